From an optimization exercise on the open Yosys and OpenROAD flow, aimed at small area; shortcuts taken in it are not production practice.
Where RTL was checked, it was by simulation tests only, not by an equivalence proof against the original.
Order is by start time. A run may have started before the one above it ended, and the first run may already hold edits.
Not every run is shown, and edits may drop behaviour that the tests do not exercise.
No functional check of the RTL was part of run 1.
The clock input has no modelled driver; a real chip could not lean on it and would need a root buffer or a full tree.
No activity file was given, so power comes from the tool's default toggle rates.

==> flow/design.v <==
module graphics(
	input vgaclk,  
	input rst,  
	input [63:0] grid_flat,
	input [1:0] state,
	input [9:0] hc,
	input [9:0] vc,
	output reg [11:0] color  
);
	wire [3:0] grid [0:15];
	genvar g;
	generate for (g = 0; g < 16; g = g + 1) begin : grid_unpack
		assign grid[g] = grid_flat[4*g+3:4*g];
	end endgenerate
	localparam [0:3071] bitmap = {
		16'b0000000000000000,
		16'b0000000000000000,
		16'b0000000000000000,
		16'b0000000000000000,
		16'b0000000000000000,
		16'b0000000000000000,
		16'b0000000000000000,
		16'b0000000000000000,
		16'b0000000000000000,
		16'b0000000000000000,
		16'b0000000000000000,
		16'b0000000000000000,
		16'b0000000000000000,
		16'b0000000000000000,
		16'b0000000000000000,
		16'b0000000000000000,
		16'b0000000000000000,
		16'b0001100000000000,
		16'b0010010000000000,
		16'b0000010000000000,
		16'b0000100000000000,
		16'b0001000000000000,
		16'b0011110000000000,
		16'b0000000000000000,
		16'b0000000000000000,
		16'b0000000000000000,
		16'b0000000000000000,
		16'b0000000000000000,
		16'b0000000000000000,
		16'b0000000000000000,
		16'b0000000000000000,
		16'b0000000000000000,
		16'b0000000000000000,
		16'b0000110000000000,
		16'b0001010000000000,
		16'b0010010000000000,
		16'b0011111000000000,
		16'b0000010000000000,
		16'b0000010000000000,
		16'b0000000000000000,
		16'b0000000000000000,
		16'b0000000000000000,
		16'b0000000000000000,
		16'b0000000000000000,
		16'b0000000000000000,
		16'b0000000000000000,
		16'b0000000000000000,
		16'b0000000000000000,
		16'b0000000000000000,
		16'b0011110000000000,
		16'b0010010000000000,
		16'b0010010000000000,
		16'b0011110000000000,
		16'b0010010000000000,
		16'b0011110000000000,
		16'b0000000000000000,
		16'b0000000000000000,
		16'b0000000000000000,
		16'b0000000000000000,
		16'b0000000000000000,
		16'b0000000000000000,
		16'b0000000000000000,
		16'b0000000000000000,
		16'b0000000000000000,
		16'b0000000000000000,
		16'b0000100000111100,
		16'b0001100000100000,
		16'b0010100000100000,
		16'b0000100000111100,
		16'b0000100000100100,
		16'b0011110000111100,
		16'b0000000000000000,
		16'b0000000000000000,
		16'b0000000000000000,
		16'b0000000000000000,
		16'b0000000000000000,
		16'b0000000000000000,
		16'b0000000000000000,
		16'b0000000000000000,
		16'b0000000000000000,
		16'b0000000000000000,
		16'b0011110000011000,
		16'b0000010000100100,
		16'b0000010000000100,
		16'b0011110000001000,
		16'b0000010000010000,
		16'b0011110000111100,
		16'b0000000000000000,
		16'b0000000000000000,
		16'b0000000000000000,
		16'b0000000000000000,
		16'b0000000000000000,
		16'b0000000000000000,
		16'b0000000000000000,
		16'b0000000000000000,
		16'b0000000000000000,
		16'b0000000000000000,
		16'b0011110000001100,
		16'b0010000000010100,
		16'b0010000000100100,
		16'b0011110000111110,
		16'b0010010000000100,
		16'b0011110000000100,
		16'b0000000000000000,
		16'b0000000000000000,
		16'b0000000000000000,
		16'b0000000000000000,
		16'b0000000000000000,
		16'b0000000000000000,
		16'b0000000000000000,
		16'b0000000000000000,
		16'b0000000000000000,
		16'b0000000000000000,
		16'b0000100000011000,
		16'b0001100000100100,
		16'b0010100000000100,
		16'b0000100000001000,
		16'b0000100000010000,
		16'b0011110000111100,
		16'b0000000000000000,
		16'b0000000000000000,
		16'b0011110000000000,
		16'b0010010000000000,
		16'b0010010000000000,
		16'b0011110000000000,
		16'b0010010000000000,
		16'b0011110000000000,
		16'b0000000000000000,
		16'b0000000000000000,
		16'b0001100000111100,
		16'b0010010000100000,
		16'b0000010000100000,
		16'b0000100000111100,
		16'b0001000000000100,
		16'b0011110000111100,
		16'b0000000000000000,
		16'b0000000000000000,
		16'b0011110000000000,
		16'b0010000000000000,
		16'b0010000000000000,
		16'b0011110000000000,
		16'b0010010000000000,
		16'b0011110000000000,
		16'b0000000000000000,
		16'b0000000000000000,
		16'b0011110000001000,
		16'b0010000000011000,
		16'b0010000000101000,
		16'b0011110000001000,
		16'b0000010000001000,
		16'b0011110000111100,
		16'b0000000000000000,
		16'b0000000000000000,
		16'b0001100000000000,
		16'b0010010000000000,
		16'b0000010000000000,
		16'b0000100000000000,
		16'b0001000000000000,
		16'b0011110000000000,
		16'b0000000000000000,
		16'b0000000000000000,
		16'b0000100000111100,
		16'b0001100000100100,
		16'b0010100000100100,
		16'b0000100000100100,
		16'b0000100000100100,
		16'b0011110000111100,
		16'b0000000000000000,
		16'b0000000000000000,
		16'b0001100000001100,
		16'b0010010000010100,
		16'b0000010000100100,
		16'b0000100000111110,
		16'b0001000000000100,
		16'b0011110000000100,
		16'b0000000000000000,
		16'b0000000000000000,
		16'b0001100000111100,
		16'b0010010000100100,
		16'b0000010000100100,
		16'b0000100000100100,
		16'b0001000000100100,
		16'b0011110000111100,
		16'b0000000000000000,
		16'b0000000000000000,
		16'b0000110000111100,
		16'b0001010000100100,
		16'b0010010000100100,
		16'b0011111000111100,
		16'b0000010000100100,
		16'b0000010000111100,
		16'b0000000000000000
	};
	wire [11:0] palette [0:23];
	reg [6:0] x;
	reg [6:0] y;
	assign x = hc/7;
	assign y = vc/7;
	reg [3:0] xi;
	reg [3:0] yi;
	assign xi = x % 16;
	assign yi = y % 16;
	reg [3:0] block;
	assign block = x/16 + (y/16)*4;
	always @(posedge vgaclk) begin
		if (x >= 64 || y >= 64 || block >= 16) begin
			color <= 12'd0;
		end else begin
			color <= palette[grid[block]*2 + bitmap[grid[block]*256 + xi + yi*16]];
		end
	end
	assign palette[0]  = 12'b1111_1111_1111;
	assign palette[1]  = 12'b0000_0000_0000;
	assign palette[2]  = 12'b1111_0000_0000;
	assign palette[3]  = 12'b0000_0000_0000;
	assign palette[4]  = 12'b1111_1000_0000;
	assign palette[5]  = 12'b0000_0000_0000;
	assign palette[6]  = 12'b1111_1111_0000;
	assign palette[7]  = 12'b0000_0000_0000;
	assign palette[8]  = 12'b1000_1111_0000;
	assign palette[9]  = 12'b0000_0000_0000;
	assign palette[10] = 12'b0000_1111_0000;
	assign palette[11] = 12'b0000_0000_0000;
	assign palette[12] = 12'b0000_1111_1000;
	assign palette[13] = 12'b0000_0000_0000;
	assign palette[14] = 12'b0000_1111_1111;
	assign palette[15] = 12'b0000_0000_0000;
	assign palette[16] = 12'b0000_1000_1111;
	assign palette[17] = 12'b0000_0000_0000;
	assign palette[18] = 12'b0000_0000_1111;
	assign palette[19] = 12'b0000_0000_0000;
	assign palette[20] = 12'b1000_0000_1111;
	assign palette[21] = 12'b0000_0000_0000;
	assign palette[22] = 12'b1111_0000_1111;
	assign palette[23] = 12'b0000_0000_0000;
endmodule
module vga(
	input vgaclk,
	input rst,
	input [3:0] input_red,
	input [3:0] input_green,
	input [3:0] input_blue,
	output logic [9:0] hc_out,
	output logic [9:0] vc_out,
	output logic hsync,
	output logic vsync,
	output logic [3:0] red,
	output logic [3:0] green,
	output logic [3:0] blue
);
	localparam HPIXELS  = 640;     
	localparam HFP      = 16;      
	localparam HSPULSE  = 96;      
	localparam HBP      = 48;      
	localparam VPIXELS  = 480;     
	localparam VFP      = 10;      
	localparam VSPULSE  = 2;       
	localparam VBP      = 33;      
	localparam WIDTH    = HPIXELS + HFP + HSPULSE + HBP;
	localparam HEIGHT   = VPIXELS + VFP + VSPULSE + VBP;
	initial begin
		if (HPIXELS + HFP + HSPULSE + HBP != 800 || VPIXELS + VFP + VSPULSE + VBP != 525) begin
			$error("Expected horizontal pixels to add up to 800 and vertical pixels to add up to 525");
		end
	end
	logic [9:0] hc;
	logic [9:0] vc;
	assign hc_out = hc;
	assign vc_out = vc;
	always_ff @(posedge vgaclk) begin
		if (!rst) begin
			hc <= 0;
			vc <= 0;
		end else begin
			if (hc == WIDTH-1 && vc == HEIGHT-1) begin
				hc <= 0;
				vc <= 0;
			end else if (hc == WIDTH-1) begin
				hc <= 0;
				vc <= vc + 1;
			end else begin
				hc <= hc + 1;
			end
		end
	end
	always @(*) begin
		if (hc >= HPIXELS + HFP && hc <= HPIXELS + HFP + HSPULSE - 1)
			hsync = 0;
		else
			hsync = 1;
		if (vc >= VPIXELS + VFP && vc <= VPIXELS + VFP + VSPULSE - 1)
			vsync = 0;
		else
			vsync = 1;
	end
	always_comb begin
		if (hc < HPIXELS && vc < VPIXELS) begin
			red = input_red;
			green = input_green;
			blue = input_blue;
		end else begin
        		red = 0;
        		green = 0;
        		blue = 0;
		end
	end
endmodule
module display_top (
	input         clk,     
	input         rst_n,   
	input  [63:0] grid,
	output        hsync,
	output        vsync,
	output [3:0]  red,
	output [3:0]  green,
	output [3:0]  blue
);
	wire [9:0]  hc;
	wire [9:0]  vc;
	wire [11:0] color;
	graphics graphics1(clk, rst_n, grid, 2'd0, hc, vc, color);
	vga vga1(clk, rst_n, color[11:8], color[7:4], color[3:0],
		hc, vc, hsync, vsync, red, green, blue);
endmodule
==> flow/run.sh <==
#!/bin/bash
# synth_recipe.tcl (not shown) runs the flow's synth.tcl, then flattens the netlist and writes it again
# the make line also repeats each setting of config.mk as NAME=value (left out here)
make -C /OpenROAD-flow-scripts/flow DESIGN_CONFIG=/design/flow/config.mk WORK_HOME=/design/flow/orfs CLKGATE_MAP_FILE= SYNTH_SCRIPT=/design/flow/synth_recipe.tcl finish
==> flow/config.mk <==
export PLATFORM = sky130hd
export DESIGN_NAME = display_top
export DESIGN_NICKNAME = display_top
export VERILOG_FILES = /design/flow/design.v
export SDC_FILE = /design/flow/constraint.sdc
export NUM_CORES = 4
export LEC_CHECK = 0
export CAP_MARGIN = 20
export CORE_MARGIN = 2
export CORE_UTILIZATION = 40
export SLEW_MARGIN = 20
==> flow/constraint.sdc <==
create_clock -name core_clock -period 39.7 [get_ports {clk}]
set_input_delay 7.9400 -clock core_clock [delete_from_list [all_inputs] [get_ports {clk}]]
set_output_delay 7.9400 -clock core_clock [all_outputs]
set_load 0.01 [all_outputs]
==> reports/results.txt, run 1 <==
The tool flagged a number of max-cap violations equal to 0. The area of the die came out at 0.01580 mm2. The library cells used most frequently in the layout, excluding fill and tap cells, are sky130_fd_sc_hd__nand2_1, sky130_fd_sc_hd__clkdlybuf4s50_1, sky130_fd_sc_hd__nor2_1. The detailed router finished its first iteration with 1009 violations. By area the synthesized netlist is led by sky130_fd_sc_hd__dfxtp_1, sky130_fd_sc_hd__nand2_1, sky130_fd_sc_hd__ha_1. The cell count of the worst hold path was 1. The sink count of the clock tree was 26.

For this design, the slowest cell found on the critical path is sky130_fd_sc_hd__mux2i_2. Summed over all layers, the global routing overflow is 0. The run gives 31.7% as the sequential share of power.

The flow ran to the end and the layout has no timing, DRC or antenna violations. Area growth from synthesis to layout: 13.83%. Post-CTS repair changed the size of 0 cells. The number of antenna diodes in the final layout is 0. The smallest clock period supported by the final layout is computed as 13.57 ns.

In this run the vertical extent of the chip is 125.7 um. The tools report the worst flop-to-flop path startpoint as vga1.vc[8]. The worst hold path terminates at vga1.hc[0]. The worst register-to-register path has a setup slack of 30.18 ns.

Library cell occupying the most area in the post-synthesis netlist: sky130_fd_sc_hd__dfxtp_1. Counting cells, the worst reg-to-reg path comes to 42. Across the routed clock network, the largest skew measured is 0.008456 ns. Traced cell by cell, the critical path runs through clkdlybuf4s50_1 > a21oi_1 > a311oi_1 > a31oi_1 > a21oi_1 > o32a_1 > inv_1 > ha_1 > nor2b_1 > o21ai_0 > nand2_1 > a211oi_1 > a21oi_2 > mux2i_2 > o21ai_1 > or2_0 > o311ai_0 > a41oi_1 > a32oi_1 > a31o_1 > nor2_2 > or4_1 > nand3_1. The final layout contains routed wiring with a total length of 19280 um.

Dividing the detail-routed wire length by the instance count gives 17.96 um. For the final routed database, the setup TNS stands at 0 ns. For the cell area reported after detailed placement, the log shows 0.006639 mm2. The HPWL after detailed placement is 14310 um. Final max-slew violation count: 0. The largest net degree at the start of global routing was 26; the initial antenna violation count was 0. The run gives 6134 as the via count of the first global-routing pass.

The run gives 13.80 ns as the data arrival time of the critical path. The finished layout holds 1074 standard cells, fillers aside. Number of top-level design ports: 80.

The deepest level of the CTS H-tree was 1; the fmax was 73.68 MHz. The tools report the wire length of the first global-routing pass as 31330 um. The detail route stage leaves a number of antenna-violating nets equal to 0. Leaving out fill and tap cells, the most frequent cell in the layout is sky130_fd_sc_hd__nand2_1. The worst setup path is captured at a flip-flop.

The tools report the headroom to the max-slew limit as 40.57%. Cell internal power was estimated by the tool at 0.06319 mW. The tools report the starting density of the core as 40.92%.

The routed layout has 6915 vias. The part of the total power dissipated in the clock network is 36.9%, and the final-report setup violation count is 0. In this run the mean area of a mapped cell was 6.857 um2. Setup repair after global routing left no endpoint under its margin.

The largest single stage delay on the critical path is 0.64 ns. The tools report the number of search-and-repair iterations in the first detailed-routing pass as 5. The number of buffers created by CTS came out at 3. TritonCTS built the clock tree. The share of total power dissipated in combinational logic is 31.5%. The run gives 7 as the total of warnings raised by yosys. The run gives 106 as the post-synthesis cell type count.

The net load switching power was 0.02547 mW; the total power per unit cell area was 13.15 mW/mm2. The most used flip-flop cell after synthesis is sky130_fd_sc_hd__dfxtp_1. Counting flops with a built-in enable in the synthesized netlist gives 0.

Summing internal, switching and leakage power gives 0.08867 mW. Summed over its instances, the top area cell type makes up 8.786% of the synthesized netlist area. After routing the design area is 0.006744 mm2.

After clock tree synthesis, the flow added hold-fix buffers numbering 0. The number of buffers between clock root and the deepest sink was 2. In this run, placement finished with an instance count of 1070.

For this run, the total global-route usage over all layers was measured as 23.39%. At the worst endpoint, the required time is 39.93 ns. The share of synthesized area occupied by flip-flops and latches is 8.786%, and the post-CTS setup repair buffer count is 0.

The endpoint identified for the worst register-to-register timing path is graphics1.color[6]. The most critical setup path has its startpoint at grid[12]. Cells with a size suffix above 1 make up 6.966% of the layout. In the routed layout, each cell is associated on average with a via count of 6.439. For the worst-skew pair, the clock arrives at the later sink with an insertion delay of 0.28 ns. In this design, the largest share of critical-path delay is due to compound AO/OA/AOI/OAI gates. Buffers placed on the I/O ports in this run total 79.

The floorplan step defined a core boundary enclosing 0.01448 mm2. The floorplan die width came out at 125.7 um. The number of buffers and inverters on the critical path is 2. The netlist area before placement is 0.005924 mm2, and the number of hold violations in the final report is 0. The floorplan has 44 rows. The synthesized flop and latch total was 26; the weighted congestion reported at the end of routability-driven placement was 0.9383. Number of nets in the synthesized netlist: 953.

After detailed routing, the number of remaining DRC violations is 0. The switching power as a share of total power was 28.73%. The tree is rooted in a sky130_fd_sc_hd__clkbuf_16.

IR analysis of the VDD net gives a maximum drop of 0.02256 mV. The most numerous cell type found on the critical path is sky130_fd_sc_hd__a21oi_1. The worst path uses 34.19% of the clock period. In this run the worst hold path is classified as reg2reg. In this run the static leakage power is 2.529 nW. The clock slew seen by the registers of the worst setup and hold paths is 0.09 ns, and the maximum fanout along the worst path is 12. The slew of the pin with the lowest slew margin came out at 0.8848 ns. The net count of the finished layout is 980.

The critical path is of the in2reg type. The post-synthesis async set-or-reset flop share works out to 0%. The launching element type of the critical path was an input port. The worst hold path begins at vga1.hc[0]. The number of instances in the synthesized netlist was 864.
==> kinds of logic after synthesis <==
group	share of synthesized area [%]
compound gates	41.16
xor+xnor	4.287
simple gates	28.68
fa+ha+maj	5.026
flops	8.786
buf+inv	7.962
mux	4.097
==> worst max-delay path by stage <==
stage	to	cells past startpoint
floorplan	graphics1.color[6]	24
global placement	graphics1.color[6]	21
detailed placement	graphics1.color[6]	23
CTS	graphics1.color[6]	23
global route	graphics1.color[6]	23
finish	graphics1.color[6]	23
==> power by group through the flow <==
stage	Combinational [mW]	Sequential (mW)	Clock, mW
finish	0.0279	0.0281	0.0327
global route	0.0304	0.0283	0.0344
CTS	0.0279	0.0281	0.0333
detailed placement	0.0277	0.0287	0
global placement	0.0279	0.0287	0
floorplan	0.0158	0.0284	0
==> layout make-up <==
class | count | area, um2
clock inverters | 1 | 30.03
well taps | 184 | 230.2
repair buffers | 85 | 835.8
flip-flops and latches | 26 | 520.5
inverters | 32 | 120.1
multi-input cells | 743 | 4932
fillers | 1483 | 7735
clock buffers | 3 | 75.07
==> synth_stat cells, types with 23 or more instances <==
cell and count:
sky130_fd_sc_hd__a211oi_1 24, sky130_fd_sc_hd__dfxtp_1 26, sky130_fd_sc_hd__inv_1 29, sky130_fd_sc_hd__nand3_1 36, sky130_fd_sc_hd__o21ai_0 43, sky130_fd_sc_hd__clkbuf_1 32, sky130_fd_sc_hd__nand2_1 102, sky130_fd_sc_hd__ha_1 23
sky130_fd_sc_hd__nor3_1 29, sky130_fd_sc_hd__nor2_1 70, sky130_fd_sc_hd__a21oi_1 56
==> layer usage <==
layer | GRT usage [%] | routed length [um] | vias up
met5 | 0 | 0 | -
met4 | 5.948 | 397 | 0
met3 | 3.229 | 1673 | 39
met2 | 38.31 | 8553 | 340
met1 | 32.38 | 8660 | 3175
li1 | - | - | 3361
==> state kept, by name (all words and copies together), names as in the netlist <==
name,count
graphics1.color,6
vga1.vc,10
vga1.hc,10
==> through the flow <==
step,worst slack [ns],hold slack [ns],utilization (%)
after floorplan,27.38,0.4297,-
after global placement,25.96,0.4523,45.85
after detailed placement,25.99,0.4569,45.85
after CTS,26.25,0.4772,46.58
after global routing,25.72,0.5238,46.58
final,26.13,0.4744,46.58
==> run 2: changes to the inputs <==
==> flow/design.v (replaced) <==
module graphics(
	input             vgaclk,
	input      [63:0] grid_flat,
	input      [6:0]  x,
	input      [6:0]  y,
	output     [3:0]  red,
	output     [3:0]  green,
	output     [3:0]  blue
);
	wire [3:0] v = grid_flat[{y[5:4], x[5:4], 2'b00} +: 4];
	reg       gv;
	reg [2:0] gi;
	always @* begin
		gv = 1'b1;
		gi = 3'bxxx;
		case ({v, y[3], x[3]})
			6'd4: gi = 3'd0;
			6'd8: gi = 3'd1;
			6'd12: gi = 3'd2;
			6'd16: gi = 3'd3;
			6'd17: gi = 3'd4;
			6'd20: gi = 3'd5;
			6'd21: gi = 3'd0;
			6'd24: gi = 3'd4;
			6'd25: gi = 3'd1;
			6'd28: gi = 3'd3;
			6'd29: gi = 3'd0;
			6'd30: gi = 3'd2;
			6'd32: gi = 3'd0;
			6'd33: gi = 3'd6;
			6'd34: gi = 3'd4;
			6'd36: gi = 3'd6;
			6'd37: gi = 3'd3;
			6'd38: gi = 3'd0;
			6'd40: gi = 3'd3;
			6'd41: gi = 3'd7;
			6'd42: gi = 3'd0;
			6'd43: gi = 3'd1;
			6'd44: gi = 3'd0;
			6'd45: gi = 3'd7;
			6'd46: gi = 3'd1;
			6'd47: gi = 3'd2;
			default: gv = 1'b0;
		endcase
	end
	reg gb;
	always @* begin
		case ({gi, y[2:0], x[2:0]})
			9'd11: gb = 1'b1;
			9'd12: gb = 1'b1;
			9'd18: gb = 1'b1;
			9'd21: gb = 1'b1;
			9'd29: gb = 1'b1;
			9'd36: gb = 1'b1;
			9'd43: gb = 1'b1;
			9'd50: gb = 1'b1;
			9'd51: gb = 1'b1;
			9'd52: gb = 1'b1;
			9'd53: gb = 1'b1;
			9'd76: gb = 1'b1;
			9'd77: gb = 1'b1;
			9'd83: gb = 1'b1;
			9'd85: gb = 1'b1;
			9'd90: gb = 1'b1;
			9'd93: gb = 1'b1;
			9'd98: gb = 1'b1;
			9'd99: gb = 1'b1;
			9'd100: gb = 1'b1;
			9'd101: gb = 1'b1;
			9'd102: gb = 1'b1;
			9'd109: gb = 1'b1;
			9'd117: gb = 1'b1;
			9'd138: gb = 1'b1;
			9'd139: gb = 1'b1;
			9'd140: gb = 1'b1;
			9'd141: gb = 1'b1;
			9'd146: gb = 1'b1;
			9'd149: gb = 1'b1;
			9'd154: gb = 1'b1;
			9'd157: gb = 1'b1;
			9'd162: gb = 1'b1;
			9'd163: gb = 1'b1;
			9'd164: gb = 1'b1;
			9'd165: gb = 1'b1;
			9'd170: gb = 1'b1;
			9'd173: gb = 1'b1;
			9'd178: gb = 1'b1;
			9'd179: gb = 1'b1;
			9'd180: gb = 1'b1;
			9'd181: gb = 1'b1;
			9'd204: gb = 1'b1;
			9'd211: gb = 1'b1;
			9'd212: gb = 1'b1;
			9'd218: gb = 1'b1;
			9'd220: gb = 1'b1;
			9'd228: gb = 1'b1;
			9'd236: gb = 1'b1;
			9'd242: gb = 1'b1;
			9'd243: gb = 1'b1;
			9'd244: gb = 1'b1;
			9'd245: gb = 1'b1;
			9'd266: gb = 1'b1;
			9'd267: gb = 1'b1;
			9'd268: gb = 1'b1;
			9'd269: gb = 1'b1;
			9'd274: gb = 1'b1;
			9'd282: gb = 1'b1;
			9'd290: gb = 1'b1;
			9'd291: gb = 1'b1;
			9'd292: gb = 1'b1;
			9'd293: gb = 1'b1;
			9'd298: gb = 1'b1;
			9'd301: gb = 1'b1;
			9'd306: gb = 1'b1;
			9'd307: gb = 1'b1;
			9'd308: gb = 1'b1;
			9'd309: gb = 1'b1;
			9'd330: gb = 1'b1;
			9'd331: gb = 1'b1;
			9'd332: gb = 1'b1;
			9'd333: gb = 1'b1;
			9'd341: gb = 1'b1;
			9'd349: gb = 1'b1;
			9'd354: gb = 1'b1;
			9'd355: gb = 1'b1;
			9'd356: gb = 1'b1;
			9'd357: gb = 1'b1;
			9'd365: gb = 1'b1;
			9'd370: gb = 1'b1;
			9'd371: gb = 1'b1;
			9'd372: gb = 1'b1;
			9'd373: gb = 1'b1;
			9'd394: gb = 1'b1;
			9'd395: gb = 1'b1;
			9'd396: gb = 1'b1;
			9'd397: gb = 1'b1;
			9'd402: gb = 1'b1;
			9'd410: gb = 1'b1;
			9'd418: gb = 1'b1;
			9'd419: gb = 1'b1;
			9'd420: gb = 1'b1;
			9'd421: gb = 1'b1;
			9'd429: gb = 1'b1;
			9'd434: gb = 1'b1;
			9'd435: gb = 1'b1;
			9'd436: gb = 1'b1;
			9'd437: gb = 1'b1;
			9'd458: gb = 1'b1;
			9'd459: gb = 1'b1;
			9'd460: gb = 1'b1;
			9'd461: gb = 1'b1;
			9'd466: gb = 1'b1;
			9'd469: gb = 1'b1;
			9'd474: gb = 1'b1;
			9'd477: gb = 1'b1;
			9'd482: gb = 1'b1;
			9'd485: gb = 1'b1;
			9'd490: gb = 1'b1;
			9'd493: gb = 1'b1;
			9'd498: gb = 1'b1;
			9'd499: gb = 1'b1;
			9'd500: gb = 1'b1;
			9'd501: gb = 1'b1;
			default: gb = 1'b0;
		endcase
	end
	wire pix = gv & gb;
	wire black = x[6] | y[6] | pix;
	reg [3:0] code;
	always @(posedge vgaclk)
		code <= {v[3] | black, v[2] | black, v[1:0]};
	wire red_hi = (code == 4'd0) | (code == 4'd1) | (code == 4'd2) | (code == 4'd3) | (code == 4'd4) | (code == 4'd10) | (code == 4'd11);
	wire red_lo = (code == 4'd0) | (code == 4'd1) | (code == 4'd2) | (code == 4'd3) | (code == 4'd11);
	wire green_hi = (code == 4'd0) | (code == 4'd2) | (code == 4'd3) | (code == 4'd4) | (code == 4'd5) | (code == 4'd6) | (code == 4'd7) | (code == 4'd8);
	wire green_lo = (code == 4'd0) | (code == 4'd3) | (code == 4'd4) | (code == 4'd5) | (code == 4'd6) | (code == 4'd7);
	wire blue_hi = (code == 4'd0) | (code == 4'd6) | (code == 4'd7) | (code == 4'd8) | (code == 4'd9) | (code == 4'd10) | (code == 4'd11);
	wire blue_lo = (code == 4'd0) | (code == 4'd7) | (code == 4'd8) | (code == 4'd9) | (code == 4'd10) | (code == 4'd11);
	assign red = {red_hi, {3{red_lo}}};
	assign green = {green_hi, {3{green_lo}}};
	assign blue = {blue_hi, {3{blue_lo}}};
endmodule
module vga(
	input            vgaclk,
	input            rst,       
	output reg [6:0] hq,
	output reg [2:0] hr,
	output reg [6:0] vq,
	output reg [2:0] vr,
	output           hsync,
	output           vsync
);
	wire hr_wrap  = (hr == 3'd6);
	wire line_end = (hq == 7'd114) && (hr == 3'd1);
	wire vr_wrap  = (vr == 3'd6);
	wire frame_end = (vq == 7'd74) && vr_wrap;
	always @(posedge vgaclk) begin
		if (!rst || line_end) begin
			hq <= 7'd0;
			hr <= 3'd0;
		end else if (hr_wrap) begin
			hq <= hq + 7'd1;
			hr <= 3'd0;
		end else begin
			hr <= hr + 3'd1;
		end
		if (!rst || (line_end && frame_end)) begin
			vq <= 7'd0;
			vr <= 3'd0;
		end else if (line_end) begin
			if (vr_wrap) begin
				vq <= vq + 7'd1;
				vr <= 3'd0;
			end else begin
				vr <= vr + 3'd1;
			end
		end
	end
	assign hsync = !((hq > 7'd93 && hq < 7'd107) ||
	                 (hq == 7'd93 && hr >= 3'd5) ||
	                 (hq == 7'd107 && hr <= 3'd2));
	assign vsync = !(vq == 7'd70 && vr <= 3'd1);
endmodule
module display_top (
	input         clk,     
	input         rst_n,   
	input  [63:0] grid,
	output        hsync,
	output        vsync,
	output [3:0]  red,
	output [3:0]  green,
	output [3:0]  blue
);
	wire [6:0] hq, vq;
	wire [2:0] hr, vr;
	vga vga1(clk, rst_n, hq, hr, vq, vr, hsync, vsync);
	graphics graphics1(clk, grid, hq, vq, red, green, blue);
endmodule
==> reports/results.txt, run 2 <==
The run finished with no timing, DRC or antenna violations. The overall global routing resource usage came out at 20.03% (-3.4 points). The logs give 80 (unchanged) for the number of top-level design ports and 39.86 ns (-0.07 ns) for the required time at the worst-slack endpoint.

For the initial antenna violation count, the log shows 0 (unchanged). The number of search-and-repair iterations in the first detailed-routing pass is 5 (unchanged), and the peak per-stage delay on the critical path is 0.50 ns (-0.14 ns). The violation count after the first detailed-route iteration was 110 (-89%); the HPWL reported at the end of detailed placement was 5811 um (-59%). The biggest area contributor in the post-synthesis netlist is sky130_fd_sc_hd__dfxtp_1. The mean area per synthesized cell is 8.464 um2 (+23%), and the netlist area before placement is 0.002700 mm2 (-54%). Post-synthesis async set-or-reset flop share: 0% (unchanged). The synthesized flop and latch total works out to 24 (-7.7%).

The most frequent standard cell in the layout excluding fill and tap cells is sky130_fd_sc_hd__clkdlybuf4s50_1. The mux share of post-synthesis cell area is 17.24% (+13 points), and the weighted congestion reported at the end of routability-driven placement is 0.8605 (-8.3%). For the remaining antenna violation count after routing, the log shows 0 (unchanged). The worst setup path is of the in2reg kind. The final period utilization is 27.18% (-7.0 points). For the via count of the first global-routing pass, the log shows 2406 (-61%). The met2 routed wirelength is 3400 um (-60%), and the deepest level of the CTS H-tree is 1 (unchanged).

The post-synthesis simple-gate area fraction is 20.48% (-8.2 points), and the wire length of the first global-routing pass is 11960 um (-62%). The tools report the remaining global-route overflow as 0 (unchanged). The tools report the final-report setup violation count as 0 (unchanged). The share of synthesized area occupied by flip-flops and latches was 17.79% (+9.0 points). Number of hold violations in the final report: 0 (unchanged). Area share of the largest cell type after synthesis: 17.79% (+9.0 points). Post-synthesis adder-cell area fraction: 8.804% (+3.8 points). The share of the synthesized netlist area taken by xor and xnor gates came out at 4.217% (-0.070 points).

Setup repair after global routing left no endpoint under its margin. Worst-skew pair later-pin latency: 0.28 ns (about the same). The sort of element at the end of the critical path is a flip-flop. For the routed length on met3, the log shows 263 um (-84%). By area, the combinational part of the netlist is dominated by compound AO/OA/AOI/OAI gates. In the layout the commonest cells are sky130_fd_sc_hd__clkdlybuf4s50_1, sky130_fd_sc_hd__nor2_1, sky130_fd_sc_hd__nand2_1. Starting density of the core: 42.04% (+1.1 points). The average wire per cell in the routed design was 16.17 um (-10%). The antenna diode instance count is 0 (unchanged), and the count of input and output buffers is 79 (unchanged). The cell area reported after detailed placement was 0.003393 mm2 (-49%); the number of nets in the synthesized netlist was 404 (-58%).

The logs give 0.01722 mW (-32%) for the net load switching power and 33.6% (-3.3 points) for the part of the total power dissipated in the clock network. The run gives 0 (unchanged) as the count of hold buffers inserted by post-cts repair. The signal on the critical path passes through clkdlybuf4s50_1 > mux4_1 > a22oi_1 > and3_1 > inv_4 > a211oi_1 > o21ai_1 > a21o_1 > a21o_1 > a311oi_1 > o31ai_1.

The fraction of layout cells with a size suffix above 1 was 8.000% (+1.0 points). TritonCTS built the clock tree. The routed via count is 2582 (-63%), and the floorplan die width is 86.16 um (-31%). The largest net degree at the start of global routing is 22 (-15%), and the number of buffers created by CTS is 3 (unchanged).

The headroom to the max-slew limit is 40.52% (-0.051 points). The leakage component of the power is 1.202 nW (-52%). Complex-gate fraction of the synthesized area: 21.41% (-20 points). On the critical path, the stage with the largest delay is an instance of sky130_fd_sc_hd__mux4_1. The clock tree skew after final layout is 0.004245 ns (-0.004211 ns). Data arrival time of the critical path: 10.95 ns (-2.85 ns).

The logs give 0.003465 mm2 (-49%) for the post-layout instance area and 319 (-63%) for the number of instances in the synthesized netlist. The DRC violation count after routing was 0 (unchanged). The area growth from synthesis to layout was 28.31%; the worst setup slack for register-to-register paths was 36.13 ns (+5.95 ns). The maximum fanout along the worst path was 12 (unchanged). The buffer and inverter count on the worst path was 2 (unchanged). The internal power contribution was 0.05051 mW (-20%).

The total length of routed wires is 7308 um (-62%), and the number of enable flip-flop cells after synthesis is 0 (unchanged). For the sequential share of power, the log shows 37.8% (+6.1 points). Number of buffers between clock root and the deepest sink: 2 (unchanged).

The run gives 28.6% (-2.9 points) as the combinational power share. The logs give 0 (unchanged) for the number of max-cap violations and 3496 um (-60%) for the routed metal-1 wire length. The path class of the tightest hold or removal check is reg2reg. The fmax is 92.66 MHz (+26%). The tools report the total of warnings raised by yosys as 2 (-5). The run gives 0 (unchanged) as the post-CTS setup repair buffer count. The root cell of the clock tree was sky130_fd_sc_hd__clkbuf_8. The number of nets in the layout is 461 (-53%).

The most used flip-flop cell after synthesis is sky130_fd_sc_hd__dfxtp_1. The largest registers in the layout are vga1.hq (7), vga1.vq (7), graphics1.code (4). The cell repeated most along the worst path is sky130_fd_sc_hd__a21o_1. The highest metal layer used by the detailed router is met4. The run gives 29 (-34%) as the number of rows in the core area. STA classifies the critical path startpoint as an input port. The most frequent cell after synthesis is sky130_fd_sc_hd__nor2_1. The logs give 24 (-7.7%) for the sink count of the clock tree and 0 (unchanged) for the final max-slew violation count. The final setup TNS came out at 0 ns (unchanged). By area the synthesized netlist is led by sky130_fd_sc_hd__dfxtp_1, sky130_fd_sc_hd__ha_1, sky130_fd_sc_hd__mux4_1. For the area of the core, the log shows 0.006422 mm2 (-56%). The commonest cells after synthesis are sky130_fd_sc_hd__nor2_1, sky130_fd_sc_hd__nand2_1, sky130_fd_sc_hd__dfxtp_1. The final critical-path required period is 10.79 ns (-2.780 ns). The cell class contributing the biggest share of worst-path delay was compound AO/OA/AOI/OAI gates. The clock slew seen by the registers of the worst setup and hold paths is 0.10 ns (about the same).

The count of filler cells inserted in the layout is 594 (-60%). The worst supply voltage drop on vdd is 0.01490 mV (-34%), and the number of vias per cell is 5.712 (-11%). Total power per unit cell area: 19.55 mW/mm2 (+49%).

The run gives 0.007424 mm2 (-53%) as the area of the die. The total power of the final layout was 0.06773 mW (-24%); the slew of the pin with the lowest slew margin was 0.8910 ns (+0.006199 ns). Die boundary height: 86.16 um (-31%).

The logs give 0.5154 ns (+0.04102 ns) for the worst-case hold slack and 452 (-58%) for the final non-filler cell total. The post-synthesis cell type count is 61 (-42%), and the switching power as a share of total power is 25.42% (-3.3 points). The tools report the count of instances resized after the clock tree is built as 0 (unchanged). The run gives 448 (-58%) as the cell count after placement.
==> run 2: cell types whose count changed after synthesis, sizes merged, moves of 15 or more <==
cell | previous run | this run
nor3 | 32 | 11
and2 | 19 | 4
a211oi | 27 | 8
nand2 | 104 | 27
nand3 | 36 | 9
nor2 | 73 | 34
clkbuf | 32 | 8
a21oi | 60 | 18
o21ai | 58 | 19
==> run 2: layout make-up <==
| type | count | area (um2) | area share (%) |
|---|---|---|---|
| inverters | 18 | 70.07 | 2.022 |
| clock inverters | 1 | 30.03 | 0.8667 |
| flip-flops and latches | 24 | 480.5 | 13.87 |
| well taps | 77 | 96.34 | 2.781 |
| repair buffers | 80 | 798.3 | 23.04 |
| clock buffers | 3 | 41.29 | 1.192 |
| multi-input cells | 249 | 1948 | 56.23 |
==> run 2: kinds of logic (layout without fill, tap and decap cells) <==
kind of cell	count (synthesis)	in the layout
flops	24	24
xor+xnor	13	13
buf+inv	46	102
mux	25	25
compound gates	79	79
fa+ha+maj	19	19
simple gates	113	113
==> run 2: through the flow <==
step,utilization [%],setup slack (ns)
finish,53.95,28.91
global route,53.95,28.70
CTS,53.95,28.94
detailed placement,52.83,28.64
global placement,52.83,28.76
floorplan,-,29.47
==> run 2: power by group through the flow <==
stage	combinational, mW	sequential [mW]	clock (mW)
finish	0.0194	0.0256	0.0227
global route	0.0209	0.0258	0.0247
floorplan	0.0113	0.0259	0
CTS	0.0193	0.0256	0.0233
detailed placement	0.0193	0.0262	0
global placement	0.0190	0.0262	0
==> run 2: worst paths after layout <==
check | start | cells past startpoint | to
max | grid[1] | 11 | graphics1.code[3]
min | vga1.hr[0] | 1 | vga1.hr[0]
max reg2reg | vga1.hq[5] | 10 | graphics1.code[3]
min reg2reg | vga1.hr[0] | 1 | vga1.hr[0]
==> run 2: per-layer routing <==
metal / vias up / track usage, %
li1: 1287 / -
met1: 1199 / 27.80
met2: 80 / 32.06
met3: 16 / 3.080
met4: 0 / 5.916
met5: - / 0
==> run 3: changes to the inputs <==
==> flow/flow/run.sh (new file) <==
#!/bin/bash
# Own layout flow: the standard synthesis, its combinational logic re-mapped
# for area (flip-flops untouched), then the standard ORFS layout with the
# port buffers made of the smallest buffer cell.
set -euo pipefail
WORK=$PWD
FLOWDIR=$WORK/flow
R=$WORK/orfs/results/$FLOW_PLATFORM/display_top/base

bash standard.sh synth > $WORK/std_synth.log 2>&1

cp $R/1_2_yosys.v $WORK/std_netlist.v
LIB=$FLOW_HOME/platforms/sky130hd/lib/sky130_fd_sc_hd__tt_025C_1v80.lib
DU=$(cat $FLOWDIR/dont_use.txt)
LIB_FILE=$LIB STD_NETLIST=$WORK/std_netlist.v OUT_NETLIST=$WORK/resynth_netlist.v \
  ABC_SCRIPT=$FLOWDIR/resynth.abc DONT_USE_ARGS="$DU" RESYNTH_STAT=$WORK/resynth_stat.txt \
  yosys -c $FLOWDIR/resynth.tcl > $WORK/resynth.log 2>&1
cp $WORK/resynth_netlist.v $R/1_2_yosys.v
rm -f $R/1_synth.odb $R/1_synth.sdc

bash standard.sh "BUFFER_PORTS_ARGS=-buffer_cell sky130_fd_sc_hd__buf_1" finish > $WORK/std_layout.log 2>&1
==> flow/flow/dont_use.txt (new file) <==
-dont_use sky130_fd_sc_hd__lpflow_bleeder_1 -dont_use sky130_fd_sc_hd__lpflow_clkbufkapwr_1 -dont_use sky130_fd_sc_hd__lpflow_clkbufkapwr_16 -dont_use sky130_fd_sc_hd__lpflow_clkbufkapwr_2 -dont_use sky130_fd_sc_hd__lpflow_clkbufkapwr_4 -dont_use sky130_fd_sc_hd__lpflow_clkbufkapwr_8 -dont_use sky130_fd_sc_hd__lpflow_clkinvkapwr_1 -dont_use sky130_fd_sc_hd__lpflow_clkinvkapwr_16 -dont_use sky130_fd_sc_hd__lpflow_clkinvkapwr_2 -dont_use sky130_fd_sc_hd__lpflow_clkinvkapwr_4 -dont_use sky130_fd_sc_hd__lpflow_clkinvkapwr_8 -dont_use sky130_fd_sc_hd__lpflow_decapkapwr_12 -dont_use sky130_fd_sc_hd__lpflow_decapkapwr_3 -dont_use sky130_fd_sc_hd__lpflow_decapkapwr_4 -dont_use sky130_fd_sc_hd__lpflow_decapkapwr_6 -dont_use sky130_fd_sc_hd__lpflow_decapkapwr_8 -dont_use sky130_fd_sc_hd__lpflow_inputiso0n_1 -dont_use sky130_fd_sc_hd__lpflow_inputiso0p_1 -dont_use sky130_fd_sc_hd__lpflow_inputiso1n_1 -dont_use sky130_fd_sc_hd__lpflow_inputiso1p_1 -dont_use sky130_fd_sc_hd__lpflow_inputisolatch_1 -dont_use sky130_fd_sc_hd__lpflow_isobufsrc_1 -dont_use sky130_fd_sc_hd__lpflow_isobufsrc_16 -dont_use sky130_fd_sc_hd__lpflow_isobufsrc_2 -dont_use sky130_fd_sc_hd__lpflow_isobufsrc_4 -dont_use sky130_fd_sc_hd__lpflow_isobufsrc_8 -dont_use sky130_fd_sc_hd__lpflow_isobufsrckapwr_16 -dont_use sky130_fd_sc_hd__lpflow_lsbuf_lh_hl_isowell_tap_1 -dont_use sky130_fd_sc_hd__lpflow_lsbuf_lh_hl_isowell_tap_2 -dont_use sky130_fd_sc_hd__lpflow_lsbuf_lh_hl_isowell_tap_4 -dont_use sky130_fd_sc_hd__lpflow_lsbuf_lh_isowell_4 -dont_use sky130_fd_sc_hd__lpflow_lsbuf_lh_isowell_tap_1 -dont_use sky130_fd_sc_hd__lpflow_lsbuf_lh_isowell_tap_2 -dont_use sky130_fd_sc_hd__lpflow_lsbuf_lh_isowell_tap_4 -dont_use sky130_fd_sc_hd__probe_p_8 -dont_use sky130_fd_sc_hd__probec_p_8 
==> flow/flow/resynth.abc (new file) <==
strash
&get -n
&deepsyn -T 90
&put
&get -n
&dch -f
&nf -R 1000
&put
==> flow/flow/resynth.tcl (new file) <==
# Re-maps the combinational logic of the standard synthesis netlist for area.
# The flip-flops stay as they are (same instances, names and cells).
set lib $::env(LIB_FILE)
yosys read_liberty -ignore_miss_func $lib
yosys read_verilog $::env(STD_NETLIST)
yosys hierarchy -top $::env(FLOW_TOP)
foreach ff {dfxtp_1 dfxtp_2 dfxtp_4} {
  yosys setattr -mod -set keep_hierarchy 1 sky130_fd_sc_hd__$ff
}
yosys flatten
yosys opt_clean -purge
yosys select $::env(FLOW_TOP)
yosys abc -liberty $lib {*}$::env(DONT_USE_ARGS) -script $::env(ABC_SCRIPT)
yosys opt_clean -purge
yosys hilomap -singleton -hicell sky130_fd_sc_hd__conb_1 HI -locell sky130_fd_sc_hd__conb_1 LO
yosys insbuf -buf sky130_fd_sc_hd__buf_1 A X
yosys select -clear
yosys tee -o $::env(RESYNTH_STAT) stat -liberty $lib $::env(FLOW_TOP)
yosys select $::env(FLOW_TOP)
yosys write_verilog -noattr -selected $::env(OUT_NETLIST)
==> flow/standard.sh (new file) <==
#!/bin/bash
# synth_recipe.tcl (not shown) runs the flow's synth.tcl, then flattens the netlist and writes it again
# the make line also repeats each setting of config.mk as NAME=value (left out here)
make -C /OpenROAD-flow-scripts/flow DESIGN_CONFIG=/design/flow/config.mk WORK_HOME=/design/flow/orfs CLKGATE_MAP_FILE= SYNTH_SCRIPT=/design/flow/synth_recipe.tcl "${@:-finish}"
removed: flow/run.sh
==> reports/results.txt, run 3 <==
The flow ran to the end and the layout has no timing, DRC or antenna violations. The run gives 0 (unchanged) as the remaining antenna violation count after routing. The remaining global-route overflow was 0 (unchanged). The clock slew seen by the registers of the worst setup and hold paths was 0.09 ns (about the same). The logs give 39.85 ns (about the same) for the required time at the worst-slack endpoint and 153 (+39%) for the violation count after the first detailed-route iteration.

The fraction of layout cells with a size suffix above 1 was 1.231% (-6.8 points). The tools report the launching element type of the critical path as an input port. The routed via count is 2123 (-18%). The floorplan die width came out at 69.68 um (-19%). In this run the most critical hold path is launched from vga1.vq[6]. The average wire per cell in the routed design works out to 13.10 um (-19%). Leaving out fill and tap cells, the most frequent cell in the layout is sky130_fd_sc_hd__buf_1.

For the DRC violation count after routing, the log shows 0 (unchanged). For the count of instances resized after the clock tree is built, the log shows 0 (unchanged). The run gives 0 ns (unchanged) as the final setup TNS. The weighted congestion reported at the end of routability-driven placement was 0.8686 (+0.94%). The logs give 0.002133 mm2 (-38%) for the post-layout instance area and 24 (unchanged) for the sink count of the clock tree.

The final period utilization was 26.16% (-1.0 points); the final-report setup violation count was 0 (unchanged). Setup repair after global routing left no endpoint under its margin. The sort of element at the end of the critical path is a flip-flop.

Kind of path behind the tightest hold check: reg2reg. Number of hold violations in the final report: 0 (unchanged). The area growth from synthesis to layout works out to 23.64%. The logs give 0 (unchanged) for the count of hold buffers inserted by post-cts repair and 2 (unchanged) for the total of warnings raised by yosys.

In the final layout, the registers with the most flip-flops are vga1.hq (7), vga1.vq (7), graphics1.code (4). For the clock tree skew after final layout, the log shows 0.004154 ns (-0.00009015 ns). Final max-slew violation count: 0 (unchanged). The maximum fanout along the worst path came out at 6 (-6). The tools report the root cell of the clock tree as sky130_fd_sc_hd__clkbuf_8.

The antenna diode instance count is 0 (unchanged). The slew of the pin with the lowest slew margin was 1.042 ns (+0.1508 ns). Timing startpoint of the critical path: grid[8]. The total power per unit cell area is 26.28 mW/mm2 (+34%).

For the sequential share of power, the log shows 45.4% (+7.6 points). The logs give 0.01395 mW (-19%) for the net load switching power and 0.004086 mm2 (-36%) for the area of the core. The run gives 1933 (-20%) as the via count of the first global-routing pass. The starting density of the core was 42.22% (+0.18 points). The number of buffers between clock root and the deepest sink is 2 (unchanged).

Number of vias per cell: 5.661 (-0.89%). The fmax was 96.28 MHz (+3.9%); the initial antenna violation count was 0 (unchanged). HPWL reported at the end of detailed placement: 3895 um (-33%). The worst setup path is of the in2reg kind.

The deepest level of the CTS H-tree is 1 (unchanged), and the final critical-path required period is 10.39 ns (-0.4062 ns). The tools report the number of nets in the layout as 392 (-15%). The mean area per synthesized cell came out at 6.957 um2 (-18%). Leakage component of the power: 0.7254 nW (-40%). The switching power as a share of total power is 24.88% (-0.54 points), and the worst setup slack for register-to-register paths is 36.19 ns (+0.06 ns). The tools report the wire length of the first global-routing pass as 8452 um (-29%).

The tools report the number of search-and-repair iterations in the first detailed-routing pass as 7 (+2). Count of input and output buffers: 79 (unchanged). The post-route core utilization is 52.20% (-1.7 points), and the data arrival time of the critical path is 10.54 ns (-0.41 ns).

The netlist area before placement is 0.001725 mm2 (-36%). Part of the total power dissipated in the clock network: 39.0% (+5.4 points). The die boundary height was 69.68 um (-19%); the largest net degree at the start of global routing was 18 (-18%). The worst-skew pair later-pin latency is 0.27 ns (about the same). The worst flop-to-flop path startpoint is vga1.vq[4].

The number of nets in the synthesized netlist was 314 (-22%). The internal power contribution is 0.04210 mW (-17%), and the number of buffers created by CTS is 3 (unchanged). The tools report the post-CTS setup repair buffer count as 0 (unchanged).

For the number of instances in the synthesized netlist, the log shows 248 (-22%). The total length of routed wires is 4911 um (-33%), and the number of max-cap violations is 0 (unchanged). Number of rows in the core area: 23 (-21%). For the worst supply voltage drop on vdd, the log shows 0.02552 mV (+71%). The logs give 0.002062 mm2 (-39%) for the cell area reported after detailed placement and 20.76% (+0.73 points) for the overall global routing resource usage.

Number of top-level design ports: 80 (unchanged). In the layout the commonest cells are sky130_fd_sc_hd__buf_1, sky130_fd_sc_hd__nand2_1, sky130_fd_sc_hd__nor2_1. The area of the die was 0.004855 mm2 (-35%); the combinational power share was 15.6% (-13 points). The headroom to the max-slew limit came out at 29.64% (-11 points). TritonCTS built the clock tree.
-- run 3: worst max-delay path, cell delays in order --
cell and delay [ns]:
sky130_fd_sc_hd__buf_1 0.06, sky130_fd_sc_hd__o21ai_0 0.14, sky130_fd_sc_hd__nor2_1 0.06, sky130_fd_sc_hd__o21ai_0 0.06
sky130_fd_sc_hd__o21ai_0 0.10, sky130_fd_sc_hd__nor3_1 0.51, sky130_fd_sc_hd__xor2_1 0.29, sky130_fd_sc_hd__nor2_1 0.08
sky130_fd_sc_hd__a21oi_1 0.25, sky130_fd_sc_hd__nor2_1 0.10, sky130_fd_sc_hd__o21ai_0 0.13, sky130_fd_sc_hd__o21ai_0 0.14
sky130_fd_sc_hd__a221oi_1 0.31, sky130_fd_sc_hd__a31o_1 0.14, sky130_fd_sc_hd__a21oi_1 0.05, sky130_fd_sc_hd__o21ai_0 0.10
sky130_fd_sc_hd__nand3_1 0.09
-- run 3: final timing paths --
kind | end | depth (start not counted)
max | graphics1.code[2] | 17
min | vga1.vq[6] | 1
max reg2reg | graphics1.code[2] | 15
min reg2reg | vga1.vq[6] | 1
-- run 3: power groups by stage --
| stage | sequential (mW) | combinational [mW] | clock [mW] |
|---|---|---|---|
| after floorplan | 0.0258 | 0.00518 | 0 |
| after global placement | 0.0260 | 0.00871 | 0 |
| after detailed placement | 0.0260 | 0.00873 | 0 |
| after CTS | 0.0254 | 0.00878 | 0.0227 |
| after global routing | 0.0256 | 0.00995 | 0.0235 |
| final | 0.0254 | 0.00874 | 0.0219 |
-- run 3: routing by layer --
metal	up-vias	routed length [um]	track usage, %
met3	5	332	4.215
met2	66	2279	36.00
met4	0	44	4.701
li1	1095	-	-
met5	-	0	0
met1	957	2255	26.51
-- run 3: final cells by class --
cell class	instances	area [um2]
inverters	4	15.01
flip-flops and latches	24	480.5
multi-input cells	214	1207
fillers	419	1953
clock inverters	1	30.03
well taps	50	62.56
repair buffers	79	296.5
clock buffers	3	41.29
-- run 3: through the flow --
| step | hold WS [ns] | std cells | power [mW] | setup WS (ns) |
|---|---|---|---|---|
| after floorplan | 0.4708 | 248 | 0.03100 | 29.46 |
| after global placement | 0.4966 | 371 | 0.03473 | 29.10 |
| after detailed placement | 0.5012 | 371 | 0.03474 | 29.01 |
| after CTS | 0.5149 | 375 | 0.05692 | 29.31 |
| after global routing | 0.5430 | 375 | 0.05908 | 28.72 |
| final | 0.5161 | 375 | 0.05605 | 29.31 |
==> run 4: changes to the inputs <==
--- a/flow/flow/run.sh
+++ b/flow/flow/run.sh
@@ -18,4 +18,6 @@
 cp $WORK/resynth_netlist.v $R/1_2_yosys.v
 rm -f $R/1_synth.odb $R/1_synth.sdc
 
-bash standard.sh "BUFFER_PORTS_ARGS=-buffer_cell sky130_fd_sc_hd__buf_1" finish > $WORK/std_layout.log 2>&1
+bash standard.sh "BUFFER_PORTS_ARGS=-buffer_cell sky130_fd_sc_hd__buf_1" \
+  "CTS_ARGS=-sink_clustering_enable -sink_clustering_size 30 -sink_clustering_max_diameter 300 -repair_clock_nets -dont_use_dummy_load -buf_list sky130_fd_sc_hd__clkbuf_8 -root_buf sky130_fd_sc_hd__clkbuf_8" \
+  finish > $WORK/std_layout.log 2>&1
==> reports/results.txt, run 4 <==
The run finished with no timing, DRC or antenna violations. The number of nets in the synthesized netlist is 322 (+2.5%). The largest registers in the layout are vga1.hq (7), vga1.vq (7), graphics1.code (4). The area of the die was 0.004871 mm2 (+0.34%); the overall global routing resource usage was 20.60% (-0.16 points).

The reg-to-reg endpoint was graphics1.code[2]. The worst supply voltage drop on vdd is 0.01783 mV (-30%). The run gives 436 (+4.1%) as the count of filler cells inserted in the layout.

The number of top-level design ports is 80 (unchanged), and the slew of the pin with the lowest slew margin is 0.8104 ns (-0.2314 ns). The tree is rooted in a sky130_fd_sc_hd__clkbuf_8. The logs give 480.5 um2 (unchanged) for the sequential cell area and 0 (unchanged) for the count of instances resized after the clock tree is built. The maximum fanout along the worst path works out to 4 (-2). The number of max-cap violations came out at 0 (unchanged).

The via count of the first global-routing pass was 1966 (+1.7%); the post-layout worst setup margin was 29.20 ns (-0.1138 ns). For the number of rows in the core area, the log shows 23 (unchanged). The total length of routed wires came out at 5012 um (+2.1%).

For the post-placement setup slack, the log shows 28.95 ns (-0.06210 ns). The worst hold path belongs to the class reg2reg. The worst setup path category was in2reg. The met2 demand-to-capacity share in global routing is 35.56% (-0.45 points), and the count of hold buffers inserted by post-cts repair is 0 (unchanged). The run gives 45.51% (+16 points) as the headroom to the max-slew limit. Launching element type of the critical path: an input port.

For the routed via count, the log shows 2133 (+0.47%). The run gives 0.01298 ns (+0.008829 ns) as the clock tree skew after final layout. TritonCTS built the clock tree. The netlist area before placement is 0.001732 mm2 (+0.36%). The global routing met1 resource utilization came out at 26.76% (+0.25 points). The mean area per synthesized cell is 6.764 um2 (-2.8%), and the starting density of the core is 42.38% (+0.15 points). Sink count of the clock tree: 24 (unchanged). The post-route core utilization came out at 51.62% (-0.58 points). The leakage component of the power came out at 0.7009 nW (-3.4%). The worst register-to-register path begins at vga1.vq[5]. The required time at the worst-slack endpoint was 39.89 ns (+0.04 ns); the weighted congestion reported at the end of routability-driven placement was 0.8800 (+1.3%). The timing startpoint of the critical path was grid[20]. The critical path ends at graphics1.code[2].

Leaving out fill and tap cells, the most frequent cell in the layout is sky130_fd_sc_hd__buf_1. The tools report the sort of element at the end of the critical path as a flip-flop. Remaining antenna violation count after routing: 0 (unchanged). The initial antenna violation count was 0 (unchanged). The run gives 8528 um (+0.90%) as the wire length of the first global-routing pass.

The library cells used most frequently in the layout, excluding fill and tap cells, are sky130_fd_sc_hd__buf_1, sky130_fd_sc_hd__nor2_1, sky130_fd_sc_hd__nand2_1. Most utilized layer in the global route result: met2. The run gives 36.12 ns (-0.07 ns) as the worst setup slack for register-to-register paths. The average wire per cell in the routed design was 13.12 um (+0.19%); the floorplan die width was 69.80 um (+0.17%). The area of the core was 0.004086 mm2 (unchanged); the worst-skew pair later-pin latency was 0.28 ns (about the same).

For the final max-slew violation count, the log shows 0 (unchanged). The run gives 3 (unchanged) as the number of buffers created by CTS. The number of vias per cell came out at 5.584 (-1.4%). The final period utilization works out to 26.45% (+0.29 points). The final setup TNS was 0 ns (unchanged); the count of input and output buffers was 79 (unchanged). The remaining global-route overflow was 0 (unchanged); the data arrival time of the critical path was 10.69 ns (+0.15 ns). The met3 routing resource usage after global routing was 4.651% (+0.44 points); the number of instances in the synthesized netlist was 256 (+3.2%). The logs give 0.001217 mm2 (+0.83%) for the area used by multi-input combinational logic and 3961 um (+1.7%) for the HPWL reported at the end of detailed placement. Setup repair after global routing left no endpoint under its margin.

The final non-filler cell total was 382 (+1.9%). The clock slew seen by the registers of the worst setup and hold paths is 0.09 ns (about the same), and the number of buffers between clock root and the deepest sink is 2 (unchanged). The run gives 0 (unchanged) as the final-report setup violation count.

The deepest level of the CTS H-tree was 1 (unchanged). The final critical-path required period was 10.50 ns (+0.1138 ns). The total power per unit cell area is 22.93 mW/mm2 (-13%), and the area growth from synthesis to layout is 21.82%.

The cell count after placement is 379 (+2.2%). The fraction of layout cells with a size suffix above 1 works out to 0.9036% (-0.33 points). The total of warnings raised by yosys is 2 (unchanged).

The count of cells along the worst register-to-register path was 16 (+1). The DRC violation count after routing is 0 (unchanged). For the number of hold violations in the final report, the log shows 0 (unchanged). The die boundary height was 69.80 um (+0.17%); the number of search-and-repair iterations in the first detailed-routing pass was 4 (-3). The logs give 0 (unchanged) for the antenna diode instance count and 178 (+16%) for the violation count after the first detailed-route iteration. The run gives 0 (unchanged) as the post-CTS setup repair buffer count. For the fmax, the log shows 95.24 MHz (-1.1%).

The largest net degree at the start of global routing is 15 (-3), and the number of nets in the layout is 400 (+2.0%).
## run 4: area by class of cell
type	count	share of cell area, %
clock buffers	3	1.957
inverters	3	0.5338
multi-input cells	223	57.71
flip-flops and latches	24	22.78
well taps	50	2.966
repair buffers	79	14.06
## run 4: layer usage
layer | wire length (um) | share of wire [%]
met1 | 2281 | 46
met2 | 2450 | 49
met3 | 237 | 4.7
met4 | 43 | 0.86
met5 | 0 | 0
## run 4: worst min path at each step
stage	from	endpoint	slack, ns	depth (start not counted)
after detailed placement	vga1.vr[2]	vga1.vr[2]	0.49	2
after global routing	vga1.vr[1]	vga1.vr[1]	0.56	1
final	vga1.vr[0]	vga1.vr[0]	0.52	2
after global placement	vga1.vr[2]	vga1.vr[2]	0.49	2
after floorplan	vga1.vr[2]	vga1.vr[2]	0.45	2
after CTS	vga1.vr[2]	vga1.vr[2]	0.51	2
## run 4: per-stage QoR
stage	cell area, um2	total power [mW]	hold slack (ns)
floorplan	1732	0.03053	0.4516
global placement	2068	0.03412	0.4868
detailed placement	2068	0.03417	0.4947
CTS	2110	0.04869	0.5140
global route	2110	0.05102	0.5552
finish	2110	0.04838	0.5167
## run 4: report_power, final
group | switching, mW | internal [mW] | leakage (nW)
combinational | 0.00457 | 0.00377 | 0.484
sequential | 0.000701 | 0.0246 | 0.195
clock | 0.00796 | 0.00681 | 0.0216
## run 4: worst max-delay path, stage by stage
cell and delay, ns:
sky130_fd_sc_hd__buf_1 0.07, sky130_fd_sc_hd__o21ai_0 0.17, sky130_fd_sc_hd__nor3_1 0.08, sky130_fd_sc_hd__or4_1 0.59, sky130_fd_sc_hd__or2_0 0.29, sky130_fd_sc_hd__and2_0 0.19
sky130_fd_sc_hd__nor2_1 0.11, sky130_fd_sc_hd__xor2_1 0.08, sky130_fd_sc_hd__nor2_1 0.20, sky130_fd_sc_hd__nor2_1 0.11, sky130_fd_sc_hd__a22oi_1 0.19, sky130_fd_sc_hd__xnor2_1 0.15
sky130_fd_sc_hd__a22oi_1 0.09, sky130_fd_sc_hd__o22ai_1 0.22, sky130_fd_sc_hd__nand2_1 0.07, sky130_fd_sc_hd__o211ai_1 0.16
==> run 5: changes to the inputs <==
--- a/flow/flow/run.sh
+++ b/flow/flow/run.sh
@@ -19,5 +19,5 @@
 rm -f $R/1_synth.odb $R/1_synth.sdc
 
 bash standard.sh "BUFFER_PORTS_ARGS=-buffer_cell sky130_fd_sc_hd__buf_1" \
-  "CTS_ARGS=-sink_clustering_enable -sink_clustering_size 30 -sink_clustering_max_diameter 300 -repair_clock_nets -dont_use_dummy_load -buf_list sky130_fd_sc_hd__clkbuf_8 -root_buf sky130_fd_sc_hd__clkbuf_8" \
+  "CTS_ARGS=-repair_clock_nets -dont_use_dummy_load -buf_list sky130_fd_sc_hd__clkbuf_8 -root_buf sky130_fd_sc_hd__clkbuf_8" \
   finish > $WORK/std_layout.log 2>&1
==> reports/results.txt, run 5 <==
The run finished with no timing, DRC or antenna violations. The HPWL reported at the end of detailed placement was 3961 um (unchanged). The largest registers in the layout are vga1.hq (7), vga1.vq (7), graphics1.code (4). The die boundary height works out to 69.80 um (unchanged). The fraction of layout cells with a size suffix above 1 was 0.9036% (unchanged); the fmax was 95.24 MHz (unchanged). The worst setup path is captured at a flip-flop. The number of top-level design ports is 80 (unchanged). The tools report the final max-slew violation count as 0 (unchanged). Setup repair after global routing left no endpoint under its margin. The worst supply voltage drop on vdd was 0.01783 mV (unchanged). For the data arrival time of the critical path, the log shows 10.69 ns (about the same). Root cell of the clock tree: sky130_fd_sc_hd__clkbuf_8.

The top cell types in the final layout, fill and taps aside, are sky130_fd_sc_hd__buf_1, sky130_fd_sc_hd__nor2_1, sky130_fd_sc_hd__nand2_1. The remaining antenna violation count after routing is 0 (unchanged), and the area of the core is 0.004086 mm2 (unchanged). The number of buffers between clock root and the deepest sink came out at 2 (unchanged). The number of buffers created by CTS was 3 (unchanged); the violation count after the first detailed-route iteration was 178 (unchanged). The number of rows in the core area was 23 (unchanged); the count of filler cells inserted in the layout was 436 (unchanged). TritonCTS built the clock tree. The wire length of the first global-routing pass was 8528 um (unchanged). The run gives 5012 um (unchanged) as the total length of routed wires.

The mean area per synthesized cell works out to 6.764 um2 (unchanged). The number of max-cap violations is 0 (unchanged), and the weighted congestion reported at the end of routability-driven placement is 0.8800 (unchanged). The slew of the pin with the lowest slew margin came out at 0.8104 ns (unchanged). The maximum fanout along the worst path works out to 4 (unchanged). For the number of search-and-repair iterations in the first detailed-routing pass, the log shows 4 (unchanged). The tools report the count of hold buffers inserted by post-cts repair as 0 (unchanged). The critical path is of the in2reg type. The required time at the worst-slack endpoint came out at 39.89 ns (about the same). The kind of path behind the tightest hold check was reg2reg.

The starting density of the core is 42.38% (unchanged), and the final critical-path required period is 10.50 ns (unchanged). The area growth from synthesis to layout is 21.82% (unchanged). The largest net degree at the start of global routing came out at 15 (unchanged).

The count of input and output buffers is 79 (unchanged). Leaving out fill and tap cells, the most frequent cell in the layout is sky130_fd_sc_hd__buf_1. The final setup TNS is 0 ns (unchanged), and the clock tree skew after final layout is 0.01298 ns (unchanged).

The floorplan die width was 69.80 um (unchanged); the netlist area before placement was 0.001732 mm2 (unchanged). The final period utilization works out to 26.45% (unchanged). The tools report the number of hold violations in the final report as 0 (unchanged). Via count of the first global-routing pass: 1966 (unchanged). The clock slew seen by the registers of the worst setup and hold paths is 0.09 ns (about the same). The launching element type of the critical path is an input port. The final-report setup violation count came out at 0 (unchanged).

The DRC violation count after routing is 0 (unchanged), and the initial antenna violation count is 0 (unchanged). The count of instances resized after the clock tree is built was 0 (unchanged); the post-CTS setup repair buffer count was 0 (unchanged). The final non-filler cell total is 382 (unchanged). The sink count of the clock tree was 24 (unchanged); the total power per unit cell area was 22.93 mW/mm2 (unchanged).

The cell count after placement is 379 (unchanged). The total of warnings raised by yosys is 2 (unchanged), and the antenna diode instance count is 0 (unchanged). The overall global routing resource usage was 20.60% (unchanged). The run gives 1 (unchanged) as the deepest level of the CTS H-tree. The number of nets in the synthesized netlist is 322 (unchanged). The leakage component of the power is 0.7009 nW (unchanged), and the average wire per cell in the routed design is 13.12 um (unchanged). The number of vias per cell is 5.584 (unchanged). The worst-skew pair later-pin latency is 0.28 ns (about the same).

The number of instances in the synthesized netlist was 256 (unchanged); the routed via count was 2133 (unchanged). The headroom to the max-slew limit was 45.51% (unchanged); the number of nets in the layout was 400 (unchanged). The tools report the remaining global-route overflow as 0 (unchanged). The area of the die was 0.004871 mm2 (unchanged).
## run 5: cell counts in the layout (fill, tap and decap cells not counted)
Identical to the previous run, type by type.
## run 5: worst paths after layout
| check | slack, ns | depth (start not counted) | endpoint | startpoint |
|---|---|---|---|---|
| worst min-delay path | 0.52 | 2 | vga1.vr[0] | vga1.vr[0] |
| worst max-delay path | 29.20 | 16 | graphics1.code[2] | grid[20] |
| worst min register to register | 0.52 | 2 | vga1.vr[0] | vga1.vr[0] |
| worst max register to register | 36.12 | 16 | graphics1.code[2] | vga1.vq[5] |
## run 5: cell type report
cell class / count / area, um2 / share of cell area, %
Clock buffer: 3 / 41.29 / 1.957
Sequential cell: 24 / 480.5 / 22.78
Multi-Input combinational cell: 223 / 1217 / 57.71
Timing Repair Buffer: 79 / 296.5 / 14.06
Inverter: 3 / 11.26 / 0.5338
Tap cell: 50 / 62.56 / 2.966
## run 5: metrics by stage
stage	area, um2	power (mW)	utilization [%]	hold WS, ns	setup WS, ns
2_1_floorplan	1732	0.03053	-	0.4516	29.28
3_3_place_gp	2068	0.03412	50.61	0.4868	29.02
3_5_place_dp	2068	0.03417	50.61	0.4947	28.95
4_1_cts	2110	0.04869	51.62	0.5140	29.21
5_1_grt	2110	0.05102	51.62	0.5552	28.91
6_report	2110	0.04838	51.62	0.5167	29.20
## run 5: critical path, stage by stage
cell and delay [ns]:
sky130_fd_sc_hd__buf_1 0.07, sky130_fd_sc_hd__o21ai_0 0.17, sky130_fd_sc_hd__nor3_1 0.08, sky130_fd_sc_hd__or4_1 0.59, sky130_fd_sc_hd__or2_0 0.29, sky130_fd_sc_hd__and2_0 0.19
sky130_fd_sc_hd__nor2_1 0.11, sky130_fd_sc_hd__xor2_1 0.08, sky130_fd_sc_hd__nor2_1 0.20, sky130_fd_sc_hd__nor2_1 0.11, sky130_fd_sc_hd__a22oi_1 0.19, sky130_fd_sc_hd__xnor2_1 0.15
sky130_fd_sc_hd__a22oi_1 0.09, sky130_fd_sc_hd__o22ai_1 0.22, sky130_fd_sc_hd__nand2_1 0.07, sky130_fd_sc_hd__o211ai_1 0.16
## run 5: metal layers
metal,wire length [um],global-route usage (%)
met1,2281,26.76
met2,2450,35.56
met3,237,4.651
met4,43,2.991
met5,0,0
## run 5: where the power goes
| group | leakage (nW) | switching, mW | internal [mW] |
|---|---|---|---|
| combinational | 0.484 | 0.00457 | 0.00377 |
| sequential | 0.195 | 0.000701 | 0.0246 |
| clock | 0.0216 | 0.00796 | 0.00681 |
==> run 6: changes to the inputs <==
==> flow/design.v (replaced) <==
module graphics(
	input             vgaclk,
	input      [63:0] grid_flat,
	input      [6:0]  x,
	input      [6:0]  y,
	output     [3:0]  red,
	output     [3:0]  green,
	output     [3:0]  blue
);
	wire [3:0] v = grid_flat[{y[5:4], x[5:4], 2'b00} +: 4];
	reg       gv;
	reg [2:0] gi;
	always @* begin
		gv = 1'b1;
		gi = 3'd0;
		case ({v, y[3], x[3]})
			6'd4: gi = 3'd0;
			6'd8: gi = 3'd1;
			6'd12: gi = 3'd2;
			6'd16: gi = 3'd3;
			6'd17: gi = 3'd4;
			6'd20: gi = 3'd5;
			6'd21: gi = 3'd0;
			6'd24: gi = 3'd4;
			6'd25: gi = 3'd1;
			6'd28: gi = 3'd3;
			6'd29: gi = 3'd0;
			6'd30: gi = 3'd2;
			6'd32: gi = 3'd0;
			6'd33: gi = 3'd6;
			6'd34: gi = 3'd4;
			6'd36: gi = 3'd6;
			6'd37: gi = 3'd3;
			6'd38: gi = 3'd0;
			6'd40: gi = 3'd3;
			6'd41: gi = 3'd7;
			6'd42: gi = 3'd0;
			6'd43: gi = 3'd1;
			6'd44: gi = 3'd0;
			6'd45: gi = 3'd7;
			6'd46: gi = 3'd1;
			6'd47: gi = 3'd2;
			default: gv = 1'b0;
		endcase
	end
	reg [7:0] grow;
	always @* begin
		case ({gi, y[2:0]})
			6'd1: grow = 8'b00011000;
			6'd2: grow = 8'b00100100;
			6'd3: grow = 8'b00100000;
			6'd4: grow = 8'b00010000;
			6'd5: grow = 8'b00001000;
			6'd6: grow = 8'b00111100;
			6'd9: grow = 8'b00110000;
			6'd10: grow = 8'b00101000;
			6'd11: grow = 8'b00100100;
			6'd12: grow = 8'b01111100;
			6'd13: grow = 8'b00100000;
			6'd14: grow = 8'b00100000;
			6'd17: grow = 8'b00111100;
			6'd18: grow = 8'b00100100;
			6'd19: grow = 8'b00100100;
			6'd20: grow = 8'b00111100;
			6'd21: grow = 8'b00100100;
			6'd22: grow = 8'b00111100;
			6'd25: grow = 8'b00010000;
			6'd26: grow = 8'b00011000;
			6'd27: grow = 8'b00010100;
			6'd28: grow = 8'b00010000;
			6'd29: grow = 8'b00010000;
			6'd30: grow = 8'b00111100;
			6'd33: grow = 8'b00111100;
			6'd34: grow = 8'b00000100;
			6'd35: grow = 8'b00000100;
			6'd36: grow = 8'b00111100;
			6'd37: grow = 8'b00100100;
			6'd38: grow = 8'b00111100;
			6'd41: grow = 8'b00111100;
			6'd42: grow = 8'b00100000;
			6'd43: grow = 8'b00100000;
			6'd44: grow = 8'b00111100;
			6'd45: grow = 8'b00100000;
			6'd46: grow = 8'b00111100;
			6'd49: grow = 8'b00111100;
			6'd50: grow = 8'b00000100;
			6'd51: grow = 8'b00000100;
			6'd52: grow = 8'b00111100;
			6'd53: grow = 8'b00100000;
			6'd54: grow = 8'b00111100;
			6'd57: grow = 8'b00111100;
			6'd58: grow = 8'b00100100;
			6'd59: grow = 8'b00100100;
			6'd60: grow = 8'b00100100;
			6'd61: grow = 8'b00100100;
			6'd62: grow = 8'b00111100;
			default: grow = 8'd0;
		endcase
	end
	wire pix = gv & grow[x[2:0]];
	wire black = x[6] | y[6] | pix;
	reg [3:0] code;
	always @(posedge vgaclk)
		code <= {v[3] | black, v[2] | black, v[1:0]};
	wire red_hi = (code == 4'd0) | (code == 4'd1) | (code == 4'd2) | (code == 4'd3) | (code == 4'd4) | (code == 4'd10) | (code == 4'd11);
	wire red_lo = (code == 4'd0) | (code == 4'd1) | (code == 4'd2) | (code == 4'd3) | (code == 4'd11);
	wire green_hi = (code == 4'd0) | (code == 4'd2) | (code == 4'd3) | (code == 4'd4) | (code == 4'd5) | (code == 4'd6) | (code == 4'd7) | (code == 4'd8);
	wire green_lo = (code == 4'd0) | (code == 4'd3) | (code == 4'd4) | (code == 4'd5) | (code == 4'd6) | (code == 4'd7);
	wire blue_hi = (code == 4'd0) | (code == 4'd6) | (code == 4'd7) | (code == 4'd8) | (code == 4'd9) | (code == 4'd10) | (code == 4'd11);
	wire blue_lo = (code == 4'd0) | (code == 4'd7) | (code == 4'd8) | (code == 4'd9) | (code == 4'd10) | (code == 4'd11);
	assign red = {red_hi, {3{red_lo}}};
	assign green = {green_hi, {3{green_lo}}};
	assign blue = {blue_hi, {3{blue_lo}}};
endmodule
module vga(
	input            vgaclk,
	input            rst,       
	output reg [6:0] hq,
	output reg [2:0] hr,
	output reg [6:0] vq,
	output reg [2:0] vr,
	output           hsync,
	output           vsync
);
	wire hr_wrap   = hr[2] & hr[1];                           
	wire line_end  = hq[6] & hq[5] & hq[4] & hq[1] & (hr == 3'd1);  
	wire vr_wrap   = vr[2] & vr[1];                           
	wire frame_end = vq[6] & vq[3] & vq[1] & vr_wrap;         
	always @(posedge vgaclk) begin
		if (!rst || line_end) begin
			hq <= 7'd0;
			hr <= 3'd0;
		end else if (hr_wrap) begin
			hq <= hq + 7'd1;
			hr <= 3'd0;
		end else begin
			hr <= hr + 3'd1;
		end
		if (!rst || (line_end && frame_end)) begin
			vq <= 7'd0;
			vr <= 3'd0;
		end else if (line_end) begin
			if (vr_wrap) begin
				vq <= vq + 7'd1;
				vr <= 3'd0;
			end else begin
				vr <= vr + 3'd1;
			end
		end
	end
	assign hsync = !((hq > 7'd93 && hq < 7'd107) ||
	                 (hq == 7'd93 && hr >= 3'd5) ||
	                 (hq == 7'd107 && hr <= 3'd2));
	assign vsync = !(vq[6] & ~vq[3] & vq[2] & vq[1] & ~vq[0] & ~vr[2] & ~vr[1]);
endmodule
module display_top (
	input         clk,     
	input         rst_n,   
	input  [63:0] grid,
	output        hsync,
	output        vsync,
	output [3:0]  red,
	output [3:0]  green,
	output [3:0]  blue
);
	wire [6:0] hq, vq;
	wire [2:0] hr, vr;
	vga vga1(clk, rst_n, hq, hr, vq, vr, hsync, vsync);
	graphics graphics1(clk, grid, hq, vq, red, green, blue);
endmodule
==> reports/results.txt, run 6 <==
The number of hold violations in the final report was 0 (unchanged); the fraction of layout cells with a size suffix above 1 was 0.9524% (+0.049 points). The final non-filler cell total came out at 365 (-4.5%). The largest registers in the layout are vga1.hq (7), vga1.vq (7), graphics1.code (4). The tools report the worst supply voltage drop on vdd as 0.01464 mV (-18%). The run gives 0 (unchanged) as the post-CTS setup repair buffer count. The slew of the pin with the lowest slew margin is 0.9476 ns (+0.1373 ns). The area growth from synthesis to layout is 22.64%, and the data arrival time of the critical path is 11.36 ns (+0.67 ns). The worst register-to-register path ends at graphics1.code[2]. The final-report setup violation count came out at 0 (unchanged).

The clock tree skew after final layout was 0.009641 ns (-0.003343 ns); the mean area per synthesized cell was 6.984 um2 (+3.2%). Total length of routed wires: 4744 um (-5.3%). The run finished with no timing, DRC or antenna violations.

For the worst setup slack for register-to-register paths, the log shows 34.90 ns (-1.22 ns). The routed length on met3 is 348 um (+47%). Setup repair after global routing left no endpoint under its margin. The worst setup path is captured at a flip-flop.

The met2 routed wirelength came out at 2213 um (-9.7%). TritonCTS built the clock tree. The largest net degree at the start of global routing came out at 16 (+1). Die boundary height: 68.60 um (-1.7%). Routed signal wires occupy layers up through met4. Sink count of the clock tree: 24 (unchanged). The deepest level of the CTS H-tree is 1 (unchanged).

The peak per-stage delay on the critical path works out to 0.58 ns (about the same). The leakage component of the power is 0.6818 nW (-2.7%), and the final max-slew violation count is 0 (unchanged). Cell count after placement: 362 (-4.5%). The worst setup path is of the in2reg kind. On the critical path, the stage with the largest delay is an instance of sky130_fd_sc_hd__o32ai_1. The number of vias per cell was 5.696 (+2.0%); the worst-skew pair later-pin latency was 0.26 ns (-0.02 ns).

The termination of the worst setup path was graphics1.code[2]. The clock slew seen by the registers of the worst setup and hold paths was 0.08 ns (about the same). The tools report the number of instances in the synthesized netlist as 239 (-6.6%).

The headroom to the max-slew limit is 36.69% (-8.8 points). The wire length of the first global-routing pass is 7169 um (-16%). The min-delay analysis places its worst path in the category reg2reg.

Traced cell by cell, the critical path runs through buf_1 > a222oi_1 > and3_1 > a21oi_1 > and3_1 > clkinv_1 > xnor2_1 > nor2_1 > nor2_1 > o32ai_1 > clkinv_1 > a21oi_1 > o21ai_0 > a21oi_1 > o21ai_0 > o21ai_0 > nand2_1 > a311oi_1 > nand2_1. The tools report the timing startpoint of the critical path as grid[37]. The tools report the area of the die as 0.004705 mm2 (-3.4%).

Root cell of the clock tree: sky130_fd_sc_hd__clkbuf_8. The area used by multi-input combinational logic is 0.001151 mm2 (-5.4%), and the routed metal-1 wire length is 2161 um (-5.3%). Via count of the first global-routing pass: 1617 (-18%).

Fmax: 89.20 MHz (-6.3%). The maximum fanout along the worst path was 6 (+2). Number of rows in the core area: 23 (unchanged).

The weighted congestion reported at the end of routability-driven placement was 0.9205 (+4.6%); the HPWL reported at the end of detailed placement was 3755 um (-5.2%). The run gives 233 (+31%) as the violation count after the first detailed-route iteration. The launching element type of the critical path is an input port. The overall global routing resource usage came out at 19.36% (-1.2 points). The total power per unit cell area is 23.32 mW/mm2 (+1.7%), and the starting density of the core is 41.73% (-0.65 points). The tools report the number of buffers between clock root and the deepest sink as 2 (unchanged). The most frequent standard cell in the layout excluding fill and tap cells was sky130_fd_sc_hd__buf_1.

The number of buffers created by CTS was 3 (unchanged). The logs give 383 (-4.3%) for the number of nets in the layout and 0.001669 mm2 (-3.6%) for the netlist area before placement. The count of cells along the worst register-to-register path came out at 19 (+3).

The count of instances resized after the clock tree is built is 0 (unchanged), and the routed via count is 2079 (-2.5%). The worst register-to-register path begins at vga1.hq[5]. The floorplan die width is 68.60 um (-1.7%), and the required time at the worst-slack endpoint is 39.84 ns (-0.05 ns). The tools report the sequential cell area as 480.5 um2 (unchanged).

The area of the core was 0.004000 mm2 (-2.1%). The tools report the worst-case hold slack as 0.4910 ns (-0.02569 ns). The initial antenna violation count is 0 (unchanged), and the number of top-level design ports is 80 (unchanged). Count of filler cells inserted in the layout: 412 (-5.5%). The number of search-and-repair iterations in the first detailed-routing pass came out at 9 (+5). Leaving out fill and tap cells, the most frequent cells in the layout are sky130_fd_sc_hd__buf_1, sky130_fd_sc_hd__nor2_1, sky130_fd_sc_hd__nand2_1.

The remaining antenna violation count after routing was 0 (unchanged); the number of nets in the synthesized netlist was 305 (-5.3%). Final period utilization: 28.24% (+1.8 points). The final setup TNS is 0 ns (unchanged), and the number of max-cap violations is 0 (unchanged). The final critical-path required period came out at 11.21 ns (+0.7113 ns).

The antenna diode instance count is 0 (unchanged), and the DRC violation count after routing is 0 (unchanged). The remaining global-route overflow was 0 (unchanged). Average wire per cell in the routed design: 13.00 um (-0.94%). Count of hold buffers inserted by post-cts repair: 0 (unchanged). The count of input and output buffers was 79 (unchanged); the total of warnings raised by yosys was 2 (unchanged).
==> run 6: cell types whose count changed in the layout (fill, tap and decap cells not counted), moves of 4 or more <==
cell                      before  now
sky130_fd_sc_hd__and3_1        5   10
sky130_fd_sc_hd__o21ai_0       9   14
sky130_fd_sc_hd__nor3b_1       4    0
sky130_fd_sc_hd__nor2_1       42   29
sky130_fd_sc_hd__nand2_1      40   28
sky130_fd_sc_hd__nor3_1       17   13
sky130_fd_sc_hd__nor2b_1       9    5
sky130_fd_sc_hd__a21oi_1      14   24
sky130_fd_sc_hd__o22ai_1       7    2
==> run 6: area by class of cell <==
type	instances	area share, %
Tap cell	50	3.056
Timing Repair Buffer	79	14.49
Multi-Input combinational cell	205	56.23
Inverter	4	0.7335
Clock buffer	3	2.017
Sequential cell	24	23.47
==> run 6: how the worst min path moves through the flow <==
stage                          start    endpoint  slack [ns]  cells past startpoint
after floorplan           vga1.hr[0]  vga1.hr[0]        0.44                      1
after global placement    vga1.hr[0]  vga1.hr[0]        0.47                      1
after detailed placement  vga1.hr[0]  vga1.hr[0]        0.48                      1
after CTS                 vga1.vr[0]  vga1.vr[0]        0.49                      2
after global routing      vga1.hr[0]  vga1.hr[0]        0.53                      1
final                     vga1.vr[0]  vga1.vr[0]        0.49                      2
==> run 6: critical path, delay by kind of cell <==
kind                      cells  cell delay (ns)
AOI/OAI and AO/OA             9             1.89
buffers and inverters         3             0.43
and+or+nand+nor               6             0.92
xor gates and xnor gates      1             0.17
==> run 6: metal layers <==
layer  GRT usage, %  up-vias
met5              0        -
met1          29.18      916
met2          29.09       87
li1               -     1071
met3          3.247        5
met4          3.000        0
==> run 6: power by group <==
group	leakage [nW]	switching, mW	internal [mW]	total (mW)
clock network	0.0216	0.00716	0.00677	0.0139
registers	0.195	0.000632	0.0245	0.0252
logic	0.465	0.00481	0.00380	0.00862
==> run 6: stage by stage <==
stage / total power [mW] / cell area [um2] / util (%) / setup slack (ns)
6_report: 0.04773 / 2047 / 51.17 / 28.49
5_1_grt: 0.05066 / 2047 / 51.17 / 27.96
4_1_cts: 0.04822 / 2047 / 51.17 / 28.51
3_5_place_dp: 0.03428 / 2006 / 50.14 / 28.25
3_3_place_gp: 0.03427 / 2006 / 50.14 / 28.36
2_1_floorplan: 0.03069 / 1669 / - / 28.78
==> run 7: changes to the inputs <==
--- a/flow/flow/run.sh
+++ b/flow/flow/run.sh
@@ -12,9 +12,17 @@
 cp $R/1_2_yosys.v $WORK/std_netlist.v
 LIB=$FLOW_HOME/platforms/sky130hd/lib/sky130_fd_sc_hd__tt_025C_1v80.lib
 DU=$(cat $FLOWDIR/dont_use.txt)
-LIB_FILE=$LIB STD_NETLIST=$WORK/std_netlist.v OUT_NETLIST=$WORK/resynth_netlist.v \
-  ABC_SCRIPT=$FLOWDIR/resynth.abc DONT_USE_ARGS="$DU" RESYNTH_STAT=$WORK/resynth_stat.txt \
-  yosys -c $FLOWDIR/resynth.tcl > $WORK/resynth.log 2>&1
+# deepsyn is randomised: run it with a few seeds and keep the smallest netlist
+for S in 1 2 3 4; do
+  sed "s/@SEED@/$S/" $FLOWDIR/resynth.abc > $WORK/resynth_$S.abc
+  LIB_FILE=$LIB STD_NETLIST=$WORK/std_netlist.v OUT_NETLIST=$WORK/resynth_netlist_$S.v \
+    ABC_SCRIPT=$WORK/resynth_$S.abc DONT_USE_ARGS="$DU" RESYNTH_STAT=$WORK/resynth_stat_$S.txt \
+    yosys -c $FLOWDIR/resynth.tcl > $WORK/resynth_$S.log 2>&1 &
+done
+wait
+BEST=$(for S in 1 2 3 4; do echo "$(awk '/Chip area/{print $NF}' $WORK/resynth_stat_$S.txt) $S"; done | sort -g | head -1 | cut -d' ' -f2)
+echo "best seed $BEST" > $WORK/resynth_choice.txt
+cp $WORK/resynth_netlist_$BEST.v $WORK/resynth_netlist.v
 cp $WORK/resynth_netlist.v $R/1_2_yosys.v
 rm -f $R/1_synth.odb $R/1_synth.sdc
 
==> flow/flow/resynth.abc (replaced) <==
strash
&get -n
&deepsyn -T 60 -S @SEED@
&put
&get -n
&dch -f
&nf -R 1000
&put
==> reports/results.txt, run 7 <==
The run gives 3805 um (+1.3%) as the HPWL reported at the end of detailed placement. Data arrival time of the critical path: 11.48 ns (+0.12 ns). The number of buffers created by CTS is 3 (unchanged), and the die boundary height is 68.89 um (+0.42%). The tools report the violation count after the first detailed-route iteration as 83 (-64%). The run gives 0 (unchanged) as the number of max-cap violations. The peak per-stage delay on the critical path was 0.91 ns (+0.33 ns); the switching power as a share of total power was 26.55% (+0.14 points).

The logs give 17 (+1) for the largest net degree at the start of global routing and 27.6% (-1.6 points) for the part of the total power dissipated in the clock network. The run gives 80 (unchanged) as the number of top-level design ports. The logs give 369 (+1.9%) for the cell count after placement and 0 (unchanged) for the final-report setup violation count. The run gives 35.38 ns (+0.48 ns) as the worst setup slack for register-to-register paths. The net load switching power was 0.01290 mW (+2.4%); the clock slew seen by the registers of the worst setup and hold paths was 0.08 ns (about the same). The area of the core is 0.004029 mm2 (+0.72%). Worst setup path category: in2reg.

Floorplan die width: 68.89 um (+0.42%). TritonCTS built the clock tree. The maximum fanout along the worst path works out to 7 (+1). The number of vias per cell was 5.546 (-2.6%); the total power of the final layout was 0.04860 mW (+1.8%). The cell that appears most often on the critical path is sky130_fd_sc_hd__nor2_1. The remaining antenna violation count after routing is 0 (unchanged), and the count of instances resized after the clock tree is built is 0 (unchanged). The overall global routing resource usage was 21.29% (+1.9 points).

Kind of path behind the tightest hold check: reg2reg. Worst flop-to-flop path startpoint: vga1.vq[4]. For the routed via count, the log shows 2063 (-0.77%). Walking the worst path, the cells encountered are buf_1 > o22ai_1 > nor4_1 > nor4_1 > nor2_1 > nor2_1 > nand2b_1 > o21ai_0 > a22o_1 > nand2_1 > nor2_1 > a21oi_1 > o32ai_1 > o21ai_0 > nand2_1 > o311ai_0 > a311o_1 > or2_0.

The sink count of the clock tree was 24 (unchanged); the total of warnings raised by yosys was 2 (unchanged). The tools report the post-CTS setup repair buffer count as 0 (unchanged). The count of cells along the worst register-to-register path came out at 17 (-2).

Most frequent standard cell in the layout excluding fill and tap cells: sky130_fd_sc_hd__buf_1. Number of search-and-repair iterations in the first detailed-routing pass: 7 (-2). The run gives 0 (unchanged) as the final max-slew violation count.

The starting density of the core was 41.80% (+0.075 points); the area growth from synthesis to layout was 22.44%. Netlist area before placement: 0.001684 mm2 (+0.90%). The count of input and output buffers is 79 (unchanged), and the area of the die is 0.004745 mm2 (+0.85%). The largest registers in the layout are vga1.hq (7), vga1.vq (7), graphics1.code (4).

The number of instances in the synthesized netlist was 246 (+2.9%). The depth of the critical timing path with buffers and inverters included was 18 (-1); the sequential share of power was 54.0% (+1.3 points). The fraction of layout cells with a size suffix above 1 was 0.9317% (-0.021 points). Tracing the worst setup path back leads to its startpoint at grid[13]. The cell family contributing the most delay on the critical path is simple AND/OR/NAND/NOR gates.

Leaving out fill and tap cells, the most frequent cells in the layout are sky130_fd_sc_hd__buf_1, sky130_fd_sc_hd__nor2_1, sky130_fd_sc_hd__nand2_1. The worst supply voltage drop on vdd was 0.02535 mV (+73%); the antenna diode instance count was 0 (unchanged). The worst-skew pair later-pin latency was 0.26 ns (about the same); the number of nets in the synthesized netlist was 312 (+2.3%). The wire length of the first global-routing pass was 7755 um (+8.2%).

The fmax was 88.24 MHz (-1.1%); the final critical-path required period was 11.33 ns (+0.1217 ns). The combinational power share came out at 18.4% (+0.3 points). The headroom to the max-slew limit came out at 29.63% (-7.1 points). For the number of rows in the core area, the log shows 23 (unchanged). Clock tree synthesis selected as its root buffer the cell sky130_fd_sc_hd__clkbuf_8. The run finished with no timing, DRC or antenna violations.

The run gives 0.03569 mW (+1.6%) as the internal power contribution. Termination of the worst setup path: graphics1.code[3]. The final period utilization is 28.55% (+0.31 points), and the number of hold violations in the final report is 0 (unchanged). Count of hold buffers inserted by post-cts repair: 0 (unchanged). Clock tree skew after final layout: 0.006194 ns (-0.003447 ns).

For the number of buffers between clock root and the deepest sink, the log shows 2 (unchanged). The buffer and inverter count on the worst path was 1 (-2); the weighted congestion reported at the end of routability-driven placement was 0.8164 (-11%). The slew of the pin with the lowest slew margin came out at 1.046 ns (+0.09820 ns). Setup repair after global routing left no endpoint under its margin.

Reg-to-reg endpoint: graphics1.code[3]. The logs give 372 (+1.9%) for the final non-filler cell total and 0 ns (unchanged) for the final setup TNS. The average wire per cell in the routed design was 12.69 um (-2.3%). The deepest level of the CTS H-tree was 1 (unchanged).

The run gives 1783 (+10%) as the via count of the first global-routing pass. In this run the most critical hold path is launched from vga1.vr[0]. The DRC violation count after routing is 0 (unchanged).

The slowest stage cell on the critical path was sky130_fd_sc_hd__nor4_1. The launching element type of the critical path was an input port. The logs give 39.84 ns (about the same) for the required time at the worst-slack endpoint and 0.4711 ns (-0.01999 ns) for the worst-case hold slack.

For the initial antenna violation count, the log shows 0 (unchanged). The total length of routed wires came out at 4722 um (-0.46%). STA classifies the critical path endpoint as a flip-flop. The mean area per synthesized cell was 6.846 um2 (-2.0%); the leakage component of the power was 0.6853 nW (+0.52%). The tools report the remaining global-route overflow as 0 (unchanged). For the number of nets in the layout, the log shows 390 (+1.8%). The total power per unit cell area works out to 23.57 mW/mm2 (+1.1%).
==> run 7: changes by cell type in the layout (fill, tap and decap cells not counted), sizes merged, moves of 4 or more <==
cell    change
a222oi      -5
and2        -5
and3        -4
nand2b      +4
nand3      -10
nor2       +12
nor3        +4
o22ai       +5
==> run 7: power by group through the flow <==
stage	sequential, mW	combinational (mW)	clock [mW]
floorplan	0.0265	0.00531	0
global placement	0.0268	0.00879	0
detailed placement	0.0268	0.00885	0
CTS	0.0262	0.00889	0.0141
global route	0.0264	0.0103	0.0155
finish	0.0262	0.00894	0.0134
==> run 7: area by class of cell <==
cell class | instances | area [um2]
fill | 419 | 1967
timing repair buffer | 79 | 296.5
clock buffer | 3 | 41.29
multi-input combinational | 210 | 1159
tap | 50 | 62.56
inverter | 6 | 22.52
sequential | 24 | 480.5
==> run 7: worst min-delay path by stage <==
stage	end	slack, ns	cells after the start
finish	vga1.vr[0]	0.47	2
CTS	vga1.vr[0]	0.48	2
global placement	vga1.vr[0]	0.46	2
global route	vga1.vr[0]	0.50	2
detailed placement	vga1.vr[0]	0.46	2
floorplan	vga1.vr[0]	0.44	2
==> run 7: stage by stage <==
stage / worst slack [ns] / util (%) / cell area, um2
global route: 27.86 / 51.18 / 2062
floorplan: 28.76 / - / 1684
detailed placement: 28.13 / 50.16 / 2021
CTS: 28.38 / 51.18 / 2062
global placement: 28.26 / 50.16 / 2021
finish: 28.37 / 51.18 / 2062
==> run 7: routing by layer <==
metal,vias up,GRT usage [%],wire [um]
li1,1072,-,-
met1,926,28.26,2161
met2,63,37.02,2291
met3,2,3.571,255
met4,0,2.941,13
met5,-,0,0
==> run 7: worst min-delay path, stage by stage (launching register included) <==
cell,delay (ns)
sky130_fd_sc_hd__dfxtp_1,0.33
sky130_fd_sc_hd__nor2_1,0.05
sky130_fd_sc_hd__nor2_1,0.06
==> run 8: changes to the inputs <==
--- a/flow/flow/run.sh
+++ b/flow/flow/run.sh
@@ -20,7 +20,8 @@
     yosys -c $FLOWDIR/resynth.tcl > $WORK/resynth_$S.log 2>&1 &
 done
 wait
-BEST=$(for S in 1 2 3 4; do echo "$(awk '/Chip area/{print $NF}' $WORK/resynth_stat_$S.txt) $S"; done | sort -g | head -1 | cut -d' ' -f2)
+BEST=$(for S in 1 2 3 4; do A=$(awk '/Chip area/{print $NF}' $WORK/resynth_stat_$S.txt 2>/dev/null || true); [ -n "$A" ] && [ -s $WORK/resynth_netlist_$S.v ] && echo "$A $S"; done | sort -g | head -1 | cut -d" " -f2 || true)
+if [ -z "$BEST" ]; then echo "resynthesis failed" >&2; exit 1; fi
 echo "best seed $BEST" > $WORK/resynth_choice.txt
 cp $WORK/resynth_netlist_$BEST.v $WORK/resynth_netlist.v
 cp $WORK/resynth_netlist.v $R/1_2_yosys.v
==> flow/flow/resynth.abc (replaced) <==
strash
&get -n
&deepsyn -T 150 -S @SEED@
&put
&get -n
&dch -f
&nf -R 1000
&put
==> reports/results.txt, run 8 <==
The flow ran to the end and the layout has no timing, DRC or antenna violations. The number of buffers created by CTS was 3 (unchanged); the total of warnings raised by yosys was 2 (unchanged). The run gives 0 (unchanged) as the count of hold buffers inserted by post-cts repair. The slew of the pin with the lowest slew margin was 1.046 ns (unchanged); the number of instances in the synthesized netlist was 246 (unchanged).

The leakage component of the power came out at 0.6853 nW (unchanged). The final period utilization is 28.55% (unchanged). The logs give 0 (unchanged) for the DRC violation count after routing and 4722 um (unchanged) for the total length of routed wires. The weighted congestion reported at the end of routability-driven placement was 0.8164 (unchanged).

The run gives 2063 (unchanged) as the routed via count. The worst setup path category was in2reg. The average wire per cell in the routed design is 12.69 um (unchanged), and the final max-slew violation count is 0 (unchanged).

The total power of the final layout was 0.04860 mW (unchanged). For the fmax, the log shows 88.24 MHz (unchanged). For the number of max-cap violations, the log shows 0 (unchanged). The headroom to the max-slew limit is 29.63% (unchanged), and the deepest level of the CTS H-tree is 1 (unchanged).

The cell count of the worst hold path works out to 2 (unchanged). The run gives 0 (unchanged) as the remaining global-route overflow. For the initial antenna violation count, the log shows 0 (unchanged). In the final layout, the registers with the most flip-flops are vga1.hq (7), vga1.vq (7), graphics1.code (4). Setup repair after global routing left no endpoint under its margin. The run gives 23 (unchanged) as the number of rows in the core area. Number of top-level design ports: 80 (unchanged). TritonCTS built the clock tree.

The area of the die is 0.004745 mm2 (unchanged), and the total power per unit cell area is 23.57 mW/mm2 (unchanged). The tools report the number of nets in the layout as 390 (unchanged). Number of buffers between clock root and the deepest sink: 2 (unchanged). For the count of filler cells inserted in the layout, the log shows 419 (unchanged).

The count of input and output buffers is 79 (unchanged). Overall global routing resource usage: 21.29% (unchanged). The run gives 0.4711 ns (unchanged) as the worst-case hold slack.

The clock slew seen by the registers of the worst setup and hold paths is 0.08 ns (about the same), and the area used by multi-input combinational logic is 0.001159 mm2 (unchanged). The kind of path behind the tightest hold check is reg2reg. The number of search-and-repair iterations in the first detailed-routing pass is 7 (unchanged). The floorplan die width was 68.89 um (unchanged).

For the area of the core, the log shows 0.004029 mm2 (unchanged). The routed metal-1 wire length was 2161 um (unchanged); the number of nets in the synthesized netlist was 312 (unchanged). The library cell used most frequently in the layout, excluding fill and tap cells, is sky130_fd_sc_hd__buf_1.

The number of vias per cell was 5.546 (unchanged); the data arrival time of the critical path was 11.48 ns (about the same). The final setup TNS was 0 ns (unchanged). Number of hold violations in the final report: 0 (unchanged). The count of cells along the worst register-to-register path is 17 (unchanged).

The final critical-path required period was 11.33 ns (unchanged). The clock tree skew after final layout is 0.006194 ns (unchanged), and the sequential cell area is 480.5 um2 (unchanged). Leaving out fill and tap cells, the most frequent cells in the layout are sky130_fd_sc_hd__buf_1, sky130_fd_sc_hd__nor2_1, sky130_fd_sc_hd__nand2_1. Wire length of the first global-routing pass: 7755 um (unchanged).

In this run the top signal layer used is met4. The largest net degree at the start of global routing was 17 (unchanged). The worst setup path is launched from an input port. The required time at the worst-slack endpoint is 39.84 ns (about the same), and the die boundary height is 68.89 um (unchanged). The fraction of layout cells with a size suffix above 1 was 0.9317% (unchanged); the met2 routed wirelength was 2291 um (unchanged). The tools report the final-report setup violation count as 0 (unchanged).

Sort of element at the end of the critical path: a flip-flop. The worst supply voltage drop on vdd is 0.02535 mV (unchanged), and the violation count after the first detailed-route iteration is 83 (unchanged). Via count of the first global-routing pass: 1783 (unchanged). The netlist area before placement was 0.001684 mm2 (unchanged). The logs give 41.80% (unchanged) for the starting density of the core and 0 (unchanged) for the remaining antenna violation count after routing. The sink count of the clock tree is 24 (unchanged), and the antenna diode instance count is 0 (unchanged). The routed length on met3 is 255 um (unchanged), and the HPWL reported at the end of detailed placement is 3805 um (unchanged).

The area growth from synthesis to layout was 22.44% (unchanged). Root cell of the clock tree: sky130_fd_sc_hd__clkbuf_8. The maximum fanout along the worst path came out at 7 (unchanged). The count of instances resized after the clock tree is built was 0 (unchanged).

The worst-skew pair later-pin latency was 0.26 ns (about the same); the mean area per synthesized cell was 6.846 um2 (unchanged). For the post-CTS setup repair buffer count, the log shows 0 (unchanged).
-- run 8: cell counts in the layout (fill, tap and decap cells not counted) --
Identical to the previous run, type by type.
-- run 8: worst max-delay path, stage by stage --
cell                       delay, ns
sky130_fd_sc_hd__buf_1          0.07
sky130_fd_sc_hd__o22ai_1        0.17
sky130_fd_sc_hd__nor4_1         0.07
sky130_fd_sc_hd__nor4_1         0.91
sky130_fd_sc_hd__nor2_1         0.19
sky130_fd_sc_hd__nor2_1         0.20
sky130_fd_sc_hd__nand2b_1       0.10
sky130_fd_sc_hd__o21ai_0        0.22
sky130_fd_sc_hd__a22o_1         0.29
sky130_fd_sc_hd__nand2_1        0.10
sky130_fd_sc_hd__nor2_1         0.15
sky130_fd_sc_hd__a21oi_1        0.09
sky130_fd_sc_hd__o32ai_1        0.18
sky130_fd_sc_hd__o21ai_0        0.14
sky130_fd_sc_hd__nand2_1        0.06
sky130_fd_sc_hd__o311ai_0       0.11
sky130_fd_sc_hd__a311o_1        0.29
sky130_fd_sc_hd__or2_0          0.20
-- run 8: power breakdown --
part	total [mW]	switching [mW]	internal (mW)
clock	0.0134	0.00666	0.00676
combinational	0.00894	0.00502	0.00392
sequential	0.0262	0.00123	0.0250
total	0.0486	0.0129	0.0357
-- run 8: per-layer routing --
layer | vias to the layer above | global-route usage (%)
met5 | - | 0
li1 | 1072 | -
met3 | 2 | 3.571
met1 | 926 | 28.26
met2 | 63 | 37.02
met4 | 0 | 2.941
-- run 8: layout make-up --
type | count | share of cell area [%]
clock buffer | 3 | 2.002
inverter | 6 | 1.092
multi-input combinational | 210 | 56.19
sequential | 24 | 23.30
tap | 50 | 3.034
timing repair buffer | 79 | 14.38
-- run 8: metrics by stage --
step	area (um2)	std cells	worst slack, ns	utilization, %
4_1_cts	2062	372	28.38	51.18
2_1_floorplan	1684	246	28.76	-
3_3_place_gp	2021	369	28.26	50.16
3_5_place_dp	2021	369	28.13	50.16
6_report	2062	372	28.37	51.18
5_1_grt	2062	372	27.86	51.18
-- run 8: path summary, 6_finish.rpt --
path	end	from	slack (ns)
max	graphics1.code[3]	grid[13]	28.37
min	vga1.vr[0]	vga1.vr[0]	0.47
max reg2reg	graphics1.code[3]	vga1.vq[4]	35.38
min reg2reg	vga1.vr[0]	vga1.vr[0]	0.47
==> run 9: changes to the inputs <==
--- a/flow/flow/run.sh
+++ b/flow/flow/run.sh
@@ -27,6 +27,8 @@
 cp $WORK/resynth_netlist.v $R/1_2_yosys.v
 rm -f $R/1_synth.odb $R/1_synth.sdc
 
-bash standard.sh "BUFFER_PORTS_ARGS=-buffer_cell sky130_fd_sc_hd__buf_1" \
-  "CTS_ARGS=-repair_clock_nets -dont_use_dummy_load -buf_list sky130_fd_sc_hd__clkbuf_8 -root_buf sky130_fd_sc_hd__clkbuf_8" \
-  finish > $WORK/std_layout.log 2>&1
+ARGS=("BUFFER_PORTS_ARGS=-buffer_cell sky130_fd_sc_hd__buf_1"
+  "CTS_ARGS=-repair_clock_nets -dont_use_dummy_load -buf_list sky130_fd_sc_hd__clkbuf_8 -root_buf sky130_fd_sc_hd__clkbuf_8")
+bash standard.sh "${ARGS[@]}" cts > $WORK/std_place_cts.log 2>&1
+CTS_ODB=$R/4_cts.odb CLK_PORT=clk openroad -no_init -exit $FLOWDIR/cts_trim.tcl > $WORK/cts_trim.log 2>&1
+bash standard.sh "${ARGS[@]}" finish > $WORK/std_layout.log 2>&1
==> flow/flow/cts_trim.tcl (new file) <==
read_db $::env(CTS_ODB)
set block [ord::get_db_block]
set clk [$block findNet $::env(CLK_PORT)]
set roots {}
foreach it [$clk getITerms] {
  if {[$it isInputSignal]} { lappend roots [$it getInst] }
}
if {[llength $roots] != 1} {
  puts "cts_trim: clock port drives [llength $roots] cells, nothing to do"
  exit 0
}
set root [lindex $roots 0]
set out ""
foreach it [$root getITerms] {
  if {[$it isOutputSignal]} { set out [$it getNet] }
}
set loads {}
foreach it [$out getITerms] {
  if {[$it isInputSignal]} { lappend loads $it }
}
set ok 1
foreach it $loads {
  set m [[$it getInst] getMaster]
  if {![string match "*clkbuf*" [$m getName]]} { set ok 0 }
}
if {!$ok || [llength $loads] > 4} {
  puts "cts_trim: root drives [llength $loads] pins, not only a few clock buffers; nothing to do"
  exit 0
}
puts "cts_trim: removing [$root getName] ([[$root getMaster] getName]), clock port now drives [llength $loads] buffers"
foreach it $loads {
  $it disconnect
  $it connect $clk
}
odb::dbInst_destroy $root
odb::dbNet_destroy $out
write_db $::env(CTS_ODB)
==> reports/results.txt, run 9 <==
The tools report the starting density of the core as 41.80% (unchanged). Number of instances in the synthesized netlist: 246 (unchanged). The net load switching power is 0.01188 mW (-8.0%), and the routed length on met3 is 220 um (-14%).

The mean area per synthesized cell was 6.846 um2 (unchanged). The internal power contribution is 0.03354 mW (-6.0%), and the count of hold buffers inserted by post-cts repair is 0 (unchanged). The overall global routing resource usage was 20.98% (-0.31 points). For the largest net degree at the start of global routing, the log shows 17 (unchanged). The worst-case hold slack is 0.4724 ns (+0.001333 ns), and the part of the total power dissipated in the clock network is 22.5% (-5.1 points). Sort of element at the end of the critical path: a flip-flop. The count of cells along the worst register-to-register path came out at 17 (unchanged). The most frequent standard cell in the layout excluding fill and tap cells is sky130_fd_sc_hd__buf_1. The sequential cell area is 480.5 um2 (unchanged), and the post-CTS setup repair buffer count is 0 (unchanged).

The flow ran to the end and the layout has no timing, DRC or antenna violations. The final-report setup violation count is 0 (unchanged), and the required time at the worst-slack endpoint is 39.73 ns (-0.11 ns). The run gives 0.8164 (unchanged) as the weighted congestion reported at the end of routability-driven placement. The total of warnings raised by yosys is 2 (unchanged), and the total power per unit cell area is 22.17 mW/mm2 (-5.9%). Data arrival time of the critical path: 11.50 ns (+0.02 ns). HPWL reported at the end of detailed placement: 3805 um (unchanged). The area of the core came out at 0.004029 mm2 (unchanged).

The total power of the final layout was 0.04541 mW (-6.6%); the worst supply voltage drop on vdd was 0.02106 mV (-17%). The cell count of the worst hold path is 2 (unchanged). The final setup TNS is 0 ns (unchanged).

The worst setup path is launched from an input port. Fraction of layout cells with a size suffix above 1: 0.6231% (-0.31 points). For the sink count of the clock tree, the log shows 24 (unchanged). The combinational power share was 19.7% (+1.3 points); the number of vias per cell was 5.531 (-0.27%).

The logs give 4739 um (+0.36%) for the total length of routed wires and 1777 (-0.34%) for the via count of the first global-routing pass. The maximum fanout along the worst path was 7 (unchanged). Final period utilization: 28.90% (+0.36 points). For the number of nets in the synthesized netlist, the log shows 312 (unchanged). In the layout the commonest cells are sky130_fd_sc_hd__buf_1, sky130_fd_sc_hd__nor2_1, sky130_fd_sc_hd__nand2_1. The slew of the pin with the lowest slew margin is 1.066 ns (+0.02061 ns).

The tools report the end point of the most critical hold path as vga1.vr[0]. The count of filler cells inserted in the layout was 420 (+0.24%). The highest metal layer used by the detailed router was met4. The number of rows in the core area was 23 (unchanged); the number of top-level design ports was 80 (unchanged). The cell count after placement is 369 (unchanged). The cell area reported after detailed placement was 0.002021 mm2 (unchanged); the clock slew seen by the registers of the worst setup and hold paths was 0.08 ns (about the same).

The count of input and output buffers is 79 (unchanged), and the switching power as a share of total power is 26.15% (-0.40 points). The violation count after the first detailed-route iteration came out at 106 (+28%). For the wire length of the first global-routing pass, the log shows 7721 um (-0.44%). The largest registers in the layout are vga1.hq (7), vga1.vq (7), graphics1.code (4). For the final non-filler cell total, the log shows 371 (-0.27%). The kind of path behind the tightest hold check is reg2reg. The worst register-to-register path ends at graphics1.code[3]. The number of hold violations in the final report was 0 (unchanged). The die boundary height was 68.89 um (unchanged).

Headroom to the max-slew limit: 28.25% (-1.4 points). The area growth from synthesis to layout is 21.62%. Setup repair after global routing left no endpoint under its margin. The fmax is 87.15 MHz (-1.2%). The tools report the worst-skew pair later-pin latency as 0.14 ns (-0.12 ns). The average wire per cell in the routed design is 12.77 um (+0.63%), and the initial antenna violation count is 0 (unchanged). The run gives 35.36 ns (-0.02 ns) as the worst setup slack for register-to-register paths. The post-layout instance area was 0.002048 mm2 (-0.67%). The logs give 0 (unchanged) for the remaining antenna violation count after routing and 0 (unchanged) for the antenna diode instance count. The clock tree skew after final layout is 0.005957 ns (-0.0002368 ns). The area of the die is 0.004745 mm2 (unchanged), and the floorplan die width is 68.89 um (unchanged). The final critical-path required period was 11.47 ns (+0.1420 ns).

The final max-slew violation count is 0 (unchanged), and the routed via count is 2052 (-0.53%). The sequential share of power came out at 57.8% (+3.8 points). Area used by multi-input combinational logic: 0.001159 mm2 (unchanged). The critical path in this run is classified as in2reg.

The run gives 389 (-0.26%) as the number of nets in the layout. In this run the critical register-to-register path is launched from vga1.vq[4]. The tools report the leakage component of the power as 0.6781 nW (-1.0%).

For the met2 routed wirelength, the log shows 2302 um (+0.48%). The startpoint identified for the worst hold timing path is vga1.vr[0]. The remaining global-route overflow was 0 (unchanged); the count of instances resized after the clock tree is built was 0 (unchanged). The number of search-and-repair iterations in the first detailed-routing pass is 7 (unchanged), and the routed metal-1 wire length is 2202 um (+1.9%). The number of max-cap violations was 0 (unchanged); the netlist area before placement was 0.001684 mm2 (unchanged).

The run gives 0 (unchanged) as the DRC violation count after routing.
## run 9: how the worst max path moves through the flow
stage / to / depth (start not counted) / startpoint / slack (ns)
final: graphics1.code[3] / 18 / grid[13] / 28.23
after global routing: graphics1.code[2] / 19 / grid[37] / 27.73
after CTS: graphics1.code[3] / 19 / grid[37] / 28.38
after detailed placement: graphics1.code[3] / 19 / grid[37] / 28.13
after global placement: graphics1.code[3] / 19 / grid[37] / 28.26
after floorplan: graphics1.code[3] / 18 / grid[37] / 28.76
## run 9: cell type report
class,count,area share (%)
multi-input combinational,210,56.57
sequential,24,23.46
timing repair buffer,79,14.48
tap,50,3.054
clock buffer,2,1.344
inverter,6,1.100
## run 9: worst max-delay path, cell delays in order
cell and delay, ns:
sky130_fd_sc_hd__buf_1 0.07, sky130_fd_sc_hd__o22ai_1 0.17, sky130_fd_sc_hd__nor4_1 0.07, sky130_fd_sc_hd__nor4_1 0.93
sky130_fd_sc_hd__nor2_1 0.18, sky130_fd_sc_hd__nor2_1 0.20, sky130_fd_sc_hd__nand2b_1 0.11, sky130_fd_sc_hd__o21ai_0 0.22
sky130_fd_sc_hd__a22o_1 0.29, sky130_fd_sc_hd__nand2_1 0.10, sky130_fd_sc_hd__nor2_1 0.16, sky130_fd_sc_hd__a21oi_1 0.09
sky130_fd_sc_hd__o32ai_1 0.18, sky130_fd_sc_hd__o21ai_0 0.14, sky130_fd_sc_hd__nand2_1 0.06, sky130_fd_sc_hd__o311ai_0 0.11
sky130_fd_sc_hd__a311o_1 0.29, sky130_fd_sc_hd__or2_0 0.20
## run 9: per-stage QoR
step / utilization (%) / worst slack, ns
2_1_floorplan: - / 28.76
3_3_place_gp: 50.16 / 28.26
3_5_place_dp: 50.16 / 28.13
4_1_cts: 51.18 / 28.38
5_1_grt: 50.84 / 27.73
6_report: 50.84 / 28.23
## run 9: metal layers
| layer | GRT usage (%) | vias to the layer above |
|---|---|---|
| met4 | 2.206 | 0 |
| met3 | 2.597 | 3 |
| met2 | 37.02 | 57 |
| met1 | 28.26 | 920 |
| li1 | - | 1072 |
| met5 | 0 | - |
## run 9: power by group through the flow
stage                     sequential, mW  clock [mW]  combinational (mW)
after floorplan                   0.0265           0             0.00531
after global placement            0.0268           0             0.00879
after detailed placement          0.0268           0             0.00885
after CTS                         0.0262      0.0141             0.00889
after global routing              0.0264      0.0120              0.0103
final                             0.0262      0.0102             0.00897
==> run 10: changes to the inputs <==
--- a/flow/flow/run.sh
+++ b/flow/flow/run.sh
@@ -12,9 +12,10 @@
 cp $R/1_2_yosys.v $WORK/std_netlist.v
 LIB=$FLOW_HOME/platforms/sky130hd/lib/sky130_fd_sc_hd__tt_025C_1v80.lib
 DU=$(cat $FLOWDIR/dont_use.txt)
-# deepsyn is randomised: run it with a few seeds and keep the smallest netlist
+# deepsyn is randomised: run a few rounds of it and mapping with a few seeds,
+# and keep the smallest netlist
 for S in 1 2 3 4; do
-  sed "s/@SEED@/$S/" $FLOWDIR/resynth.abc > $WORK/resynth_$S.abc
+  for K in 1 2 3 4 5 6 7; do sed "s/@SEED@/$((S * 10 + K))/" $FLOWDIR/resynth_round.abc; done > $WORK/resynth_$S.abc
   LIB_FILE=$LIB STD_NETLIST=$WORK/std_netlist.v OUT_NETLIST=$WORK/resynth_netlist_$S.v \
     ABC_SCRIPT=$WORK/resynth_$S.abc DONT_USE_ARGS="$DU" RESYNTH_STAT=$WORK/resynth_stat_$S.txt \
     yosys -c $FLOWDIR/resynth.tcl > $WORK/resynth_$S.log 2>&1 &
==> flow/flow/resynth_round.abc (new file) <==
strash
&get -n
&deepsyn -T 20 -S @SEED@
&put
&get -n
&dch -f
&nf -R 1000
&put
removed: flow/flow/resynth.abc
==> reports/results.txt, run 10 <==
The count of input and output buffers works out to 79 (unchanged). The final setup TNS came out at 0 ns (unchanged). The floorplan die width was 68.16 um (-1.1%); the headroom to the max-slew limit was 29.47% (+1.2 points).

The run gives 0.4703 ns (-0.002080 ns) as the worst-case hold slack. The logs give 19.28% (-1.7 points) for the overall global routing resource usage and 428 (+1.9%) for the count of filler cells inserted in the layout. The number of vias per cell is 5.651 (+2.2%).

The weighted congestion reported at the end of routability-driven placement came out at 0.8408 (+3.0%). The violation count after the first detailed-route iteration was 125 (+18%). Area of the die: 0.004646 mm2 (-2.1%). The clock slew seen by the registers of the worst setup and hold paths was 0.08 ns (about the same). Kind of path behind the tightest hold check: reg2reg. The final-report setup violation count came out at 0 (unchanged).

The critical path is of the in2reg type. Relative to the synthesized area, the layout overhead comes to 22.57%. The die boundary height was 68.16 um (-1.1%); the fraction of layout cells with a size suffix above 1 was 0.9646% (+0.34 points). The run gives 39.73 ns (about the same) as the required time at the worst-slack endpoint. The tools report the number of hold violations in the final report as 0 (unchanged). The run gives 0 (unchanged) as the initial antenna violation count. The count of hold buffers inserted by post-cts repair is 0 (unchanged). The largest registers in the layout are vga1.hq (7), vga1.vq (7), graphics1.code (4). The final max-slew violation count was 0 (unchanged); the routed via count was 2040 (-0.58%).

In the layout the commonest cells are sky130_fd_sc_hd__buf_1, sky130_fd_sc_hd__nor2_1, sky130_fd_sc_hd__nand2_1. For the starting density of the core, the log shows 41.46% (-0.34 points). The timing startpoint of the critical path is grid[36]. The run gives 301 (-3.5%) as the number of nets in the synthesized netlist. The tools report the sort of element at the end of the critical path as a flip-flop. The DRC violation count after routing came out at 0 (unchanged). The run gives 0 (unchanged) as the remaining antenna violation count after routing.

Most frequent standard cell in the layout excluding fill and tap cells: sky130_fd_sc_hd__buf_1. The buffer and inverter count on the worst path was 1 (unchanged). The netlist area before placement was 0.001647 mm2 (-2.2%); the count of instances resized after the clock tree is built was 0 (unchanged). The HPWL reported at the end of detailed placement is 3773 um (-0.85%). The startpoint identified for the worst register-to-register timing path is vga1.hq[5].

Clock tree skew after final layout: 0.007203 ns (+0.001246 ns). The maximum fanout along the worst path was 6 (-1). The final critical-path required period works out to 10.92 ns (-0.5548 ns).

The logs give 16 (-1) for the largest net degree at the start of global routing and 0.6970 nW (+2.8%) for the leakage component of the power. The peak per-stage delay on the critical path works out to 0.53 ns (-0.40 ns). The count of cells along the worst register-to-register path was 16 (-1); the worst-skew pair later-pin latency was 0.14 ns (about the same). Setup repair after global routing left no endpoint under its margin.

The antenna diode instance count is 0 (unchanged). Number of search-and-repair iterations in the first detailed-routing pass: 7 (unchanged). The total of warnings raised by yosys was 2 (unchanged); the final period utilization was 27.51% (-1.4 points).

The run gives 4838 um (+2.1%) as the total length of routed wires. Remaining global-route overflow: 0 (unchanged). The run gives 1592 (-10%) as the via count of the first global-routing pass. The tools report the worst setup slack for register-to-register paths as 35.23 ns (-0.13 ns). The cell class contributing the biggest share of worst-path delay was simple AND/OR/NAND/NOR gates.

The slew of the pin with the lowest slew margin is 1.056 ns (-0.01073 ns), and the number of rows in the core area is 23 (unchanged). The termination of the worst setup path was graphics1.code[3]. The tools report the worst supply voltage drop on vdd as 0.01597 mV (-24%).

The average wire per cell in the routed design is 13.40 um (+4.9%). The largest individual stage delay along the critical path comes from the cell sky130_fd_sc_hd__nor4_1. For the data arrival time of the critical path, the log shows 10.95 ns (-0.55 ns). The mean area per synthesized cell is 7.007 um2 (+2.3%). The run finished with no timing, DRC or antenna violations. The endpoint identified for the worst register-to-register timing path is graphics1.code[3]. The number of top-level design ports came out at 80 (unchanged). The cell that appears most often on the critical path is sky130_fd_sc_hd__nor2_1. The number of max-cap violations came out at 0 (unchanged). The sink count of the clock tree was 24 (unchanged); the area of the core was 0.003971 mm2 (-1.4%). The worst setup path is launched from an input port. The depth of the critical timing path with buffers and inverters included was 16 (-2). The tools report the number of nets in the layout as 379 (-2.6%). The wire length of the first global-routing pass is 7127 um (-7.7%). Traced cell by cell, the critical path runs through buf_1 > a222oi_1 > and3_1 > nor4_1 > nor2_1 > or3_1 > o211ai_1 > nor2_1 > nor2_1 > nand2_1 > nor2_1 > a21oi_1 > nor2_1 > nor3_1 > a311oi_1 > nand2_1.

The number of instances in the synthesized netlist came out at 235 (-4.5%). The total power per unit cell area is 22.07 mW/mm2 (-0.46%). The fmax came out at 91.58 MHz (+5.1%). The post-CTS setup repair buffer count was 0 (unchanged).
[run 10: how the worst min path moves through the flow]
stage | slack, ns | depth (start not counted) | from | to
2_1_floorplan | 0.44 | 1 | vga1.hr[0] | vga1.hr[0]
3_3_place_gp | 0.46 | 1 | vga1.hr[0] | vga1.hr[0]
3_5_place_dp | 0.46 | 1 | vga1.hr[0] | vga1.hr[0]
4_1_cts | 0.48 | 1 | vga1.hr[0] | vga1.hr[0]
5_1_grt | 0.51 | 1 | vga1.hr[0] | vga1.hr[0]
6_report | 0.47 | 1 | vga1.hr[0] | vga1.hr[0]
[run 10: where the power goes]
group,internal [mW],switching (mW),total [mW]
clock,0.00463,0.00638,0.0110
combinational,0.00371,0.00465,0.00837
sequential,0.0246,0.000607,0.0252
total,0.0329,0.0116,0.0445
[run 10: final cells by class]
| type | instances | area [um2] | area share [%] |
|---|---|---|---|
| Tap cell | 50 | 62.56 | 3.100 |
| Inverter | 6 | 22.52 | 1.116 |
| Clock buffer | 2 | 27.53 | 1.364 |
| Timing Repair Buffer | 80 | 304.0 | 15.07 |
| Sequential cell | 24 | 480.5 | 23.81 |
| Multi-Input combinational cell | 199 | 1121 | 55.55 |
[run 10: layer usage]
| metal | GRT usage [%] | share of wire [%] | up-vias |
|---|---|---|---|
| li1 | - | - | 1051 |
| met1 | 25.95 | 46 | 914 |
| met2 | 34.34 | 48 | 72 |
| met3 | 1.645 | 6.2 | 3 |
| met4 | 2.250 | 0.48 | 0 |
| met5 | 0 | 0 | - |
[run 10: through the flow]
step	std cells	setup WS, ns	power [mW]	instance area [um2]	utilization [%]
5_1_grt	361	28.27	0.04715	2018	50.82
3_5_place_dp	359	28.61	0.03405	1991	50.13
4_1_cts	362	28.89	0.04833	2032	51.17
6_report	361	28.78	0.04454	2018	50.82
3_3_place_gp	359	28.72	0.03398	1991	50.13
2_1_floorplan	235	29.19	0.03045	1647	-
==> run 11: changes to the inputs <==
==> flow/flow/run.sh (replaced) <==
#!/bin/bash
# Own layout flow: the standard synthesis, its combinational logic re-mapped
# for area (flip-flops untouched), then the standard ORFS layout with the
# port buffers made of the smallest buffer cell.
set -euo pipefail
WORK=$PWD
FLOWDIR=$WORK/flow
R=$WORK/orfs/results/$FLOW_PLATFORM/display_top/base

bash standard.sh synth > $WORK/std_synth.log 2>&1

cp $R/1_2_yosys.v $WORK/std_netlist.v
LIB=$FLOW_HOME/platforms/sky130hd/lib/sky130_fd_sc_hd__tt_025C_1v80.lib
DU=$(cat $FLOWDIR/dont_use.txt)
# deepsyn is randomised: in each of a few stages, run rounds of it and
# mapping with four seeds from the best netlist so far, and keep the smallest
cp $WORK/std_netlist.v $WORK/resynth_in_0.v
for T in 1 2 3; do
  for S in 1 2 3 4; do
    for K in 1 2 3 4; do sed "s/@SEED@/$((T * 100 + S * 10 + K))/" $FLOWDIR/resynth_round.abc; done > $WORK/resynth_${T}_$S.abc
    LIB_FILE=$LIB STD_NETLIST=$WORK/resynth_in_$((T - 1)).v OUT_NETLIST=$WORK/resynth_netlist_${T}_$S.v \
      ABC_SCRIPT=$WORK/resynth_${T}_$S.abc DONT_USE_ARGS="$DU" RESYNTH_STAT=$WORK/resynth_stat_${T}_$S.txt \
      yosys -c $FLOWDIR/resynth.tcl > $WORK/resynth_${T}_$S.log 2>&1 &
  done
  wait
  BEST=$(for S in 1 2 3 4; do A=$(awk '/Chip area/{print $NF}' $WORK/resynth_stat_${T}_$S.txt 2>/dev/null || true); [ -n "$A" ] && [ -s $WORK/resynth_netlist_${T}_$S.v ] && echo "$A $S"; done | sort -g | head -1 | cut -d" " -f2 || true)
  if [ -z "$BEST" ]; then echo "resynthesis failed" >&2; exit 1; fi
  echo "stage $T: best seed $BEST" >> $WORK/resynth_choice.txt
  cp $WORK/resynth_netlist_${T}_$BEST.v $WORK/resynth_in_$T.v
done
cp $WORK/resynth_in_3.v $WORK/resynth_netlist.v
cp $WORK/resynth_netlist.v $R/1_2_yosys.v
rm -f $R/1_synth.odb $R/1_synth.sdc

ARGS=("BUFFER_PORTS_ARGS=-buffer_cell sky130_fd_sc_hd__buf_1"
  "CTS_ARGS=-repair_clock_nets -dont_use_dummy_load -buf_list sky130_fd_sc_hd__clkbuf_8 -root_buf sky130_fd_sc_hd__clkbuf_8")
bash standard.sh "${ARGS[@]}" cts > $WORK/std_place_cts.log 2>&1
CTS_ODB=$R/4_cts.odb CLK_PORT=clk openroad -no_init -exit $FLOWDIR/cts_trim.tcl > $WORK/cts_trim.log 2>&1
bash standard.sh "${ARGS[@]}" finish > $WORK/std_layout.log 2>&1
==> flow/flow/resynth_round.abc (replaced) <==
strash
&get -n
&deepsyn -T 15 -S @SEED@
&put
&get -n
&dch -f
&nf -R 1000
&put
==> reports/results.txt, run 11 <==
The depth of the critical timing path with buffers and inverters included is 16 (unchanged), and the net load switching power is 0.01137 mW (-2.3%). Routed via count: 1995 (-2.2%). For the worst-skew pair later-pin latency, the log shows 0.14 ns (about the same). The final setup TNS is 0 ns (unchanged). The average wire per cell in the routed design is 13.35 um (-0.39%). The slowest stage cell on the critical path is sky130_fd_sc_hd__a32oi_1. The logs give 230 (-2.1%) for the number of instances in the synthesized netlist and 0 (unchanged) for the post-CTS setup repair buffer count.

The count of hold buffers inserted by post-cts repair was 0 (unchanged). The remaining global-route overflow came out at 0 (unchanged). The clock slew seen by the registers of the worst setup and hold paths was 0.08 ns (about the same). The die boundary height is 68.11 um (about the same), and the clock tree skew after final layout is 0.006253 ns (-0.0009499 ns). For the number of nets in the layout, the log shows 373 (-1.6%).

The total power per unit cell area was 22.10 mW/mm2 (+0.13%). The violation count after the first detailed-route iteration is 106 (-15%), and the overall global routing resource usage is 20.47% (+1.2 points). The number of max-cap violations was 0 (unchanged); the largest net degree at the start of global routing was 16 (unchanged). The cell count of the worst hold path is 1 (unchanged), and the data arrival time of the critical path is 11.45 ns (+0.50 ns).

The area of the die is 0.004639 mm2 (-0.15%). The fraction of layout cells with a size suffix above 1 is 0.6557% (-0.31 points). The worst-case hold slack was 0.5077 ns (+0.03735 ns); the slew of the pin with the lowest slew margin was 0.9803 ns (-0.07544 ns). The headroom to the max-slew limit came out at 34.51% (+5.0 points). The run gives 0.03301 mW (+0.33%) as the internal power contribution.

The run gives 0.001644 mm2 (-0.15%) as the netlist area before placement. The combinational power share came out at 19.5% (+0.7 points). The worst supply voltage drop on vdd is 0.01340 mV (-16%), and the via count of the first global-routing pass is 1778 (+12%).

In this run the worst hold path is classified as reg2reg. The antenna diode instance count is 0 (unchanged). The fmax was 87.57 MHz (-4.4%).

The critical path goes through buf_1 > a222oi_1 > nand3_1 > and4_1 > nand2b_1 > nor3_1 > nor2_1 > a32oi_1 > xor2_1 > or2_0 > nor2b_1 > o21ai_0 > o311ai_0 > a211oi_1 > or3_1 > nand2b_1. The maximum fanout along the worst path is 7 (+1), and the count of cells along the worst register-to-register path is 16 (unchanged). For the sequential share of power, the log shows 56.6% (about the same).

The total of warnings raised by yosys is 2 (unchanged). The area growth from synthesis to layout works out to 22.15%. Setup repair after global routing left no endpoint under its margin. The sink count of the clock tree came out at 24 (unchanged). The tools report the HPWL reported at the end of detailed placement as 3685 um (-2.3%).

Peak per-stage delay on the critical path: 0.44 ns (-0.09 ns). The wire length of the first global-routing pass was 7465 um (+4.7%). The largest registers in the layout are vga1.hq (7), vga1.vq (7), graphics1.code (4). The DRC violation count after routing is 0 (unchanged). The logs give 80 (unchanged) for the number of top-level design ports and 0.7010 nW (+0.58%) for the leakage component of the power. The switching power as a share of total power was 25.62% (-0.51 points).

The count of input and output buffers was 79 (unchanged); the starting density of the core was 41.40% (-0.063 points). For the total length of routed wires, the log shows 4739 um (-2.0%). The floorplan die width is 68.11 um (about the same), and the final critical-path required period is 11.42 ns (+0.4990 ns). The run gives 0 (unchanged) as the final-report setup violation count. The area of the core was 0.003971 mm2 (unchanged); the number of hold violations in the final report was 0 (unchanged). The final period utilization was 28.76% (+1.3 points).

The flow ran to the end and the layout has no timing, DRC or antenna violations. The most frequent standard cell in the layout excluding fill and tap cells is sky130_fd_sc_hd__buf_1. Broken down by cell family, the worst path's largest delay share belongs to simple AND/OR/NAND/NOR gates. The count of filler cells inserted in the layout was 416 (-2.8%).

The run gives 0 (unchanged) as the remaining antenna violation count after routing. The number of vias per cell came out at 5.620 (-0.55%). The required time at the worst-slack endpoint came out at 39.73 ns (about the same).

The critical path in this run is classified as in2reg. The area used by multi-input combinational logic was 0.001126 mm2 (+0.45%); the buffer and inverter count on the worst path was 1 (unchanged). The number of search-and-repair iterations in the first detailed-routing pass is 4 (-3), and the count of instances resized after the clock tree is built is 0 (unchanged).

Counting stages on the worst path, the most repeated cell is sky130_fd_sc_hd__nand2b_1. The launching element type of the critical path is an input port. STA classifies the critical path endpoint as a flip-flop. The top cell types in the final layout, fill and taps aside, are sky130_fd_sc_hd__buf_1, sky130_fd_sc_hd__nand2_1, sky130_fd_sc_hd__nor2_1, sky130_fd_sc_hd__dfxtp_1, sky130_fd_sc_hd__nand3_1. For the weighted congestion reported at the end of routability-driven placement, the log shows 0.8297 (-1.3%).

For the sequential cell area, the log shows 480.5 um2 (unchanged). The mean area per synthesized cell was 7.148 um2 (+2.0%). The number of nets in the synthesized netlist is 296 (-1.7%), and the number of rows in the core area is 23 (unchanged). The tools report the initial antenna violation count as 0 (unchanged). The run gives 0 (unchanged) as the final max-slew violation count. The tools report the part of the total power dissipated in the clock network as 23.9% (-0.8 points).
## run 11: cell types whose count changed in the layout (fill, tap and decap cells not counted), moves of 3 or more
cell | before | now
sky130_fd_sc_hd__nand2_1 | 34 | 31
sky130_fd_sc_hd__nor2b_1 | 4 | 8
sky130_fd_sc_hd__nor3_1 | 11 | 14
sky130_fd_sc_hd__nand2b_1 | 1 | 4
sky130_fd_sc_hd__o22ai_1 | 5 | 0
sky130_fd_sc_hd__nand3_1 | 13 | 20
sky130_fd_sc_hd__nor2_1 | 37 | 24
sky130_fd_sc_hd__and3_1 | 10 | 7
## run 11: area by class of cell
cell class | instances | area share (%)
Multi-Input combinational cell | 196 | 56.07
Inverter | 4 | 0.7477
Timing Repair Buffer | 79 | 14.77
Sequential cell | 24 | 23.93
Tap cell | 50 | 3.115
Clock buffer | 2 | 1.371
## run 11: power groups by stage
stage | registers (mW) | clock network, mW | logic (mW)
2_1_floorplan | 0.0255 | 0 | 0.00513
3_3_place_gp | 0.0257 | 0 | 0.00852
3_5_place_dp | 0.0257 | 0 | 0.00862
4_1_cts | 0.0251 | 0.0146 | 0.00868
5_1_grt | 0.0252 | 0.0117 | 0.00999
6_report | 0.0251 | 0.0106 | 0.00866
## run 11: through the flow
step           util, %  total power [mW]  cell area, um2  setup WS [ns]  cells
6_report         50.57           0.04438            2008          28.28    355
5_1_grt          50.57           0.04691            2008          27.71    355
4_1_cts          50.91           0.04838            2022          28.40    356
3_5_place_dp     49.87           0.03429            1981          28.12    353
3_3_place_gp     49.87           0.03419            1981          28.22    353
2_1_floorplan        -           0.03066            1644          28.68    230
## run 11: worst paths after layout
check / start / end / slack [ns]
max: grid[44] / graphics1.code[2] / 28.28
min: vga1.hr[0] / vga1.hr[0] / 0.51
max reg2reg: vga1.hq[4] / graphics1.code[2] / 34.94
min reg2reg: vga1.hr[0] / vga1.hr[0] / 0.51
## run 11: layer usage
layer / routed length [um] / track usage (%)
met5: 0 / 0
met4: 38 / 4.500
met3: 345 / 2.632
met2: 2208 / 38.83
met1: 2146 / 24.25
==> run 12: changes to the inputs <==
--- a/flow/flow/run.sh
+++ b/flow/flow/run.sh
@@ -13,9 +13,12 @@
 LIB=$FLOW_HOME/platforms/sky130hd/lib/sky130_fd_sc_hd__tt_025C_1v80.lib
 DU=$(cat $FLOWDIR/dont_use.txt)
 # deepsyn is randomised: in each of a few stages, run rounds of it and
-# mapping with four seeds from the best netlist so far, and keep the smallest
+# mapping with four seeds from the best netlist so far, and keep the
+# smallest netlist found
+NSTAGE=6
 cp $WORK/std_netlist.v $WORK/resynth_in_0.v
-for T in 1 2 3; do
+BESTA=1e12
+for T in $(seq 1 $NSTAGE); do
   for S in 1 2 3 4; do
     for K in 1 2 3 4; do sed "s/@SEED@/$((T * 100 + S * 10 + K))/" $FLOWDIR/resynth_round.abc; done > $WORK/resynth_${T}_$S.abc
     LIB_FILE=$LIB STD_NETLIST=$WORK/resynth_in_$((T - 1)).v OUT_NETLIST=$WORK/resynth_netlist_${T}_$S.v \
@@ -23,12 +26,18 @@
       yosys -c $FLOWDIR/resynth.tcl > $WORK/resynth_${T}_$S.log 2>&1 &
   done
   wait
-  BEST=$(for S in 1 2 3 4; do A=$(awk '/Chip area/{print $NF}' $WORK/resynth_stat_${T}_$S.txt 2>/dev/null || true); [ -n "$A" ] && [ -s $WORK/resynth_netlist_${T}_$S.v ] && echo "$A $S"; done | sort -g | head -1 | cut -d" " -f2 || true)
-  if [ -z "$BEST" ]; then echo "resynthesis failed" >&2; exit 1; fi
-  echo "stage $T: best seed $BEST" >> $WORK/resynth_choice.txt
-  cp $WORK/resynth_netlist_${T}_$BEST.v $WORK/resynth_in_$T.v
+  cp $WORK/resynth_in_$((T - 1)).v $WORK/resynth_in_$T.v
+  for S in 1 2 3 4; do
+    A=$(awk '/Chip area/{print $NF}' $WORK/resynth_stat_${T}_$S.txt 2>/dev/null || true)
+    if [ -n "$A" ] && [ -s $WORK/resynth_netlist_${T}_$S.v ] && awk -v a="$A" -v b="$BESTA" 'BEGIN{exit !(a < b)}'; then
+      BESTA=$A
+      cp $WORK/resynth_netlist_${T}_$S.v $WORK/resynth_in_$T.v
+      echo "stage $T: seed $S, area $A" >> $WORK/resynth_choice.txt
+    fi
+  done
 done
-cp $WORK/resynth_in_3.v $WORK/resynth_netlist.v
+if [ "$BESTA" = 1e12 ]; then echo "resynthesis failed" >&2; exit 1; fi
+cp $WORK/resynth_in_$NSTAGE.v $WORK/resynth_netlist.v
 cp $WORK/resynth_netlist.v $R/1_2_yosys.v
 rm -f $R/1_synth.odb $R/1_synth.sdc
 
==> reports/results.txt, run 12 <==
The flow ran to the end and the layout has no timing, DRC or antenna violations. For the remaining global-route overflow, the log shows 0 (unchanged). The clock slew seen by the registers of the worst setup and hold paths works out to 0.08 ns (about the same). The cell class contributing the biggest share of worst-path delay was simple AND/OR/NAND/NOR gates. For the HPWL reported at the end of detailed placement, the log shows 3710 um (+0.67%).

Wire length of the first global-routing pass: 7790 um (+4.4%). The count of instances resized after the clock tree is built came out at 0 (unchanged). The final period utilization was 27.35% (-1.4 points); the die boundary height was 68.23 um (+0.18%). The post-layout worst setup margin is 28.84 ns (+0.5624 ns), and the violation count after the first detailed-route iteration is 149 (+41%). The count of input and output buffers was 79 (unchanged). The largest net degree at the start of global routing is 18 (+2). Total power of the final layout: 0.04398 mW (-0.91%). The final non-filler cell total is 364 (+2.5%).

The cell count after placement is 362 (+2.5%), and the count of hold buffers inserted by post-cts repair is 0 (unchanged). The overall global routing resource usage was 21.34% (+0.87 points); the routed via count was 2050 (+2.8%). Number of nets in the layout: 382 (+2.4%). The number of vias per cell is 5.632 (+0.22%), and the fmax is 92.11 MHz (+5.2%). The worst supply voltage drop on vdd was 0.01611 mV (+20%); the number of max-cap violations was 0 (unchanged). The DRC violation count after routing came out at 0 (unchanged).

The cell repeated most along the worst path is sky130_fd_sc_hd__nand2_1. The run gives 0 (unchanged) as the initial antenna violation count. The sequential cell area is 480.5 um2 (unchanged). The tools report the number of top-level design ports as 80 (unchanged). Post-CTS setup repair buffer count: 0 (unchanged).

The tools report the total length of routed wires as 4737 um (about the same). The worst hold path belongs to the class reg2reg. Maximum fanout along the worst path: 5 (-2). Antenna diode instance count: 0 (unchanged). The average wire per cell in the routed design was 13.01 um (-2.5%). The floorplan die width is 68.23 um (+0.18%). For the number of rows in the core area, the log shows 23 (unchanged).

The weighted congestion reported at the end of routability-driven placement is 0.8821 (+6.3%). The leakage component of the power came out at 0.6770 nW (-3.4%). The tools report the sink count of the clock tree as 24 (unchanged). The largest registers in the layout are vga1.hq (7), vga1.vq (7), graphics1.code (4).

The tools report the count of filler cells inserted in the layout as 429 (+3.1%). The most frequent standard cell in the layout excluding fill and tap cells was sky130_fd_sc_hd__buf_1. The logs give 0.001121 mm2 (-0.44%) for the area used by multi-input combinational logic and 41.56% (+0.16 points) for the starting density of the core. The post-route core utilization came out at 50.72% (+0.16 points). The number of nets in the synthesized netlist was 305 (+3.0%); the buffer and inverter count on the worst path was 2 (+1). The run gives 0.001650 mm2 (+0.38%) as the netlist area before placement. The mean area per synthesized cell came out at 6.905 um2 (-3.4%).

The worst setup path category is in2reg. The slew of the pin with the lowest slew margin is 0.9994 ns (+0.01912 ns), and the number of search-and-repair iterations in the first detailed-routing pass is 7 (+3). Area of the core: 0.003971 mm2 (unchanged). For the required time at the worst-slack endpoint, the log shows 39.73 ns (about the same). The total power per unit cell area came out at 21.83 mW/mm2 (-1.2%). In the layout the commonest cells are sky130_fd_sc_hd__buf_1, sky130_fd_sc_hd__nand2_1, sky130_fd_sc_hd__nor2_1.

The run gives 239 (+3.9%) as the number of instances in the synthesized netlist. The area of the die is 0.004655 mm2 (+0.35%), and the remaining antenna violation count after routing is 0 (unchanged). STA classifies the critical path endpoint as a flip-flop. The run gives 0 (unchanged) as the final-report setup violation count. The run gives 0.14 ns (about the same) as the worst-skew pair later-pin latency. The slowest stage of the critical path belongs to the cell sky130_fd_sc_hd__o311ai_0. The area growth from synthesis to layout is 22.06% (about the same), and the headroom to the max-slew limit is 33.24% (-1.3 points). For the number of hold violations in the final report, the log shows 0 (unchanged).

The tools report the total of warnings raised by yosys as 2 (unchanged). The post-placement setup slack is 28.80 ns (+0.6794 ns). STA classifies the critical path startpoint as an input port.

The peak per-stage delay on the critical path was 0.39 ns (-0.05 ns); the data arrival time of the critical path was 10.88 ns (-0.57 ns). The final critical-path required period was 10.86 ns (-0.5624 ns); the clock tree skew after final layout was 0.004071 ns (-0.002182 ns). The final setup TNS was 0 ns (unchanged). Traced cell by cell, the critical path runs through buf_1 > a222oi_1 > nand3_1 > and4_1 > clkinv_1 > nand2_1 > and3_1 > or3_1 > nand2_1 > or2_0 > nor2_1 > o21ai_0 > a21oi_1 > o311ai_0 > a211oi_1 > nor3_1 > nand2_1. The run gives 1840 (+3.5%) as the via count of the first global-routing pass. The fraction of layout cells with a size suffix above 1 is 0.6369% (-0.019 points).

The final max-slew violation count is 0 (unchanged). Setup repair after global routing left no endpoint under its margin.
## run 12: changes by cell type in the layout (fill, tap and decap cells not counted), sizes merged, moves of 2 or more
cell and change:
a22oi +2, nor3 -2, a211oi +2, or2 +2, and3 -2, a222oi -2
o211ai -2, nand2 +10, a21oi +5, nor2 +2, o22ai +3, clkinv +3
nor2b -3
## run 12: layout make-up
cell class,count,share of cell area (%)
multi-input cells,202,55.65
flip-flops and latches,24,23.85
repair buffers,79,14.72
well taps,50,3.106
clock buffers,2,1.366
inverters,7,1.304
## run 12: worst paths after layout
kind	start	end	slack, ns	depth (start not counted)
worst max-delay path	grid[40]	graphics1.code[3]	28.84	17
worst min-delay path	vga1.hr[0]	vga1.hr[0]	0.48	1
worst max register to register	vga1.hq[5]	graphics1.code[3]	35.51	17
worst min register to register	vga1.hr[0]	vga1.hr[0]	0.48	1
## run 12: through the flow
stage	instance area [um2]	hold slack [ns]
global route	2014	0.5062
floorplan	1650	0.4336
finish	2014	0.4802
global placement	1987	0.4611
detailed placement	1987	0.4617
CTS	2028	0.4813
## run 12: metal layers
metal  GRT usage [%]  part of all wire [%]
met1           28.50                    48
met3           3.289                   4.1
met5               0                     0
met2           36.17                    47
met4           4.750                  0.72
## run 12: power breakdown
group / total, mW / switching [mW] / internal (mW)
Clock: 0.0109 / 0.00624 / 0.00462
Sequential: 0.0251 / 0.000613 / 0.0245
Combinational: 0.00798 / 0.00445 / 0.00353
Total: 0.0440 / 0.0113 / 0.0327
==> run 13: changes to the inputs <==
--- a/flow/flow/run.sh
+++ b/flow/flow/run.sh
@@ -13,13 +13,15 @@
 LIB=$FLOW_HOME/platforms/sky130hd/lib/sky130_fd_sc_hd__tt_025C_1v80.lib
 DU=$(cat $FLOWDIR/dont_use.txt)
 # deepsyn is randomised: in each of a few stages, run rounds of it and
-# mapping with four seeds from the best netlist so far, and keep the
-# smallest netlist found
-NSTAGE=6
+# mapping with eight seeds (four at a time) from the best netlist so far,
+# and keep the smallest netlist found
+NSTAGE=4
+NSEED=8
 cp $WORK/std_netlist.v $WORK/resynth_in_0.v
 BESTA=1e12
 for T in $(seq 1 $NSTAGE); do
-  for S in 1 2 3 4; do
+  for S in $(seq 1 $NSEED); do
+    while [ $(jobs -rp | wc -l) -ge 4 ]; do sleep 1; done
     for K in 1 2 3 4; do sed "s/@SEED@/$((T * 100 + S * 10 + K))/" $FLOWDIR/resynth_round.abc; done > $WORK/resynth_${T}_$S.abc
     LIB_FILE=$LIB STD_NETLIST=$WORK/resynth_in_$((T - 1)).v OUT_NETLIST=$WORK/resynth_netlist_${T}_$S.v \
       ABC_SCRIPT=$WORK/resynth_${T}_$S.abc DONT_USE_ARGS="$DU" RESYNTH_STAT=$WORK/resynth_stat_${T}_$S.txt \
@@ -27,7 +29,7 @@
   done
   wait
   cp $WORK/resynth_in_$((T - 1)).v $WORK/resynth_in_$T.v
-  for S in 1 2 3 4; do
+  for S in $(seq 1 $NSEED); do
     A=$(awk '/Chip area/{print $NF}' $WORK/resynth_stat_${T}_$S.txt 2>/dev/null || true)
     if [ -n "$A" ] && [ -s $WORK/resynth_netlist_${T}_$S.v ] && awk -v a="$A" -v b="$BESTA" 'BEGIN{exit !(a < b)}'; then
       BESTA=$A
==> reports/results.txt, run 13 <==
Total length of routed wires: 4857 um (+2.5%). The final max-slew violation count was 0 (unchanged); the number of nets in the layout was 380 (-0.52%). The final-report setup violation count is 0 (unchanged), and the net load switching power is 0.01148 mW (+1.6%).

Sequential share of power: 56.7% (-0.5 points). The final non-filler cell total is 362 (-0.55%). The sink count of the clock tree is 24 (unchanged), and the number of instances in the synthesized netlist is 237 (-0.84%). The mean area per synthesized cell was 6.932 um2 (+0.39%); the fmax was 96.05 MHz (+4.3%). The setup path with the least slack is of type in2reg. The HPWL reported at the end of detailed placement was 3810 um (+2.7%).

Largest net degree at the start of global routing: 14 (-4). The starting density of the core came out at 41.37% (-0.19 points). The count of hold buffers inserted by post-cts repair is 0 (unchanged).

Worst-skew pair later-pin latency: 0.14 ns (about the same). Among all stages on the critical path, the largest delay is contributed by sky130_fd_sc_hd__a222oi_1. The area of the die is 0.004636 mm2 (-0.42%), and the number of nets in the synthesized netlist is 303 (-0.66%).

The count of cells along the worst register-to-register path came out at 14 (-3). Setup repair after global routing left no endpoint under its margin. The violation count after the first detailed-route iteration is 205 (+38%). The run gives 0 (unchanged) as the remaining global-route overflow.

The run gives 0.003971 mm2 (unchanged) as the area of the core. The leakage component of the power is 0.6583 nW (-2.8%). The cell class contributing the biggest share of worst-path delay is simple AND/OR/NAND/NOR gates. The number of vias per cell was 5.754 (+2.2%); the netlist area before placement was 0.001643 mm2 (-0.45%).

The run gives 21.35% (about the same) as the overall global routing resource usage. For the count of filler cells inserted in the layout, the log shows 438 (+2.1%). The run gives 0 (unchanged) as the number of hold violations in the final report. The buffer and inverter count on the worst path was 1 (-1). The worst supply voltage drop on vdd came out at 0.01770 mV (+9.9%). The worst setup path is captured at a flip-flop. For the DRC violation count after routing, the log shows 0 (unchanged). The number of rows in the core area was 23 (unchanged). The combinational power share came out at 19.0% (+0.9 points). The signal on the critical path passes through buf_1 > a222oi_1 > nand3_1 > and4_1 > xnor2_1 > o21ai_0 > xnor2_1 > nand2_1 > xor2_1 > nor2_1 > nor3_1 > a21oi_1 > o221ai_1 > nand3_1. The floorplan die width is 68.09 um (-0.21%), and the data arrival time of the critical path is 10.44 ns (-0.44 ns). The largest registers in the layout are vga1.hq (7), vga1.vq (7), graphics1.code (4).

In this run the worst hold path is classified as reg2reg. The count of instances resized after the clock tree is built is 0 (unchanged). The flow ran to the end and the layout has no timing, DRC or antenna violations. The run gives 0 (unchanged) as the number of max-cap violations. The final setup TNS was 0 ns (unchanged); the antenna diode instance count was 0 (unchanged).

For the via count of the first global-routing pass, the log shows 1780 (-3.3%). The wire length of the first global-routing pass was 7817 um (+0.35%); the headroom to the max-slew limit was 41.72% (+8.5 points). The logs give 0 (unchanged) for the initial antenna violation count and 360 (-0.55%) for the cell count after placement.

The tools report the worst setup slack for register-to-register paths as 36.15 ns (+0.64 ns). Remaining antenna violation count after routing: 0 (unchanged). Most frequent standard cell in the layout excluding fill and tap cells: sky130_fd_sc_hd__buf_1. Maximum fanout along the worst path: 5 (unchanged). The clock slew seen by the registers of the worst setup and hold paths was 0.08 ns (about the same); the depth of the critical timing path with buffers and inverters included was 14 (-3). For the weighted congestion reported at the end of routability-driven placement, the log shows 0.8659 (-1.8%). The total of warnings raised by yosys is 2 (unchanged), and the final critical-path required period is 10.41 ns (-0.4457 ns). The count of input and output buffers was 79 (unchanged); the area growth from synthesis to layout was 22.16% (about the same). Leaving out fill and tap cells, the most frequent cells in the layout are sky130_fd_sc_hd__buf_1, sky130_fd_sc_hd__nand2_1, sky130_fd_sc_hd__nor2_1. Die boundary height: 68.09 um (-0.21%). The slew of the pin with the lowest slew margin came out at 0.8651 ns (-0.1343 ns). The routed via count came out at 2083 (+1.6%). The run gives 80 (unchanged) as the number of top-level design ports. The average wire per cell in the routed design was 13.42 um (+3.1%); the required time at the worst-slack endpoint was 39.73 ns (about the same). For the part of the total power dissipated in the clock network, the log shows 24.3% (-0.4 points).

The launching element type of the critical path is an input port. For the internal power contribution, the log shows 0.03291 mW (+0.71%). The switching power as a share of total power is 25.87% (+0.17 points), and the cell count of the worst hold path is 1 (unchanged). The clock tree skew after final layout was 0.008288 ns (+0.004217 ns); the post-CTS setup repair buffer count was 0 (unchanged). Fraction of layout cells with a size suffix above 1: 0.6410% (+0.0041 points).

The total power per unit cell area is 22.12 mW/mm2 (+1.3%). The final period utilization is 26.22% (-1.1 points). The number of search-and-repair iterations in the first detailed-routing pass was 7 (unchanged). The peak per-stage delay on the critical path came out at 0.37 ns (-0.02 ns).
-- run 13: worst reg2reg max path: cells and delay by family, from the launching register on --
kind | cells | cell delay, ns
AOI/OAI and AO/OA | 5 | 1.18
xor gates and xnor gates | 1 | 0.16
DFF | 1 | 0.42
and+or+nand+nor | 8 | 1.70
-- run 13: layout make-up --
cell class              count  area [um2]  area share (%)
clock buffers               2       27.53           1.372
inverters                   7       26.28           1.309
multi-input cells         200        1114           55.49
flip-flops and latches     24       480.5           23.94
well taps                  50       62.56           3.117
repair buffers             79       296.5           14.78
-- run 13: worst paths after layout --
| check | start | endpoint |
|---|---|---|
| worst max-delay path | grid[24] | graphics1.code[3] |
| worst min-delay path | vga1.hr[0] | vga1.hr[0] |
| worst max register to register | vga1.hq[4] | graphics1.code[3] |
| worst min register to register | vga1.hr[0] | vga1.hr[0] |
-- run 13: routing by layer --
layer,up-vias,routed length [um],GRT usage (%)
met4,0,9,2.500
met5,-,0,0
met3,2,234,3.783
li1,1053,-,-
met1,971,2410,30.39
met2,57,2203,34.59
-- run 13: per-stage QoR --
step | power, mW | utilization, % | hold WS [ns] | setup WS (ns) | instance area [um2]
3_5_place_dp | 0.03407 | 49.84 | 0.4627 | 29.15 | 1979
4_1_cts | 0.04787 | 50.88 | 0.4808 | 29.43 | 2021
2_1_floorplan | 0.03046 | - | 0.4382 | 29.51 | 1643
6_report | 0.04439 | 50.54 | 0.4794 | 29.29 | 2007
3_3_place_gp | 0.03410 | 49.84 | 0.4642 | 29.20 | 1979
5_1_grt | 0.04671 | 50.54 | 0.4959 | 29.01 | 2007
-- run 13: power groups by stage --
stage | clock network, mW | registers [mW] | logic, mW
global placement | 0 | 0.0257 | 0.00838
detailed placement | 0 | 0.0257 | 0.00836
floorplan | 0 | 0.0256 | 0.00490
finish | 0.0108 | 0.0252 | 0.00845
global route | 0.0119 | 0.0252 | 0.00962
CTS | 0.0143 | 0.0251 | 0.00840
==> run 14: changes to the inputs <==
--- a/flow/design.v
+++ b/flow/design.v
@@ -8,41 +8,37 @@
 	output     [3:0]  blue
 );
 	wire [3:0] v = grid_flat[{y[5:4], x[5:4], 2'b00} +: 4];
-	reg       gv;
-	reg [2:0] gi;
-	always @* begin
-		gv = 1'b1;
-		gi = 3'd0;
-		case ({v, y[3], x[3]})
-			6'd4: gi = 3'd0;
-			6'd8: gi = 3'd1;
-			6'd12: gi = 3'd2;
-			6'd16: gi = 3'd3;
-			6'd17: gi = 3'd4;
-			6'd20: gi = 3'd5;
-			6'd21: gi = 3'd0;
-			6'd24: gi = 3'd4;
-			6'd25: gi = 3'd1;
-			6'd28: gi = 3'd3;
-			6'd29: gi = 3'd0;
-			6'd30: gi = 3'd2;
-			6'd32: gi = 3'd0;
-			6'd33: gi = 3'd6;
-			6'd34: gi = 3'd4;
-			6'd36: gi = 3'd6;
-			6'd37: gi = 3'd3;
-			6'd38: gi = 3'd0;
-			6'd40: gi = 3'd3;
-			6'd41: gi = 3'd7;
-			6'd42: gi = 3'd0;
-			6'd43: gi = 3'd1;
-			6'd44: gi = 3'd0;
-			6'd45: gi = 3'd7;
-			6'd46: gi = 3'd1;
-			6'd47: gi = 3'd2;
-			default: gv = 1'b0;
-		endcase
-	end
+	wire       gv;
+	wire [2:0] gi;
+	assign gi[0] =
+		  (~y[3] & ~v[0] & v[1] & ~v[2])
+		| (x[3] & ~v[0] & v[1])
+		| (~x[3] & ~v[1] & v[2])
+		| (~x[3] & ~y[3] & v[0] & v[2])
+		| (x[3] & ~y[3] & v[0] & v[3])
+		| (~x[3] & y[3] & v[0] & v[1] & v[3]);
+	assign gi[1] =
+		  (~x[3] & v[0] & v[1] & ~v[3])
+		| (~x[3] & ~v[0] & ~v[1] & v[2])
+		| (x[3] & ~y[3] & v[3])
+		| (~y[3] & v[0] & ~v[1] & v[3])
+		| (x[3] & v[0] & v[3])
+		| (~y[3] & ~v[0] & v[1] & v[3]);
+	assign gi[2] =
+		  (x[3] & ~v[0] & ~v[1])
+		| (y[3] & ~v[0] & ~v[1])
+		| (~x[3] & v[0] & ~v[1] & v[2])
+		| (~x[3] & ~v[0] & v[1] & v[2])
+		| (~x[3] & ~y[3] & v[0] & ~v[1] & v[3])
+		| (x[3] & ~y[3] & v[1] & v[3]);
+	assign gv =
+		  (~x[3] & ~y[3] & v[0])
+		| (~x[3] & ~y[3] & v[1])
+		| (~y[3] & v[2])
+		| (~x[3] & v[0] & v[1] & v[2])
+		| (~y[3] & v[3])
+		| (~x[3] & v[3])
+		| (v[1] & v[3]);
 	reg [7:0] grow;
 	always @* begin
 		case ({gi, y[2:0]})
==> reports/results.txt, run 14 <==
The run finished with no timing, DRC or antenna violations. The remaining global-route overflow was 0 (unchanged). The data arrival time of the critical path is 11.14 ns (+0.70 ns).

Kind of path behind the tightest hold check: reg2reg. The clock slew seen by the registers of the worst setup and hold paths was 0.08 ns (about the same); the number of search-and-repair iterations in the first detailed-routing pass was 4 (-3). The count of instances resized after the clock tree is built is 0 (unchanged). The wire length of the first global-routing pass was 7624 um (-2.5%); the fraction of layout cells with a size suffix above 1 was 0.6329% (-0.0081 points). Weighted congestion reported at the end of routability-driven placement: 0.8325 (-3.9%).

The overall global routing resource usage came out at 21.16% (-0.19 points). The final period utilization works out to 28.06% (+1.8 points). For the area of the core, the log shows 0.003971 mm2 (unchanged). The switching power as a share of total power was 25.01% (-0.86 points). The fmax is 89.76 MHz (-6.6%).

The final critical-path required period was 11.14 ns (+0.7302 ns); the area growth from synthesis to layout was 22.21% (about the same). The number of rows in the core area came out at 23 (unchanged). The run gives 0.14 ns (about the same) as the worst-skew pair later-pin latency. The worst hold path begins at vga1.hr[0]. The cell count of the worst hold path is 1 (unchanged). The maximum fanout along the worst path works out to 6 (+1). For the violation count after the first detailed-route iteration, the log shows 70 (-66%).

The run gives 0 (unchanged) as the DRC violation count after routing. For the routed length on met3, the log shows 336 um (+44%). The count of filler cells inserted in the layout is 417 (-4.8%). The final max-slew violation count was 0 (unchanged). The total power per unit cell area is 21.63 mW/mm2 (-2.2%).

Final setup TNS: 0 ns (unchanged). The highest metal layer used by the detailed router was met4. The run gives 0 (unchanged) as the final-report setup violation count. The number of vias per cell is 5.555 (-3.5%). The tools report the launching element type of the critical path as an input port.

The die boundary height came out at 68.02 um (-0.10%). The logs give 0 (unchanged) for the number of hold violations in the final report and 17.5% (-1.5 points) for the combinational power share. For the sequential cell area, the log shows 480.5 um2 (unchanged). The run gives 0.01084 mW (-5.6%) as the net load switching power. Setup repair after global routing left no endpoint under its margin. The headroom to the max-slew limit was 46.24% (+4.5 points); the largest net degree at the start of global routing was 19 (+5). Post-CTS setup repair buffer count: 0 (unchanged).

The worst setup path is of the in2reg kind. The required time at the worst-slack endpoint is 39.70 ns (-0.03 ns), and the post-layout worst setup margin is 28.56 ns (-0.7302 ns). For the count of hold buffers inserted by post-cts repair, the log shows 0 (unchanged). Part of the total power dissipated in the clock network: 24.6% (+0.3 points). The via count of the first global-routing pass was 1800 (+1.1%). The number of max-cap violations is 0 (unchanged). Most frequent standard cell in the layout excluding fill and tap cells: sky130_fd_sc_hd__buf_1. The remaining antenna violation count after routing is 0 (unchanged), and the netlist area before placement is 0.001639 mm2 (-0.23%). The count of input and output buffers came out at 79 (unchanged).

For the number of instances in the synthesized netlist, the log shows 241 (+1.7%). In this run the critical register-to-register path is launched from vga1.hq[4]. The tools report the antenna diode instance count as 0 (unchanged). The run gives 0.01923 mV (+8.6%) as the worst supply voltage drop on vdd. For the met2 routed wirelength, the log shows 2302 um (+4.5%).

The post-placement setup slack is 28.58 ns (-0.5653 ns), and the sink count of the clock tree is 24 (unchanged). The run gives 0.001976 mm2 (-0.19%) as the cell area reported after detailed placement. Leaving out fill and tap cells, the most frequent cells in the layout are sky130_fd_sc_hd__buf_1, sky130_fd_sc_hd__nor2_1, sky130_fd_sc_hd__dfxtp_1. Post-layout instance area: 0.002003 mm2 (-0.19%). Number of top-level design ports: 80 (unchanged). The clock tree skew after final layout is 0.01024 ns (+0.001955 ns), and the count of cells along the worst register-to-register path is 17 (+3). The run gives 0 (unchanged) as the initial antenna violation count. The leakage component of the power came out at 0.6553 nW (-0.46%). The total length of routed wires came out at 4795 um (-1.3%).

The starting density of the core is 41.27% (-0.095 points), and the routed metal-1 wire length is 2108 um (-13%). For the area used by multi-input combinational logic, the log shows 0.001125 mm2 (+1.0%). The area of the die was 0.004626 mm2 (-0.21%). The mean area per synthesized cell came out at 6.801 um2 (-1.9%). The run gives 3746 um (-1.7%) as the HPWL reported at the end of detailed placement. The internal power contribution was 0.03249 mW (-1.3%). The largest registers in the layout are vga1.hq (7), vga1.vq (7), graphics1.code (4). The routed via count was 2033 (-2.4%). Sort of element at the end of the critical path: a flip-flop. The tools report the timing startpoint of the critical path as grid[18]. The post-route core utilization came out at 50.44% (-0.094 points).

The number of nets in the layout came out at 384 (+1.1%). The floorplan die width was 68.02 um (-0.10%); the average wire per cell in the routed design was 13.10 um (-2.4%). The total of warnings raised by yosys came out at 2 (unchanged). The sequential share of power was 58.0% (+1.3 points); the slew of the pin with the lowest slew margin was 0.8064 ns (-0.05874 ns). The number of nets in the synthesized netlist came out at 307 (+1.3%). The total power of the final layout came out at 0.04332 mW (-2.4%).
-- run 14: path summary, 6_finish.rpt --
check / endpoint / slack [ns]
max: graphics1.code[3] / 28.56
min: vga1.hr[0] / 0.45
max reg2reg: graphics1.code[3] / 35.45
min reg2reg: vga1.hr[0] / 0.45
-- run 14: area by class of cell --
type                            count  area share, %
Clock buffer                        2          1.374
Inverter                            3         0.5621
Timing Repair Buffer               79          14.80
Multi-Input combinational cell    208          56.15
Sequential cell                    24          23.99
Tap cell                           50          3.123
-- run 14: power by group through the flow --
stage          Sequential [mW]  Clock (mW)  Combinational, mW
2_1_floorplan           0.0255           0            0.00414
3_3_place_gp            0.0257           0            0.00747
3_5_place_dp            0.0257           0            0.00749
4_1_cts                 0.0251      0.0148            0.00756
5_1_grt                 0.0252      0.0122            0.00871
6_report                0.0251      0.0107            0.00756
-- run 14: per-layer routing --
layer	GRT usage (%)	up-vias
met5	0	-
met4	6.500	0
met3	2.467	5
met2	39.93	72
met1	24.62	904
li1	-	1052
-- run 14: critical path: stages --
cell	delay, ns
sky130_fd_sc_hd__buf_1	0.07
sky130_fd_sc_hd__o21ai_0	0.18
sky130_fd_sc_hd__nor3_1	0.09
sky130_fd_sc_hd__nor4_1	0.58
sky130_fd_sc_hd__or2_0	0.36
sky130_fd_sc_hd__nor2_1	0.09
sky130_fd_sc_hd__a31oi_1	0.13
sky130_fd_sc_hd__o21ai_0	0.20
sky130_fd_sc_hd__and3_1	0.26
sky130_fd_sc_hd__nor2_1	0.09
sky130_fd_sc_hd__o21ai_0	0.11
sky130_fd_sc_hd__a31oi_1	0.24
sky130_fd_sc_hd__o21ai_0	0.13
sky130_fd_sc_hd__a21oi_1	0.14
sky130_fd_sc_hd__o221ai_1	0.14
sky130_fd_sc_hd__a211oi_1	0.31
sky130_fd_sc_hd__nand2_1	0.08
-- run 14: per-stage QoR --
stage / hold slack [ns] / std cells
after floorplan: 0.4133 / 241
after global placement: 0.4295 / 364
after detailed placement: 0.4375 / 364
after CTS: 0.4545 / 367
after global routing: 0.4779 / 366
final: 0.4510 / 366
==> run 15: changes to the inputs <==
--- a/flow/flow/run.sh
+++ b/flow/flow/run.sh
@@ -15,7 +15,7 @@
 # deepsyn is randomised: in each of a few stages, run rounds of it and
 # mapping with eight seeds (four at a time) from the best netlist so far,
 # and keep the smallest netlist found
-NSTAGE=4
+NSTAGE=6
 NSEED=8
 cp $WORK/std_netlist.v $WORK/resynth_in_0.v
 BESTA=1e12
==> reports/results.txt, run 15 <==
The buffer and inverter count on the worst path is 2 (+1), and the worst-case hold slack is 0.4749 ns (+0.02394 ns). The worst setup path category is in2reg. The tightest min-delay check is of the reg2reg type. The routed length on met3 is 366 um (+8.9%).

The tools report the net load switching power as 0.01096 mW (+1.1%). After detailed routing, no signal wire sits above met4. The tools report the area of the die as 0.004593 mm2 (-0.72%). The area of the core came out at 0.003943 mm2 (-0.72%). The number of vias per cell came out at 5.522 (-0.59%). The cell repeated most along the worst path is sky130_fd_sc_hd__nor2_1. The sort of element at the end of the critical path is a flip-flop. Switching power as a share of total power: 25.17% (+0.16 points). Slowest stage cell on the critical path: sky130_fd_sc_hd__nor3_1. The number of search-and-repair iterations in the first detailed-routing pass is 5 (+1).

For the routed metal-1 wire length, the log shows 2213 um (+5.0%). The starting density of the core came out at 41.26% (about the same). The run gives 0 (unchanged) as the remaining global-route overflow.

Tracing the worst setup path back leads to its startpoint at grid[20]. The clock tree skew after final layout is 0.01288 ns (+0.002634 ns). The tools report the final max-slew violation count as 0 (unchanged). The HPWL reported at the end of detailed placement is 3802 um (+1.5%), and the final setup TNS is 0 ns (unchanged).

For the count of filler cells inserted in the layout, the log shows 413 (-0.96%). The cell class contributing the biggest share of worst-path delay is compound AO/OA/AOI/OAI gates. The final critical-path required period is 10.82 ns (-0.3257 ns), and the sequential cell area is 480.5 um2 (unchanged).

The mean area per synthesized cell was 6.694 um2 (-1.6%); the number of instances in the synthesized netlist was 243 (+0.83%). The floorplan die width is 67.77 um (-0.36%), and the area used by multi-input combinational logic is 0.001101 mm2 (-2.1%). The run gives 1767 (-1.8%) as the via count of the first global-routing pass. Setup repair after global routing left no endpoint under its margin.

The worst flop-to-flop path startpoint is vga1.hq[4]. The total power per unit cell area was 21.87 mW/mm2 (+1.1%); the fraction of layout cells with a size suffix above 1 was 0.6289% (-0.0040 points). The slew of the pin with the lowest slew margin was 0.6431 ns (-0.1633 ns); the die boundary height was 67.77 um (-0.36%). The fmax is 92.46 MHz (+3.0%), and the number of hold violations in the final report is 0 (unchanged). The count of instances resized after the clock tree is built was 0 (unchanged).

The clock slew seen by the registers of the worst setup and hold paths was 0.08 ns (about the same); the weighted congestion reported at the end of routability-driven placement was 0.8585 (+3.1%). The final period utilization is 27.24% (-0.82 points). The run gives 15 (-4) as the largest net degree at the start of global routing. The logs give 24.1% (-0.5 points) for the part of the total power dissipated in the clock network and 0.03257 mW (+0.27%) for the internal power contribution. The count of input and output buffers is 79 (unchanged), and the DRC violation count after routing is 0 (unchanged). Overall global routing resource usage: 20.96% (-0.20 points). The worst setup path is launched from an input port. The combinational power share is 18.1% (+0.6 points), and the total length of routed wires is 4881 um (+1.8%). Remaining antenna violation count after routing: 0 (unchanged). In the layout the commonest cells are sky130_fd_sc_hd__buf_1, sky130_fd_sc_hd__nor2_1, sky130_fd_sc_hd__nand2_1, sky130_fd_sc_hd__dfxtp_1, sky130_fd_sc_hd__a21oi_1.

The maximum fanout along the worst path was 4 (-2); the average wire per cell in the routed design was 13.26 um (+1.2%). The area growth from synthesis to layout was 22.38%; the number of nets in the synthesized netlist was 309 (+0.65%). The logs give 0 (unchanged) for the post-CTS setup repair buffer count and 386 (+0.52%) for the number of nets in the layout. The initial antenna violation count is 0 (unchanged).

The peak per-stage delay on the critical path is 0.37 ns (-0.21 ns), and the number of rows in the core area is 23 (unchanged). The tools report the leakage component of the power as 0.6940 nW (+5.9%). The sequential share of power was 57.8% (-0.2 points); the sink count of the clock tree was 24 (unchanged). The run gives 10.85 ns (-0.29 ns) as the data arrival time of the critical path. The startpoint identified for the worst hold timing path is vga1.hr[0]. For the netlist area before placement, the log shows 0.001627 mm2 (-0.76%). The worst supply voltage drop on vdd was 0.01897 mV (-1.3%); the headroom to the max-slew limit was 57.13% (+11 points).

The required time at the worst-slack endpoint came out at 39.73 ns (+0.03 ns). The run finished with no timing, DRC or antenna violations. Routed via count: 2032 (-0.049%). For the antenna diode instance count, the log shows 0 (unchanged).

Leaving out fill and tap cells, the most frequent cell in the layout is sky130_fd_sc_hd__buf_1. For the wire length of the first global-routing pass, the log shows 7569 um (-0.72%). The total of warnings raised by yosys is 2 (unchanged), and the worst-skew pair later-pin latency is 0.14 ns (about the same).

The critical path goes through buf_1 > o21ai_0 > nor2_1 > o21ai_0 > o21ai_0 > nor3_1 > clkinv_1 > nor2_1 > nor2_1 > a21oi_1 > nor2_1 > a21oi_1 > o31ai_1 > a32oi_1 > o2111ai_1 > a31oi_1 > nor2_1 > a211oi_1 > nand2_1. The run gives 80 (unchanged) as the number of top-level design ports. The run gives 0 (unchanged) as the number of max-cap violations. The count of hold buffers inserted by post-cts repair came out at 0 (unchanged). The run gives 84 (+20%) as the violation count after the first detailed-route iteration. The tools report the final-report setup violation count as 0 (unchanged). The largest registers in the layout are vga1.hq (7), vga1.vq (7), graphics1.code (4).

Met2 routed wirelength: 2274 um (-1.2%).
run 15: cell count changes in the layout (fill, tap and decap cells not counted), sizes merged, moves of 3 or more:
cell    before  now
o221ai       6    3
nand2       18   24
clkinv       3    6
xnor2        6    3
nor3        22   19
a222oi       0    4
o22ai       16   13
run 15: worst paths after layout:
check,end,slack (ns),cells past startpoint
worst max-delay path,graphics1.code[2],28.88,19
worst min-delay path,vga1.hr[0],0.47,1
worst max register to register,graphics1.code[2],35.81,19
worst min register to register,vga1.hr[0],0.47,1
run 15: routing by layer:
metal | global-route usage, % | vias to the layer above
li1 | - | 1052
met3 | 2.667 | 3
met2 | 39.46 | 71
met4 | 3.000 | 0
met5 | 0 | -
met1 | 25.76 | 906
run 15: area by class of cell:
class	instances	share of cell area, %
Clock buffer	2	1.383
Timing Repair Buffer	79	14.90
Tap cell	50	3.143
Multi-Input combinational cell	207	55.31
Inverter	6	1.131
Sequential cell	24	24.14
run 15: stage by stage:
step / area (um2) / util [%] / total power, mW / setup WS (ns) / instances
final: 1991 / 50.49 / 0.04353 / 28.88 / 368
after CTS: 2004 / 50.84 / 0.04738 / 29.03 / 369
after detailed placement: 1963 / 49.79 / 0.03350 / 28.77 / 366
after global placement: 1963 / 49.79 / 0.03354 / 28.88 / 366
after global routing: 1991 / 50.49 / 0.04639 / 28.52 / 368
after floorplan: 1627 / - / 0.02993 / 29.18 / 243
run 15: power by group through the flow:
| stage | combinational (mW) | clock, mW | sequential [mW] |
|---|---|---|---|
| finish | 0.00789 | 0.0105 | 0.0251 |
| global route | 0.00888 | 0.0123 | 0.0252 |
| CTS | 0.00789 | 0.0144 | 0.0251 |
| detailed placement | 0.00781 | 0 | 0.0257 |
| global placement | 0.00784 | 0 | 0.0257 |
| floorplan | 0.00437 | 0 | 0.0256 |
run 15: worst register-to-register path: cells and delay by family (launching register included):
kind / cells / cell delay, ns
buf+inv: 1 / 0.22
simple gates: 8 / 1.26
flops: 1 / 0.47
compound gates: 10 / 1.84
==> run 16: changes to the inputs <==
--- a/flow/design.v
+++ b/flow/design.v
@@ -8,37 +8,41 @@
 	output     [3:0]  blue
 );
 	wire [3:0] v = grid_flat[{y[5:4], x[5:4], 2'b00} +: 4];
-	wire       gv;
-	wire [2:0] gi;
-	assign gi[0] =
-		  (~y[3] & ~v[0] & v[1] & ~v[2])
-		| (x[3] & ~v[0] & v[1])
-		| (~x[3] & ~v[1] & v[2])
-		| (~x[3] & ~y[3] & v[0] & v[2])
-		| (x[3] & ~y[3] & v[0] & v[3])
-		| (~x[3] & y[3] & v[0] & v[1] & v[3]);
-	assign gi[1] =
-		  (~x[3] & v[0] & v[1] & ~v[3])
-		| (~x[3] & ~v[0] & ~v[1] & v[2])
-		| (x[3] & ~y[3] & v[3])
-		| (~y[3] & v[0] & ~v[1] & v[3])
-		| (x[3] & v[0] & v[3])
-		| (~y[3] & ~v[0] & v[1] & v[3]);
-	assign gi[2] =
-		  (x[3] & ~v[0] & ~v[1])
-		| (y[3] & ~v[0] & ~v[1])
-		| (~x[3] & v[0] & ~v[1] & v[2])
-		| (~x[3] & ~v[0] & v[1] & v[2])
-		| (~x[3] & ~y[3] & v[0] & ~v[1] & v[3])
-		| (x[3] & ~y[3] & v[1] & v[3]);
-	assign gv =
-		  (~x[3] & ~y[3] & v[0])
-		| (~x[3] & ~y[3] & v[1])
-		| (~y[3] & v[2])
-		| (~x[3] & v[0] & v[1] & v[2])
-		| (~y[3] & v[3])
-		| (~x[3] & v[3])
-		| (v[1] & v[3]);
+	reg       gv;
+	reg [2:0] gi;
+	always @* begin
+		gv = 1'b1;
+		gi = 3'd0;
+		case ({v, y[3], x[3]})
+			6'd4: gi = 3'd0;
+			6'd8: gi = 3'd1;
+			6'd12: gi = 3'd2;
+			6'd16: gi = 3'd3;
+			6'd17: gi = 3'd4;
+			6'd20: gi = 3'd5;
+			6'd21: gi = 3'd0;
+			6'd24: gi = 3'd4;
+			6'd25: gi = 3'd1;
+			6'd28: gi = 3'd3;
+			6'd29: gi = 3'd0;
+			6'd30: gi = 3'd2;
+			6'd32: gi = 3'd0;
+			6'd33: gi = 3'd6;
+			6'd34: gi = 3'd4;
+			6'd36: gi = 3'd6;
+			6'd37: gi = 3'd3;
+			6'd38: gi = 3'd0;
+			6'd40: gi = 3'd3;
+			6'd41: gi = 3'd7;
+			6'd42: gi = 3'd0;
+			6'd43: gi = 3'd1;
+			6'd44: gi = 3'd0;
+			6'd45: gi = 3'd7;
+			6'd46: gi = 3'd1;
+			6'd47: gi = 3'd2;
+			default: gv = 1'b0;
+		endcase
+	end
 	reg [7:0] grow;
 	always @* begin
 		case ({gi, y[2:0]})
==> reports/results.txt, run 16 <==
The run finished with no timing, DRC or antenna violations. The depth of the critical timing path with buffers and inverters included works out to 16 (-3). The fmax was 86.37 MHz (-6.6%); the met2 routed wirelength was 2160 um (-5.0%).

The logs give 28.03 ns (-0.7413 ns) for the post-placement setup slack and 40.69% (-0.57 points) for the starting density of the core. The logs give 0 ns (unchanged) for the final setup TNS and 129 (+54%) for the violation count after the first detailed-route iteration. The floorplan die width was 67.33 um (-0.66%). Peak per-stage delay on the critical path: 0.72 ns (+0.35 ns). The final critical-path required period was 11.58 ns (+0.7628 ns). Leaving out fill and tap cells, the most frequent cell in the layout is sky130_fd_sc_hd__buf_1. Grouping stages by cell kind, the critical path spends the most delay in compound AO/OA/AOI/OAI gates. The run gives 0.004533 mm2 (-1.3%) as the area of the die.

The cell count of the worst hold path was 1 (unchanged); the worst supply voltage drop on vdd was 0.02223 mV (+17%). In the final layout, the registers with the most flip-flops are vga1.hq (7), vga1.vq (7), graphics1.code (4). The worst-skew pair later-pin latency is 0.14 ns (about the same), and the buffer and inverter count on the worst path is 2 (unchanged). The run gives 0 (unchanged) as the antenna diode instance count. The clock tree skew after final layout came out at 0.009335 ns (-0.003542 ns).

The average wire per cell in the routed design was 12.84 um (-3.2%). Leaving out fill and tap cells, the most frequent cells in the layout are sky130_fd_sc_hd__buf_1, sky130_fd_sc_hd__nand2_1, sky130_fd_sc_hd__nor2_1. Count of instances resized after the clock tree is built: 0 (unchanged). The count of filler cells inserted in the layout is 420 (+1.7%), and the DRC violation count after routing is 0 (unchanged). The tightest min-delay check is of the reg2reg type. The count of input and output buffers works out to 79 (unchanged).

The number of hold violations in the final report is 0 (unchanged), and the weighted congestion reported at the end of routability-driven placement is 0.9577 (+12%). The number of nets in the synthesized netlist was 291 (-5.8%). Highest metal layer used by the detailed router: met4.

The wire length of the first global-routing pass is 7120 um (-5.9%). The final period utilization was 29.16% (+1.9 points); the number of vias per cell was 5.666 (+2.6%). The logs give 0 (unchanged) for the final max-slew violation count and 28.12 ns (-0.7628 ns) for the post-layout worst setup margin. The slowest stage cell on the critical path was sky130_fd_sc_hd__a222oi_1.

The HPWL reported at the end of detailed placement is 3518 um (-7.5%). Setup repair after global routing left no endpoint under its margin. The critical path is of the in2reg type.

The total of warnings raised by yosys is 2 (unchanged), and the routed metal-1 wire length is 2008 um (-9.3%). The required time at the worst-slack endpoint was 39.78 ns (+0.05 ns). The slew of the pin with the lowest slew margin is 1.106 ns (+0.4633 ns), and the area of the core is 0.003943 mm2 (unchanged).

The clock slew seen by the registers of the worst setup and hold paths was 0.08 ns (about the same). The mean area per synthesized cell is 7.129 um2 (+6.5%). The worst setup slack for register-to-register paths is 34.67 ns (-1.14 ns), and the via count of the first global-routing pass is 1652 (-6.5%).

The overall global routing resource usage was 19.90% (-1.1 points). The number of search-and-repair iterations in the first detailed-routing pass came out at 9 (+4). Sort of element at the end of the critical path: a flip-flop. The logs give 0.6744 nW (-2.8%) for the leakage component of the power and 480.5 um2 (unchanged) for the sequential cell area. The area used by multi-input combinational logic was 0.001090 mm2 (-1.0%); the number of top-level design ports was 80 (unchanged). Number of nets in the layout: 368 (-4.7%). The total power per unit cell area was 22.53 mW/mm2 (+3.0%). The area growth from synthesis to layout is 22.70%. Walking the worst path, the cells encountered are buf_1 > a222oi_1 > nand3_1 > nand4_1 > clkinv_1 > nand2_1 > o21ai_0 > a222oi_1 > xnor2_1 > a211oi_1 > o21ai_0 > nand2b_1 > a22o_1 > a2111oi_0 > nor3_1 > nand2b_1. The launching element type of the critical path is an input port. The largest net degree at the start of global routing was 16 (+1); the fraction of layout cells with a size suffix above 1 was 0.6667% (+0.038 points). The total length of routed wires was 4493 um (-7.9%); the routed length on met3 was 287 um (-22%). Post-CTS setup repair buffer count: 0 (unchanged). The number of instances in the synthesized netlist is 225 (-7.4%). The netlist area before placement was 0.001604 mm2 (-1.4%). For the routed via count, the log shows 1983 (-2.4%).

The run gives 0 (unchanged) as the remaining global-route overflow. For the number of rows in the core area, the log shows 23 (unchanged). The final non-filler cell total is 350 (-4.9%). The headroom to the max-slew limit is 26.09% (-31 points). Count of cells along the worst register-to-register path: 18 (-1). The run gives 348 (-4.9%) as the cell count after placement.

The initial antenna violation count was 0 (unchanged). Maximum fanout along the worst path: 8 (+4). For the data arrival time of the critical path, the log shows 11.66 ns (+0.81 ns). The final-report setup violation count was 0 (unchanged); the count of hold buffers inserted by post-cts repair was 0 (unchanged). Die boundary height: 67.33 um (-0.66%). Number of max-cap violations: 0 (unchanged).

The tools report the remaining antenna violation count after routing as 0 (unchanged). The sink count of the clock tree came out at 24 (unchanged).
## run 16: path summary, 6_finish.rpt
kind	start	endpoint
worst max-delay path	grid[45]	graphics1.code[2]
worst min-delay path	vga1.hr[0]	vga1.hr[0]
worst max register to register	vga1.hq[4]	graphics1.code[2]
worst min register to register	vga1.hr[0]	vga1.hr[0]
## run 16: layer usage
metal	vias up	track usage, %
li1	1002	-
met4	0	3.571
met3	6	2.500
met1	913	26.73
met2	62	34.41
met5	-	0
## run 16: metrics by stage
stage	util, %	hold WS, ns	instance area, um2	total power, mW
after floorplan	-	0.4368	1604	0.03104
after global placement	49.22	0.4689	1941	0.03449
after detailed placement	49.22	0.4789	1941	0.03460
after CTS	50.27	0.5003	1982	0.04831
after global routing	49.92	0.5191	1968	0.04722
final	49.92	0.4908	1968	0.04435
## run 16: cell type report
type | count | share of cell area (%)
multi-input combinational | 192 | 55.37
sequential | 24 | 24.41
timing repair buffer | 79 | 15.07
tap | 50 | 3.179
clock buffer | 2 | 1.399
inverter | 3 | 0.5722
## run 16: report_power, final
part           internal (mW)  total [mW]  switching (mW)  leakage [nW]
Sequential            0.0246      0.0252        0.000584         0.195
Combinational        0.00411     0.00892         0.00480         0.465
Clock                0.00461      0.0103         0.00567        0.0144
## run 16: worst reg2reg max path, stage by stage (launching register included)
cell,delay [ns]
sky130_fd_sc_hd__dfxtp_1,0.41
sky130_fd_sc_hd__nor2b_1,0.89
sky130_fd_sc_hd__a22oi_1,0.22
sky130_fd_sc_hd__nand3_1,0.15
sky130_fd_sc_hd__a21oi_1,0.04
sky130_fd_sc_hd__a31oi_1,0.15
sky130_fd_sc_hd__and3_1,0.26
sky130_fd_sc_hd__nor2_1,0.09
sky130_fd_sc_hd__nor3_1,0.27
sky130_fd_sc_hd__nor3b_1,0.09
sky130_fd_sc_hd__a222oi_1,0.67
sky130_fd_sc_hd__xnor2_1,0.20
sky130_fd_sc_hd__a211oi_1,0.39
sky130_fd_sc_hd__o21ai_0,0.17
sky130_fd_sc_hd__nand2b_1,0.17
sky130_fd_sc_hd__a22o_1,0.22
sky130_fd_sc_hd__a2111oi_0,0.41
sky130_fd_sc_hd__nor3_1,0.11
sky130_fd_sc_hd__nand2b_1,0.08
==> run 17: changes to the inputs <==
--- a/flow/flow/run.sh
+++ b/flow/flow/run.sh
@@ -15,7 +15,7 @@
 # deepsyn is randomised: in each of a few stages, run rounds of it and
 # mapping with eight seeds (four at a time) from the best netlist so far,
 # and keep the smallest netlist found
-NSTAGE=6
+NSTAGE=10
 NSEED=8
 cp $WORK/std_netlist.v $WORK/resynth_in_0.v
 BESTA=1e12
==> reports/results.txt, run 17 <==
For the overall global routing resource usage, the log shows 21.03% (+1.1 points). The run gives 1764 (+6.8%) as the via count of the first global-routing pass. The logs give 0 (unchanged) for the number of max-cap violations and 0 (unchanged) for the initial antenna violation count.

The logs give 0 (unchanged) for the final-report setup violation count and 0 (unchanged) for the remaining antenna violation count after routing. The weighted congestion reported at the end of routability-driven placement was 0.8678 (-9.4%). The signal on the critical path passes through buf_1 > o22ai_1 > nor3_1 > nor4_1 > a211oi_1 > nand2_1 > a21oi_1 > a211oi_1 > a21o_1 > a211oi_1 > a21oi_1 > a211oi_1 > o21ai_0 > a221oi_1 > nor4_1 > nor3_1 > nand2_1. The count of instances resized after the clock tree is built was 0 (unchanged).

The die boundary height was 67.70 um (+0.55%); the wire length of the first global-routing pass was 7617 um (+7.0%). The required time at the worst-slack endpoint is 39.72 ns (-0.06 ns), and the count of cells along the worst register-to-register path is 17 (-1). The count of filler cells inserted in the layout came out at 410 (-2.4%).

The tools report the area used by multi-input combinational logic as 0.001105 mm2 (+1.4%). The cell count of the worst hold path was 1 (unchanged). The run gives 0.003943 mm2 (unchanged) as the area of the core.

The peak per-stage delay on the critical path is 0.53 ns (-0.19 ns), and the worst-skew pair later-pin latency is 0.14 ns (about the same). STA classifies the critical path startpoint as an input port. The buffer and inverter count on the worst path was 1 (-1).

The tools report the number of instances in the synthesized netlist as 237 (+5.3%). The tools report the worst-case hold slack as 0.4941 ns (+0.003339 ns). The antenna diode instance count was 0 (unchanged); the final setup TNS was 0 ns (unchanged). The mean area per synthesized cell is 6.847 um2 (-4.0%). Relative to the synthesized area, the layout overhead comes to 22.44%.

The floorplan die width was 67.70 um (+0.55%); the sink count of the clock tree was 24 (unchanged). For the area of the die, the log shows 0.004583 mm2 (+1.1%). Setup repair after global routing left no endpoint under its margin. The number of nets in the synthesized netlist is 303 (+4.1%).

The headroom to the max-slew limit is 45.21% (+19 points). The tools report the total length of routed wires as 4728 um (+5.2%). The largest net degree at the start of global routing came out at 15 (-1). Leakage component of the power: 0.6370 nW (-5.5%). The run gives 0 (unchanged) as the remaining global-route overflow. The logs give 2010 (+1.4%) for the routed via count and 3687 um (+4.8%) for the HPWL reported at the end of detailed placement.

The final critical-path required period is 11.29 ns (-0.2835 ns), and the maximum fanout along the worst path is 5 (-3). Fraction of layout cells with a size suffix above 1: 0.6410% (-0.026 points). The clock tree skew after final layout was 0.01360 ns (+0.004265 ns); the count of input and output buffers was 79 (unchanged). The run finished with no timing, DRC or antenna violations. Average wire per cell in the routed design: 13.06 um (+1.7%).

The final max-slew violation count is 0 (unchanged). The number of rows in the core area came out at 23 (unchanged). The depth of the critical timing path with buffers and inverters included was 17 (+1); the clock slew seen by the registers of the worst setup and hold paths was 0.08 ns (about the same).

The final period utilization came out at 28.45% (-0.71 points). The slew of the pin with the lowest slew margin was 0.8133 ns (-0.2931 ns). The sort of element at the end of the critical path was a flip-flop. The tools report the data arrival time of the critical path as 11.32 ns (-0.34 ns).

The worst setup path category was in2reg. The tools report the starting density of the core as 41.16% (+0.48 points). Origin of the worst min-delay path: vga1.hr[0].

The most frequent standard cell in the layout excluding fill and tap cells is sky130_fd_sc_hd__buf_1. The count of hold buffers inserted by post-cts repair is 0 (unchanged), and the worst setup slack for register-to-register paths is 35.12 ns (+0.45 ns). The post-CTS setup repair buffer count was 0 (unchanged). Broken down by cell family, the worst path's largest delay share belongs to compound AO/OA/AOI/OAI gates. The number of search-and-repair iterations in the first detailed-routing pass was 4 (-5); the number of top-level design ports was 80 (unchanged). The violation count after the first detailed-route iteration came out at 72 (-44%).

The sequential cell area is 480.5 um2 (unchanged). The largest registers in the layout are vga1.hq (7), vga1.vq (7), graphics1.code (4). The fmax was 88.54 MHz (+2.5%). The run gives 0.001623 mm2 (+1.2%) as the netlist area before placement. The slowest stage cell on the critical path is sky130_fd_sc_hd__a211oi_1. The total power per unit cell area works out to 22.13 mW/mm2 (-1.8%). The tools report the number of hold violations in the final report as 0 (unchanged). In this run the worst hold path is classified as reg2reg. Number of vias per cell: 5.552 (-2.0%).

The endpoint identified for the worst register-to-register timing path is graphics1.code[3]. The end point of the most critical hold path was vga1.hr[0]. The worst supply voltage drop on vdd was 0.01602 mV (-28%); the number of nets in the layout was 380 (+3.3%). The total of warnings raised by yosys came out at 2 (unchanged).

The tools report the DRC violation count after routing as 0 (unchanged). Among the stages of the critical path, the cell type that occurs most often is sky130_fd_sc_hd__a211oi_1. The startpoint identified for the worst register-to-register timing path is vga1.vq[4]. The top cell types in the final layout, fill and taps aside, are sky130_fd_sc_hd__buf_1, sky130_fd_sc_hd__nor2_1, sky130_fd_sc_hd__dfxtp_1.
[run 17: cell types whose count changed in the layout (fill, tap and decap cells not counted), sizes merged, moves of 10 or more]
cell / previous run / this run
a222oi: 16 / 4
nor2: 26 / 36
nand2: 35 / 23
nand3: 18 / 6
o21ai: 9 / 22
o22ai: 0 / 13
[run 17: per-stage QoR]
stage | cells | instance area, um2 | setup slack (ns) | total power, mW | util, %
after floorplan | 237 | 1623 | 28.87 | 0.03053 | -
after global placement | 360 | 1959 | 28.40 | 0.03406 | 49.70
after detailed placement | 360 | 1959 | 28.33 | 0.03407 | 49.70
after CTS | 363 | 2001 | 28.56 | 0.04806 | 50.75
after global routing | 362 | 1987 | 27.97 | 0.04670 | 50.40
final | 362 | 1987 | 28.41 | 0.04396 | 50.40
[run 17: layout make-up]
cell class / instances / share of cell area (%)
inverters: 4 / 0.7557
flip-flops and latches: 24 / 24.18
clock buffers: 2 / 1.385
well taps: 50 / 3.149
repair buffers: 79 / 14.92
multi-input cells: 203 / 55.60
[run 17: worst max-delay path by stage]
stage               startpoint                end
global route           grid[0]  graphics1.code[3]
global placement       grid[0]  graphics1.code[3]
finish                 grid[0]  graphics1.code[3]
floorplan             grid[29]  graphics1.code[3]
detailed placement     grid[0]  graphics1.code[3]
CTS                    grid[0]  graphics1.code[3]
[run 17: layer usage]
metal	part of all wire [%]	global-route usage [%]	vias to the layer above
li1	-	-	1037
met1	45	25.71	885
met2	46	39.09	81
met3	7.9	2.167	7
met4	1.3	4.847	0
met5	0	0	-
[run 17: where the power goes]
part	leakage, nW	switching, mW	internal, mW	total [mW]
clock network	0.0144	0.00574	0.00461	0.0103
logic	0.427	0.00452	0.00385	0.00838
registers	0.195	0.000655	0.0246	0.0252
==> run 18: changes to the inputs <==
--- a/flow/design.v
+++ b/flow/design.v
@@ -8,41 +8,37 @@
 	output     [3:0]  blue
 );
 	wire [3:0] v = grid_flat[{y[5:4], x[5:4], 2'b00} +: 4];
-	reg       gv;
-	reg [2:0] gi;
-	always @* begin
-		gv = 1'b1;
-		gi = 3'd0;
-		case ({v, y[3], x[3]})
-			6'd4: gi = 3'd0;
-			6'd8: gi = 3'd1;
-			6'd12: gi = 3'd2;
-			6'd16: gi = 3'd3;
-			6'd17: gi = 3'd4;
-			6'd20: gi = 3'd5;
-			6'd21: gi = 3'd0;
-			6'd24: gi = 3'd4;
-			6'd25: gi = 3'd1;
-			6'd28: gi = 3'd3;
-			6'd29: gi = 3'd0;
-			6'd30: gi = 3'd2;
-			6'd32: gi = 3'd0;
-			6'd33: gi = 3'd6;
-			6'd34: gi = 3'd4;
-			6'd36: gi = 3'd6;
-			6'd37: gi = 3'd3;
-			6'd38: gi = 3'd0;
-			6'd40: gi = 3'd3;
-			6'd41: gi = 3'd7;
-			6'd42: gi = 3'd0;
-			6'd43: gi = 3'd1;
-			6'd44: gi = 3'd0;
-			6'd45: gi = 3'd7;
-			6'd46: gi = 3'd1;
-			6'd47: gi = 3'd2;
-			default: gv = 1'b0;
-		endcase
-	end
+	wire       gv;
+	wire [2:0] gi;
+	assign gi[0] =
+		  (~y[3] & ~v[0] & v[1] & ~v[2])
+		| (x[3] & ~v[0] & v[1])
+		| (~x[3] & ~v[1] & v[2])
+		| (~x[3] & ~y[3] & v[0] & v[2])
+		| (x[3] & ~y[3] & v[0] & v[3])
+		| (~x[3] & y[3] & v[0] & v[1] & v[3]);
+	assign gi[1] =
+		  (~x[3] & v[0] & v[1] & ~v[3])
+		| (~x[3] & ~v[0] & ~v[1] & v[2])
+		| (x[3] & ~y[3] & v[3])
+		| (~y[3] & v[0] & ~v[1] & v[3])
+		| (x[3] & v[0] & v[3])
+		| (~y[3] & ~v[0] & v[1] & v[3]);
+	assign gi[2] =
+		  (x[3] & ~v[0] & ~v[1])
+		| (y[3] & ~v[0] & ~v[1])
+		| (~x[3] & v[0] & ~v[1] & v[2])
+		| (~x[3] & ~v[0] & v[1] & v[2])
+		| (~x[3] & ~y[3] & v[0] & ~v[1] & v[3])
+		| (x[3] & ~y[3] & v[1] & v[3]);
+	assign gv =
+		  (~x[3] & ~y[3] & v[0])
+		| (~x[3] & ~y[3] & v[1])
+		| (~y[3] & v[2])
+		| (~x[3] & v[0] & v[1] & v[2])
+		| (~y[3] & v[3])
+		| (~x[3] & v[3])
+		| (v[1] & v[3]);
 	reg [7:0] grow;
 	always @* begin
 		case ({gi, y[2:0]})
==> reports/results.txt, run 18 <==
The flow ran to the end and the layout has no timing, DRC or antenna violations. The area growth from synthesis to layout was 23.02%. The run gives 39.83% (+0.74 points) as the met2 demand-to-capacity share in global routing. The startpoint identified for the worst register-to-register timing path is vga1.hq[4]. Headroom to the max-slew limit: 44.38% (-0.83 points). Die boundary height: 67.52 um (-0.26%). The number of search-and-repair iterations in the first detailed-routing pass came out at 4 (unchanged). The average wire per cell in the routed design came out at 13.32 um (+2.0%).

The logs give 22.05% (+1.0 points) for the overall global routing resource usage and 0.01173 mW (+7.4%) for the net load switching power. Fraction of layout cells with a size suffix above 1: 0.9677% (+0.33 points). The number of hold violations in the final report was 0 (unchanged). The DRC violation count after routing was 0 (unchanged); the combinational power share was 19.5% (+0.4 points). The antenna diode instance count was 0 (unchanged). The weighted congestion reported at the end of routability-driven placement was 0.8740 (+0.71%).

The worst supply voltage drop on vdd was 0.01769 mV (+10%); the maximum fanout along the worst path was 5 (unchanged). The run gives 0 (unchanged) as the final-report setup violation count. The cell count of the worst hold path came out at 1 (unchanged). The mean area per synthesized cell is 6.898 um2 (+0.74%), and the worst setup slack for register-to-register paths is 35.48 ns (+0.36 ns). The tools report the number of rows in the core area as 23 (unchanged).

The run gives 0.14 ns (about the same) as the worst-skew pair later-pin latency. met2 is the most crowded layer. Part of the total power dissipated in the clock network: 24.3% (+0.8 points). The final critical-path required period works out to 11.27 ns (-0.02020 ns). For hold timing, the worst endpoint is vga1.hr[0].

Traced cell by cell, the critical path runs through buf_1 > o21ai_0 > nor3_1 > nor4_1 > clkinv_1 > nor2_1 > clkinv_1 > a21oi_1 > or2_0 > nor2_1 > o21bai_1 > nand2b_1 > o21ai_0 > a31oi_1 > nor3b_1 > a31oi_1 > a311oi_1 > nor3_1 > nand2_1. The worst hold path belongs to the class reg2reg. The clock tree skew after final layout came out at 0.005559 ns (-0.008041 ns).

The area of the core was 0.003943 mm2 (unchanged); the final max-slew violation count was 0 (unchanged). The violation count after the first detailed-route iteration is 124 (+72%), and the number of top-level design ports is 80 (unchanged). For this design, the slowest cell found on the critical path is sky130_fd_sc_hd__nor4_1. Setup repair after global routing left no endpoint under its margin. Final period utilization: 28.40% (-0.051 points). The critical path is of the in2reg type. Fmax: 88.70 MHz (+0.18%).

In the layout the commonest cells are sky130_fd_sc_hd__buf_1, sky130_fd_sc_hd__nor2_1, sky130_fd_sc_hd__a21oi_1. The slew of the pin with the lowest slew margin is 0.8256 ns (+0.01235 ns). Count of cells along the worst register-to-register path: 19 (+2). The worst setup path is captured at a flip-flop. The run gives 11.36 ns (+0.04 ns) as the data arrival time of the critical path. The routed via count came out at 2024 (+0.70%). Number of nets in the layout: 378 (-0.53%). The required time at the worst-slack endpoint was 39.79 ns (+0.07 ns); the met3 routing resource usage after global routing was 2.000% (-0.17 points). The global routing met1 resource utilization came out at 28.02% (+2.3 points). The sink count of the clock tree came out at 24 (unchanged).

Origin of the worst min-delay path: vga1.hr[0]. The count of instances resized after the clock tree is built was 0 (unchanged). The run gives 40.94% (-0.22 points) as the starting density of the core. The most frequent standard cell in the layout excluding fill and tap cells was sky130_fd_sc_hd__buf_1. The logs give 300 (-0.99%) for the number of nets in the synthesized netlist and 0.6508 nW (+2.2%) for the leakage component of the power. The total power per unit cell area is 22.54 mW/mm2 (+1.9%), and the HPWL reported at the end of detailed placement is 3680 um (-0.18%). The largest net degree at the start of global routing is 16 (+1).

Peak per-stage delay on the critical path: 0.62 ns (+0.09 ns). The run gives 0 (unchanged) as the number of max-cap violations. The area of the die was 0.004559 mm2 (-0.52%). The sequential share of power is 56.2% (-1.2 points).

The count of input and output buffers is 79 (unchanged). The floorplan die width was 67.52 um (-0.26%). The final setup TNS came out at 0 ns (unchanged). The netlist area before placement was 0.001614 mm2 (-0.54%). For the internal power contribution, the log shows 0.03304 mW (about the same). For the number of instances in the synthesized netlist, the log shows 234 (-1.3%).

The switching power as a share of total power works out to 26.20% (+1.4 points). The via count of the first global-routing pass came out at 1834 (+4.0%). The total of warnings raised by yosys is 2 (unchanged). Launching element type of the critical path: an input port. The initial antenna violation count came out at 0 (unchanged). The worst-case hold slack came out at 0.4961 ns (+0.001922 ns). The total length of routed wires came out at 4795 um (+1.4%). Reg-to-reg endpoint: graphics1.code[2]. The largest registers in the layout are vga1.hq (7), vga1.vq (7), graphics1.code (4). The clock slew seen by the registers of the worst setup and hold paths is 0.08 ns (about the same), and the post-CTS setup repair buffer count is 0 (unchanged). The tools report the remaining antenna violation count after routing as 0 (unchanged).

The wire length of the first global-routing pass is 7969 um (+4.6%), and the remaining global-route overflow is 0 (unchanged). The number of vias per cell is 5.622 (+1.3%). The count of hold buffers inserted by post-cts repair was 0 (unchanged).
run 18: power by group through the flow:
stage | clock [mW] | sequential, mW | combinational [mW]
detailed placement | 0 | 0.0257 | 0.00863
global route | 0.0121 | 0.0253 | 0.00992
global placement | 0 | 0.0257 | 0.00851
floorplan | 0 | 0.0256 | 0.00509
finish | 0.0109 | 0.0251 | 0.00874
CTS | 0.0148 | 0.0251 | 0.00870
run 18: per-layer routing:
layer	part of all wire, %	vias up
met5	0	-
met4	1.1	0
met3	5.9	7
met2	47	64
met1	46	918
li1	-	1035
run 18: worst max path at each step:
stage               slack, ns  cells after the start                 to      from
global placement        28.47                     17  graphics1.code[2]  grid[29]
detailed placement      28.34                     17  graphics1.code[3]  grid[29]
global route            27.83                     19  graphics1.code[2]  grid[21]
CTS                     28.58                     19  graphics1.code[2]  grid[29]
finish                  28.43                     19  graphics1.code[2]  grid[29]
floorplan               28.87                     18  graphics1.code[2]  grid[29]
run 18: critical path, delay by kind of cell:
family                 cells  cell delay [ns]
AO/OA/AOI/OAI              7             1.15
buffers and inverters      3             0.47
AND/OR/NAND/NOR            9             1.79
run 18: final cells by class:
class	count	area, um2
Timing Repair Buffer	80	304.0
Multi-Input combinational cell	200	1096
Tap cell	50	62.56
Inverter	4	15.01
Sequential cell	24	480.5
Clock buffer	2	27.53
Fill cell	423	1957
run 18: through the flow:
| stage | setup slack (ns) | cells | instance area [um2] | total power, mW | utilization, % |
|---|---|---|---|---|---|
| after floorplan | 28.87 | 234 | 1614 | 0.03066 | - |
| after global placement | 28.47 | 358 | 1958 | 0.03423 | 49.67 |
| after detailed placement | 28.34 | 358 | 1958 | 0.03434 | 49.67 |
| after CTS | 28.58 | 361 | 1999 | 0.04864 | 50.71 |
| after global routing | 27.83 | 360 | 1986 | 0.04724 | 50.37 |
| final | 28.43 | 360 | 1986 | 0.04477 | 50.37 |
==> run 19: changes to the inputs <==
--- a/flow/design.v
+++ b/flow/design.v
@@ -8,37 +8,41 @@
 	output     [3:0]  blue
 );
 	wire [3:0] v = grid_flat[{y[5:4], x[5:4], 2'b00} +: 4];
-	wire       gv;
-	wire [2:0] gi;
-	assign gi[0] =
-		  (~y[3] & ~v[0] & v[1] & ~v[2])
-		| (x[3] & ~v[0] & v[1])
-		| (~x[3] & ~v[1] & v[2])
-		| (~x[3] & ~y[3] & v[0] & v[2])
-		| (x[3] & ~y[3] & v[0] & v[3])
-		| (~x[3] & y[3] & v[0] & v[1] & v[3]);
-	assign gi[1] =
-		  (~x[3] & v[0] & v[1] & ~v[3])
-		| (~x[3] & ~v[0] & ~v[1] & v[2])
-		| (x[3] & ~y[3] & v[3])
-		| (~y[3] & v[0] & ~v[1] & v[3])
-		| (x[3] & v[0] & v[3])
-		| (~y[3] & ~v[0] & v[1] & v[3]);
-	assign gi[2] =
-		  (x[3] & ~v[0] & ~v[1])
-		| (y[3] & ~v[0] & ~v[1])
-		| (~x[3] & v[0] & ~v[1] & v[2])
-		| (~x[3] & ~v[0] & v[1] & v[2])
-		| (~x[3] & ~y[3] & v[0] & ~v[1] & v[3])
-		| (x[3] & ~y[3] & v[1] & v[3]);
-	assign gv =
-		  (~x[3] & ~y[3] & v[0])
-		| (~x[3] & ~y[3] & v[1])
-		| (~y[3] & v[2])
-		| (~x[3] & v[0] & v[1] & v[2])
-		| (~y[3] & v[3])
-		| (~x[3] & v[3])
-		| (v[1] & v[3]);
+	reg       gv;
+	reg [2:0] gi;
+	always @* begin
+		gv = 1'b1;
+		gi = 3'd0;
+		case ({v, y[3], x[3]})
+			6'd4: gi = 3'd0;
+			6'd8: gi = 3'd1;
+			6'd12: gi = 3'd2;
+			6'd16: gi = 3'd3;
+			6'd17: gi = 3'd4;
+			6'd20: gi = 3'd5;
+			6'd21: gi = 3'd0;
+			6'd24: gi = 3'd4;
+			6'd25: gi = 3'd1;
+			6'd28: gi = 3'd3;
+			6'd29: gi = 3'd0;
+			6'd30: gi = 3'd2;
+			6'd32: gi = 3'd0;
+			6'd33: gi = 3'd6;
+			6'd34: gi = 3'd4;
+			6'd36: gi = 3'd6;
+			6'd37: gi = 3'd3;
+			6'd38: gi = 3'd0;
+			6'd40: gi = 3'd3;
+			6'd41: gi = 3'd7;
+			6'd42: gi = 3'd0;
+			6'd43: gi = 3'd1;
+			6'd44: gi = 3'd0;
+			6'd45: gi = 3'd7;
+			6'd46: gi = 3'd1;
+			6'd47: gi = 3'd2;
+			default: gv = 1'b0;
+		endcase
+	end
 	reg [7:0] grow;
 	always @* begin
 		case ({gi, y[2:0]})
@@ -118,35 +122,31 @@
 	output           hsync,
 	output           vsync
 );
-	wire hr_wrap   = hr[2] & hr[1];                           
-	wire line_end  = hq[6] & hq[5] & hq[4] & hq[1] & (hr == 3'd1);  
-	wire vr_wrap   = vr[2] & vr[1];                           
+	wire hr_wrap   = hr[2] & ~hr[1] & ~hr[0];                 
+	wire line_end  = hq[6] & hq[5] & hq[4] & hq[1] & (hr == 3'b001);  
+	wire vr_wrap   = vr[2] & ~vr[1] & ~vr[0];                 
 	wire frame_end = vq[6] & vq[3] & vq[1] & vr_wrap;         
 	always @(posedge vgaclk) begin
 		if (!rst || line_end) begin
 			hq <= 7'd0;
 			hr <= 3'd0;
-		end else if (hr_wrap) begin
-			hq <= hq + 7'd1;
-			hr <= 3'd0;
 		end else begin
-			hr <= hr + 3'd1;
+			if (hr_wrap)
+				hq <= hq + 7'd1;
+			hr <= {hr[1:0], ~(hr[2] ^ hr[1])};
 		end
 		if (!rst || (line_end && frame_end)) begin
 			vq <= 7'd0;
 			vr <= 3'd0;
 		end else if (line_end) begin
-			if (vr_wrap) begin
+			if (vr_wrap)
 				vq <= vq + 7'd1;
-				vr <= 3'd0;
-			end else begin
-				vr <= vr + 3'd1;
-			end
+			vr <= {vr[1:0], ~(vr[2] ^ vr[1])};
 		end
 	end
 	assign hsync = !((hq > 7'd93 && hq < 7'd107) ||
-	                 (hq == 7'd93 && hr >= 3'd5) ||
-	                 (hq == 7'd107 && hr <= 3'd2));
+	                 (hq == 7'd93 && (hr == 3'b010 || hr == 3'b100)) ||
+	                 (hq == 7'd107 && (hr == 3'b000 || hr == 3'b001 || hr == 3'b011)));
 	assign vsync = !(vq[6] & ~vq[3] & vq[2] & vq[1] & ~vq[0] & ~vr[2] & ~vr[1]);
 endmodule
 module display_top (
--- a/flow/flow/run.sh
+++ b/flow/flow/run.sh
@@ -15,7 +15,7 @@
 # deepsyn is randomised: in each of a few stages, run rounds of it and
 # mapping with eight seeds (four at a time) from the best netlist so far,
 # and keep the smallest netlist found
-NSTAGE=10
+NSTAGE=6
 NSEED=8
 cp $WORK/std_netlist.v $WORK/resynth_in_0.v
 BESTA=1e12
==> reports/results.txt, run 19 <==
STA classifies the critical path endpoint as a flip-flop. The run gives 374 (-1.1%) as the number of nets in the layout. The part of the total power dissipated in the clock network is 23.9% (-0.4 points), and the area of the core is 0.003971 mm2 (+0.73%). The fraction of layout cells with a size suffix above 1 was 1.307% (+0.34 points). The count of hold buffers inserted by post-cts repair was 0 (unchanged). The logs give 35.58 ns (+0.10 ns) for the worst setup slack for register-to-register paths and 435 (+2.8%) for the count of filler cells inserted in the layout. The post-layout worst setup margin was 28.84 ns (+0.4161 ns). Violation count after the first detailed-route iteration: 138 (+11%). The logs give 19.7% (+0.2 points) for the combinational power share and 0.6530 nW (+0.34%) for the leakage component of the power.

The final-report setup violation count was 0 (unchanged). Buffer and inverter count on the worst path: 1 (-2). The tools report the termination of the worst setup path as graphics1.code[3].

In the layout the commonest cells are sky130_fd_sc_hd__buf_1, sky130_fd_sc_hd__nand2_1, sky130_fd_sc_hd__a21oi_1. Kind of path behind the tightest hold check: reg2reg. The final period utilization came out at 27.35% (-1.0 points).

The starting density of the core was 41.40% (+0.46 points); the count of cells along the worst register-to-register path was 16 (-3). The number of hold violations in the final report is 0 (unchanged), and the slew of the pin with the lowest slew margin is 1.014 ns (+0.1880 ns). Most frequent standard cell in the layout excluding fill and tap cells: sky130_fd_sc_hd__buf_1. The run gives 0.01713 mV (-3.2%) as the worst supply voltage drop on vdd. The tools report the data arrival time of the critical path as 10.87 ns (-0.49 ns). The final setup TNS was 0 ns (unchanged). The sequential cell area was 480.5 um2 (unchanged). The tools report the total length of routed wires as 4614 um (-3.8%). Setup repair after global routing left no endpoint under its margin. Mean area per synthesized cell: 7.117 um2 (+3.2%). The tools report the worst-skew pair later-pin latency as 0.14 ns (about the same).

The run finished with no timing, DRC or antenna violations. Compared with the post-synthesis result, the final layout area differs by 22.45%. The weighted congestion reported at the end of routability-driven placement was 0.8724 (-0.18%). The cell class contributing the biggest share of worst-path delay is compound AO/OA/AOI/OAI gates.

The run gives 39.72 ns (-0.07 ns) as the required time at the worst-slack endpoint. The post-layout instance area was 0.002013 mm2 (+1.4%); the average wire per cell in the routed design was 12.96 um (-2.7%). The tools report the launching element type of the critical path as an input port. Number of vias per cell: 5.646 (+0.42%). The tools report the reg-to-reg endpoint as graphics1.code[3].

The run gives 0.001981 mm2 (+1.2%) as the cell area reported after detailed placement. The worst-case hold slack is 0.4548 ns (-0.04126 ns), and the antenna diode instance count is 0 (unchanged). The floorplan die width is 68.11 um (+0.87%). The critical path is of the in2reg type. Number of rows in the core area: 23 (unchanged). The count of input and output buffers is 79 (unchanged), and the via count of the first global-routing pass is 1728 (-5.8%). The clock slew seen by the registers of the worst setup and hold paths is 0.08 ns (about the same), and the total of warnings raised by yosys is 2 (unchanged). The final critical-path required period works out to 10.86 ns (-0.4161 ns). The largest registers in the layout are vga1.hq (7), vga1.vq (7), graphics1.code (4). The run gives 80 (unchanged) as the number of top-level design ports. The logs give 24 (unchanged) for the sink count of the clock tree and 0.04457 mW (-0.43%) for the total power of the final layout. Final max-slew violation count: 0 (unchanged).

The sequential share of power came out at 56.3% (about the same). The clock tree skew after final layout is 0.002164 ns (-0.003394 ns). The switching power as a share of total power works out to 25.58% (-0.62 points). The worst flop-to-flop path startpoint was vga1.hq[4]. The area of the die is 0.004639 mm2 (+1.8%).

The critical path goes through buf_1 > a222oi_1 > nand3_1 > a32o_1 > xnor2_1 > nor2b_1 > a21oi_1 > xor2_1 > nor2b_1 > o21a_1 > o221a_1 > nor3_1 > nor3_1 > nor3_1 > nor3_1 > nand2_1. In this run the most critical hold path is launched from vga1.vr[0]. The cell repeated most along the worst path was sky130_fd_sc_hd__nor3_1. The logs give 0 (unchanged) for the remaining global-route overflow and 92.10 MHz (+3.8%) for the fmax. The area used by multi-input combinational logic was 0.001127 mm2 (+2.9%); the initial antenna violation count was 0 (unchanged). Netlist area before placement: 0.001644 mm2 (+1.9%). The run gives 9 (+5) as the number of search-and-repair iterations in the first detailed-routing pass. The die boundary height came out at 68.11 um (+0.87%). The tools report the internal power contribution as 0.03317 mW (+0.40%). The routed via count was 2010 (-0.69%). For the number of instances in the synthesized netlist, the log shows 231 (-1.3%).

The overall global routing resource usage came out at 19.77% (-2.3 points). The depth of the critical timing path with buffers and inverters included works out to 16 (-3). The tools report the timing startpoint of the critical path as grid[57]. HPWL reported at the end of detailed placement: 3585 um (-2.6%). For the headroom to the max-slew limit, the log shows 32.18% (-12 points). On the critical path, the stage with the largest delay is an instance of sky130_fd_sc_hd__xor2_1.

For the post-placement setup slack, the log shows 28.72 ns (+0.3876 ns). The logs give 0.01140 mW (-2.8%) for the net load switching power and 0 (unchanged) for the count of instances resized after the clock tree is built. The total power per unit cell area came out at 22.14 mW/mm2 (-1.8%). The tools report the DRC violation count after routing as 0 (unchanged). The number of nets in the synthesized netlist was 297 (-1.0%). The post-CTS setup repair buffer count was 0 (unchanged); the maximum fanout along the worst path was 7 (+2).

For the number of max-cap violations, the log shows 0 (unchanged). The logs give 7251 um (-9.0%) for the wire length of the first global-routing pass and 19 (+3) for the largest net degree at the start of global routing. Peak per-stage delay on the critical path: 0.40 ns (-0.22 ns). The remaining antenna violation count after routing was 0 (unchanged).
run 19: metal layers:
metal	part of all wire, %	global-route usage, %	wire [um]	vias to the layer above
met1	45	23.19	2064	895
met5	0	0	0	-
li1	-	-	-	1034
met4	0.48	5.000	22	0
met3	7.6	2.303	351	3
met2	47	37.62	2176	78
run 19: worst min-delay path by stage:
stage	endpoint	depth (start not counted)
after floorplan	vga1.vr[1]	2
after global placement	vga1.vr[1]	2
after detailed placement	vga1.vr[1]	2
after CTS	vga1.vr[1]	2
after global routing	vga1.vr[1]	2
final	vga1.vr[1]	2
run 19: cell type report:
class,count,share of cell area [%]
Inverter,5,0.9323
Clock buffer,2,1.367
Multi-Input combinational cell,196,56.00
Sequential cell,24,23.87
Tap cell,50,3.108
Timing Repair Buffer,79,14.73
run 19: tightest hold or removal path, stage by stage, from the launching register on:
cell and delay (ns):
sky130_fd_sc_hd__dfxtp_1 0.30, sky130_fd_sc_hd__clkinv_1 0.06, sky130_fd_sc_hd__a21oi_1 0.05
run 19: power groups by stage:
stage	logic (mW)	registers, mW	clock network [mW]
global route	0.0101	0.0252	0.0120
CTS	0.00882	0.0251	0.0148
detailed placement	0.00876	0.0257	0
global placement	0.00876	0.0257	0
floorplan	0.00520	0.0255	0
finish	0.00879	0.0251	0.0107
run 19: per-stage QoR:
stage,std cells,util (%)
after floorplan,231,-
after global placement,354,49.87
after detailed placement,354,49.87
after CTS,357,50.91
after global routing,356,50.69
final,356,50.69
==> run 20: changes to the inputs <==
--- a/flow/design.v
+++ b/flow/design.v
@@ -8,41 +8,37 @@
 	output     [3:0]  blue
 );
 	wire [3:0] v = grid_flat[{y[5:4], x[5:4], 2'b00} +: 4];
-	reg       gv;
-	reg [2:0] gi;
-	always @* begin
-		gv = 1'b1;
-		gi = 3'd0;
-		case ({v, y[3], x[3]})
-			6'd4: gi = 3'd0;
-			6'd8: gi = 3'd1;
-			6'd12: gi = 3'd2;
-			6'd16: gi = 3'd3;
-			6'd17: gi = 3'd4;
-			6'd20: gi = 3'd5;
-			6'd21: gi = 3'd0;
-			6'd24: gi = 3'd4;
-			6'd25: gi = 3'd1;
-			6'd28: gi = 3'd3;
-			6'd29: gi = 3'd0;
-			6'd30: gi = 3'd2;
-			6'd32: gi = 3'd0;
-			6'd33: gi = 3'd6;
-			6'd34: gi = 3'd4;
-			6'd36: gi = 3'd6;
-			6'd37: gi = 3'd3;
-			6'd38: gi = 3'd0;
-			6'd40: gi = 3'd3;
-			6'd41: gi = 3'd7;
-			6'd42: gi = 3'd0;
-			6'd43: gi = 3'd1;
-			6'd44: gi = 3'd0;
-			6'd45: gi = 3'd7;
-			6'd46: gi = 3'd1;
-			6'd47: gi = 3'd2;
-			default: gv = 1'b0;
-		endcase
-	end
+	wire       gv;
+	wire [2:0] gi;
+	assign gi[0] =
+		  (~y[3] & ~v[0] & v[1] & ~v[2])
+		| (x[3] & ~v[0] & v[1])
+		| (~x[3] & ~v[1] & v[2])
+		| (~x[3] & ~y[3] & v[0] & v[2])
+		| (x[3] & ~y[3] & v[0] & v[3])
+		| (~x[3] & y[3] & v[0] & v[1] & v[3]);
+	assign gi[1] =
+		  (~x[3] & v[0] & v[1] & ~v[3])
+		| (~x[3] & ~v[0] & ~v[1] & v[2])
+		| (x[3] & ~y[3] & v[3])
+		| (~y[3] & v[0] & ~v[1] & v[3])
+		| (x[3] & v[0] & v[3])
+		| (~y[3] & ~v[0] & v[1] & v[3]);
+	assign gi[2] =
+		  (x[3] & ~v[0] & ~v[1])
+		| (y[3] & ~v[0] & ~v[1])
+		| (~x[3] & v[0] & ~v[1] & v[2])
+		| (~x[3] & ~v[0] & v[1] & v[2])
+		| (~x[3] & ~y[3] & v[0] & ~v[1] & v[3])
+		| (x[3] & ~y[3] & v[1] & v[3]);
+	assign gv =
+		  (~x[3] & ~y[3] & v[0])
+		| (~x[3] & ~y[3] & v[1])
+		| (~y[3] & v[2])
+		| (~x[3] & v[0] & v[1] & v[2])
+		| (~y[3] & v[3])
+		| (~x[3] & v[3])
+		| (v[1] & v[3]);
 	reg [7:0] grow;
 	always @* begin
 		case ({gi, y[2:0]})
==> reports/results.txt, run 20 <==
The run gives 0 (unchanged) as the DRC violation count after routing. The tools report the post-CTS setup repair buffer count as 0 (unchanged). The number of vias per cell was 5.758 (+2.0%); the sink count of the clock tree was 24 (unchanged). The count of hold buffers inserted by post-cts repair came out at 0 (unchanged). The cell area reported after detailed placement was 0.001967 mm2 (-0.69%); the routed via count was 2067 (+2.8%). The most frequent standard cell in the layout excluding fill and tap cells is sky130_fd_sc_hd__buf_1. The run gives 0.001994 mm2 (-0.93%) as the post-layout instance area. The post-placement setup slack was 28.20 ns (-0.5267 ns); the initial antenna violation count was 0 (unchanged). The worst setup path is launched from an input port. The post-layout worst setup margin was 28.36 ns (-0.4802 ns). The tools report the timing startpoint of the critical path as grid[16]. The mean area per synthesized cell was 6.967 um2 (-2.1%). The worst hold path begins at vga1.vr[0]. The run gives 23 (unchanged) as the number of rows in the core area. The overall global routing resource usage was 22.04% (+2.3 points). Count of cells along the worst register-to-register path: 20 (+4). For the HPWL reported at the end of detailed placement, the log shows 3964 um (+11%). The maximum fanout along the worst path is 8 (+1), and the final setup TNS is 0 ns (unchanged). The count of input and output buffers works out to 79 (unchanged).

The required time at the worst-slack endpoint came out at 39.72 ns (about the same). The data arrival time of the critical path came out at 11.36 ns (+0.49 ns). The final period utilization came out at 28.56% (+1.2 points). For the number of hold violations in the final report, the log shows 0 (unchanged). The logs give 4984 um (+8.0%) for the total length of routed wires and 300 (+1.0%) for the number of nets in the synthesized netlist. Walking the worst path, the cells encountered are buf_1 > o21ai_0 > o311ai_0 > nand2_1 > nand2_1 > nand3_1 > o21ai_0 > a21oi_1 > o21ai_0 > o22ai_1 > a21oi_1 > nand2_1 > o21ai_0 > a211oi_1 > a21oi_1 > nor2_1 > nor3_1 > nand2_1. The largest registers in the layout are vga1.hq (7), vga1.vq (7), graphics1.code (4). The worst register-to-register path begins at vga1.hq[5]. The weighted congestion reported at the end of routability-driven placement came out at 0.8508 (-2.5%).

Setup repair after global routing left no endpoint under its margin. The number of instances in the synthesized netlist is 234 (+1.3%), and the worst supply voltage drop on vdd is 0.02050 mV (+20%). The clock slew seen by the registers of the worst setup and hold paths was 0.08 ns (about the same). The area of the core came out at 0.003971 mm2 (unchanged). The peak per-stage delay on the critical path came out at 0.86 ns (+0.46 ns). The worst hold path terminates at vga1.vr[1]. The run gives 0 (unchanged) as the count of instances resized after the clock tree is built. The area growth from synthesis to layout was 22.33% (about the same). By startpoint and endpoint, the worst setup path is classified as in2reg. For the number of max-cap violations, the log shows 0 (unchanged). For the wire length of the first global-routing pass, the log shows 7879 um (+8.7%). The largest net degree at the start of global routing is 14 (-5). The remaining global-route overflow was 0 (unchanged). The number of top-level design ports came out at 80 (unchanged). The cell count after placement came out at 357 (+0.85%). Slowest stage cell on the critical path: sky130_fd_sc_hd__o311ai_0. The number of search-and-repair iterations in the first detailed-routing pass is 8 (-1). The violation count after the first detailed-route iteration is 142 (+2.9%), and the total power per unit cell area is 21.84 mW/mm2 (-1.4%).

The endpoint identified for the worst register-to-register timing path is graphics1.code[2]. The headroom to the max-slew limit is 34.87% (+2.7 points), and the netlist area before placement is 0.001630 mm2 (-0.84%). The sort of element at the end of the critical path is a flip-flop. The worst-skew pair later-pin latency is 0.14 ns (about the same), and the fmax is 88.20 MHz (-4.2%).

The slew of the pin with the lowest slew margin works out to 0.9647 ns (-0.04890 ns). Via count of the first global-routing pass: 1774 (+2.7%). The clock tree skew after final layout is 0.01110 ns (+0.008940 ns). For the starting density of the core, the log shows 41.05% (-0.35 points). The top cell types in the final layout, fill and taps aside, are sky130_fd_sc_hd__buf_1, sky130_fd_sc_hd__a21oi_1, sky130_fd_sc_hd__nor2_1. The final max-slew violation count is 0 (unchanged). Fraction of layout cells with a size suffix above 1: 0.6472% (-0.66 points).

The run gives 0 (unchanged) as the antenna diode instance count. The worst hold path belongs to the class reg2reg. The run gives 0.004602 mm2 (-0.79%) as the area of the die. The final non-filler cell total is 359 (+0.84%), and the die boundary height is 67.84 um (-0.40%).

The worst setup slack for register-to-register paths was 35.20 ns (-0.38 ns). For the total of warnings raised by yosys, the log shows 2 (unchanged). The flow ran to the end and the layout has no timing, DRC or antenna violations.

Cell count of the worst hold path: 2 (unchanged). The leakage component of the power was 0.6298 nW (-3.6%); the remaining antenna violation count after routing was 0 (unchanged). The final-report setup violation count was 0 (unchanged); the final critical-path required period was 11.34 ns (+0.4802 ns). The tools report the number of nets in the layout as 377 (+0.80%). The floorplan die width is 67.84 um (-0.40%), and the worst-case hold slack is 0.4811 ns (+0.02631 ns).

The average wire per cell in the routed design was 13.88 um (+7.1%).
[run 20: how the worst max path moves through the flow]
stage                                   end  slack, ns  cells after the start
after floorplan           graphics1.code[2]      28.85                     17
after global placement    graphics1.code[2]      28.40                     18
after detailed placement  graphics1.code[2]      28.20                     18
after CTS                 graphics1.code[2]      28.50                     18
after global routing      graphics1.code[2]      27.85                     18
final                     graphics1.code[2]      28.36                     18
[run 20: worst max-delay path, delay by kind of cell]
family	cells	cell delay (ns)
buffers and inverters	1	0.06
and+or+nand+nor	7	0.78
AOI/OAI and AO/OA	10	2.60
[run 20: layout make-up]
class / instances / area [um2]
repair buffers: 79 / 296.5
well taps: 50 / 62.56
inverters: 6 / 22.52
flip-flops and latches: 24 / 480.5
fillers: 440 / 1977
clock buffers: 2 / 27.53
multi-input cells: 198 / 1105
[run 20: layer usage]
layer | GRT usage [%] | wire [um] | up-vias
li1 | - | - | 1053
met1 | 29.97 | 2278 | 927
met2 | 37.25 | 2302 | 81
met3 | 3.289 | 344 | 6
met4 | 4.250 | 59 | 0
met5 | 0 | 0 | -
[run 20: through the flow]
step / utilization [%] / power [mW]
CTS: 50.57 / 0.04745
global placement: 49.53 / 0.03337
global route: 50.22 / 0.04608
finish: 50.22 / 0.04355
floorplan: - / 0.02991
detailed placement: 49.53 / 0.03334
[run 20: report_power, final]
| part | total [mW] | switching (mW) | internal [mW] |
|---|---|---|---|
| logic | 0.00780 | 0.00425 | 0.00355 |
| registers | 0.0250 | 0.000520 | 0.0245 |
| clock network | 0.0107 | 0.00611 | 0.00462 |
| total | 0.0436 | 0.0109 | 0.0327 |

[static timing again, ports no longer ideal]
In the flow no input, the clock included, has a driving cell. The finished layouts below were timed again as built, in two steps.
Step 1: set_driving_cell puts a clkbuf_16 on clk and a buf_2 on each other input, an assumption about the parent block.
Step 2 moves the port delays by t, midway between the first and last clock arrival at a register: inputs arrive t later, outputs are due t later. That takes back most of the time a late clock gives input paths.
Three values: ideal, step 1, step 2; two values: the first two.
run	t (ns)	slack for setup (ns)	worst slew at a driven data input, ns	pins driven straight from the clock port
run 1	0.320	26.128 / 26.147 / 25.828	0.05	1
run 2	0.306	28.908 / 28.913 / 28.607	0.05	1
run 3	0.298	29.314 / 29.318 / 29.020	0.04	1
run 4	0.292	29.200 / 29.202 / 28.909	0.04	1
run 5	0.292	29.200 / 29.202 / 28.909	0.04	1
run 6	0.280	28.489 / 28.486 / 28.206	0.04	1
run 7	0.278	28.367 / 28.367 / 28.090	0.04	1
run 8	0.278	28.367 / 28.367 / 28.090	0.04	1
run 9	0.167	28.225 / 28.234 / 28.067	0.04	2
run 10	0.171	28.780 / 28.788 / 28.616	0.04	2
run 11	0.170	28.281 / 28.292 / 28.122	0.04	2
run 12	0.175	28.844 / 28.858 / 28.683	0.04	2
run 13	0.172	29.289 / 29.299 / 29.127	0.04	2
run 14	0.172	28.559 / 28.570 / 28.398	0.05	2
run 15	0.169	28.885 / 28.897 / 28.727	0.04	2
run 16	0.167	28.122 / 28.131 / 27.965	0.04	2
run 17	0.170	28.405 / 28.416 / 28.246	0.04	2
run 18	0.173	28.426 / 28.437 / 28.264	0.04	2
run 19	0.171	28.842 / 28.852 / 28.681	0.04	2
run 20	0.169	28.362 / 28.370 / 28.201	0.04	2
After both steps setup and hold are still met in every run listed. The setup slack of run 2, which loses most, moves by +0.005 ns with the drivers and by -0.301 ns with both steps.
